Source: an optimization exercise on an open RTL-to-GDS flow (aim: small area). Production flows keep margins and buffers that such runs may drop. RTL that was checked went through simulation tests only; none was proved equivalent to the original. The runs stand in the order in which they began. Some may have run side by side, so a run need not build on the results above it, and the first need not be the original design. Some runs may be left out. An edit can pass the tests and still lose a function that they never use. Only the layout flow was run in run 3; the RTL was not checked for function there. Power and IR drop assume default switching activity.

==> flow/run.sh <==
#!/bin/bash
# synth_recipe.tcl (not shown) runs the flow's synth.tcl, then flattens the netlist and writes it again
# the make line also repeats each setting of config.mk as NAME=value (left out here)
make -C /OpenROAD-flow-scripts/flow DESIGN_CONFIG=/design/flow/config.mk WORK_HOME=/design/flow/orfs CLKGATE_MAP_FILE= SYNTH_SCRIPT=/design/flow/synth_recipe.tcl finish
==> flow/config.mk <==
export PLATFORM = sky130hd
export DESIGN_NAME = MIPS
export DESIGN_NICKNAME = MIPS
export VERILOG_FILES = /design/flow/design.v
export SDC_FILE = /design/flow/constraint.sdc
export NUM_CORES = 4
export LEC_CHECK = 0
export CAP_MARGIN = 20
export CORE_MARGIN = 2
export CORE_UTILIZATION = 40
export PLACE_DENSITY = 0.6
export SLEW_MARGIN = 20
==> flow/constraint.sdc <==
create_clock -name core_clock -period 12.0 [get_ports {clk}]
set_input_delay 2.4000 -clock core_clock [delete_from_list [all_inputs] [get_ports {clk}]]
set_output_delay 2.4000 -clock core_clock [all_outputs]
set_load 0.01 [all_outputs]
==> flow/design.v <==
`timescale 1ns / 1ps
module JC_block(
    input [15:0] jmp_address_pm,
    input [15:0] current_address,
    input [5:0] op,
    input [1:0] flag_ex,
    input interrupt,
    input clk,
    input reset,
    output [15:0] jmp_loc,
    output pc_mux_sel
    );
    wire JV;
    wire JNV;
    wire JZ;
    wire JNZ;
    wire JMP;
    wire RET;
    wire [1:0] flag_mux_1;
    wire [1:0] flag_mux_2;
    reg [1:0] flag_reg;
    wire [15:0] nxt_address;
    wire [15:0] current_address_mux;
    reg [15:0] current_address_reg;
    wire [15:0] jmp_address_mux;
    reg F1;
    reg F2;
    assign JV =  ~op[5] & op[4] & op[3] & op[2] & ~op[1] & ~op[0] ;  
    assign JNV = ~op[5] & op[4] & op[3] & op[2] & ~op[1] & op[0] ;  
    assign JZ =  ~op[5] & op[4] & op[3] & op[2] & op[1] & ~op[0] ;  
    assign JNZ = ~op[5] & op[4] & op[3] & op[2] & op[1] & op[0] ;  
    assign JMP = ~op[5] & op[4] & op[3] & ~op[2] & ~op[1] & ~op[0] ;
    assign RET = ~op[5] & op[4] & ~op[3] & ~op[2] & ~op[1] & ~op[0] ;
    assign flag_mux_1 = (F2) ? flag_ex : flag_reg ;
    assign flag_mux_2 = (RET) ? flag_reg : flag_ex ;
    assign nxt_address = current_address + 1;
    assign current_address_mux = (interrupt)? nxt_address : current_address_reg ;
    assign jmp_address_mux = (F1) ? 'hf0000 : jmp_address_pm;
    assign jmp_loc = (RET) ? current_address_reg : jmp_address_mux ;
    assign pc_mux_sel = ( JV & flag_mux_2[0] ) | ( ~flag_mux_2[0] & JNV ) | ( JZ & flag_mux_2[1] ) | ( ~flag_mux_2[1] & JNZ ) | JMP | RET | F1 ;
    always @(posedge clk ) begin
        if (reset) begin
            flag_reg <= flag_mux_1 ;
            current_address_reg <= current_address_mux ;
            F1 <= interrupt;
            F2 <= interrupt;  
        end
        else begin
            flag_reg <= 0 ;
            current_address_reg <= 0 ;
            F1 <= 0 ;
            F2 <= 0 ;
        end
    end
endmodule  
`timescale 1ns / 1ps
module stall_control_block(
    input [5:0] op,
    input clk,
    input reset,
    output stall,
    output reg stall_pm
    );
    wire HLT;
    wire ld;
    wire JUMP;
    reg ldD0;
    reg jumpD0;
    reg jumpD1;
    assign HLT = op[0] & (~op[1]) & (~op[2]) & (~op[3]) & op[4] & (~op[5]);
    assign ld  = (~op[0]) & (~op[1]) & op[2] & (~op[3]) & op[4] & (~op[5]) & (~ldD0);
    assign JUMP = op[2] & op[3] & op[4] & (~op[5]) &( ~jumpD1);
    assign stall = HLT | ld | JUMP;
    always @(posedge clk)
    begin
			if(reset)begin
					ldD0 <= ld;
					jumpD0 <= JUMP;
					jumpD1 <= jumpD0;
					stall_pm <= stall;
            end
			else begin
					ldD0 <= 0;
					jumpD0 <= 0;
					jumpD1 <= 0;
					stall_pm <= 0;
			end
     end
endmodule
`timescale 1ns / 1ps
module program_memory_block(
    output [31:0] ins,
    output [15:0] current_address,
    input [15:0] jmp_loc,
    input pc_mux_sel,
    input [31:0] pm_rdata,
    input stall,
    input stall_pm,
    input reset,
    input clk
    );
    wire [31:0] PM_out;
    wire [15:0] hold_address_tmp;
    wire [15:0] next_address_tmp;
    wire [31:0] ins_prv_tmp;
	wire [31:0] ins_pm;
    assign PM_out = pm_rdata;
    reg [15:0] hold_address;
    reg [15:0] next_address;
    wire [15:0] CAJ;
    wire [15:0] CAR; 
    reg [31:0] ins_prv;
    assign CAJ = (stall == 1'b0) ? next_address : hold_address;
    assign CAR = (pc_mux_sel == 1'b0) ? CAJ : jmp_loc;
    assign current_address  = (reset == 1'b0) ? 16'b0 : CAR;
    assign ins_pm = (stall_pm == 1'b0) ? PM_out : ins_prv;
    assign ins = (reset == 1'b0) ? 32'b0 : ins_pm;
    assign hold_address_tmp = (reset == 1'b0) ? 16'b0 : current_address;
    assign next_address_tmp = (reset == 1'b0) ? 16'b0 : current_address + 16'b0000000000000001;
    assign ins_prv_tmp = (reset == 1'b0) ? 32'b0 : ins;
    always @ (posedge clk) begin
    if(reset)
       begin
            hold_address <= hold_address_tmp;
            next_address <= next_address_tmp;
            ins_prv <= ins_prv_tmp;
       end
       else begin
            hold_address <= 0;
            next_address <= 0;
            ins_prv <= 0;
       end
    end
endmodule
`timescale 1ns / 1ps
module Register_Bank_Block(
     input [15:0] ans_ex,
    input [15:0] ans_dm,
    input [15:0] ans_wb,
    input [15:0] imm,
    input [4:0] RA,
    input [4:0] RB,
    input [4:0] RW_dm,
    input [1:0] mux_sel_A,
    input [1:0] mux_sel_B,
    input imm_sel,
    input clk,
    output [15:0] A,
    output [15:0] B
    );
reg [15:0] RegBank [31:0];
reg [15:0] AR;
reg [15:0] BR;
wire [15:0] BI;
always @(posedge clk)
begin  
        AR <= RegBank[RA];
        BR <= RegBank[RB];
        RegBank[RW_dm] <= ans_dm;
end
assign A = (mux_sel_A == 2'b00) ? AR :
    (mux_sel_A == 2'b01) ? ans_ex :
    (mux_sel_A == 2'b10) ? ans_dm :
    (mux_sel_A == 2'b11) ? ans_wb : 0 ;
assign BI = (mux_sel_B == 2'b00) ? BR :
    (mux_sel_B == 2'b01) ? ans_ex :
    (mux_sel_B == 2'b10) ? ans_dm :
    (mux_sel_B == 2'b11) ? ans_wb : 0 ;
assign B = (imm_sel == 1'b0) ? BI : imm ;
endmodule
`timescale 1ns / 1ps
module execution_block(input [15:0] A,
                       input [15:0] B,
                       input [15:0] data_in,
                       input [5:0] op_dec,
                       input clk,
                       input reset,
                       output reg [15:0] ans_ex,
                       output reg [15:0] DM_data,
                       output reg [15:0] data_out,
                       output [1:0] flag_ex);
    wire [15:0] ans_tmp;
    wire [15:0] data_out_buff;
    reg [1:0] flag_prv;
    assign {flag_ex[0], ans_tmp} = (op_dec == 6'b000000) ? A + B :   
                                   (op_dec == 6'b000001) ? A + (~B) + 1 :   
                                   (op_dec == 6'b000010) ? {1'b0, B} :   
                                   (op_dec == 6'b000100) ? {1'b0, A & B} :   
                                   (op_dec == 6'b000101) ? {1'b0, A | B} :   
                                   (op_dec == 6'b000110) ? {1'b0, A ^ B} :   
                                   (op_dec == 6'b000111) ? {1'b0, ~B} :   
                                   (op_dec == 6'b001000) ? A + B :   
                                   (op_dec == 6'b001001) ? A + (~B) + 1 :   
                                   (op_dec == 6'b001010) ? {1'b0, B} :   
                                   (op_dec == 6'b001100) ? {1'b0, A & B} :   
                                   (op_dec == 6'b001101) ? {1'b0, A | B} :   
                                   (op_dec == 6'b001110) ? {1'b0, A ^ B} :   
                                   (op_dec == 6'b001111) ? {1'b0, ~B} :   
                                   (op_dec == 6'b010000) ? {1'b0, ans_ex} :   
                                   (op_dec == 6'b010001) ? {1'b0, ans_ex} :   
                                   (op_dec == 6'b010100) ? {1'b0, A} :   
                                   (op_dec == 6'b010101) ? {1'b0, A} :   
                                   (op_dec == 6'b010110) ? {1'b0, data_in} :   
                                   (op_dec == 6'b010111) ? {1'b0, ans_ex} :   
                                   (op_dec == 6'b011000) ? {1'b0, ans_ex} :   
                                   (op_dec == 6'b011001) ? {1'b0, A << B} :   
                                   (op_dec == 6'b011010) ? {1'b0, A >> B} :   
                                   (op_dec == 6'b011011) ? {1'b0, $signed(A) >>> B} :   
                                   (op_dec == 6'b011100) ? {flag_prv[0], ans_ex} :   
                                   (op_dec == 6'b011101) ? {flag_prv[0], ans_ex} :   
                                   (op_dec == 6'b011110) ? {flag_prv[0], ans_ex} :   
                                   (op_dec == 6'b011111) ? {flag_prv[0], ans_ex} :   
                                   {1'b0, 16'b0};   
    assign data_out_buff = (op_dec == 6'b010111) ? A : 0;   
    assign flag_ex[1] = (op_dec >= 6'b011100) ? flag_prv[1]:
                        (op_dec >= 6'b010000 & op_dec != 6'b010111) ? 0:
                         (ans_ex == 0) ? 1'b1 : 0;
    always @(posedge clk) begin
        if (reset) begin
            ans_ex <= ans_tmp;
            data_out <= data_out_buff;
            DM_data <= B;
            flag_prv <= flag_ex;
        end
        else begin
            ans_ex <= 0;
            data_out <= 0;
            DM_data <= 0;
            flag_prv <= 0;
        end
    end
endmodule  
`timescale 1ns / 1ps
module Data_Memory_Block(
    input [15:0] ans_ex,
    input [15:0] DM_data,
    input mem_rw_ex,
    input mem_en_ex,
    input mem_mux_sel_dm,
    input reset,
    input clk,
    output dm_en,
    output dm_we,
    output [15:0] dm_addr,
    output [15:0] dm_wdata,
    input [15:0] dm_rdata,
    output [15:0] ans_dm
    );
reg [15:0] Ex_out;
wire [15:0] DM_out;
assign dm_en = mem_en_ex;
assign dm_we = mem_rw_ex;
assign dm_addr = ans_ex;
assign dm_wdata = DM_data;
assign DM_out = dm_rdata;
always @(posedge clk)
begin
    if(reset)
       begin
            Ex_out <= ans_ex;
       end
       else begin
            Ex_out <= 0;
       end
end
assign ans_dm = (mem_mux_sel_dm == 1'b0)? Ex_out : DM_out;
endmodule
`timescale 1ns / 1ps
module dc_block(
input [31:0]ins,
input clk,
input reset,
output reg [15:0] imm,
output reg[5:0]op_dec,
output [4:0] RW_dm,
output [1:0] mux_sel_A,
output [1:0] mux_sel_B,
output reg imm_sel,
output reg mem_en_ex,
output reg mem_rw_ex,
output reg mem_mux_sel_dm
    );
wire JMP,Cond_J,LD_fb,Imm,ld,ST;
reg ld_dff,st_dff,lower_dff;
assign JMP = (~ins[31] && ins[30] && ins[29] && ~ins[28] && ~ins[27] && ~ins[26]);
assign Cond_J = (~ins[31] && ins[30] && ins[29] && ins[28]);
assign LD_fb = (~ins[31] && ins[30] && ~ins[29] && ins[28] && ~ins[27] && ~ins[26] && ~ld_dff);
assign Imm = (~ins[31] && ~ins[30] && ins[29]);
assign ld = (~ins[31] && ins[30] && ~ins[29] && ins[28] && ~ins[27] && ~ins[26]);
assign ST = (~ins[31] && ins[30] && ~ins[29] && ins[28] && ~ins[27] && ins[26]);
wire [5:0]op_dec_tmp;
wire [14:0]extendand;
wire [14:0]extend;
assign op_dec_tmp = (reset==0?5'b0:ins[31:26]);
wire JCnor,ld_fb_dff_tmp;
reg ld_fb_dff;
assign JCnor = ~(JMP || Cond_J || ld_dff);
assign ld_fb_dff_tmp  = (reset==0?0:ld_fb_dff);
assign extend = (JCnor==0?15'b0:15'b111111111111111);
assign extendand[0] = (extend[0] && ins[11]);    
assign extendand[1] = (extend[1] && ins[12]); 
assign extendand[2] = (extend[2] && ins[13]); 
assign extendand[3] = (extend[3] && ins[14]); 
assign extendand[4] = (extend[4] && ins[15]); 
assign extendand[5] = (extend[5] && ins[16]); 
assign extendand[6] = (extend[6] && ins[17]); 
assign extendand[7] = (extend[7] && ins[18]); 
assign extendand[8] = (extend[8] && ins[19]); 
assign extendand[9] = (extend[9] && ins[20]); 
assign extendand[10] = (extend[10] && ins[21]); 
assign extendand[11] = (extend[11] && ins[22]); 
assign extendand[12] = (extend[12] && ins[23]); 
assign extendand[13] = (extend[13] && ins[24]); 
assign extendand[14] = (extend[14] && ins[25]); 
wire ldand,ld_dff_tmp,st_dff_tmp,lower_dff_tmp;
assign ldand = (ld && ~ld_dff);
assign ld_dff_tmp = (reset==0?0:ldand);
assign st_dff_tmp = (reset==0?0:ST);
assign lower_dff_tmp = (reset==0?0:ins[26]);
wire loweror,lowerand,ldff1_tmp,ldff2_tmp,ldff3_tmp,ldff4_tmp;
reg ldff_2;
assign loweror = (ld_dff || st_dff);
assign lowerand = (loweror && ~lower_dff);
assign ldff1_tmp = (reset==0?0:lower_dff);
assign ldff2_tmp = (reset==0?0:lowerand);
assign ldff3_tmp = (reset==0?0:loweror);
assign ldff4_tmp = (reset==0?0:ldff_2);
wire immdff_tmp;
assign immdff_tmp = (reset==0?0:Imm);
wire [15:0]immreg_tmp;
assign immreg_tmp = (reset==0?0:ins[15:0]);
reg [4:0]r1,r2,r3,r4,r5,r6;
wire [4:0]r1_tmp,r2_tmp,r3_tmp,r4_tmp,r5_tmp,r6_tmp;
assign r1_tmp = (reset==0?0:extendand[9:5]);
assign r2_tmp = (reset==0?0:extendand[14:10]);
assign r3_tmp = (reset==0?0:r2);
assign r4_tmp = (reset==0?0:r3);
assign r5_tmp = (reset==0?0:r4);
assign r6_tmp = (reset==0?0:extendand[4:0]);
assign RW_dm = r4;
wire comp1,comp2,comp3,comp4,comp5,comp6;
wire a1,a2,a3,a4;
assign comp1 = (r1==r3?1:0);
assign comp2 = (r1==r4?1:0);
assign comp3 = (r5==r1?1:0);
assign comp4 = (r3==r6?1:0);
assign comp5 = (r6==r4?1:0);
assign comp6 = (r5==r6?1:0);
assign a1 = (~comp1 && comp2);
assign a2 = (~comp1 && ~comp2 && comp3);
assign a3 = (~comp4 && comp5);
assign a4 = (~comp4 && ~comp5 && comp6);
wire [1:0]enc1,enc2;
assign enc1 = ((1 && (comp1==0) && (a1==0) && (a2==0))==1?2'b00:
                ((1 && (comp1==1) && (a1==0) && (a2==0))==1?2'b01:
					 ( (1 && (comp1==0 || comp1==1) && (a1==1) && (a2==0))==1?2'b10:2'b11)));
assign enc2 = ((1 && (comp4==0) && (a3==0) && (a4==0))==1?2'b00:
                ((1 && (comp4==1) && (a3==0) && (a4==0))==1?2'b01:
					 ( (1 && (comp4==0 || comp4==1) && (a3==1) && (a4==0))==1?2'b10:2'b11)));
assign mux_sel_A = enc1;
assign mux_sel_B = enc2;
always @(posedge clk)
begin
op_dec <= op_dec_tmp;
ld_fb_dff <= ld_fb_dff_tmp;
ld_dff <= ld_dff_tmp;
st_dff <= st_dff_tmp;
lower_dff <= lower_dff_tmp;
mem_rw_ex <= ldff1_tmp;
ldff_2 <= ldff2_tmp;
mem_mux_sel_dm <= ldff4_tmp;
mem_en_ex <= ldff3_tmp;
imm_sel <= immdff_tmp;
imm <= immreg_tmp;
r1 <= r1_tmp;
r2 <= r2_tmp;
r3 <= r3_tmp;
r4 <= r4_tmp;
r5 <= r5_tmp;
r6 <= r6_tmp;
end
endmodule
`timescale 1ns / 1ps
module write_back_block(
    input [15:0] ans_dm,
    input clk,
    input reset,
    output reg [15:0] ans_wb
    );
    always @(posedge clk)
    begin
       if(reset)
       begin
            ans_wb  <= ans_dm;
       end
       else begin
            ans_wb <= 0;
       end
    end
endmodule
`timescale 1ns / 1ps
module MIPS(
    input [15:0] data_in,
    input clk,
    input interrupt,
    input reset,
    output [15:0] data_out,
    output [15:0] pm_addr,
    input [31:0] pm_rdata,
    output dm_en,
    output dm_we,
    output [15:0] dm_addr,
    output [15:0] dm_wdata,
    input [15:0] dm_rdata
    );
wire [31:0] ins;
wire [15:0] A;
wire [15:0] B;
wire [15:0] Current_Address;
wire [15:0] ans_ex;
wire [15:0] ans_dm;
wire [15:0] ans_wb;
wire [1:0] mux_sel_A;
wire [1:0] mux_sel_B;
wire imm_sel;
assign pm_addr = Current_Address;
wire stall,stall_pm,pc_mux_sel;
wire [15:0] jmp_loc;
wire [1:0] flag_ex;
wire [15:0] DM_data;
wire [15:0] imm;
wire [5:0] op_dec;
wire [4:0] RW_dm;
wire mem_en_ex,mem_rw_ex,mem_mux_sel_dm;
JC_block jc(
    .jmp_address_pm(ins[14:0]),
    .current_address(Current_Address),
    .op(ins[31:26]),
    .flag_ex(flag_ex),
    .interrupt(interrupt),
    .clk(clk),
    .reset(reset),
    .jmp_loc(jmp_loc),
    .pc_mux_sel(pc_mux_sel)
    );
stall_control_block sc(
    .op(ins[31:26]),
    .clk(clk),
    .reset(reset),
    .stall(stall),
    .stall_pm(stall_pm)
    );
program_memory_block pm(
    .ins(ins),
    .current_address(Current_Address),
    .jmp_loc(jmp_loc),
    .pc_mux_sel(pc_mux_sel),
    .pm_rdata(pm_rdata),
    .stall(stall),
    .stall_pm(stall_pm),
    .reset(reset),
    .clk(clk)
    );
Register_Bank_Block reg_bank(
    .ans_ex(ans_ex),
    .ans_dm(ans_dm),
    .ans_wb(ans_wb),
    .imm(imm),
    .RA(ins[20:16]),
    .RB(ins[15:11]),
    .RW_dm(RW_dm),
    .mux_sel_A(mux_sel_A),
    .mux_sel_B(mux_sel_B),
    .imm_sel(imm_sel),
    .clk(clk),
    .A(A),
    .B(B)
    );
execution_block ex(
		.A(A),
		.B(B),
      .data_in(data_in),
      .op_dec(op_dec),
      .clk(clk),
      .reset(reset),
      .ans_ex(ans_ex),
      .DM_data(DM_data),
      .data_out(data_out),
      .flag_ex(flag_ex)
		);
Data_Memory_Block dm(
	 .ans_ex(ans_ex),
    .DM_data(DM_data),
    .mem_rw_ex(mem_rw_ex),
    .mem_en_ex(mem_en_ex),
    .mem_mux_sel_dm(mem_mux_sel_dm),
    .reset(reset),
    .clk(clk),
    .dm_en(dm_en),
    .dm_we(dm_we),
    .dm_addr(dm_addr),
    .dm_wdata(dm_wdata),
    .dm_rdata(dm_rdata),
    .ans_dm(ans_dm)
    );
dc_block dc(
	 .ins(ins),
    .clk(clk),
	 .reset(reset),
    .imm(imm),
    .op_dec(op_dec),
    .RW_dm(RW_dm),
    .mux_sel_A(mux_sel_A),
    .mux_sel_B(mux_sel_B),
    .imm_sel(imm_sel),
    .mem_en_ex(mem_en_ex),
    .mem_rw_ex(mem_rw_ex),
    .mem_mux_sel_dm(mem_mux_sel_dm)
    );
write_back_block wb(
    .ans_dm(ans_dm),
    .clk(clk),
    .reset(reset),
    .ans_wb(ans_wb)
    );
endmodule
==> notes.md, run 1 <==
# setup viols final=0; CTS Root Buffer Type=clkbuf_16; Post-synth EDFFs=roughly 510; top flop regs=reg_bank.RegBank (512), pm.ins_prv (32); worst-path fanout max=35; max incr delay on CP=640 ps; setup bufs post-CTS=0; DRT iter0 DRCs=between 4k and 5k; HPWL after DPL=roughly 110 mm; WP buf/inv=4; Worst slew margin=0.141; die span in y=approximately 320 µm; worst endpoint required time=9600 ps; crit path DAT=between 8000 and 9000 ps; DR WL/cell=roughly 31 µm; Tcrit/Tclk final=0.947; clock transition at the registers of the reported paths=~60 ps; Synth Flop Type=edfxtp_1; share of layout cells above drive strength 1=0.127; setup TNS=0 ps; CTS tree=built; fraction of registers with async set/reset=0; Crit. End Element=primary output; synth-to-layout area growth=14.0%; Design Area, Final=approximately 46,000 µm²; I/O Buffers=between 100 and 150; Post-DP Area=between 40,000 and 50,000 µm²; crit path from=dm_rdata[0]; post-CTS sizing=0; crit-path cells=clkdlybuf4s50_1, mux2_2, or3_1, a21oi_1, o31a_1, clkinv_2, ha_1, inv_1, fa_1, o21bai_1, a21oi_2, o21ai_1, a21oi_2, a31oi_1, or3_1, a221o_1, a41oi_2, o21a_4, nor2b_1, a211oi_1, clkdlybuf4s50_1; clk_skew=24.4 ps; crit start category=primary input; Congestion Overflow GR=0; commonest non-fill, non-tap cell in the layout=nand2_1; Die ar.=a little over 100,000 µm²; Worst Setup EP=pm_addr[1]; Clk Latency, worst-skew pair=680 ps; Worst Hold Class=flop to flop; unrepaired setup endpoints after global routing=no; CTS Buf Count=82; mapped cell area=between 40,000 and 50,000 µm²; Worst VDD drop=0.104 mV; maximum clock rate=0.0880 GHz; family with the most delay on the worst path=compound AO/OA/AOI/OAI gates; placer's final routability congestion estimate=1.02; slowest library cell on the worst path=clkdlybuf4s50_1; Crit. path cell count=21; Clock Sinks=749; Yosys reg bits=roughly 750; syn_nets=approximately 4.1k; DIE WIDTH=roughly 320 µm; max-slew violation count=0; most frequent cells in the layout=nand2_1 (812), edfxtp_1 (512), nand3_1 (259); htree depth=3; Syn. warnings=9; I/O pin cnt=~130; GR Util met1=0.395; vias per cell=roughly 6.4; final count of hold timing violations=0; critical path type=primary input to primary output; leakage=about 17 nW; clk buf depth=3; synthesized area per cell=between 10 and 15 µm²; Distinct cells, synth=98; core area=~100,000 µm²; Final min period=11,360 ps; nets=~4.2k; met2 Track Usage GR=0.507; largest net degree at the start of global routing=~150; grt peak-use layer=met2; initial antenna violation count=6; Core Rows=between 100 and 150; P per Cell Area=168 nW/µm²; Hold Buf Count CTS=0; fillers=9,423; sequential-to-total area share from yosys stat=0.497; antenna-violating nets left=0; Reg-to-Reg End=jc.current_address_reg[14]$_SDFFE_PN0P_; vias in the first global route=~33k; total number of vias=between 30k and 40k; cells after synthesis=4,017; drt first pass iters=8; Largest Register=reg_bank.RegBank; max-cap violations=0; max reg flops=roughly 510; Reg2Reg Setup Slack=a little over 3000 ps; wirelength, routed=about 170 mm; Residual DRC=0; initial core utilization=0.404; Reg2Reg Depth=27; RR Startpoint=dc.r4[4]$_SDFF_PN0_; global-route wire length before repair=between 200 and 250 mm; GR Layer Usage met3=0.0617; worst slew pin tran=about 1300 ps; status=finished clean; Global Route Usage Sum=0.317
## worst min path at each step
stage / endpoint / start / depth (start not counted) / slack (ps)
6_report: sc.ldD0$_SDFF_PN0_ / sc.ldD0$_SDFF_PN0_ / 1 / 420
5_1_grt: sc.ldD0$_SDFF_PN0_ / sc.ldD0$_SDFF_PN0_ / 1 / 440
4_1_cts: sc.ldD0$_SDFF_PN0_ / sc.ldD0$_SDFF_PN0_ / 1 / 420
3_5_place_dp: sc.ldD0$_SDFF_PN0_ / sc.ldD0$_SDFF_PN0_ / 1 / 410
3_3_place_gp: sc.ldD0$_SDFF_PN0_ / sc.ldD0$_SDFF_PN0_ / 1 / 410
2_1_floorplan: sc.ldD0$_SDFF_PN0_ / sc.ldD0$_SDFF_PN0_ / 1 / 390
## power breakdown
| part | switching (mW) | internal [mW] | total (mW) | leakage [nW] |
|---|---|---|---|---|
| clock | 1.10 | 1.43 | 2.53 | 1.31 |
| sequential | 0.0930 | 2.90 | 2.99 | 6.73 |
| combinational | 1.52 | 0.728 | 2.25 | 8.64 |
| total | 2.71 | 5.06 | 7.77 | 16.7 |
## per-layer routing
metal	share of wire	routed length [µm]
met4	0.071	11900
met3	0.086	14300
met2	0.46	76800
met1	0.38	64000
met5	0.00020	34
## cell usage after synthesis (all sizes together), types with 10 or more instances
master,number,share of area
dfxtp,237,0.12
a211oi,44,0.0089
o21ai,152,0.019
or2,13,0.0020
inv,87,0.0081
xnor2,50,0.011
a31oi,37,0.0057
o21bai,10,0.0019
edfxtp,512,0.38
o2111ai,11,0.0024
a221oi,31,0.0070
and3,78,0.012
mux2i,92,0.023
a221o,12,0.0030
mux2,44,0.012
a311oi,132,0.029
ha,49,0.015
a21oi,149,0.019
mux4,128,0.071
nor2,266,0.025
xor2,20,0.0043
nor3,66,0.0083
clkbuf,205,0.019
nand3,260,0.032
o221ai,27,0.0058
nand2,819,0.076
nor2b,20,0.0032
nand2b,25,0.0039
and2,60,0.0093
nor4,21,0.0036
nand4,14,0.0022
buf,100,0.012
o211ai,27,0.0050
o31ai,35,0.0066
a22o,11,0.0024
o22ai,19,0.0029
a21o,11,0.0020
a2111oi,10,0.0022
or3,33,0.0051
## stage by stage
| stage | total power, mW | worst slack (ps) | util | hold slack [ps] | cells |
|---|---|---|---|---|---|
| 6_report | 7.77 | 637 | 0.461 | 417 | 5429 |
| 5_1_grt | 8.01 | 441 | 0.461 | 444 | 5429 |
| 4_1_cts | 7.72 | 783 | 0.460 | 419 | 5426 |
| 3_5_place_dp | 5.21 | 818 | 0.433 | 406 | 5276 |
| 3_3_place_gp | 5.24 | 907 | 0.433 | 406 | 5276 |
| 2_1_floorplan | 4.34 | 2300 | - | 393 | 4017 |
## area by class of cell
| class | instances | area [µm²] | share of cell area |
|---|---|---|---|
| inverters | 90 | 364 | 0.00789 |
| multi-input cells | 2873 | 18900 | 0.411 |
| flip-flops and latches | 749 | 20100 | 0.436 |
| diodes | 1 | 2.50 | 0.0000542 |
| clock buffers | 118 | 2340 | 0.0507 |
| well taps | 1298 | 1620 | 0.0352 |
| repair buffers | 268 | 2420 | 0.0524 |
| clock inverters | 32 | 325 | 0.00705 |
## logic make-up after synthesis
family | share of synthesized area
adders and majority gates | 0.0161
muxes | 0.107
xor gates and xnor gates | 0.0152
and+or+nand+nor | 0.187
DFF | 0.497
buffers and inverters | 0.0390
AOI/OAI and AO/OA | 0.139
==> run 2: changes to the inputs <==
--- a/flow/config.mk
+++ b/flow/config.mk
@@ -8,5 +8,7 @@
 export CAP_MARGIN = 20
 export CORE_MARGIN = 2
-export CORE_UTILIZATION = 40
-export PLACE_DENSITY = 0.6
+export CORE_UTILIZATION = 55
+export CTS_BUF_LIST = sky130_fd_sc_hd__clkbuf_4 sky130_fd_sc_hd__clkbuf_8
+export CTS_CLUSTER_SIZE = 25
+export PLACE_DENSITY = 0.7
 export SLEW_MARGIN = 20
==> run 2 against run 1 <==
Net effect: sequential power barely moved; area after synthesis unchanged; critical path depth decreased by 1; clock power fell by 4%; worst setup slack worse by 290 ps; fmax is 2.5% lower; routed wire length shrank 4.8%; flip-flop and latch count stayed put; critical endpoint is now pm_addr[3].
==> notes.md, run 2 <==
fraction of registers with async set/reset=0 (unchanged); commonest non-fill, non-tap cell in the layout=nand2_1; Yosys reg bits=749 (unchanged); Clk pwr share=0.317 (-0.008); post-CTS sizing=0 (unchanged); Clock Sinks=749 (unchanged); crit path DAT=9260 ps (+300 ps); # setup viols final=0 (unchanged); Tcrit/Tclk final=0.971 (+0.0245); max-slew violation count=0 (unchanged); worst-path fanout max=37 (+5.7%); crit start category=primary input; unrepaired setup endpoints after global routing=no; clk buf depth=3 (unchanged); placer's final routability congestion estimate=1.10 (+7.7%); leakage=16.8 nW (+0.57%); most common cell in the synthesized netlist=nand2_1; Area contributors post-synth=edfxtp_1 (38%), dfxtp_1 (12%), nand2_1 (7.6%), mux4_2 (7.1%), nand3_1 (3.2%); Compound-Gate Fraction of Synth Area=0.139 (unchanged); DIE WIDTH=275 µm (-15%); Final WS setup=343 ps (-294 ps); Distinct cells, synth=98 (unchanged); Design Area, Final=45,700 µm² (-1.0%); Post-synth EDFFs=512 (unchanged); Worst VDD drop=0.106 mV (+1.3%); syn_nets=4,135 (unchanged); Commonest cells post-synth=nand2_1 (818), edfxtp_1 (512), nor2_1 (263), nand3_1 (259), dfxtp_1 (237); DRT iter0 DRCs=5,035 (+11%); maximum clock rate=0.0858 GHz (-2.5%); Post-Synth Adder-Cell Area=0.0161 (unchanged); antenna-violating nets left=0 (unchanged); Final min period=11,660 ps (+294 ps); Power Internal=4.99 mW (-1.4%); nets=4,218 (+0.86%); CTS Root Buffer Type=clkbuf_8; synth-to-layout area growth=12.9%; Syn. warnings=9 (unchanged); P per Cell Area=168 nW/µm² (-0.52%); share of layout cells above drive strength 1=0.142 (+0.0148); Core Rows=99 (-15%); wirelength, routed=159 mm (-4.8%); Reg2Reg Depth=29 (+7.4%); max-cap violations=0 (unchanged); initial core utilization=0.555 (+0.151); status=finished clean; largest family of logic cells by synthesized area=simple AND/OR/NAND/NOR gates; Synth Area in Simple Gates=0.187 (unchanged); worst endpoint required time=9600 ps (about the same); Seq pwr share=0.393 (+0.008); clock transition at the registers of the reported paths=50 ps (about the same); I/O Buffers=132 (unchanged); Worst Hold Class=flop to flop; cells after synthesis=4,017 (unchanged); critical path type=primary input to primary output; Hold Path Cell Cnt=1 (unchanged); final count of hold timing violations=0 (unchanged); Synth Flop Type=edfxtp_1; Post-Synth XOR/XNOR Area=0.0152 (unchanged); post-route total power=7.65 mW (-1.5%); Hold Buf Count CTS=0 (unchanged); largest net degree at the start of global routing=139 (-6.7%); Post-DP Area=42,900 µm² (-1.1%); clk_skew=40.9 ps (+16.5 ps); synthesized area per cell=10.1 µm² (unchanged); post-synthesis mux area share=0.107 (unchanged); vias in the first global route=33.5k (+0.69%); top flop regs=reg_bank.RegBank (512), pm.ins_prv (32); setup TNS=0 ps (unchanged); Residual DRC=0 (unchanged); HPWL after DPL=104 mm (-6.9%); worst slew pin tran=1260 ps (-13.2 ps); Worst slew margin=0.154 (+0.0130); CTS tree=built; mapped cell area=40,500 µm² (unchanged); core area=72,800 µm² (-27%); Crit. End Element=primary output; total number of vias=35.6k (+2.9%); I/O pin cnt=133 (unchanged); vias per cell=6.88 (+8.1%); switching fraction of total power=0.348 (-0.000577); most frequent cells in the layout=nand2_1 (813), edfxtp_1 (512), nand3_1 (259); switching pwr=2.66 mW (-1.7%); global-route wire length before repair=229 mm (-3.9%); Global Route Usage Sum=0.418 (+0.101); setup bufs post-CTS=0 (unchanged); Largest Register=reg_bank.RegBank; htree depth=3 (unchanged); max reg flops=512 (unchanged); DR WL/cell=30.7 µm (about the same); sequential-to-total area share from yosys stat=0.497 (unchanged); top-area cell type share of the netlist area=0.380 (unchanged); die span in y=275 µm (-15%); pre-CTS setup slack=612 ps (-206 ps); initial antenna violation count=16 (+10); Congestion Overflow GR=0 (unchanged); drt first pass iters=12 (+4); Clk Latency, worst-skew pair=760 ps (+80 ps); CTS Buf Count=119 (+45%); leading area contributor after synthesis=edfxtp_1; logic gate share of total power=0.290 (about the same); Die ar.=75,700 µm² (-27%)
## run 2: path summary, 6_finish.rpt
kind | start | end | slack [ps]
worst min-delay path | sc.ldD0$_SDFF_PN0_ | sc.ldD0$_SDFF_PN0_ | 420
worst max register to register | dc.mem_mux_sel_dm$_SDFF_PN0_ | jc.current_address_reg[12]$_SDFFE_PN0P_ | 3220
worst min register to register | sc.ldD0$_SDFF_PN0_ | sc.ldD0$_SDFF_PN0_ | 420
worst max-delay path | dm_rdata[13] | pm_addr[3] | 340
## run 2: metrics by stage
| stage | hold WS [ps] | cells | util |
|---|---|---|---|
| 6_report | 423 | 5171 | 0.627 |
| 5_1_grt | 447 | 5160 | 0.627 |
| 4_1_cts | 423 | 5157 | 0.626 |
| 3_5_place_dp | 409 | 4938 | 0.589 |
| 3_3_place_gp | 413 | 4937 | 0.589 |
| 2_1_floorplan | 393 | 4017 | - |
## run 2: power groups by stage
stage	clock network (mW)	logic, mW	registers, mW
6_report	2.43	2.22	3.01
5_1_grt	2.55	2.32	3.01
4_1_cts	2.44	2.10	3.00
3_5_place_dp	0	2.09	3.05
3_3_place_gp	0	2.11	3.05
2_1_floorplan	0	1.34	3.00
## run 2: layout make-up
| cell class | instances | area [µm²] |
|---|---|---|
| diodes | 14 | 35.0 |
| clock buffers | 189 | 2310 |
| clock inverters | 30 | 365 |
| fillers | 5989 | 27200 |
| inverters | 90 | 363 |
| multi-input cells | 2873 | 18900 |
| flip-flops and latches | 749 | 20100 |
| well taps | 959 | 1200 |
| repair buffers | 267 | 2380 |
## run 2: logic make-up after synthesis
group / Yosys count
compound gates: 794
simple gates: 1694
buf+inv: 395
flops: 749
mux: 264
xor+xnor: 70
fa+ha+maj: 51
## run 2: critical path, cell delays in order
cell and delay, ps:
clkdlybuf4s50_1 400, mux2i_1 240, clkinv_1 860, a22o_1 470, a221oi_2 620, inv_1 180, ha_1 450, a21oi_1 250
nor2b_1 190, nand2_1 70, o211ai_1 100, a31oi_1 60, buf_4 170, or3_1 340, a221o_1 510, a41oi_2 280
o21a_4 460, buf_4 270, mux2i_2 300, clkdlybuf4s50_1 580
## run 2: routing by layer
metal / wire length (µm) / GRT usage / vias to the layer above
li1: - / - / 15100
met5: 27 / 0 / -
met3: 19100 / 0.121 / 749
met1: 56900 / 0.521 / 17000
met2: 70000 / 0.634 / 2744
met4: 12900 / 0.277 / 4
==> run 3: changes to the inputs <==
==> flow/design.v (replaced) <==
module MIPS(
    input [15:0] data_in,
    input clk,
    input interrupt,
    input reset,
    output reg [15:0] data_out,
    output [15:0] pm_addr,
    input [31:0] pm_rdata,
    output reg dm_en,
    output reg dm_we,
    output reg [15:0] dm_addr,
    output reg [15:0] dm_wdata,
    input [15:0] dm_rdata
    );
reg [31:0] ins_prv;      
reg stall_pm;
reg [15:0] hold_address;
reg rq;                  
reg ldD0, jumpD0, jumpD1;
reg F1;
reg [15:0] creg;         
wire [31:0] ins = reset ? (stall_pm ? ins_prv : pm_rdata) : 32'b0;
wire [5:0] op = ins[31:26];
wire op_ld   = (op == 6'b010100);
wire op_hlt  = (op == 6'b010001);
wire op_ret  = (op == 6'b010000);
wire op_jmp  = (op == 6'b011000);
wire op_cj   = (op[5:2] == 4'b0111);
wire ld   = op_ld & ~ldD0;
wire jump = op_cj & ~jumpD1;
wire stall = op_hlt | ld | jump;
wire [1:0] flag_ex;
wire take_cj = op_cj & (op[1] ? (flag_ex[1] ^ op[0]) : (flag_ex[0] ^ op[0]));
wire pc_mux_sel = take_cj | op_jmp | op_ret | F1;
wire [15:0] inc = hold_address + 16'd1;
wire [15:0] creg_eff = F1 ? inc : creg;
wire [15:0] jmp_loc = op_ret ? creg_eff : (F1 ? 16'b0 : {1'b0, ins[14:0]});
wire [15:0] CAJ = (stall | ~rq) ? hold_address : inc;
wire [15:0] current_address = reset ? (pc_mux_sel ? jmp_loc : CAJ) : 16'b0;
assign pm_addr = current_address;
wire jcnor = ~(op_jmp | op_cj | ldD0);
reg jc_q;
always @(posedge clk) begin
    ins_prv <= ins;
    stall_pm <= stall;
    hold_address <= current_address;
    rq <= reset;
    ldD0 <= ld;
    jumpD0 <= jump;
    jumpD1 <= reset & jumpD0;
    F1 <= reset & interrupt;
    creg <= reset ? creg_eff : 16'b0;
    jc_q <= jcnor;
end
wire [5:0] op_dec = ins_prv[31:26];
wire [15:0] imm = ins_prv[15:0];
wire imm_sel = (op_dec[5:3] == 3'b001);
wire st_dff = (op_dec == 6'b010101);
wire lower_dff = op_dec[0];
wire loweror = ldD0 | st_dff;
wire [4:0] r1 = jc_q ? ins_prv[20:16] : 5'b0;
wire [4:0] r2 = jc_q ? ins_prv[25:21] : 5'b0;
wire [4:0] r6 = jc_q ? ins_prv[15:11] : 5'b0;
reg [4:0] r3, r4, r5;
reg ldff_2, mem_mux_sel_dm;
always @(posedge clk) begin
    r3 <= reset ? r2 : 5'b0;
    r4 <= reset ? r3 : 5'b0;
    r5 <= reset ? r4 : 5'b0;
    dm_we <= reset & lower_dff;
    ldff_2 <= reset & loweror & ~lower_dff;
    mem_mux_sel_dm <= reset & ldff_2;
    dm_en <= reset & loweror;
end
reg [15:0] RegBank [0:31];
reg [15:0] AR, BR;
reg [15:0] ans_ex, Ex_out, ans_wb;
wire [15:0] ans_dm = mem_mux_sel_dm ? dm_rdata : Ex_out;
genvar g, k;
generate for (g = 0; g < 32; g = g + 1) begin : wr
    always @(posedge clk) if (r4 == g) RegBank[g] <= ans_dm;
end endgenerate
wire [31:0] sa = 32'b1 << ins[20:16];
wire [31:0] sb = 32'b1 << ins[15:11];
wire [15:0] rda, rdb;
generate for (k = 0; k < 16; k = k + 1) begin : rd
    wire [31:0] col;
    for (g = 0; g < 32; g = g + 1) begin : c
        assign col[g] = RegBank[g][k];
    end
    rd32 ua(.d(col), .s(sa), .y(rda[k]));
    rd32 ub(.d(col), .s(sb), .y(rdb[k]));
end endgenerate
always @(posedge clk) begin
    AR <= rda;
    BR <= rdb;
end
wire [15:0] A = (r1 == r3) ? ans_ex : (r1 == r4) ? ans_dm : (r1 == r5) ? ans_wb : AR;
wire [15:0] B = imm_sel ? imm :
                (r6 == r3) ? ans_ex : (r6 == r4) ? ans_dm : (r6 == r5) ? ans_wb : BR;
reg [1:0] flag_prv;
wire sub = op_dec[0];
wire [15:0] Bx = sub ? ~B : B;
wire [16:0] sum = {1'b0, A} + {1'b0, Bx} + {16'b0, sub};
wire addc = sub ? ~sum[16] : sum[16];
wire [15:0] Arev;
genvar gi;
generate for (gi = 0; gi < 16; gi = gi + 1) begin : rv
    assign Arev[gi] = A[15-gi];
end endgenerate
wire sh_left = (op_dec[1:0] == 2'b01);
wire fill = (op_dec[1:0] == 2'b11) & A[15];
wire [15:0] sh_in = sh_left ? Arev : A;
wire [31:0] sh_full = {{16{fill}}, sh_in} >> B[3:0];
wire [15:0] sh_r = (|B[15:4]) ? {16{fill}} : sh_full[15:0];
wire [15:0] sh_rrev;
generate for (gi = 0; gi < 16; gi = gi + 1) begin : rv2
    assign sh_rrev[gi] = sh_r[15-gi];
end endgenerate
wire [15:0] sh_res = sh_left ? sh_rrev : sh_r;
reg [15:0] ans_tmp;
reg c_tmp;
always @* begin
    ans_tmp = 16'b0;
    c_tmp = 1'b0;
    if (op_dec[5:4] == 2'b00) begin
        case (op_dec[2:0])
            3'b000, 3'b001: begin ans_tmp = sum[15:0]; c_tmp = addc; end
            3'b010: ans_tmp = B;
            3'b100: ans_tmp = A & B;
            3'b101: ans_tmp = A | B;
            3'b110: ans_tmp = A ^ B;
            3'b111: ans_tmp = ~B;
            default: ans_tmp = 16'b0;
        endcase
    end else if (op_dec[5:4] == 2'b01) begin
        case (op_dec[3:0])
            4'b0000, 4'b0001, 4'b0111, 4'b1000: ans_tmp = ans_ex;
            4'b0100, 4'b0101: ans_tmp = A;
            4'b0110: ans_tmp = data_in;
            4'b1001, 4'b1010, 4'b1011: ans_tmp = sh_res;
            4'b1100, 4'b1101, 4'b1110, 4'b1111: begin ans_tmp = ans_ex; c_tmp = flag_prv[0]; end
            default: ans_tmp = 16'b0;
        endcase
    end
end
assign flag_ex[0] = c_tmp;
assign flag_ex[1] = (op_dec[5] | (op_dec[4:2] == 3'b111)) ? flag_prv[1] :
                    (op_dec[4] & (op_dec[3:0] != 4'b0111)) ? 1'b0 :
                    (ans_ex == 16'b0);
always @(posedge clk) begin
    ans_ex <= reset ? ans_tmp : 16'b0;
    data_out <= (reset && op_dec == 6'b010111) ? A : 16'b0;
    dm_wdata <= B;
    flag_prv <= reset ? flag_ex : 2'b0;
    Ex_out <= ans_ex;
    ans_wb <= ans_dm;
end
always @* dm_addr = ans_ex;
endmodule
module cell_aoi222(input a1, a2, b1, b2, c1, c2, output y);
    assign y = ~((a1 & a2) | (b1 & b2) | (c1 & c2));
endmodule
module cell_aoi22(input a1, a2, b1, b2, output y);
    assign y = ~((a1 & a2) | (b1 & b2));
endmodule
module rd32(input [31:0] d, input [31:0] s, output y);
    wire [10:0] n;
    genvar g;
    generate for (g = 0; g < 10; g = g + 1) begin : a
        cell_aoi222 u(.a1(d[3*g]), .a2(s[3*g]), .b1(d[3*g+1]), .b2(s[3*g+1]), .c1(d[3*g+2]), .c2(s[3*g+2]), .y(n[g]));
    end endgenerate
    cell_aoi22 u10(.a1(d[30]), .a2(s[30]), .b1(d[31]), .b2(s[31]), .y(n[10]));
    assign y = ~&n;
endmodule
==> flow/config.mk (replaced) <==
export PLATFORM = sky130hd
export DESIGN_NAME = MIPS
export DESIGN_NICKNAME = MIPS
export VERILOG_FILES = /design/flow/design.v
export SDC_FILE = /design/flow/constraint.sdc
export NUM_CORES = 4
export LEC_CHECK = 0
export CAP_MARGIN = 20
export CORE_MARGIN = 2
export CORE_UTILIZATION = 40
export PLACE_DENSITY = 0.6
export SLEW_MARGIN = 20
export SYNTH_HIERARCHICAL = 1
export SYNTH_MINIMUM_KEEP_SIZE = 0
==> run 3 against run 2 <==
Net effect: still clean; total power shrank 4.8%; area after synthesis shrank 17%; global-route usage shrank 10 points; clock power grew 4%; largest power group unchanged.
==> notes.md, run 3 <==
status=finished clean; leakage=13.5 nW (-19%); Post-Synth Adder-Cell Area=0.0185 (+0.00236); Worst Hold Class=flop to flop; clock transition at the registers of the reported paths=50 ps (about the same); sequential-to-total area share from yosys stat=0.580 (+0.0829); Seq pwr share=0.411 (+0.018); most frequent cells in the layout=edfxtp_1 (512), a222oi_1 (323), nor2_1 (225); Global Route Usage Sum=0.313 (-0.104); P per Cell Area=185 nW/µm² (+10%); Design Area, Final=39,400 µm² (-14%); Largest Register=RegBank; Commonest cells post-synth=edfxtp_1 (512), a222oi_1 (323), nor2_1 (291), dfxtp_1 (204), nand2_1 (168); max-slew violation count=0 (unchanged); core area=83,300 µm² (+14%); share of layout cells above drive strength 1=0.136 (-0.00594); mapped cell area=33,500 µm² (-17%); fraction of registers with async set/reset=0 (unchanged); commonest non-fill, non-tap cell in the layout=edfxtp_1; HPWL after DPL=92.0 mm (-11%); logic gate share of total power=0.242 (-0.048); total number of vias=28.1k (-21%); initial core utilization=0.403 (-0.153); Crit. End Element=primary output; Compound-Gate Fraction of Synth Area=0.202 (+0.0629); fillers=7,452 (+24%); CTS tree=built; Worst slew margin=0.128 (-0.0262); Hold Path Cell Cnt=1 (unchanged); Final min period=10,870 ps (-784 ps); vias per cell=6.86 (-0.34%); maximum clock rate=0.0920 GHz (+7.2%); final count of hold timing violations=0 (unchanged); post-synthesis mux area share=0.0462 (-0.0604); setup TNS=0 ps (unchanged); Congestion Overflow GR=0 (unchanged); Distinct cells, synth=93 (-5.1%); DRT iter0 DRCs=5,402 (+7.3%); worst endpoint required time=9600 ps (about the same); top flop regs=RegBank (512), ins_prv (32); Reg2Reg Depth=21 (-28%); Tcrit/Tclk final=0.906 (-0.0653); syn_nets=2,871 (-31%); wirelength, routed=139 mm (-13%); Yosys reg bits=716 (-4.4%); Power Internal=4.91 mW (-1.6%); nets=3,066 (-27%); post-CTS sizing=0 (unchanged); multi-input logic area=13,600 µm² (-28%); switching pwr=2.37 mW (-11%); max-cap violations=0 (unchanged); worst-path fanout max=37 (unchanged); synth-to-layout area growth=17.5%; initial antenna violation count=12 (-4); Area contributors post-synth=edfxtp_1 (46%), dfxtp_1 (12%), a222oi_1 (9.6%), nor2_1 (3.3%), mux2i_1 (2.8%); Hold Buf Count CTS=0 (unchanged); Syn. warnings=8 (-1); synthesized area per cell=12.2 µm² (+21%); CTS Buf Count=79 (-34%); crit start category=primary input; drt first pass iters=14 (+2); cells after synthesis=2,755 (-31%); vias in the first global route=27.0k (-19%); worst slew pin tran=1310 ps (+42.6 ps); DIE WIDTH=294 µm (+6.7%); # setup viols final=0 (unchanged); most common cell in the synthesized netlist=edfxtp_1; crit path DAT=8470 ps (-790 ps); Post-DP Area=36,600 µm² (-15%); Die ar.=86,200 µm² (+14%); largest net degree at the start of global routing=64 (-54%); htree depth=3 (unchanged); critical path type=primary input to primary output; Synth Flop Type=edfxtp_1; Clk pwr share=0.347 (+0.030); I/O pin cnt=133 (unchanged); antenna-violating nets left=0 (unchanged); Storage cell area=19,500 µm² (-3.3%); Residual DRC=0 (unchanged); I/O Buffers=132 (unchanged); die span in y=294 µm (+6.7%); leading area contributor after synthesis=edfxtp_1; DR WL/cell=33.9 µm (+10%); switching fraction of total power=0.326 (-0.0225); clk buf depth=3 (unchanged); final core utilization=0.473 (-0.154); Core Rows=106 (+7.1%); Post-Synth XOR/XNOR Area=0.0191 (+0.00391); Post-synth EDFFs=512 (unchanged); clk_skew=48.2 ps (+7.29 ps); CTS Root Buffer Type=clkbuf_16; Synth Area in Simple Gates=0.112 (-0.0750); post-route total power=7.28 mW (-4.8%); max reg flops=512 (unchanged); unrepaired setup endpoints after global routing=no; placer's final routability congestion estimate=0.993 (-9.7%); Worst VDD drop=0.123 mV (+17%); global-route wire length before repair=195 mm (-15%); top-area cell type share of the netlist area=0.458 (+0.0784); setup bufs post-CTS=0 (unchanged); largest family of logic cells by synthesized area=compound AO/OA/AOI/OAI gates; Clk Latency, worst-skew pair=670 ps (-90 ps); Clock Sinks=716 (-4.4%)
run 3: final timing paths:
check	slack, ps	endpoint	startpoint
setup / recovery	1130	pm_addr[1]	dm_rdata[3]
hold / removal	450	jumpD1$_DFF_P_	jumpD0$_DFF_P_
setup reg to reg	4900	hold_address[1]$_DFF_P_	r4[3]$_SDFF_PN0_
hold reg to reg	450	jumpD1$_DFF_P_	jumpD0$_DFF_P_
run 3: cell families (layout without fill, tap and decap cells):
group	after synthesis	count (layout)
AO/OA/AOI/OAI	804	804
XOR/XNOR	73	73
flip-flops	716	716
buffers and inverters	184	445
AND/OR/NAND/NOR	790	790
multiplexers	139	139
adder cells (fa/ha/maj)	49	49
other	0	2
run 3: Yosys stat by module, one instance, submodules excluded:
module	copies in the design	area (µm²)	flip-flops and latches	cells inside
MIPS	1	29200	716	2275
cell_aoi22	32	12.5	0	1
cell_aoi222	320	10.0	0	1
rd32	32	23.8	0	4
run 3: cell type report:
type | count | share of cell area
repair buffers | 226 | 0.0519
multi-input cells | 1855 | 0.344
clock inverters | 52 | 0.0156
flip-flops and latches | 716 | 0.494
inverters | 72 | 0.00692
well taps | 1080 | 0.0343
clock buffers | 95 | 0.0536
diodes | 2 | 0.000127
run 3: routing by layer:
metal	up-vias	global-route usage	part of all wire	routed length [µm]
li1	11800	-	-	-
met1	13800	0.383	0.36	49800
met2	2066	0.505	0.46	64000
met3	465	0.0676	0.11	15100
met4	2	0.198	0.072	10000
met5	-	0	0.000079	11
run 3: through the flow:
step | std cells | setup slack [ps] | hold WS [ps]
floorplan | 2755 | 2740 | 392
global placement | 3945 | 1320 | 418
detailed placement | 3946 | 1220 | 419
CTS | 4093 | 1210 | 449
global route | 4096 | 933 | 458
finish | 4098 | 1130 | 448
run 3: worst max-delay path, stage by stage:
cell	delay (ps)
clkdlybuf4s50_1	450
mux2_2	690
nor2_1	120
o31ai_2	210
buf_4	280
inv_1	280
xnor2_1	210
ha_1	370
a21oi_1	170
o211ai_1	330
nand3_1	200
and3_1	210
o21a_1	200
or3_1	360
o211ai_1	100
xor2_1	130
a311oi_4	320
buf_4	340
a311oi_1	90
a211oi_1	370
clkdlybuf4s50_1	610
run 3: power groups by stage:
stage | registers, mW | logic, mW | clock network (mW)
3_3_place_gp | 3.04 | 1.69 | 0
2_1_floorplan | 3.00 | 0.986 | 0
5_1_grt | 3.00 | 1.85 | 2.65
3_5_place_dp | 3.04 | 1.71 | 0
4_1_cts | 2.99 | 1.71 | 2.55
6_report | 2.99 | 1.76 | 2.52
==> run 4: changes to the inputs <==
==> flow/design.v (replaced) <==
module MIPS(
    input [15:0] data_in,
    input clk,
    input interrupt,
    input reset,
    output reg [15:0] data_out,
    output [15:0] pm_addr,
    input [31:0] pm_rdata,
    output reg dm_en,
    output reg dm_we,
    output [15:0] dm_addr,
    output reg [15:0] dm_wdata,
    input [15:0] dm_rdata
    );
genvar g, k;
reg [31:0] ins_prv;      
reg stall_pm;
reg [15:0] hold_address;
reg rq;                  
reg ldD0, jumpD0, jumpD1;
reg F1;
reg [15:0] creg;         
wire [31:0] ins = reset ? (stall_pm ? ins_prv : pm_rdata) : 32'b0;
wire [5:0] op = ins[31:26];
wire op_ld   = (op == 6'b010100);
wire op_hlt  = (op == 6'b010001);
wire op_ret  = (op == 6'b010000);
wire op_jmp  = (op == 6'b011000);
wire op_cj   = (op[5:2] == 4'b0111);
wire ld   = op_ld & ~ldD0;
wire jump = op_cj & ~jumpD1;
wire stall = op_hlt | ld | jump;
wire [1:0] flag_ex;
wire take_cj = op_cj & (op[1] ? (flag_ex[1] ^ op[0]) : (flag_ex[0] ^ op[0]));
wire pc_mux_sel = take_cj | op_jmp | op_ret | F1;
wire [15:0] inc = hold_address + 16'd1;
wire [15:0] creg_eff = F1 ? inc : creg;
wire seq = ~(stall | ~rq);
wire p_creg = reset & pc_mux_sel & op_ret & ~F1;
wire p_inc  = reset & (pc_mux_sel ? (op_ret & F1) : seq);
wire p_hold = reset & ~pc_mux_sel & ~seq;
wire p_ins  = reset & pc_mux_sel & ~op_ret & ~F1;
wire [15:0] jfield = {1'b0, ins[14:0]};
wire [15:0] current_address;
generate for (k = 0; k < 16; k = k + 1) begin : pcm
    wire n0;
    cell_aoi222 u0(.a1(creg[k]), .a2(p_creg), .b1(inc[k]), .b2(p_inc), .c1(hold_address[k]), .c2(p_hold), .y(n0));
    assign current_address[k] = ~(n0 & ~(jfield[k] & p_ins));
end endgenerate
assign pm_addr = current_address;
wire jcnor = ~(op_jmp | op_cj | ldD0);
reg jc_q;
always @(posedge clk) begin
    ins_prv <= ins;
    stall_pm <= stall;
    hold_address <= current_address;
    rq <= reset;
    ldD0 <= ld;
    jumpD0 <= jump;
    jumpD1 <= reset & jumpD0;
    F1 <= reset & interrupt;
    creg <= reset ? creg_eff : 16'b0;
    jc_q <= jcnor;
end
wire [5:0] op_dec = ins_prv[31:26];
wire [15:0] imm = ins_prv[15:0];
wire imm_sel = (op_dec[5:3] == 3'b001);
wire st_dff = (op_dec == 6'b010101);
wire lower_dff = op_dec[0];
wire loweror = ldD0 | st_dff;
wire [4:0] r1 = jc_q ? ins_prv[20:16] : 5'b0;
wire [4:0] r2 = jc_q ? ins_prv[25:21] : 5'b0;
wire [4:0] r6 = jc_q ? ins_prv[15:11] : 5'b0;
reg [4:0] r3, r4, r5;
reg ldff_2, mem_mux_sel_dm;
always @(posedge clk) begin
    r3 <= reset ? r2 : 5'b0;
    r4 <= reset ? r3 : 5'b0;
    r5 <= reset ? r4 : 5'b0;
    dm_we <= reset & lower_dff;
    ldff_2 <= reset & loweror & ~lower_dff;
    mem_mux_sel_dm <= reset & ldff_2;
    dm_en <= reset & loweror;
end
reg [15:0] RegBank [0:31];
reg [15:0] AR, BR;
reg [15:0] ans_ex, Ex_out, ans_wb;
wire [15:0] ans_dm = mem_mux_sel_dm ? dm_rdata : Ex_out;
generate for (g = 0; g < 32; g = g + 1) begin : wr
    wire we = (r4 == g);
    wire [15:0] dn;
    for (k = 0; k < 16; k = k + 1) begin : b
        cell_a22o u(.a1(ans_dm[k]), .a2(we), .b1(RegBank[g][k]), .b2(~we), .y(dn[k]));
    end
    always @(posedge clk) RegBank[g] <= dn;
end endgenerate
wire [31:0] sa = 32'b1 << ins[20:16];
wire [31:0] sb = 32'b1 << ins[15:11];
wire [15:0] rda, rdb;
generate for (k = 0; k < 16; k = k + 1) begin : rd
    wire [31:0] col;
    for (g = 0; g < 32; g = g + 1) begin : c
        assign col[g] = RegBank[g][k];
    end
    rd32 ua(.d(col), .s(sa), .y(rda[k]));
    rd32 ub(.d(col), .s(sb), .y(rdb[k]));
end endgenerate
always @(posedge clk) begin
    AR <= rda;
    BR <= rdb;
end
wire c1 = (r1 == r3), c2 = (r1 == r4), c3 = (r1 == r5);
wire c4 = (r6 == r3), c5 = (r6 == r4), c6 = (r6 == r5);
wire mm = mem_mux_sel_dm;
wire sA_ex = c1;
wire sA_dr = ~c1 & c2 & mm;
wire sA_eo = ~c1 & c2 & ~mm;
wire sA_wb = ~c1 & ~c2 & c3;
wire sA_ar = ~c1 & ~c2 & ~c3;
wire sB_im = imm_sel;
wire sB_ex = ~imm_sel & c4;
wire sB_dr = ~imm_sel & ~c4 & c5 & mm;
wire sB_eo = ~imm_sel & ~c4 & c5 & ~mm;
wire sB_wb = ~imm_sel & ~c4 & ~c5 & c6;
wire sB_br = ~imm_sel & ~c4 & ~c5 & ~c6;
wire [15:0] A, B;
generate for (k = 0; k < 16; k = k + 1) begin : fw
    wire na0, nb0, nb1;
    cell_aoi222 ua0(.a1(ans_ex[k]), .a2(sA_ex), .b1(dm_rdata[k]), .b2(sA_dr), .c1(Ex_out[k]), .c2(sA_eo), .y(na0));
    assign A[k] = ~(na0 & ~(ans_wb[k] & sA_wb) & ~(AR[k] & sA_ar));
    cell_aoi222 ub0(.a1(ans_ex[k]), .a2(sB_ex), .b1(dm_rdata[k]), .b2(sB_dr), .c1(Ex_out[k]), .c2(sB_eo), .y(nb0));
    cell_aoi222 ub1(.a1(ans_wb[k]), .a2(sB_wb), .b1(BR[k]), .b2(sB_br), .c1(imm[k]), .c2(sB_im), .y(nb1));
    assign B[k] = ~(nb0 & nb1);
end endgenerate
reg [1:0] flag_prv;
wire alu_grp = (op_dec[5:4] == 2'b00);
wire sub = (op_dec[2:0] == 3'b001);
wire [15:0] Bx = B ^ {16{sub}};
wire [16:0] cy;
wire [15:0] sum;
assign cy[0] = sub;
generate for (k = 0; k < 16; k = k + 1) begin : add
    cell_fa u(.a(A[k]), .b(Bx[k]), .ci(cy[k]), .s(sum[k]), .co(cy[k+1]));
end endgenerate
wire addc = cy[16] ^ sub;
wire sh_left = ~op_dec[1] & op_dec[0];
wire fill = op_dec[1] & op_dec[0] & A[15];
wire [15:0] sx0 = A;
wire [15:0] sx1, sx2, sx3, sx4;       
shstage #(.S(1), .INV(0)) st0(.x(sx0), .amt(B[0]), .left(sh_left), .fill(fill), .y(sx1));
shstage #(.S(2), .INV(1)) st1(.x(sx1), .amt(B[1]), .left(sh_left), .fill(fill), .y(sx2));
shstage #(.S(4), .INV(0)) st2(.x(sx2), .amt(B[2]), .left(sh_left), .fill(fill), .y(sx3));
shstage #(.S(8), .INV(1)) st3(.x(sx3), .amt(B[3]), .left(sh_left), .fill(fill), .y(sx4));
wire big = |B[15:4];
reg [3:0] kt;
always @* begin
    case (op_dec[2:0])
        3'b010: kt = 4'b1010;
        3'b100: kt = 4'b1000;
        3'b101: kt = 4'b1110;
        3'b110: kt = 4'b0110;
        3'b111: kt = 4'b0101;
        default: kt = 4'b0000;
    endcase
end
wire r_add  = alu_grp & ~op_dec[2] & ~op_dec[1];
wire r_lu   = alu_grp & (op_dec[2] | (op_dec[1] & ~op_dec[0]));
wire grp01  = (op_dec[5:4] == 2'b01);
wire r_hold = grp01 & ((op_dec[3:0] == 4'b0000) | (op_dec[3:0] == 4'b0001) | (op_dec[3:0] == 4'b0111) |
                       (op_dec[3:0] == 4'b1000) | (op_dec[3:2] == 2'b11));
wire r_a    = grp01 & (op_dec[3:1] == 3'b010);
wire r_in   = grp01 & (op_dec[3:0] == 4'b0110);
wire r_sh   = grp01 & (op_dec[3:2] == 2'b10) & (op_dec[1:0] != 2'b00);
wire r_shv  = r_sh & ~big;
wire r_fill = r_sh & big & fill;
wire [15:0] ans_tmp;
generate for (k = 0; k < 16; k = k + 1) begin : res
    wire lu = B[k] ? (A[k] ? kt[3] : kt[1]) : (A[k] ? kt[2] : kt[0]);
    wire n0, n1, n2;
    cell_aoi222 u0(.a1(sum[k]), .a2(r_add), .b1(lu), .b2(r_lu), .c1(ans_ex[k]), .c2(r_hold), .y(n0));
    cell_aoi222 u1(.a1(A[k]), .a2(r_a), .b1(data_in[k]), .b2(r_in), .c1(sx4[k]), .c2(r_shv), .y(n1));
    assign ans_tmp[k] = ~(n0 & n1 & ~r_fill);
end endgenerate
wire c_tmp = (r_add & addc) | (grp01 & (op_dec[3:2] == 2'b11) & flag_prv[0]);
assign flag_ex[0] = c_tmp;
assign flag_ex[1] = (op_dec[5] | (op_dec[4:2] == 3'b111)) ? flag_prv[1] :
                    (op_dec[4] & (op_dec[3:0] != 4'b0111)) ? 1'b0 :
                    (ans_ex == 16'b0);
always @(posedge clk) begin
    ans_ex <= reset ? ans_tmp : 16'b0;
    data_out <= (reset && op_dec == 6'b010111) ? A : 16'b0;
    dm_wdata <= B;
    flag_prv <= reset ? flag_ex : 2'b0;
    Ex_out <= ans_ex;
    ans_wb <= ans_dm;
end
assign dm_addr = ans_ex;
endmodule
module shstage #(parameter S = 1, parameter INV = 0) (
    input [15:0] x, input amt, input left, input fill, output [15:0] y);
    wire sk = ~amt;
    wire sl = amt & left;
    wire sr = amt & ~left;
    wire fd = INV ? ~fill : fill;               
    genvar i;
    generate for (i = 0; i < 16; i = i + 1) begin : b
        if (i - S >= 0 && i + S <= 15) begin : full
            cell_aoi222 u(.a1(x[i]), .a2(sk), .b1(x[i-S]), .b2(sl), .c1(x[i+S]), .c2(sr), .y(y[i]));
        end else if (i - S < 0) begin : le
            if (INV) begin : iv
                cell_aoi222 u(.a1(x[i]), .a2(sk), .b1(x[i+S]), .b2(sr), .c1(amt), .c2(left), .y(y[i]));
            end else begin : tr
                cell_aoi22 u(.a1(x[i]), .a2(sk), .b1(x[i+S]), .b2(sr), .y(y[i]));
            end
        end else begin : re
            cell_aoi222 u(.a1(x[i]), .a2(sk), .b1(x[i-S]), .b2(sl), .c1(fd), .c2(sr), .y(y[i]));
        end
    end endgenerate
endmodule
module cell_aoi222(input a1, a2, b1, b2, c1, c2, output y);
    assign y = ~((a1 & a2) | (b1 & b2) | (c1 & c2));
endmodule
module cell_aoi221(input a1, a2, b1, b2, c1, output y);
    assign y = ~((a1 & a2) | (b1 & b2) | c1);
endmodule
module cell_aoi22(input a1, a2, b1, b2, output y);
    assign y = ~((a1 & a2) | (b1 & b2));
endmodule
module cell_fa(input a, b, ci, output s, co);
    assign s = a ^ b ^ ci;
    assign co = (a & b) | (ci & (a ^ b));
endmodule
module rd32(input [31:0] d, input [31:0] s, output y);
    wire [9:0] n;
    genvar g;
    generate for (g = 0; g < 10; g = g + 1) begin : a
        cell_aoi222 u(.a1(d[3*g]), .a2(s[3*g]), .b1(d[3*g+1]), .b2(s[3*g+1]), .c1(d[3*g+2]), .c2(s[3*g+2]), .y(n[g]));
    end endgenerate
    wire m30, m31, p0, p1, p2;
    cell_nand2 u30(.a(d[30]), .b(s[30]), .y(m30));
    cell_nand2 u31(.a(d[31]), .b(s[31]), .y(m31));
    cell_nand4 q0(.a(n[0]), .b(n[1]), .c(n[2]), .d(n[3]), .y(p0));
    cell_nand4 q1(.a(n[4]), .b(n[5]), .c(n[6]), .d(n[7]), .y(p1));
    cell_nand4 q2(.a(n[8]), .b(n[9]), .c(m30), .d(m31), .y(p2));
    cell_or3 q3(.a(p0), .b(p1), .c(p2), .y(y));
endmodule
module cell_nand2(input a, b, output y);
    assign y = ~(a & b);
endmodule
module cell_nand4(input a, b, c, d, output y);
    assign y = ~(a & b & c & d);
endmodule
module cell_or3(input a, b, c, output y);
    assign y = a | b | c;
endmodule
module cell_a22o(input a1, a2, b1, b2, output y);
    assign y = (a1 & a2) | (b1 & b2);
endmodule
==> run 4 against run 3 <==
Net effect: the layout now fails its checks (setup timing); largest power group is now clock; final cell count is 5.0% higher; critical path type unchanged; register-to-register slack got worse by 3000 ps; critical endpoint is now pm_addr[9]; global-route usage rose by 1.8 points; critical path depth is 8 higher; combinational power shrank 65%; fmax down 18%; largest cell class is now multi-input combinational cells; highest routed layer is now met4.
==> notes.md, run 4 <==
CTS Buf Count=79 (unchanged); status=finished with violations; Worst VDD drop=0.107 mV (-13%); top flop regs=RegBank (512), ins_prv (32); clk buf depth=3 (unchanged); max reg flops=512 (unchanged); mapped cell area=30,600 µm² (-8.9%); max-cap violations=0 (unchanged); Congestion Overflow GR=0 (unchanged); Area contributors post-synth=dfxtp_1 (47%), a222oi_1 (16%), a22o_1 (15%), nand2_1 (3.2%), nor2_1 (2.1%); Post-DP Area=34,700 µm² (-5.4%); DRT iter0 DRCs=6,742 (+25%); Commonest cells post-synth=dfxtp_1 (716), a22o_1 (515), a222oi_1 (476), nand2_1 (262), nor2_1 (173); Hold Buf Count CTS=0 (unchanged); final count of hold timing violations=0 (unchanged); share of layout cells above drive strength 1=0.144 (+0.00727); initial antenna violation count=5 (-7); Power Internal=4.16 mW (-15%); placer's final routability congestion estimate=1.01 (+1.8%); worst-path fanout max=6 (-84%); Design Area, Final=37,400 µm² (-5.0%); commonest non-fill, non-tap cell in the layout=dfxtp_1; sequential-to-total area share from yosys stat=0.469 (-0.111); syn_nets=2,970 (+3.4%); CTS Root Buffer Type=clkbuf_16; DR WL/cell=31.7 µm (-6.6%); family with the most delay on the worst path=adder cells; switching fraction of total power=0.269 (-0.0571); die span in y=280 µm (-4.5%); max incr delay on CP=440 ps (-250 ps); Clock Sinks=716 (unchanged); critical path type=primary input to primary output; I/O pin cnt=133 (unchanged); pre-CTS setup slack=-2260 ps (-3480 ps); Final WS setup=-1230 ps (-2360 ps); P per Cell Area=152 nW/µm² (-18%); Worst slew margin=0.248 (+0.120); leading area contributor after synthesis=dfxtp_1; top-area cell type share of the netlist area=0.469 (+0.0105); Yosys reg bits=716 (unchanged); I/O Buffers=132 (unchanged); maximum clock rate=0.0756 GHz (-18%); Seq pwr share=0.443 (+0.032); most frequent CP cell=fa_2; synth-to-layout area growth=22.5%; Worst Hold Class=flop to flop; # setup viols final=16 (+16); leakage=14.2 nW (+4.5%); Die ar.=78,600 µm² (-8.7%); worst slew pin tran=1130 ps (-178 ps); core area=75,800 µm² (-9.0%); switching pwr=1.53 mW (-36%); Clk pwr share=0.447 (+0.100); HPWL after DPL=90.6 mm (-1.5%); DIE WIDTH=280 µm (-4.5%); fraction of registers with async set/reset=0 (unchanged); hold slack=443 ps (-5.47 ps); synthesized area per cell=10.6 µm² (-13%); Core Rows=101 (-4.7%); most common cell in the synthesized netlist=dfxtp_1; htree depth=3 (unchanged); crit path DAT=10,830 ps (+2360 ps); CTS tree=built; total number of vias=31.2k (+11%); Synth Flop Type=dfxtp_1; Tcrit/Tclk final=1.10 (+0.197); antenna-violating nets left=0 (unchanged); cells after synthesis=2,886 (+4.8%); Syn. warnings=9 (+1); largest net degree at the start of global routing=50 (-22%); Global Route Usage Sum=0.331 (+0.0181); Largest Register=RegBank; Final min period=13,230 ps (+2360 ps); Post-synth EDFFs=0 (-100%); Residual DRC=0 (unchanged); unrepaired setup endpoints after global routing=yes; global-route wire length before repair=197 mm (+1.2%); clock transition at the registers of the reported paths=60 ps (about the same); Distinct cells, synth=72 (-23%); wirelength, routed=136 mm (-1.9%); clk_skew=45.0 ps (-3.23 ps); vias in the first global route=28.8k (+6.6%); WP buf/inv=3 (-2); slowest library cell on the worst path=fa_2; max-slew violation count=0 (unchanged); crit start category=primary input; Clk Latency, worst-skew pair=670 ps (about the same); nets=3,345 (+9.1%); Reg2Reg Setup Slack=1910 ps (-2990 ps); worst endpoint required time=9600 ps (about the same); drt first pass iters=17 (+3); initial core utilization=0.403 (+0.000493); SO Viols=setup timing; most frequent cells in the layout=dfxtp_1 (715), a22o_1 (515), a222oi_1 (476); logic gate share of total power=0.109 (-0.133); Crit. End Element=primary output; vias per cell=7.26 (+5.8%)
[run 4: metal layers]
layer,share of wire,GRT usage,up-vias
met1,0.39,0.441,15400
li1,-,-,13100
met2,0.45,0.520,2391
met5,0,0,-
met4,0.047,0.136,0
met3,0.12,0.0721,316
[run 4: final timing paths]
kind / end / from / cells past startpoint
worst min register to register: jumpD0$_DFF_P_ / jumpD1$_DFF_P_ / 1
worst min-delay path: jumpD0$_DFF_P_ / jumpD1$_DFF_P_ / 1
worst max register to register: hold_address[6]$_DFF_P_ / ins_prv[11]$_DFF_P_ / 37
worst max-delay path: pm_addr[9] / dm_rdata[0] / 29
[run 4: final cells by class]
class | count | area [µm²]
well taps | 978 | 1220
inverters | 65 | 244
clock buffers | 110 | 2250
flip-flops and latches | 716 | 14300
clock inverters | 33 | 459
repair buffers | 363 | 3010
diodes | 3 | 7.51
fillers | 6900 | 38400
multi-input cells | 2036 | 15900
[run 4: logic make-up after synthesis]
family          share of synthesized area
compound gates                      0.345
xor+xnor                           0.0126
fa+ha+maj                          0.0109
buf+inv                            0.0175
flops                               0.469
mux                                0.0257
simple gates                        0.120
[run 4: what timing repair did]
action / in CTS / in global routing
cloned: 1 / 0
pin swaps: 15 / 8
setup endpoints to repair: 16 / 16
gates resized for setup: 72 / 3
buffers inserted: 10 / 2
[run 4: power by group through the flow]
stage | clock network, mW | registers [mW] | logic, mW
final | 2.55 | 2.52 | 0.623
after global routing | 2.66 | 2.53 | 0.647
after CTS | 2.56 | 2.52 | 0.600
after detailed placement | 0 | 2.57 | 0.596
after global placement | 0 | 2.57 | 0.589
after floorplan | 0 | 2.55 | 0.332
[run 4: Yosys stat by module, one instance, submodules excluded, a selection]
module,flops+latches,cells,area (µm²)
MIPS,716,1672,19800
cell_or3,0,1,6.26
cell_fa,0,1,20.0
cell_aoi222,0,1,10.0
cell_aoi22,0,1,12.5
cell_a22o,0,1,8.76
cell_nand2,0,1,3.75
cell_nand4,0,1,6.26
[run 4: per-stage QoR]
stage / total power [mW] / std cells / setup TNS, ps / utilization
floorplan: 2.88 / 2886 / -7090 / -
global placement: 3.16 / 4144 / -33770 / 0.457
detailed placement: 3.17 / 4144 / -35360 / 0.457
CTS: 5.68 / 4298 / -18220 / 0.493
global route: 5.83 / 4301 / -22250 / 0.494
finish: 5.69 / 4304 / -18540 / 0.494
==> run 5: changes to the inputs <==
--- a/flow/design.v
+++ b/flow/design.v
@@ -21,5 +21,10 @@
 reg F1;
 reg [15:0] creg;         
-wire [31:0] ins = reset ? (stall_pm ? ins_prv : pm_rdata) : 32'b0;
+wire s_pm = reset & ~stall_pm;
+wire s_prv = reset & stall_pm;
+wire [31:0] ins;
+generate for (k = 0; k < 32; k = k + 1) begin : im
+    cell_a22o u(.a1(pm_rdata[k]), .a2(s_pm), .b1(ins_prv[k]), .b2(s_prv), .y(ins[k]));
+end endgenerate
 wire [5:0] op = ins[31:26];
 wire op_ld   = (op == 6'b010100);
@@ -49,4 +54,10 @@
 end endgenerate
 assign pm_addr = current_address;
+wire s_ci = reset & F1;
+wire s_cc = reset & ~F1;
+wire [15:0] creg_d;
+generate for (k = 0; k < 16; k = k + 1) begin : cm
+    cell_a22o u(.a1(inc[k]), .a2(s_ci), .b1(creg[k]), .b2(s_cc), .y(creg_d[k]));
+end endgenerate
 wire jcnor = ~(op_jmp | op_cj | ldD0);
 reg jc_q;
@@ -60,5 +71,5 @@
     jumpD1 <= reset & jumpD0;
     F1 <= reset & interrupt;
-    creg <= reset ? creg_eff : 16'b0;
+    creg <= creg_d;
     jc_q <= jcnor;
 end
@@ -86,5 +97,9 @@
 reg [15:0] AR, BR;
 reg [15:0] ans_ex, Ex_out, ans_wb;
-wire [15:0] ans_dm = mem_mux_sel_dm ? dm_rdata : Ex_out;
+wire [15:0] ans_dm;
+wire mm_n = ~mem_mux_sel_dm;
+generate for (k = 0; k < 16; k = k + 1) begin : dmx
+    cell_a22o u(.a1(dm_rdata[k]), .a2(mem_mux_sel_dm), .b1(Ex_out[k]), .b2(mm_n), .y(ans_dm[k]));
+end endgenerate
 generate for (g = 0; g < 32; g = g + 1) begin : wr
     wire we = (r4 == g);
@@ -110,6 +125,12 @@
     BR <= rdb;
 end
-wire c1 = (r1 == r3), c2 = (r1 == r4), c3 = (r1 == r5);
-wire c4 = (r6 == r3), c5 = (r6 == r4), c6 = (r6 == r5);
+wire n1, n2, n3, n4, n5, n6;     
+cmp5 q1(.a(r1), .b(r3), .ne(n1));
+cmp5 q2(.a(r1), .b(r4), .ne(n2));
+cmp5 q3(.a(r1), .b(r5), .ne(n3));
+cmp5 q4(.a(r6), .b(r3), .ne(n4));
+cmp5 q5(.a(r6), .b(r4), .ne(n5));
+cmp5 q6(.a(r6), .b(r5), .ne(n6));
+wire c1 = ~n1, c2 = ~n2, c3 = ~n3, c4 = ~n4, c5 = ~n5, c6 = ~n6;
 wire mm = mem_mux_sel_dm;
 wire sA_ex = c1;
@@ -143,5 +164,7 @@
     cell_fa u(.a(A[k]), .b(Bx[k]), .ci(cy[k]), .s(sum[k]), .co(cy[k+1]));
 end endgenerate
-wire addc = cy[16] ^ sub;
+wire cout;
+cout16 ucl(.a(A), .b(Bx), .ci(sub), .co(cout));
+wire addc = cout ^ sub;
 wire sh_left = ~op_dec[1] & op_dec[0];
 wire fill = op_dec[1] & op_dec[0] & A[15];
@@ -164,7 +187,7 @@
     endcase
 end
-wire r_add  = alu_grp & ~op_dec[2] & ~op_dec[1];
-wire r_lu   = alu_grp & (op_dec[2] | (op_dec[1] & ~op_dec[0]));
-wire grp01  = (op_dec[5:4] == 2'b01);
+wire r_add  = reset & alu_grp & ~op_dec[2] & ~op_dec[1];
+wire r_lu   = reset & alu_grp & (op_dec[2] | (op_dec[1] & ~op_dec[0]));
+wire grp01  = reset & (op_dec[5:4] == 2'b01);
 wire r_hold = grp01 & ((op_dec[3:0] == 4'b0000) | (op_dec[3:0] == 4'b0001) | (op_dec[3:0] == 4'b0111) |
                        (op_dec[3:0] == 4'b1000) | (op_dec[3:2] == 2'b11));
@@ -176,5 +199,6 @@
 wire [15:0] ans_tmp;
 generate for (k = 0; k < 16; k = k + 1) begin : res
-    wire lu = B[k] ? (A[k] ? kt[3] : kt[1]) : (A[k] ? kt[2] : kt[0]);
+    wire lu;
+    cell_mux4 ul(.d0(kt[0]), .d1(kt[2]), .d2(kt[1]), .d3(kt[3]), .s0(A[k]), .s1(B[k]), .y(lu));
     wire n0, n1, n2;
     cell_aoi222 u0(.a1(sum[k]), .a2(r_add), .b1(lu), .b2(r_lu), .c1(ans_ex[k]), .c2(r_hold), .y(n0));
@@ -188,5 +212,5 @@
                     (ans_ex == 16'b0);
 always @(posedge clk) begin
-    ans_ex <= reset ? ans_tmp : 16'b0;
+    ans_ex <= ans_tmp;
     data_out <= (reset && op_dec == 6'b010111) ? A : 16'b0;
     dm_wdata <= B;
@@ -257,2 +281,42 @@
     assign y = (a1 & a2) | (b1 & b2);
 endmodule
+module cell_xor2(input a, b, output y);
+    assign y = a ^ b;
+endmodule
+module cell_nand3(input a, b, c, output y);
+    assign y = ~(a & b & c);
+endmodule
+module cell_xnor2(input a, b, output y);
+    assign y = ~(a ^ b);
+endmodule
+module cell_nor2(input a, b, output y);
+    assign y = ~(a | b);
+endmodule
+module cell_mux4(input d0, d1, d2, d3, s0, s1, output y);
+    assign y = s1 ? (s0 ? d3 : d2) : (s0 ? d1 : d0);
+endmodule
+module cmp5(input [4:0] a, input [4:0] b, output ne);
+    wire [4:0] x;
+    wire e0, e1;
+    genvar i;
+    generate for (i = 0; i < 4; i = i + 1) begin : b_
+        cell_xor2 u(.a(a[i]), .b(b[i]), .y(x[i]));
+    end endgenerate
+    wire e2;
+    cell_nor2 u5(.a(x[0]), .b(x[1]), .y(e0));
+    cell_nor2 u6(.a(x[2]), .b(x[3]), .y(e1));
+    cell_xnor2 u7(.a(a[4]), .b(b[4]), .y(e2));
+    cell_nand3 u8(.a(e0), .b(e1), .c(e2), .y(ne));
+endmodule
+module cout16(input [15:0] a, input [15:0] b, input ci, output co);
+    wire [15:0] g = a & b;
+    wire [15:0] t = a | b;
+    wire [3:0] G, T;
+    genvar j;
+    generate for (j = 0; j < 4; j = j + 1) begin : grp
+        assign G[j] = g[4*j+3] | (t[4*j+3] & g[4*j+2]) | (t[4*j+3] & t[4*j+2] & g[4*j+1]) |
+                      (t[4*j+3] & t[4*j+2] & t[4*j+1] & g[4*j]);
+        assign T[j] = &t[4*j+3:4*j];
+    end endgenerate
+    assign co = G[3] | (T[3] & G[2]) | (T[3] & T[2] & G[1]) | (T[3] & T[2] & T[1] & (G[0] | (T[0] & ci)));
+endmodule
--- a/flow/config.mk
+++ b/flow/config.mk
@@ -6,9 +6,11 @@
 export NUM_CORES = 4
 export LEC_CHECK = 0
-export CAP_MARGIN = 20
+export CAP_MARGIN = 10
 export CORE_MARGIN = 2
 export CORE_UTILIZATION = 40
+export CTS_CLUSTER_DIAMETER = 80
+export CTS_CLUSTER_SIZE = 20
 export PLACE_DENSITY = 0.6
-export SLEW_MARGIN = 20
+export SLEW_MARGIN = 10
 export SYNTH_HIERARCHICAL = 1
 export SYNTH_MINIMUM_KEEP_SIZE = 0
==> run 5 against run 4 <==
Net effect: the run now finishes clean; worst hold slack got worse by 4.0 ps; sequential share of layout area is 4.3 points higher; register-to-register slack improved by 280 ps; global-route usage is 1.2 points lower; via count decreased by 9.2%; total power is 17% lower; flip-flop and latch count unchanged; non-clock buffer count fell by 131; clock power down 38%; synthesized cell count shrank 11%; design area decreased by 10%; critical endpoint is now pm_addr[14]; highest routed layer is now met5.
==> notes.md, run 5 <==
status=finished clean; die span in y=274 µm (-2.3%); Worst VDD drop=0.129 mV (+21%); crit path DAT=7860 ps (-2970 ps); Worst Hold Class=flop to flop; critical path type=primary input to primary output; slowest library cell on the worst path=nor3b_2; fraction of registers with async set/reset=0 (unchanged); max-cap violations=0 (unchanged); post-CTS sizing=0 (-100%); Reg2Reg Setup Slack=2190 ps (+280 ps); I/O Buffers=132 (unchanged); Largest Register=RegBank; HPWL after DPL=83.5 mm (-7.8%); commonest non-fill, non-tap cell in the layout=dfxtp_1; leakage=12.6 nW (-11%); Syn. warnings=9 (unchanged); Distinct cells, synth=59 (-18%); DRT iter0 DRCs=6,400 (-5.1%); cells after synthesis=2,581 (-11%); crit-path cells=clkdlybuf4s50_1, a222oi_1, nand2_1, xor2_1, o22ai_1, nor2_1, a21oi_1, o2111ai_1, a211o_1, xnor2_1, o32ai_4, o21ai_2, nor3b_2, or2_4, nor3b_2, a222oi_1, o21ai_0, clkdlybuf4s50_1; Reg2Reg Depth=27 (-27%); syn_nets=2,665 (-10%); Hold Path Cell Cnt=1 (unchanged); clk buf depth=3 (unchanged); top flop regs=RegBank (512), ins_prv (32); Crit. path cell count=18 (-38%); setup TNS=0 ps (+18,540 ps); I/O pin cnt=133 (unchanged); top-area cell type share of the netlist area=0.492 (+0.0229); max reg flops=512 (unchanged); mapped cell area=29,100 µm² (-4.7%); drt first pass iters=17 (unchanged); Clk Latency, worst-skew pair=630 ps (-40 ps); Worst slew margin=0.0717 (-0.176); max incr delay on CP=900 ps (+460 ps); WP buf/inv=2 (-1); setup bufs post-CTS=0 (-10); share of layout cells above drive strength 1=0.0809 (-0.0627); Residual DRC=0 (unchanged); DR WL/cell=32.9 µm (+3.8%); Congestion Overflow GR=0 (unchanged); Area contributors post-synth=dfxtp_1 (49%), a22o_1 (17%), a222oi_1 (16%), nand4_1 (2.1%), nand2_1 (2.0%); largest net degree at the start of global routing=34 (-32%); Final WS setup=1740 ps (+2980 ps); final core utilization=0.469 (-0.0251); # setup viols final=0 (-16); Core Rows=98 (-3.0%); leading area contributor after synthesis=dfxtp_1; Global Route Usage Sum=0.320 (-0.0119); Yosys reg bits=716 (unchanged); Highest Signal Layer=met5; most common cell in the synthesized netlist=dfxtp_1; total number of vias=28.4k (-9.2%); initial core utilization=0.406 (+0.00245); htree depth=2 (-1); met1 wire length=49.8 mm (-6.8%); family with the most delay on the worst path=simple AND/OR/NAND/NOR gates; Clock Sinks=716 (unchanged); CTS tree=built; unrepaired setup endpoints after global routing=no; sequential-to-total area share from yosys stat=0.492 (+0.0229); maximum clock rate=0.0975 GHz (+29%); worst endpoint required time=9600 ps (about the same); crit start category=primary input; core area=71,900 µm² (-5.2%); final count of hold timing violations=0 (unchanged); clock transition at the registers of the reported paths=80 ps (+20 ps); initial antenna violation count=2 (-3); Post-synth EDFFs=0 (unchanged); CTS Root Buffer Type=clkbuf_16; Die ar.=75,000 µm² (-4.6%); Crit. End Element=primary output; clk_skew=30.5 ps (-14.5 ps); vias per cell=7.45 (+2.6%); synthesized area per cell=11.3 µm² (+6.6%); Synth Flop Type=dfxtp_1; most frequent cells in the layout=dfxtp_1 (716), a22o_1 (562), a222oi_1 (475); Tcrit/Tclk final=0.855 (-0.248); P per Cell Area=140 nW/µm² (-7.9%); met3 WL=14.6 mm (-7.4%); worst-path fanout max=16 (+10); DIE WIDTH=274 µm (-2.3%); worst slew pin tran=1390 ps (+259 ps); global-route wire length before repair=181 mm (-8.1%); nets=2,924 (-13%); DR WL met2=54.9 mm (-9.5%); pre-CTS setup slack=1430 ps (+3690 ps); synth-to-layout area growth=15.5%; antenna-violating nets left=0 (unchanged); Hold Buf Count CTS=0 (unchanged); placer's final routability congestion estimate=0.986 (-2.5%); max-slew violation count=0 (unchanged); vias in the first global route=26.2k (-8.9%); wirelength, routed=125 mm (-8.1%); CTS Buf Count=44 (-44%); Final min period=10,260 ps (-2980 ps); Commonest cells post-synth=dfxtp_1 (716), a22o_1 (576), a222oi_1 (475), nand2_1 (153), nor2_1 (114)
run 5: cell count changes after synthesis, sizes merged, moves of 19 or more:
cell and change:
nand2 -109, a22o +61, nor2 -59, mux2i -45, clkbuf -32, o31a -32
mux2 -28, and2 +27, o21ai -23, nor2b -20, nand4b -19
run 5: Yosys stat by module (local to each module, per instance), excerpt:
module      area [µm²]  flops+latches  cells  times used
cell_xnor2        8.76              0      1           6
cell_nand2        3.75              0      1          64
cell_xor2         8.76              0      1          24
cell_nand3        5.00              0      1           6
cell_aoi22        12.5              0      1           5
cell_or3          6.26              0      1          32
cout16             231              0     38           1
run 5: power breakdown:
part           switching [mW]  internal, mW  total (mW)
Sequential             0.0797          2.46        2.54
Combinational           0.384         0.199       0.582
Clock                   0.860         0.731        1.59
Total                    1.32          3.39        4.71
run 5: cells by family (layout without fill, tap and decap cells):
logic type | after synthesis | in the layout | synth area share
xor gates and xnor gates | 62 | 62 | 0.0186
DFF | 716 | 716 | 0.492
buffers and inverters | 83 | 358 | 0.0110
muxes | 18 | 18 | 0.0131
AOI/OAI and AO/OA | 1120 | 1120 | 0.355
other | 0 | 3 | 0
and+or+nand+nor | 562 | 562 | 0.0977
adders and majority gates | 20 | 20 | 0.0125
run 5: final timing paths:
| check | from | end |
|---|---|---|
| worst max-delay path | dm_rdata[3] | pm_addr[14] |
| worst min-delay path | jumpD1$_DFF_P_ | jumpD0$_DFF_P_ |
| worst max register to register | jc_q$_DFF_P_ | ans_ex[15]$_DFF_P_ |
| worst min register to register | jumpD1$_DFF_P_ | jumpD0$_DFF_P_ |
run 5: routing by layer:
layer,up-vias,global-route usage
met1,14000,0.440
li1,11800,-
met2,2203,0.489
met4,2,0.131
met5,-,0
met3,300,0.0641
run 5: cell type report:
| class | instances | area (µm²) |
|---|---|---|
| fillers | 6544 | 38200 |
| multi-input cells | 1782 | 14500 |
| flip-flops and latches | 716 | 14300 |
| repair buffers | 232 | 2070 |
| well taps | 950 | 1190 |
| clock buffers | 50 | 1130 |
| inverters | 64 | 240 |
| clock inverters | 12 | 174 |
| diodes | 3 | 7.51 |
run 5: stage by stage:
| stage | instance area, µm² | instances | hold WS (ps) | power [mW] |
|---|---|---|---|---|
| floorplan | 29100 | 2581 | 384 | 2.88 |
| global placement | 32300 | 3742 | 414 | 3.14 |
| detailed placement | 32300 | 3742 | 412 | 3.15 |
| CTS | 33600 | 3804 | 446 | 4.71 |
| global route | 33700 | 3806 | 457 | 4.85 |
| finish | 33700 | 3809 | 439 | 4.71 |
==> run 6: changes to the inputs <==
==> flow/flow/run.sh (new file) <==
#!/bin/bash
# Standard layout, with the smallest buffer (buf_1) on every input and output port.
set -euo pipefail
export BUFFER_PORTS_ARGS="-buffer_cell sky130_fd_sc_hd__buf_1"
bash standard.sh > standard.log 2>&1
==> flow/standard.sh (new file) <==
#!/bin/bash
# synth_recipe.tcl (not shown) runs the flow's synth.tcl, then flattens the netlist and writes it again
# the make line also repeats each setting of config.mk as NAME=value (left out here)
make -C /OpenROAD-flow-scripts/flow DESIGN_CONFIG=/design/flow/config.mk WORK_HOME=/design/flow/orfs CLKGATE_MAP_FILE= SYNTH_SCRIPT=/design/flow/synth_recipe.tcl "${@:-finish}"
removed: flow/run.sh
==> run 6 against run 5 <==
Net effect: highest routed layer unchanged; design area is 2.4% lower; first-iteration DRC count up 7.0%; worst setup slack improved by 460 ps; non-clock buffer count shrank 5; critical endpoint is now ans_ex[15]$_DFF_P_; critical path depth increased by 9; combinational power shrank 5.0%; routed wire length grew 0.12%; still clean on timing, DRC and antenna; via count grew 0.76%; critical path type is now flop to flop; clock power about the same; final cell count is 0.18% lower.
==> notes.md, run 6 <==
nets=2,919 (-0.17%); hold slack=422 ps (-16.5 ps); Storage cell area=14,300 µm² (unchanged); # setup viols final=0 (unchanged); leakage=12.2 nW (-2.7%); post-CTS sizing=0 (unchanged); max incr delay on CP=580 ps (-320 ps); initial core utilization=0.406 (unchanged); met1 wire length=49.2 mm (-1.1%); total number of vias=28.6k (+0.76%); drt first pass iters=17 (unchanged); worst-path fanout max=18 (+2); final count of hold timing violations=0 (unchanged); htree depth=2 (unchanged); clk_skew=25.9 ps (-4.61 ps); Tcrit/Tclk final=0.816 (-0.0384); WP buf/inv=2 (unchanged); Highest Signal Layer=met5; Final min period=9800 ps (-461 ps); Design Area, Final=32,900 µm² (-2.4%); global-route wire length before repair=180 mm (-0.50%); commonest non-fill, non-tap cell in the layout=dfxtp_1; fillers=6,737 (+2.9%); Area contributors post-synth=dfxtp_1 (49%), a22o_1 (17%), a222oi_1 (16%), nand4_1 (2.1%), nand2_1 (2.0%); Commonest cells post-synth=dfxtp_1 (716), a22o_1 (576), a222oi_1 (475), nand2_1 (153), nor2_1 (114); cells after synthesis=2,581 (unchanged); most common cell in the synthesized netlist=dfxtp_1; wirelength, routed=125 mm (+0.12%); Residual DRC=0 (unchanged); worst slew pin tran=1390 ps (+4.65 ps); I/O pin cnt=133 (unchanged); vias per cell=7.52 (+0.95%); Clk Latency, worst-skew pair=630 ps (about the same); family with the most delay on the worst path=adder cells; syn_nets=2,665 (unchanged); core area=71,900 µm² (unchanged); Core Rows=98 (unchanged); placed cells=3,737 (-0.13%); fraction of registers with async set/reset=0 (unchanged); met3 WL=15.5 mm (+6.5%); share of layout cells above drive strength 1=0.0821 (+0.00122); crit path DAT=10,270 ps (+2410 ps); I/O Buffers=132 (unchanged); fin cells=3,802 (-0.18%); status=finished clean; Reg2Reg Setup Slack=2200 ps (about the same); Clock Sinks=716 (unchanged); final core utilization=0.457 (-0.0114); largest net degree at the start of global routing=34 (unchanged); Reg-to-Reg End=ans_ex[15]$_DFF_P_; Worst VDD drop=0.131 mV (+1.3%); Post-synth EDFFs=0 (unchanged); DR WL/cell=33.0 µm (+0.30%); CTS tree=built; Global Route Usage Sum=0.318 (-0.00203); Crit. End Element=flop; CTS Buf Count=44 (unchanged); top-area cell type share of the netlist area=0.492 (unchanged); setup bufs post-CTS=0 (unchanged); crit path from=jc_q$_DFF_P_; slowest library cell on the worst path=dfxtp_1; Hold Buf Count CTS=0 (unchanged); Largest Register=RegBank; placer's final routability congestion estimate=0.985 (about the same); Yosys reg bits=716 (unchanged); crit start category=flop; clk buf depth=3 (unchanged); Syn. warnings=9 (unchanged); max-slew violation count=0 (unchanged); RR Startpoint=jc_q$_DFF_P_; worst endpoint required time=12,480 ps (+2880 ps); clock transition at the registers of the reported paths=80 ps (about the same); Worst slew margin=0.0686 (-0.00311); Post-DP Area=31,500 µm² (-2.7%); Distinct cells, synth=59 (unchanged); synth-to-layout area growth=12.7%; maximum clock rate=0.102 GHz (+4.7%); Worst Hold Class=flop to flop; sequential-to-total area share from yosys stat=0.492 (unchanged); most frequent cells in the layout=dfxtp_1 (716), a22o_1 (560), a222oi_1 (475); Crit. path cell count=27 (+9); initial antenna violation count=5 (+3); die span in y=274 µm (unchanged); multi-input logic area=14,500 µm² (+0.10%); Reg2Reg Depth=27 (unchanged); HPWL after DPL=83.1 mm (-0.47%); DRT iter0 DRCs=6,846 (+7.0%); max-cap violations=0 (unchanged); unrepaired setup endpoints after global routing=no; Congestion Overflow GR=0 (unchanged); max reg flops=512 (unchanged); critical path type=flop to flop; DIE WIDTH=274 µm (unchanged); leading area contributor after synthesis=dfxtp_1; P per Cell Area=143 nW/µm² (+2.5%); Die ar.=75,000 µm² (unchanged); setup TNS=0 ps (unchanged); mapped cell area=29,100 µm² (unchanged); Synth Flop Type=dfxtp_1; synthesized area per cell=11.3 µm² (unchanged); Worst Setup EP=ans_ex[15]$_DFF_P_; CTS Root Buffer Type=clkbuf_16; antenna-violating nets left=0 (unchanged); most frequent CP cell=fa_1; DR WL met2=54.7 mm (-0.41%); vias in the first global route=26.4k (+0.46%); top flop regs=RegBank (512), ins_prv (32)
[run 6: cell counts after synthesis]
Identical to the previous run, type by type.
[run 6: worst register-to-register path, stage by stage, from the launching register on]
cell      delay (ps)
dfxtp_1          580
and2_1           300
xor2_1            90
nor2_1           130
nand3_1          160
inv_1            490
nor3_1            90
buf_4            230
a222oi_1         290
nand2_1          310
fa_1             530
fa_1             390
fa_1             390
fa_1             390
fa_1             380
fa_1             390
fa_1             390
fa_1             390
fa_1             410
fa_1             400
fa_1             400
fa_1             390
fa_1             390
fa_1             390
fa_1             390
fa_1             440
a222oi_1         390
nand3_1          120
[run 6: how the worst min path moves through the flow]
stage | slack, ps | startpoint | to | cells past startpoint
2_1_floorplan | 380 | jumpD1$_DFF_P_ | jumpD0$_DFF_P_ | 1
4_1_cts | 420 | jumpD1$_DFF_P_ | jumpD0$_DFF_P_ | 1
3_3_place_gp | 400 | jumpD1$_DFF_P_ | jumpD0$_DFF_P_ | 1
5_1_grt | 430 | jumpD1$_DFF_P_ | jumpD0$_DFF_P_ | 1
6_report | 420 | jumpD1$_DFF_P_ | jumpD0$_DFF_P_ | 1
3_5_place_dp | 410 | jumpD1$_DFF_P_ | jumpD0$_DFF_P_ | 1
[run 6: logic make-up (layout without fill, tap and decap cells)]
group           Yosys count  in the layout  synth area share
xor+xnor                 62             62            0.0186
flops                   716            716             0.492
compound gates         1120           1120             0.355
mux                      18             18            0.0131
other cells               0              2                 0
simple gates            562            562            0.0977
buf+inv                  83            352            0.0110
fa+ha+maj                20             20            0.0125
[run 6: power breakdown]
group | switching (mW) | internal [mW] | total (mW)
sequential | 0.0799 | 2.46 | 2.54
combinational | 0.382 | 0.171 | 0.553
clock | 0.856 | 0.764 | 1.62
total | 1.32 | 3.39 | 4.71
[run 6: per-module statistics from Yosys, one instance, submodules excluded, a selection]
| module | flops+latches | cells | cell area, µm² |
|---|---|---|---|
| cout16 | 0 | 38 | 231 |
| cell_mux4 | 0 | 1 | 22.5 |
| cell_nand4 | 0 | 1 | 6.26 |
| MIPS | 716 | 1201 | 16900 |
| cell_xnor2 | 0 | 1 | 8.76 |
| cell_a22o | 0 | 1 | 8.76 |
| cell_aoi222 | 0 | 1 | 10.0 |
| cell_xor2 | 0 | 1 | 8.76 |
| cell_or3 | 0 | 1 | 6.26 |
| cell_aoi22 | 0 | 1 | 12.5 |
| cell_fa | 0 | 1 | 20.0 |
[run 6: area by class of cell]
class / instances / area share
inverter: 64 / 0.00731
timing repair buffer: 227 / 0.0369
tap: 950 / 0.0362
multi-input combinational: 1782 / 0.443
clock buffer: 50 / 0.0355
sequential: 716 / 0.436
antenna: 2 / 0.000152
clock inverter: 11 / 0.00510
[run 6: layer usage]
metal,up-vias,GRT usage
met2,2394,0.485
met4,2,0.124
li1,11800,-
met1,14100,0.440
met3,292,0.0626
met5,-,0
[run 6: metrics by stage]
stage               power, mW  worst slack [ps]
finish                   4.71              2200
global route             4.85              1820
CTS                      4.70              2400
detailed placement       3.12              1820
global placement         3.11              1870
floorplan                2.88              2300
==> run 7: changes to the inputs <==
--- a/flow/design.v
+++ b/flow/design.v
@@ -95,5 +95,5 @@
 end
 reg [15:0] RegBank [0:31];
-reg [15:0] AR, BR;
+reg [15:0] AR;
 reg [15:0] ans_ex, Ex_out, ans_wb;
 wire [15:0] ans_dm;
@@ -111,5 +111,5 @@
 end endgenerate
 wire [31:0] sa = 32'b1 << ins[20:16];
-wire [31:0] sb = 32'b1 << ins[15:11];
+wire [31:0] sb = 32'b1 << ins_prv[15:11];
 wire [15:0] rda, rdb;
 generate for (k = 0; k < 16; k = k + 1) begin : rd
@@ -123,7 +123,6 @@
 always @(posedge clk) begin
     AR <= rda;
-    BR <= rdb;
 end
-wire n1, n2, n3, n4, n5, n6;     
+wire n1, n2, n3, n4, n5;     
 cmp5 q1(.a(r1), .b(r3), .ne(n1));
 cmp5 q2(.a(r1), .b(r4), .ne(n2));
@@ -131,6 +130,5 @@
 cmp5 q4(.a(r6), .b(r3), .ne(n4));
 cmp5 q5(.a(r6), .b(r4), .ne(n5));
-cmp5 q6(.a(r6), .b(r5), .ne(n6));
-wire c1 = ~n1, c2 = ~n2, c3 = ~n3, c4 = ~n4, c5 = ~n5, c6 = ~n6;
+wire c1 = ~n1, c2 = ~n2, c3 = ~n3, c4 = ~n4, c5 = ~n5;
 wire mm = mem_mux_sel_dm;
 wire sA_ex = c1;
@@ -143,14 +141,12 @@
 wire sB_dr = ~imm_sel & ~c4 & c5 & mm;
 wire sB_eo = ~imm_sel & ~c4 & c5 & ~mm;
-wire sB_wb = ~imm_sel & ~c4 & ~c5 & c6;
-wire sB_br = ~imm_sel & ~c4 & ~c5 & ~c6;
+wire sB_br = ~imm_sel & ~c4 & ~c5;
 wire [15:0] A, B;
 generate for (k = 0; k < 16; k = k + 1) begin : fw
-    wire na0, nb0, nb1;
+    wire na0, nb0;
     cell_aoi222 ua0(.a1(ans_ex[k]), .a2(sA_ex), .b1(dm_rdata[k]), .b2(sA_dr), .c1(Ex_out[k]), .c2(sA_eo), .y(na0));
     assign A[k] = ~(na0 & ~(ans_wb[k] & sA_wb) & ~(AR[k] & sA_ar));
     cell_aoi222 ub0(.a1(ans_ex[k]), .a2(sB_ex), .b1(dm_rdata[k]), .b2(sB_dr), .c1(Ex_out[k]), .c2(sB_eo), .y(nb0));
-    cell_aoi222 ub1(.a1(ans_wb[k]), .a2(sB_wb), .b1(BR[k]), .b2(sB_br), .c1(imm[k]), .c2(sB_im), .y(nb1));
-    assign B[k] = ~(nb0 & nb1);
+    assign B[k] = ~(nb0 & ~(rdb[k] & sB_br) & ~(imm[k] & sB_im));
 end endgenerate
 reg [1:0] flag_prv;
==> run 7 against run 6 <==
Net effect: still clean; critical path depth is 3 lower; worst setup slack worse by 710 ps; routed wire length is 3.0% lower; synthesized cell count is 0.35% higher; final cell count is 0.29% lower; area after synthesis is 1.1% lower; flip-flop and latch count is 16 lower; worst hold slack better by 30 ps; sequential share of layout area is 0.34 points lower; total power is 3.1% lower; global-route usage is 0.64 points lower; via count is 2.2% lower.
==> notes.md, run 7 <==
Distinct cells, synth=58 (-1.7%); crit start category=flop; Final min period=10,500 ps (+707 ps); Clk pwr share=0.346 (+0.002); leading area contributor after synthesis=dfxtp_1; I/O pin cnt=133 (unchanged); placer's final routability congestion estimate=0.988 (+0.31%); Clk Latency, worst-skew pair=620 ps (about the same); Residual DRC=0 (unchanged); drt first pass iters=20 (+3); P per Cell Area=141 nW/µm² (-1.7%); DIE WIDTH=272 µm (-0.54%); initial core utilization=0.404 (-0.00168); Commonest cells post-synth=dfxtp_1 (700), a22o_1 (576), a222oi_1 (459), nand2_1 (184), nor2_1 (111); nets=2,907 (-0.41%); top flop regs=RegBank (512), ins_prv (32); CTS tree=built; HPWL after DPL=82.7 mm (-0.55%); CTS Buf Count=44 (unchanged); core area=71,400 µm² (-0.68%); I/O Buffers=132 (unchanged); Final WS setup=1500 ps (-707 ps); vias per cell=7.37 (-1.9%); Crit. End Element=primary output; Syn. warnings=9 (unchanged); clk buf depth=3 (unchanged); syn_nets=2,674 (+0.34%); Congestion Overflow GR=0 (unchanged); status=finished clean; Power Internal=3.30 mW (-2.8%); switching fraction of total power=0.278 (-0.00197); worst endpoint required time=9600 ps (-2880 ps); antenna-violating nets left=0 (unchanged); share of layout cells above drive strength 1=0.0719 (-0.0102); # setup viols final=0 (unchanged); Worst slew margin=0.105 (+0.0365); pre-CTS setup slack=1750 ps (-68.2 ps); clock transition at the registers of the reported paths=80 ps (about the same); DR WL/cell=32.1 µm (-2.8%); Post-synth EDFFs=0 (unchanged); Post-DP Area=31,000 µm² (-1.4%); Largest Register=RegBank; switching pwr=1.27 mW (-3.8%); Global Route Usage Sum=0.311 (-0.00637); synthesized area per cell=11.1 µm² (-1.4%); Clock Sinks=700 (-2.2%); mapped cell area=28,800 µm² (-1.1%); fillers=6,669 (-1.0%); sequential-to-total area share from yosys stat=0.486 (-0.00567); clk_skew=26.5 ps (+0.571 ps); global-route wire length before repair=175 mm (-2.8%); max-cap violations=0 (unchanged); max-slew violation count=0 (unchanged); initial antenna violation count=3 (-2); worst-path fanout max=17 (-1); top-area cell type share of the netlist area=0.486 (-0.00567); logic gate share of total power=0.113 (-0.004); final count of hold timing violations=0 (unchanged); Design Area, Final=32,400 µm² (-1.5%); Tcrit/Tclk final=0.875 (+0.0589); DRT iter0 DRCs=6,099 (-11%); total number of vias=28.0k (-2.2%); worst slew pin tran=1340 ps (-54.6 ps); crit path DAT=8100 ps (-2170 ps); largest net degree at the start of global routing=34 (unchanged); most frequent cells in the layout=dfxtp_1 (700), a22o_1 (569), a222oi_1 (459); Area contributors post-synth=dfxtp_1 (49%), a22o_1 (18%), a222oi_1 (16%), nand2_1 (2.4%), nand4_1 (2.1%); leakage=12.0 nW (-1.8%); Yosys reg bits=700 (-2.2%); Seq pwr share=0.540 (about the same); hold slack=453 ps (+30.1 ps); Worst VDD drop=0.111 mV (-15%); Hold Buf Count CTS=0 (unchanged); cells after synthesis=2,590 (+0.35%); setup TNS=0 ps (unchanged); critical path type=flop to primary output; setup bufs post-CTS=0 (unchanged); synth-to-layout area growth=12.3%; die span in y=272 µm (-0.54%); commonest non-fill, non-tap cell in the layout=dfxtp_1; Synth Flop Type=dfxtp_1; unrepaired setup endpoints after global routing=no; vias in the first global route=25.4k (-3.5%); wirelength, routed=122 mm (-3.0%); Core Rows=98 (unchanged); Worst Hold Class=flop to flop; htree depth=2 (unchanged); max reg flops=512 (unchanged); most common cell in the synthesized netlist=dfxtp_1; CTS Root Buffer Type=clkbuf_16; Die ar.=74,200 µm² (-1.1%); fraction of registers with async set/reset=0 (unchanged); maximum clock rate=0.0952 GHz (-6.7%); post-CTS sizing=0 (unchanged)
==> run 7: cell types whose count changed in the layout (fill, tap and decap cells not counted), moves of 7 or more <==
cell      change
nand2_1      +31
inv_1        -17
a222oi_1     -16
dfxtp_1      -16
a21boi_0     +12
o21ai_2      -12
a22o_1        +9
a22o_2        -9
o21ai_0       +9
buf_4         -7
==> run 7: path summary, 6_finish.rpt <==
kind         slack, ps                  to  cells after the start                start
max               1500          pm_addr[9]                     24  ins_prv[14]$_DFF_P_
min                450      jumpD1$_DFF_P_                      1       jumpD0$_DFF_P_
max reg2reg       1690  ans_ex[15]$_DFF_P_                     27  ins_prv[14]$_DFF_P_
min reg2reg        450      jumpD1$_DFF_P_                      1       jumpD0$_DFF_P_
==> run 7: critical path: stages, from the launching register on <==
cell and delay (ps):
dfxtp_1 760, nor2_1 110, nand2_1 230, nor2_1 70, buf_4 220, a222oi_1 590
nand4_1 340, or3_1 480, nand2_1 160, nand3_1 520, xor2_1 480, o22ai_1 140
nor2_1 200, a21oi_1 100, o2111ai_1 250, a211o_1 320, xor2_1 220, nand3_1 110
nand2_1 110, o21ai_0 130, o31ai_4 600, and3b_1 710, a222oi_1 180, o21ai_0 220
buf_1 210
==> run 7: layout make-up <==
cell class                      count  area [µm²]  share of cell area
Tap cell                          950        1190              0.0367
Clock buffer                       47        1150              0.0356
Antenna cell                        2        5.00            0.000155
Inverter                           48         180             0.00557
Sequential cell                   700       14000               0.433
Multi-Input combinational cell   1810       14500               0.448
Timing Repair Buffer              219        1150              0.0355
Clock inverter                     15         168             0.00518
==> run 7: power by group through the flow <==
stage          Combinational [mW]  Sequential, mW  Clock, mW
5_1_grt                     0.537            2.47       1.69
3_3_place_gp                0.492            2.52          0
4_1_cts                     0.500            2.46       1.60
6_report                    0.517            2.47       1.58
3_5_place_dp                0.498            2.52          0
2_1_floorplan               0.299            2.49          0
==> run 7: metal layers <==
layer	GRT usage	share of wire
met1	0.434	0.40
met2	0.466	0.43
met4	0.139	0.051
met5	0	0
met3	0.0594	0.11
==> run 7: cells by family after synthesis <==
logic type	synth area share
adders and majority gates	0.0126
DFF	0.486
xor gates and xnor gates	0.0170
AOI/OAI and AO/OA	0.356
buffers and inverters	0.0110
muxes	0.0135
and+or+nand+nor	0.104
==> run 7: per-module statistics from Yosys (local to each module, per instance), excerpt <==
module / flip-flops and latches / cell area [µm²] / copies in the design / cells
cell_nor2: 0 / 3.75 / 10 / 1
cell_mux4: 0 / 22.5 / 16 / 1
cell_nand3: 0 / 5.00 / 5 / 1
cell_a22o: 0 / 8.76 / 576 / 1
cell_aoi222: 0 / 10.0 / 459 / 1
cell_xnor2: 0 / 8.76 / 5 / 1
MIPS: 700 / 16800 / 1 / 1234
cell_fa: 0 / 20.0 / 16 / 1
cell_xor2: 0 / 8.76 / 20 / 1
cell_nand2: 0 / 3.75 / 64 / 1
cell_or3: 0 / 6.26 / 32 / 1
cell_aoi22: 0 / 12.5 / 5 / 1
cout16: 0 / 231 / 1 / 38
cell_nand4: 0 / 6.26 / 96 / 1
==> run 7: per-stage QoR <==
| step | power [mW] | util | std cells |
|---|---|---|---|
| floorplan | 2.79 | - | 2590 |
| global placement | 3.01 | 0.435 | 3726 |
| global route | 4.70 | 0.454 | 3789 |
| detailed placement | 3.01 | 0.435 | 3726 |
| finish | 4.57 | 0.454 | 3791 |
| CTS | 4.57 | 0.453 | 3788 |
==> run 8: changes to the inputs <==
--- a/flow/config.mk
+++ b/flow/config.mk
@@ -6,11 +6,12 @@
 export NUM_CORES = 4
 export LEC_CHECK = 0
-export CAP_MARGIN = 10
+export CAP_MARGIN = 20
 export CORE_MARGIN = 2
 export CORE_UTILIZATION = 40
 export CTS_CLUSTER_DIAMETER = 80
 export CTS_CLUSTER_SIZE = 20
+export GPL_TIMING_DRIVEN = 0
 export PLACE_DENSITY = 0.6
-export SLEW_MARGIN = 10
+export SLEW_MARGIN = 20
 export SYNTH_HIERARCHICAL = 1
 export SYNTH_MINIMUM_KEEP_SIZE = 0
==> run 8 against run 7 <==
Net effect: still clean; final cell count fell by 0.90%; clock power barely moved; routed wire length rose by 0.44%; clock skew rose by 0.59 ps; critical path depth increased by 3; flip-flop and latch count did not move; via count is 0.78% higher; register-to-register slack worse by 1100 ps; critical endpoint is now ans_ex[15]$_DFF_P_.
==> notes.md, run 8 <==
grt peak-use layer=met2; worst endpoint required time=12,480 ps (+2880 ps); status=finished clean; WP buf/inv=1 (-1); Tcrit/Tclk final=0.952 (+0.0766); Design Area, Final=32,500 µm² (+0.39%); DR WL/cell=32.5 µm (+1.4%); critical path type=flop to flop; I/O Buffers=132 (unchanged); wirelength, routed=122 mm (+0.44%); Syn. warnings=9 (unchanged); post-CTS sizing=0 (unchanged); family with the most delay on the worst path=adder cells; Global Route Usage Sum=0.314 (+0.00268); most frequent cells in the layout=dfxtp_1 (700), a22o_1 (560), a222oi_1 (459); Commonest cells post-synth=dfxtp_1 (700), a22o_1 (576), a222oi_1 (459), nand2_1 (184), nor2_1 (111); htree depth=2 (unchanged); placer's final routability congestion estimate=1.01 (+2.4%); total number of vias=28.2k (+0.78%); max incr delay on CP=770 ps (about the same); top-area cell type share of the netlist area=0.486 (unchanged); max-cap violations=0 (unchanged); die span in y=272 µm (unchanged); vias per cell=7.50 (+1.7%); CTS Buf Count=44 (unchanged); I/O pin cnt=133 (unchanged); worst-path fanout max=16 (-1); CTS Root Buffer Type=clkbuf_16; Residual DRC=0 (unchanged); leakage=11.8 nW (-1.5%); cells after synthesis=2,590 (unchanged); final count of hold timing violations=0 (unchanged); initial core utilization=0.404 (unchanged); antenna-violating nets left=0 (unchanged); setup TNS=0 ps (unchanged); Clk Latency, worst-skew pair=620 ps (about the same); Worst VDD drop=0.103 mV (-6.7%); Largest Register=RegBank; fraction of registers with async set/reset=0 (unchanged); clk buf depth=3 (unchanged); top flop regs=RegBank (512), ins_prv (32); # setup viols final=0 (unchanged); max-slew violation count=0 (unchanged); Final WS setup=578 ps (-920 ps); HPWL after DPL=82.3 mm (-0.45%); Post-DP Area=31,200 µm² (+0.44%); Distinct cells, synth=58 (unchanged); most frequent CP cell=fa_1; worst slew pin tran=1240 ps (-99.2 ps); CTS tree=built; max reg flops=512 (unchanged); crit start category=flop; pre-CTS setup slack=977 ps (-772 ps); Area contributors post-synth=dfxtp_1 (49%), a22o_1 (18%), a222oi_1 (16%), nand2_1 (2.4%), nand4_1 (2.1%); Core Rows=98 (unchanged); Worst Hold Class=flop to flop; syn_nets=2,674 (unchanged); nets=2,879 (-0.96%); drt first pass iters=17 (-15%); slowest library cell on the worst path=clkbuf_1; maximum clock rate=0.0875 GHz (-8.1%); DRT iter0 DRCs=6,898 (+13%); mapped cell area=28,800 µm² (unchanged); global-route wire length before repair=177 mm (+1.2%); largest net degree at the start of global routing=33 (-2.9%); hold slack=462 ps (+9.46 ps); Final min period=11,420 ps (+920 ps); initial antenna violation count=2 (-1); DIE WIDTH=272 µm (unchanged); clock transition at the registers of the reported paths=80 ps (about the same); Yosys reg bits=700 (unchanged); vias in the first global route=26.1k (+2.7%); met2 Track Usage GR=0.462 (-0.00355); Clock Sinks=700 (unchanged); Hold Path Cell Cnt=1 (unchanged); core area=71,400 µm² (unchanged); crit path DAT=11,900 ps (+3800 ps); GR Layer Usage met3=0.0775 (+0.0181); Synth Flop Type=dfxtp_1; unrepaired setup endpoints after global routing=no; Crit. path cell count=27 (+13%); leading area contributor after synthesis=dfxtp_1; Hold Buf Count CTS=0 (unchanged); Worst slew margin=0.172 (+0.0664); Post-synth EDFFs=0 (unchanged); synthesized area per cell=11.1 µm² (unchanged); synth-to-layout area growth=12.8%; Die ar.=74,200 µm² (unchanged); Crit. End Element=flop; GR Util met1=0.426 (-0.00819); Congestion Overflow GR=0 (unchanged); P per Cell Area=140 nW/µm² (-0.43%); clk_skew=27.1 ps (+0.588 ps); share of layout cells above drive strength 1=0.0791 (+0.00726); commonest non-fill, non-tap cell in the layout=dfxtp_1; sequential-to-total area share from yosys stat=0.486 (unchanged); Reg2Reg Depth=27 (unchanged); final core utilization=0.455 (+0.00179); most common cell in the synthesized netlist=dfxtp_1; setup bufs post-CTS=0 (unchanged)
-- run 8: final cells by class --
| type | count | area [µm²] |
|---|---|---|
| multi-input cells | 1810 | 14700 |
| clock buffers | 46 | 1130 |
| plain buffers | 32 | 136 |
| repair buffers | 159 | 977 |
| clock inverters | 11 | 151 |
| well taps | 950 | 1190 |
| inverters | 48 | 180 |
| diodes | 1 | 2.50 |
| flip-flops and latches | 700 | 14000 |
| fillers | 6598 | 38900 |
-- run 8: metal layers --
metal / wire length, µm / share of wire / vias to the layer above
met5: 26 / 0.00021 / -
met4: 6940 / 0.057 / 4
met3: 15400 / 0.13 / 326
met2: 52100 / 0.43 / 2247
met1: 47600 / 0.39 / 13900
li1: - / - / 11700
-- run 8: through the flow --
step | std cells | total power [mW]
after global routing | 3756 | 4.70
after detailed placement | 3698 | 3.03
after floorplan | 2590 | 2.79
final | 3757 | 4.56
after global placement | 3672 | 2.99
after CTS | 3755 | 4.56
-- run 8: final timing paths --
kind | from | endpoint | slack (ps)
hold reg to reg | ldD0$_DFF_P_ | jc_q$_DFF_P_ | 460
setup reg to reg | ins_prv[11]$_DFF_P_ | ans_ex[15]$_DFF_P_ | 580
hold / removal | ldD0$_DFF_P_ | jc_q$_DFF_P_ | 460
setup / recovery | ins_prv[11]$_DFF_P_ | ans_ex[15]$_DFF_P_ | 580
-- run 8: cells by family (layout without fill, tap and decap cells) --
| group | Yosys count | in the layout | share of synthesized area |
|---|---|---|---|
| and+or+nand+nor | 596 | 596 | 0.104 |
| AOI/OAI and AO/OA | 1119 | 1119 | 0.356 |
| muxes | 19 | 19 | 0.0135 |
| buffers and inverters | 80 | 296 | 0.0110 |
| other | 0 | 1 | 0 |
| DFF | 700 | 700 | 0.486 |
| xor gates and xnor gates | 56 | 56 | 0.0170 |
| adders and majority gates | 20 | 20 | 0.0126 |
-- run 8: report_power, final --
part           total (mW)  internal, mW  switching (mW)
Combinational       0.541         0.172           0.368
Sequential           2.46          2.39          0.0642
Clock                1.56         0.729           0.835
Total                4.56          3.30            1.27
-- run 8: Yosys stat by module (local to each module, per instance), a selection --
module / area [µm²] / copies in the design
cout16: 231 / 1
cell_xnor2: 8.76 / 5
cell_nor2: 3.75 / 10
cell_aoi222: 10.0 / 459
cell_mux4: 22.5 / 16
cell_or3: 6.26 / 32
==> run 9: changes to the inputs <==
--- a/flow/config.mk
+++ b/flow/config.mk
@@ -8,9 +8,9 @@
 export CAP_MARGIN = 20
 export CORE_MARGIN = 2
-export CORE_UTILIZATION = 40
+export CORE_UTILIZATION = 55
 export CTS_CLUSTER_DIAMETER = 80
 export CTS_CLUSTER_SIZE = 20
 export GPL_TIMING_DRIVEN = 0
-export PLACE_DENSITY = 0.6
+export PLACE_DENSITY = 0.7
 export SLEW_MARGIN = 20
 export SYNTH_HIERARCHICAL = 1
==> run 9 against run 8 <==
Net effect: area after synthesis stayed put; sequential power hardly changed; clock-buffer cell count unchanged; total power is 1.8% lower; largest power group unchanged; clock skew shrank 8.4 ps; critical path depth is the same; highest routed layer unchanged.
==> notes.md, run 9 <==
status=finished clean; DIE WIDTH=233 µm (-15%); share of layout cells above drive strength 1=0.0769 (-0.00219); setup bufs post-CTS=0 (unchanged); worst-path fanout max=16 (unchanged); setup TNS=0 ps (unchanged); syn_nets=2,674 (unchanged); I/O pin cnt=133 (unchanged); Residual DRC=0 (unchanged); top-area cell type share of the netlist area=0.486 (unchanged); placed cells=3,424 (-7.4%); Worst slew margin=0.146 (-0.0257); # setup viols final=0 (unchanged); Die ar.=54,300 µm² (-27%); leading area contributor after synthesis=dfxtp_1; leakage=11.8 nW (-0.54%); DR WL/cell=33.6 µm (+3.3%); unrepaired setup endpoints after global routing=no; fraction of registers with async set/reset=0 (unchanged); Reg2Reg Setup Slack=540 ps (-40 ps); global-route wire length before repair=167 mm (-5.6%); critical path type=flop to flop; Synth Flop Type=dfxtp_1; max-slew violation count=0 (unchanged); commonest non-fill, non-tap cell in the layout=dfxtp_1; worst slew pin tran=1280 ps (+38.4 ps); most frequent cells in the layout=dfxtp_1 (700), a22o_1 (560), a222oi_1 (459); Global Route Usage Sum=0.410 (+0.0966); CTS tree=built; Crit. End Element=flop; nets=2,871 (-0.28%); sequential-to-total area share from yosys stat=0.486 (unchanged); Worst Hold Endpoint=jumpD1$_DFF_P_; synthesized area per cell=11.1 µm² (unchanged); Syn. warnings=9 (unchanged); RR Startpoint=ins_prv[12]$_DFF_P_; Reg2Reg Depth=27 (unchanged); crit start category=flop; DRT iter0 DRCs=7,273 (+5.4%); worst endpoint required time=12,470 ps (about the same); antenna-violating nets left=0 (unchanged); post-CTS sizing=0 (unchanged); crit path DAT=11,940 ps (+40 ps); Hold Buf Count CTS=0 (unchanged); synth-to-layout area growth=11.2%; Largest Register=RegBank; max-cap violations=0 (unchanged); fin cells=3,477 (-7.5%); Distinct cells, synth=58 (unchanged); Worst VDD drop=0.111 mV (+7.2%); cells after synthesis=2,590 (unchanged); Commonest cells post-synth=dfxtp_1 (700), a22o_1 (576), a222oi_1 (459), nand2_1 (184), nor2_1 (111); maximum clock rate=0.0872 GHz (-0.37%); total number of vias=28.4k (+0.84%); clk_skew=18.7 ps (-8.38 ps); Area contributors post-synth=dfxtp_1 (49%), a22o_1 (18%), a222oi_1 (16%), nand2_1 (2.4%), nand4_1 (2.1%); htree depth=2 (unchanged); die span in y=233 µm (-15%); Clock Sinks=700 (unchanged); final count of hold timing violations=0 (unchanged); max reg flops=512 (unchanged); drt first pass iters=17 (unchanged); Post-synth EDFFs=0 (unchanged); post-route total power=4.48 mW (-1.8%); clk buf depth=3 (unchanged); vias per cell=8.17 (+9.0%); clock transition at the registers of the reported paths=80 ps (about the same); HPWL after DPL=79.1 mm (-4.0%); mapped cell area=28,800 µm² (unchanged); Yosys reg bits=700 (unchanged); Core Rows=83 (-15%); most common cell in the synthesized netlist=dfxtp_1; Reg-to-Reg End=ans_ex[15]$_DFF_P_; Final min period=11,460 ps (+42.0 ps); top flop regs=RegBank (512), ins_prv (32); hold slack=448 ps (-14.2 ps); I/O Buffers=132 (unchanged); wirelength, routed=117 mm (-4.4%); Clk Latency, worst-skew pair=600 ps (-20 ps); vias in the first global route=25.3k (-3.3%); largest net degree at the start of global routing=33 (unchanged); Hold Path Origin=jumpD0$_DFF_P_; Worst Hold Class=flop to flop; Congestion Overflow GR=0 (unchanged); initial antenna violation count=4 (+2); CTS Root Buffer Type=clkbuf_16; Hold Path Cell Cnt=1 (unchanged); core area=51,600 µm² (-28%); initial core utilization=0.558 (+0.155); Tcrit/Tclk final=0.955 (+0.00350); CTS Buf Count=41 (-6.8%); placer's final routability congestion estimate=1.01 (-0.60%); P per Cell Area=140 nW/µm² (-0.48%)
## run 9: cell counts after synthesis
Identical to the previous run, type by type.
## run 9: layout make-up
cell class / count / area, µm²
Inverter: 48 / 180
Multi-Input combinational cell: 1810 / 14700
Sequential cell: 700 / 14000
Timing Repair Buffer: 154 / 966
Antenna cell: 2 / 5.00
Clock inverter: 5 / 81.3
Fill cell: 4308 / 19600
Clock buffer: 46 / 1100
Buffer: 32 / 138
Tap cell: 680 / 851
## run 9: worst max path at each step
stage	from	endpoint	slack, ps	cells after the start
2_1_floorplan	dm_rdata[0]	ans_ex[15]$_DFF_P_	2250	21
3_3_place_gp	ins_prv[14]$_DFF_P_	ans_ex[15]$_DFF_P_	1040	27
3_5_place_dp	ins_prv[12]$_DFF_P_	ans_ex[15]$_DFF_P_	940	27
4_1_cts	ins_prv[12]$_DFF_P_	ans_ex[15]$_DFF_P_	940	27
5_1_grt	ins_prv[12]$_DFF_P_	ans_ex[15]$_DFF_P_	480	27
6_report	ins_prv[12]$_DFF_P_	ans_ex[15]$_DFF_P_	540	27
## run 9: critical path: stages (launching register included)
cell and delay [ps]:
dfxtp_1 560, nand2b_1 160, clkbuf_1 820, nor2_2 400
a222oi_1 680, nand4_1 360, or3_1 560, nand2_1 130
nand3_1 360, xor2_1 300, fa_1 480, fa_1 400
fa_1 420, fa_1 400, fa_1 410, fa_1 390
fa_1 390, fa_1 390, fa_1 410, fa_1 420
fa_1 400, fa_1 400, fa_1 400, fa_1 410
fa_1 400, fa_1 440, a222oi_1 360, nand3_1 110
## run 9: cells by family (layout without fill, tap and decap cells)
| group | Yosys count | after routing | synth area share |
|---|---|---|---|
| AO/OA/AOI/OAI | 1119 | 1119 | 0.356 |
| XOR/XNOR | 56 | 56 | 0.0170 |
| adder cells (fa/ha/maj) | 20 | 20 | 0.0126 |
| buffers and inverters | 80 | 285 | 0.0110 |
| flip-flops | 700 | 700 | 0.486 |
| multiplexers | 19 | 19 | 0.0135 |
| other | 0 | 2 | 0 |
| AND/OR/NAND/NOR | 596 | 596 | 0.104 |
## run 9: power by group
group,leakage (nW),switching [mW],total (mW),internal (mW)
logic,5.53,0.363,0.537,0.174
registers,5.66,0.0651,2.46,2.39
clock network,0.576,0.790,1.48,0.694
## run 9: routing by layer
metal	up-vias	share of wire	global-route usage
met5	-	0.00024	0
met2	2520	0.41	0.566
li1	11700	-	-
met4	6	0.048	0.174
met1	13900	0.38	0.587
met3	310	0.16	0.128
## run 9: per-stage QoR
| stage | util | area, µm² | setup WS [ps] |
|---|---|---|---|
| after floorplan | - | 28800 | 2250 |
| after global placement | 0.585 | 30200 | 1040 |
| after detailed placement | 0.597 | 30800 | 944 |
| after CTS | 0.619 | 32000 | 936 |
| after global routing | 0.621 | 32100 | 484 |
| final | 0.621 | 32100 | 536 |
## run 9: modules after synthesis (local to each module, per instance), a selection
| module | cell area [µm²] | cells | flip-flops and latches | copies in the design |
|---|---|---|---|---|
| cout16 | 231 | 38 | 0 | 1 |
| cell_a22o | 8.76 | 1 | 0 | 576 |
| cell_nand4 | 6.26 | 1 | 0 | 96 |
| cell_aoi22 | 12.5 | 1 | 0 | 5 |
| cell_aoi222 | 10.0 | 1 | 0 | 459 |
| cell_nand3 | 5.00 | 1 | 0 | 5 |
==> run 10: changes to the inputs <==
==> flow/config.mk (replaced) <==
export PLATFORM = sky130hd
export DESIGN_NAME = MIPS
export DESIGN_NICKNAME = MIPS
export VERILOG_FILES = /design/flow/design.v
export SDC_FILE = /design/flow/constraint.sdc
export NUM_CORES = 4
export LEC_CHECK = 0
export CAP_MARGIN = 10
export CORE_MARGIN = 2
export CORE_UTILIZATION = 40
export CTS_CLUSTER_DIAMETER = 80
export CTS_CLUSTER_SIZE = 25
export PLACE_DENSITY = 0.6
export SLEW_MARGIN = 10
export SYNTH_HIERARCHICAL = 1
export SYNTH_MINIMUM_KEEP_SIZE = 0
==> run 10 against run 9 <==
Net effect: final cell count grew 9.1%; still clean on timing, DRC and antenna; sequential power is essentially flat; clock skew grew 18 ps; clock-buffer cell count shrank 3; non-clock buffer count grew 34; critical path depth shrank 3; worst setup slack gained 860 ps; worst hold slack gained 5.6 ps; sequential share of layout area shrank 0.37 points; clock power grew 5%; via count shrank 1.6%; critical endpoint is now pm_addr[9]; flip-flop and latch count is the same; highest routed layer is now met4.
==> notes.md, run 10 <==
final count of hold timing violations=0 (unchanged); grt peak-use layer=met2; synth-to-layout area growth=12.2%; Synth Flop Type=dfxtp_1; syn_nets=2,674 (unchanged); Largest Register=RegBank; initial antenna violation count=3 (-1); Reg2Reg Setup Slack=1700 ps (+1160 ps); GR Layer Usage met3=0.0554 (-0.0729); mapped cell area=28,800 µm² (unchanged); max-cap violations=0 (unchanged); RR Startpoint=ins_prv[14]$_DFF_P_; DR WL/cell=32.1 µm (-4.4%); Syn. warnings=9 (unchanged); most common cell in the synthesized netlist=dfxtp_1; setup TNS=0 ps (unchanged); placer's final routability congestion estimate=0.988 (-1.8%); Congestion Overflow GR=0 (unchanged); worst slew pin tran=1370 ps (+93.0 ps); WP buf/inv=2 (+1); crit path DAT=8200 ps (-3740 ps); hold slack=453 ps (+5.55 ps); core area=71,400 µm² (+38%); Distinct cells, synth=58 (unchanged); GR Util met1=0.436 (-0.151); DRT iter0 DRCs=6,393 (-12%); Hold Path Origin=jumpD0$_DFF_P_; I/O Buffers=132 (unchanged); commonest non-fill, non-tap cell in the layout=dfxtp_1; crit start category=flop; leading area contributor after synthesis=dfxtp_1; initial core utilization=0.404 (-0.155); Tcrit/Tclk final=0.884 (-0.0717); nets=2,903 (+1.1%); Final WS setup=1400 ps (+861 ps); fillers=6,656 (+55%); max reg flops=512 (unchanged); Reg2Reg Depth=27 (unchanged); Worst slew margin=0.0836 (-0.0622); unrepaired setup endpoints after global routing=no; top flop regs=RegBank (512), ins_prv (32); Worst VDD drop=0.0918 mV (-17%); drt first pass iters=17 (unchanged); crit path from=ins_prv[14]$_DFF_P_; most frequent cells in the layout=dfxtp_1 (700), a22o_1 (569), a222oi_1 (459); Hold Path Cell Cnt=1 (unchanged); Global Route Usage Sum=0.311 (-0.0995); DIE WIDTH=272 µm (+17%); post-CTS sizing=0 (unchanged); htree depth=2 (unchanged); I/O pin cnt=133 (unchanged); # setup viols final=0 (unchanged); worst-path fanout max=17 (+1); Commonest cells post-synth=dfxtp_1 (700), a22o_1 (576), a222oi_1 (459), nand2_1 (184), nor2_1 (111); vias in the first global route=25.3k (+0.32%); sequential-to-total area share from yosys stat=0.486 (unchanged); top-area cell type share of the netlist area=0.486 (unchanged); Residual DRC=0 (unchanged); fraction of registers with async set/reset=0 (unchanged); wirelength, routed=122 mm (+4.3%); critical path type=flop to primary output; Post-synth EDFFs=0 (unchanged); Worst Hold Endpoint=jumpD1$_DFF_P_; Crit. End Element=primary output; family with the most delay on the worst path=simple AND/OR/NAND/NOR gates; worst endpoint required time=9600 ps (-2870 ps); CTS tree=built; Clock Sinks=700 (unchanged); Hold Buf Count CTS=0 (unchanged); total number of vias=28.0k (-1.6%); clk_skew=36.7 ps (+18.0 ps); met2 Track Usage GR=0.466 (-0.0996); CTS Buf Count=39 (-4.9%); maximum clock rate=0.0943 GHz (+8.1%); cells after synthesis=2,590 (unchanged); synthesized area per cell=11.1 µm² (unchanged); die span in y=272 µm (+17%); pre-CTS setup slack=1750 ps (+805 ps); P per Cell Area=140 nW/µm² (+0.31%); global-route wire length before repair=175 mm (+4.7%); share of layout cells above drive strength 1=0.0718 (-0.00512); clk buf depth=3 (unchanged); Worst Hold Class=flop to flop; Area contributors post-synth=dfxtp_1 (49%), a22o_1 (18%), a222oi_1 (16%), nand2_1 (2.4%), nand4_1 (2.1%); vias per cell=7.37 (-9.8%); Die ar.=74,200 µm² (+37%); leakage=12.0 nW (+1.9%); slowest library cell on the worst path=dfxtp_1; antenna-violating nets left=0 (unchanged); Final min period=10,600 ps (-861 ps); max-slew violation count=0 (unchanged); clock transition at the registers of the reported paths=100 ps (+20 ps); CTS Root Buffer Type=clkbuf_16; Clk Latency, worst-skew pair=630 ps (+30 ps); Core Rows=98 (+18%); max incr delay on CP=770 ps (-50 ps); setup bufs post-CTS=0 (unchanged); crit-path cells=nor2_1, nand2_1, nor2_1, buf_4, a222oi_1, nand4_1, or3_1, nand2_1, nand3_1, xor2_1, o22ai_1, nor2_1, a21oi_1, o2111ai_1, a211o_1, xor2_1, nand3_1, nand2_1, o21ai_0, o31ai_4, and3b_1, a222oi_1, o21ai_0, buf_1; status=finished clean; Reg-to-Reg End=ans_ex[15]$_DFF_P_; Yosys reg bits=700 (unchanged); HPWL after DPL=82.7 mm (+4.6%); largest net degree at the start of global routing=34 (+3.0%)
[run 10: routing by layer]
layer | wire (µm) | vias to the layer above | part of all wire
met4 | 6070 | 0 | 0.050
met3 | 13600 | 257 | 0.11
li1 | - | 11800 | -
met2 | 52700 | 2114 | 0.43
met1 | 49300 | 13800 | 0.40
met5 | 0 | - | 0
[run 10: Yosys stat by module, one instance, submodules excluded, a selection]
module	copies in the design	flops+latches	cell area, µm²	cells inside
cell_aoi22	5	0	12.5	1
cell_nand4	96	0	6.26	1
cell_or3	32	0	6.26	1
cell_mux4	16	0	22.5	1
cell_nand3	5	0	5.00	1
cell_xnor2	5	0	8.76	1
cell_nand2	64	0	3.75	1
cout16	1	0	231	38
cell_xor2	20	0	8.76	1
cell_fa	16	0	20.0	1
cell_a22o	576	0	8.76	1
MIPS	1	700	16800	1234
cell_aoi222	459	0	10.0	1
cell_nor2	10	0	3.75	1
[run 10: worst register-to-register path, stage by stage (launching register included)]
cell and delay (ps):
dfxtp_1 770, or3b_2 340, nor2_1 60, buf_4 220, a222oi_1 480, nand4_1 260, or3_1 500, nand2_1 160
nand3_1 270, xor2_1 270, fa_1 440, fa_1 410, fa_1 410, fa_1 390, fa_1 390, fa_1 380
fa_1 390, fa_1 380, fa_1 390, fa_1 390, fa_1 390, fa_1 400, fa_1 390, fa_1 390
fa_1 400, fa_1 430, a222oi_1 350, nand3_1 110
[run 10: how the worst max path moves through the flow]
stage	slack, ps	to	cells after the start
3_5_place_dp	1750	ans_ex[15]$_DFF_P_	22
6_report	1400	pm_addr[9]	24
5_1_grt	1250	pm_addr[11]	24
3_3_place_gp	1800	ans_ex[15]$_DFF_P_	22
2_1_floorplan	2250	ans_ex[15]$_DFF_P_	21
4_1_cts	1720	pm_addr[12]	24
[run 10: power breakdown]
| part | switching [mW] | internal (mW) | total (mW) | leakage (nW) |
|---|---|---|---|---|
| Sequential | 0.0726 | 2.39 | 2.47 | 5.66 |
| Clock | 0.860 | 0.687 | 1.55 | 0.612 |
| Combinational | 0.358 | 0.160 | 0.518 | 5.72 |
| Total | 1.29 | 3.24 | 4.53 | 12.0 |
[run 10: cell type report]
cell class	count	area [µm²]	area share
Antenna cell	1	2.50	0.0000774
Clock inverter	20	260	0.00805
Multi-Input combinational cell	1810	14500	0.449
Clock buffer	43	1020	0.0316
Inverter	48	180	0.00557
Sequential cell	700	14000	0.433
Timing Repair Buffer	220	1160	0.0358
Tap cell	950	1190	0.0368
[run 10: logic make-up after synthesis]
logic type / count (synthesis) / share of synthesized area
simple gates: 596 / 0.104
xor+xnor: 56 / 0.0170
flops: 700 / 0.486
fa+ha+maj: 20 / 0.0126
buf+inv: 80 / 0.0110
mux: 19 / 0.0135
compound gates: 1119 / 0.356
[run 10: metrics by stage]
step	cell area [µm²]	total power, mW	std cells	util
6_report	32300	4.53	3792	0.453
5_1_grt	32300	4.66	3791	0.453
4_1_cts	32300	4.53	3789	0.453
3_5_place_dp	31000	3.01	3726	0.435
3_3_place_gp	31000	3.01	3726	0.435
2_1_floorplan	28800	2.79	2590	-
==> run 11: changes to the inputs <==
--- a/flow/config.mk
+++ b/flow/config.mk
@@ -8,8 +8,8 @@
 export CAP_MARGIN = 10
 export CORE_MARGIN = 2
-export CORE_UTILIZATION = 40
+export CORE_UTILIZATION = 55
 export CTS_CLUSTER_DIAMETER = 80
-export CTS_CLUSTER_SIZE = 25
-export PLACE_DENSITY = 0.6
+export CTS_CLUSTER_SIZE = 20
+export PLACE_DENSITY = 0.7
 export SLEW_MARGIN = 10
 export SYNTH_HIERARCHICAL = 1
==> run 11 against run 10 <==
Net effect: register-to-register slack worse by 180 ps; via count up 2.4%; critical path depth decreased by 2; still clean on timing, DRC and antenna; flip-flop and latch count unchanged; first-iteration DRC count rose by 26%; total power is 2.3% lower; worst setup slack gained 46 ps; clock power is 7% lower; critical path type unchanged; clock skew down 5.7 ps; final cell count fell by 7.5%; core utilization grew 16 points; area after synthesis stayed put.
==> notes.md, run 11 <==
status=finished clean; HPWL after DPL=78.4 mm (-5.2%); Final min period=10,560 ps (-45.6 ps); critical path type=flop to primary output; family with the most delay on the worst path=simple AND/OR/NAND/NOR gates; Commonest cells post-synth=dfxtp_1 (700), a22o_1 (576), a222oi_1 (459), nand2_1 (184), nor2_1 (111); final core utilization=0.617 (+0.164); most frequent cells in the layout=dfxtp_1 (700), a22o_1 (575), a222oi_1 (459); max-slew violation count=0 (unchanged); antenna-violating nets left=0 (unchanged); top flop regs=RegBank (512), ins_prv (32); Yosys reg bits=700 (unchanged); die span in y=233 µm (-15%); Distinct cells, synth=58 (unchanged); # setup viols final=0 (unchanged); top-area cell type share of the netlist area=0.486 (unchanged); DIE WIDTH=233 µm (-15%); initial antenna violation count=7 (+4); Residual DRC=0 (unchanged); DRT iter0 DRCs=8,041 (+26%); placer's final routability congestion estimate=1.05 (+6.3%); crit-path cells=or3b_2, nor2_1, a222oi_1, nand4_1, or3_1, nand2_1, nand3_1, xor2_1, o22ai_1, nor2_1, a21oi_1, o2111ai_1, a211o_1, xor2_1, nand3_1, nand2_1, o21ai_0, o31ai_4, and3b_1, a222oi_1, o21ai_0, buf_1; Worst VDD drop=0.132 mV (+43%); most common cell in the synthesized netlist=dfxtp_1; Congestion Overflow GR=0 (unchanged); Post-synth EDFFs=0 (unchanged); worst endpoint required time=9600 ps (about the same); DR WL/cell=33.8 µm (+5.4%); RR Startpoint=ins_prv[15]$_DFF_P_; nets=2,903 (unchanged); vias per cell=8.17 (+11%); vias in the first global route=25.7k (+1.6%); global-route wire length before repair=171 mm (-2.1%); setup TNS=0 ps (unchanged); Storage cell area=14,000 µm² (unchanged); Die ar.=54,300 µm² (-27%); max-cap violations=0 (unchanged); Worst Hold Class=flop to flop; Hold Buf Count CTS=0 (unchanged); maximum clock rate=0.0947 GHz (+0.43%); cells after synthesis=2,590 (unchanged); leakage=11.9 nW (-0.50%); crit path from=ins_prv[15]$_DFF_P_; Largest Register=RegBank; fillers=4,271 (-36%); htree depth=2 (unchanged); Tcrit/Tclk final=0.880 (-0.00380); share of layout cells above drive strength 1=0.0655 (-0.00634); max reg flops=512 (unchanged); clock transition at the registers of the reported paths=80 ps (-20 ps); largest net degree at the start of global routing=34 (unchanged); synthesized area per cell=11.1 µm² (unchanged); Clk Latency, worst-skew pair=610 ps (-20 ps); post-CTS sizing=0 (unchanged); I/O pin cnt=133 (unchanged); wirelength, routed=119 mm (-2.5%); final count of hold timing violations=0 (unchanged); total number of vias=28.6k (+2.4%); synth-to-layout area growth=10.5%; Synth Flop Type=dfxtp_1; worst-path fanout max=17 (unchanged); initial core utilization=0.558 (+0.155); P per Cell Area=139 nW/µm² (-0.83%); Core Rows=83 (-15%); syn_nets=2,674 (unchanged); leading area contributor after synthesis=dfxtp_1; sequential-to-total area share from yosys stat=0.486 (unchanged); clk_skew=31.0 ps (-5.68 ps); CTS Buf Count=41 (+5.1%); Syn. warnings=9 (unchanged); crit start category=flop; unrepaired setup endpoints after global routing=no; Global Route Usage Sum=0.420 (+0.109); setup bufs post-CTS=0 (unchanged); multi-input logic area=14,500 µm² (about the same); Clock Sinks=700 (unchanged); post-route total power=4.43 mW (-2.3%); core area=51,600 µm² (-28%); max incr delay on CP=980 ps (+210 ps); mapped cell area=28,800 µm² (unchanged); fraction of registers with async set/reset=0 (unchanged); commonest non-fill, non-tap cell in the layout=dfxtp_1; crit path DAT=8160 ps (-40 ps); Area contributors post-synth=dfxtp_1 (49%), a22o_1 (18%), a222oi_1 (16%), nand2_1 (2.4%), nand4_1 (2.1%); worst slew pin tran=1400 ps (+30.1 ps); CTS tree=built; I/O Buffers=132 (unchanged); Hold Path Origin=jumpD0$_DFF_P_; clk buf depth=3 (unchanged); WP buf/inv=1 (-1); slowest library cell on the worst path=nor2_1; CTS Root Buffer Type=clkbuf_16; drt first pass iters=23 (+6); Worst slew margin=0.0635 (-0.0202); Crit. End Element=primary output
==> run 11: cell counts after synthesis <==
No cell type changed its count.
==> run 11: kinds of logic (layout without fill, tap and decap cells) <==
logic type / after synthesis / after routing / share of synthesized area
AO/OA/AOI/OAI: 1119 / 1119 / 0.356
flip-flops: 700 / 700 / 0.486
AND/OR/NAND/NOR: 596 / 596 / 0.104
buffers and inverters: 80 / 316 / 0.0110
XOR/XNOR: 56 / 56 / 0.0170
adder cells (fa/ha/maj): 20 / 20 / 0.0126
multiplexers: 19 / 19 / 0.0135
other: 0 / 2 / 0
==> run 11: path summary, 6_finish.rpt <==
check,depth (start not counted),to,slack (ps)
setup / recovery,22,pm_addr[14],1440
hold / removal,1,jumpD1$_DFF_P_,440
setup reg to reg,26,ans_ex[15]$_DFF_P_,1520
hold reg to reg,1,jumpD1$_DFF_P_,440
==> run 11: area by class of cell <==
type | instances | share of cell area
diodes | 2 | 0.000157
clock buffers | 45 | 0.0337
clock inverters | 5 | 0.00204
inverters | 48 | 0.00566
multi-input cells | 1810 | 0.456
flip-flops and latches | 700 | 0.440
well taps | 680 | 0.0267
repair buffers | 218 | 0.0358
==> run 11: power by group <==
part	leakage [nW]	switching (mW)	internal [mW]
sequential	5.66	0.0709	2.39
clock	0.560	0.783	0.660
combinational	5.71	0.358	0.161
total	11.9	1.21	3.22
==> run 11: metal layers <==
metal	track usage	share of wire	routed length, µm
met4	0.191	0.052	6230
met2	0.583	0.40	47700
met1	0.587	0.38	45000
met3	0.138	0.17	19800
met5	0.00735	0.00067	80
==> run 11: through the flow <==
stage,hold slack [ps],instances,cell area [µm²],setup WS (ps)
after floorplan,405,2590,28800,2250
after global placement,422,3455,30700,1850
after detailed placement,428,3455,30700,1680
after CTS,447,3505,31800,1780
after global routing,474,3506,31800,1240
final,442,3508,31800,1440
==> run 11: Yosys stat by module (local to each module, per instance), excerpt <==
module / cells inside / times used / flops+latches
cell_or3: 1 / 32 / 0
cell_nand4: 1 / 96 / 0
cell_xnor2: 1 / 5 / 0
cell_aoi222: 1 / 459 / 0
cell_a22o: 1 / 576 / 0
cell_nor2: 1 / 10 / 0
MIPS: 1234 / 1 / 700
cell_nand2: 1 / 64 / 0
cout16: 38 / 1 / 0
cell_mux4: 1 / 16 / 0
cell_fa: 1 / 16 / 0
cell_xor2: 1 / 20 / 0
cell_aoi22: 1 / 5 / 0
cell_nand3: 1 / 5 / 0
==> run 12: changes to the inputs <==
--- a/flow/config.mk
+++ b/flow/config.mk
@@ -10,5 +10,5 @@
 export CORE_UTILIZATION = 55
 export CTS_CLUSTER_DIAMETER = 80
-export CTS_CLUSTER_SIZE = 20
+export CTS_CLUSTER_SIZE = 25
 export PLACE_DENSITY = 0.7
 export SLEW_MARGIN = 10
==> run 12 against run 11 <==
Net effect: design area decreased by 0.14%; synthesized cell count unchanged; non-clock buffer count increased by 1; global-route usage increased by 0.076 points; largest power group unchanged.
==> notes.md, run 12 <==
max-slew violation count=0 (unchanged); placer's final routability congestion estimate=1.05 (unchanged); switching pwr=1.23 mW (+1.3%); CTS Root Buffer Type=clkbuf_16; setup bufs post-CTS=0 (unchanged); P per Cell Area=138 nW/µm² (-0.71%); Commonest cells post-synth=dfxtp_1 (700), a22o_1 (576), a222oi_1 (459), nand2_1 (184), nor2_1 (111); CTS Buf Count=36 (-12%); Worst VDD drop=0.156 mV (+19%); vias per cell=8.17 (about the same); vias in the first global route=25.6k (-0.37%); most frequent cells in the layout=dfxtp_1 (700), a22o_1 (575), a222oi_1 (459); mapped cell area=28,800 µm² (unchanged); Worst Hold Class=flop to flop; worst slew pin tran=1430 ps (+33.2 ps); Yosys reg bits=700 (unchanged); Post-DP Area=30,700 µm² (unchanged); maximum clock rate=0.0946 GHz (-0.12%); Synth Flop Type=dfxtp_1; Largest Register=RegBank; Reg2Reg Depth=26 (unchanged); core area=51,600 µm² (unchanged); Syn. warnings=9 (unchanged); syn_nets=2,674 (unchanged); sequential-to-total area share from yosys stat=0.486 (unchanged); Power Internal=3.16 mW (-1.7%); clk buf depth=3 (unchanged); DIE WIDTH=233 µm (unchanged); nets=2,899 (-0.14%); htree depth=2 (unchanged); Design Area, Final=31,800 µm² (-0.14%); synth-to-layout area growth=10.3%; CTS tree=built; most common cell in the synthesized netlist=dfxtp_1; worst endpoint required time=9600 ps (about the same); max-cap violations=0 (unchanged); final count of hold timing violations=0 (unchanged); synthesized area per cell=11.1 µm² (unchanged); leading area contributor after synthesis=dfxtp_1; Worst Setup EP=pm_addr[14]; switching fraction of total power=0.280 (+0.00591); crit start category=flop; die span in y=233 µm (unchanged); crit path from=ins_prv[11]$_DFF_P_; logic gate share of total power=0.118 (about the same); share of layout cells above drive strength 1=0.0668 (+0.00130); worst-path fanout max=17 (unchanged); HPWL after DPL=78.4 mm (unchanged); fin cells=3,513 (+0.14%); Tcrit/Tclk final=0.881 (+0.00107); total number of vias=28.7k (+0.21%); Seq pwr share=0.562 (+0.005); final core utilization=0.616 (-0.000849); placed cells=3,455 (unchanged); max reg flops=512 (unchanged); Clock Sinks=700 (unchanged); DR WL/cell=33.8 µm (about the same); global-route wire length before repair=171 mm (about the same); Crit. End Element=primary output; unrepaired setup endpoints after global routing=no; status=finished clean; Area contributors post-synth=dfxtp_1 (49%), a22o_1 (18%), a222oi_1 (16%), nand2_1 (2.4%), nand4_1 (2.1%); DRT iter0 DRCs=8,267 (+2.8%); Final min period=10,570 ps (+12.8 ps); Global Route Usage Sum=0.421 (+0.000759); clk_skew=27.3 ps (-3.72 ps); hold slack=443 ps (+1.84 ps); setup TNS=0 ps (unchanged); Residual DRC=0 (unchanged); # setup viols final=0 (unchanged); critical path type=flop to primary output; RR Startpoint=ins_prv[15]$_DFF_P_; post-CTS sizing=0 (unchanged); Worst slew margin=0.0413 (-0.0222); initial antenna violation count=6 (-1); Clk pwr share=0.320 (-0.006); clock transition at the registers of the reported paths=90 ps (about the same); I/O Buffers=132 (unchanged); I/O pin cnt=133 (unchanged); commonest non-fill, non-tap cell in the layout=dfxtp_1; Clk Latency, worst-skew pair=620 ps (about the same); fraction of registers with async set/reset=0 (unchanged); antenna-violating nets left=0 (unchanged); crit path DAT=8170 ps (about the same); Distinct cells, synth=58 (unchanged); Reg2Reg Setup Slack=1540 ps (+20 ps); Congestion Overflow GR=0 (unchanged); Hold Buf Count CTS=0 (unchanged); top-area cell type share of the netlist area=0.486 (unchanged); wirelength, routed=119 mm (about the same); largest net degree at the start of global routing=34 (unchanged); Reg-to-Reg End=ans_ex[15]$_DFF_P_; Die ar.=54,300 µm² (unchanged); top flop regs=RegBank (512), ins_prv (32); leakage=11.9 nW (-0.22%); Post-synth EDFFs=0 (unchanged); initial core utilization=0.558 (unchanged); cells after synthesis=2,590 (unchanged); drt first pass iters=17 (-26%); Core Rows=83 (unchanged)
-- run 12: routing by layer --
metal  share of wire  GRT usage  up-vias  wire length (µm)
met2            0.41      0.587     2730             48200
met1            0.38      0.584    13900             44600
met5         0.00094    0.00919        -               112
met4           0.052      0.189       12              6140
li1                -          -    11700                 -
met3            0.17      0.143      354             19800
-- run 12: through the flow --
step / power (mW) / setup WS (ps)
floorplan: 2.79 / 2250
global placement: 3.00 / 1850
detailed placement: 3.00 / 1680
CTS: 4.36 / 1800
global route: 4.50 / 1220
finish: 4.39 / 1430
-- run 12: cells by family (layout without fill, tap and decap cells) --
group	count (synthesis)	count (layout)	synth area share
compound gates	1119	1119	0.356
xor+xnor	56	56	0.0170
fa+ha+maj	20	20	0.0126
buf+inv	80	321	0.0110
flops	700	700	0.486
mux	19	19	0.0135
other cells	0	2	0
simple gates	596	596	0.104
-- run 12: worst min-delay path by stage --
stage / from / to / slack, ps / cells after the start
2_1_floorplan: ldD0$_DFF_P_ / jc_q$_DFF_P_ / 400 / 1
3_3_place_gp: jumpD0$_DFF_P_ / jumpD1$_DFF_P_ / 420 / 1
3_5_place_dp: ldD0$_DFF_P_ / jc_q$_DFF_P_ / 430 / 1
4_1_cts: jumpD0$_DFF_P_ / jumpD1$_DFF_P_ / 450 / 1
5_1_grt: jumpD0$_DFF_P_ / jumpD1$_DFF_P_ / 480 / 1
6_report: jumpD0$_DFF_P_ / jumpD1$_DFF_P_ / 440 / 1
-- run 12: power groups by stage --
| stage | clock [mW] | combinational, mW | sequential, mW |
|---|---|---|---|
| detailed placement | 0 | 0.489 | 2.51 |
| CTS | 1.41 | 0.492 | 2.46 |
| global route | 1.50 | 0.534 | 2.47 |
| global placement | 0 | 0.485 | 2.51 |
| floorplan | 0 | 0.299 | 2.49 |
| finish | 1.41 | 0.518 | 2.47 |
-- run 12: final cells by class --
type                            count  area (µm²)
Antenna cell                        2        5.00
Inverter                           48         180
Multi-Input combinational cell   1810       14500
Clock inverter                     13         135
Clock buffer                       41         951
Timing Repair Buffer              219        1150
Sequential cell                   700       14000
Tap cell                          680         851
Fill cell                        4312       19800
-- run 12: critical path: stages (launching register included) --
cell	delay, ps
dfxtp_1	460
nand2b_1	450
nor2_1	420
a222oi_1	790
nand4_1	430
or3_1	530
nand2_1	130
nand3_1	510
xor2_1	490
o22ai_1	140
nor2_1	200
a21oi_1	90
o2111ai_1	220
a211o_1	260
xor2_1	220
nand3_1	100
nand2_1	110
o21ai_0	130
o31ai_4	590
and3b_1	690
a222oi_1	190
o21ai_0	210
buf_1	190
-- run 12: Yosys stat by module, one instance, submodules excluded, excerpt --
module | cells inside | flip-flops and latches | copies in the design
cell_fa | 1 | 0 | 16
cell_aoi22 | 1 | 0 | 5
cell_aoi222 | 1 | 0 | 459
MIPS | 1234 | 700 | 1
cell_nor2 | 1 | 0 | 10
cell_nand2 | 1 | 0 | 64
cell_a22o | 1 | 0 | 576
cell_nand4 | 1 | 0 | 96
cell_xnor2 | 1 | 0 | 5
cell_mux4 | 1 | 0 | 16
cell_nand3 | 1 | 0 | 5
cell_or3 | 1 | 0 | 32
cell_xor2 | 1 | 0 | 20
==> run 13: changes to the inputs <==
--- a/flow/config.mk
+++ b/flow/config.mk
@@ -8,8 +8,8 @@
 export CAP_MARGIN = 10
 export CORE_MARGIN = 2
-export CORE_UTILIZATION = 55
+export CORE_UTILIZATION = 62
 export CTS_CLUSTER_DIAMETER = 80
 export CTS_CLUSTER_SIZE = 25
-export PLACE_DENSITY = 0.7
+export PLACE_DENSITY = 0.75
 export SLEW_MARGIN = 10
 export SYNTH_HIERARCHICAL = 1
==> run 13 against run 12 <==
Net effect: total power rose by 0.33%; non-clock buffer count fell by 22; critical path depth rose by 5; largest power group unchanged; register-to-register slack got worse by 350 ps; final cell count fell by 2.7%; global-route usage rose by 2.9 points; routed wire length fell by 4.5%; largest cell class unchanged; clock-buffer cell count rose by 1.
==> notes.md, run 13 <==
top flop regs=RegBank (512), ins_prv (32); Syn. warnings=9 (unchanged); Final WS setup=1190 ps (-235 ps); Clock Sinks=700 (unchanged); CTS tree=built; Final min period=10,810 ps (+235 ps); fillers=3,536 (-18%); most frequent cells in the layout=dfxtp_1 (700), a22o_1 (575), a222oi_1 (459); most common cell in the synthesized netlist=dfxtp_1; HPWL after DPL=75.3 mm (-3.9%); antenna-violating nets left=0 (unchanged); drt first pass iters=20 (+3); Core Rows=79 (-4.8%); I/O Buffers=132 (unchanged); initial core utilization=0.623 (+0.0646); Post-Synth Adder-Cell Area=0.0126 (unchanged); Post-Synth XOR/XNOR Area=0.0170 (unchanged); commonest non-fill, non-tap cell in the layout=dfxtp_1; nets=2,877 (-0.76%); worst-path fanout max=16 (-1); final count of hold timing violations=0 (unchanged); P per Cell Area=139 nW/µm² (+1.0%); CTS Buf Count=36 (unchanged); vias in the first global route=25.3k (-1.3%); Commonest cells post-synth=dfxtp_1 (700), a22o_1 (576), a222oi_1 (459), nand2_1 (184), nor2_1 (111); Crit. End Element=flop; pre-CTS setup slack=1760 ps (+74.6 ps); critical path type=flop to flop; DIE WIDTH=220 µm (-5.7%); Hold Buf Count CTS=0 (unchanged); initial antenna violation count=4 (-2); largest net degree at the start of global routing=34 (unchanged); crit path DAT=11,260 ps (+3090 ps); largest family of logic cells by synthesized area=compound AO/OA/AOI/OAI gates; clk_skew=36.4 ps (+9.08 ps); crit start category=flop; global-route wire length before repair=164 mm (-4.4%); worst slew pin tran=1370 ps (-66.5 ps); clk buf depth=3 (unchanged); Tcrit/Tclk final=0.901 (+0.0196); Congestion Overflow GR=0 (unchanged); core area=46,300 µm² (-10%); Reg-to-Reg End=ans_ex[15]$_DFF_P_; post-route total power=4.40 mW (+0.33%); setup bufs post-CTS=0 (unchanged); I/O pin cnt=133 (unchanged); die span in y=220 µm (-5.7%); RR Startpoint=ins_prv[11]$_DFF_P_; Synth Area in Simple Gates=0.104 (unchanged); max reg flops=512 (unchanged); cells after synthesis=2,590 (unchanged); fin cells=3,418 (-2.7%); Residual DRC=0 (unchanged); max-slew violation count=0 (unchanged); synthesized area per cell=11.1 µm² (unchanged); placed cells=3,361 (-2.7%); setup TNS=0 ps (unchanged); leading area contributor after synthesis=dfxtp_1; Worst Hold Class=flop to flop; total number of vias=28.8k (+0.21%); Worst slew margin=0.0858 (+0.0445); unrepaired setup endpoints after global routing=no; share of layout cells above drive strength 1=0.0595 (-0.00731); Yosys reg bits=700 (unchanged); clock transition at the registers of the reported paths=100 ps (about the same); post-synthesis mux area share=0.0135 (unchanged); DR WL/cell=33.2 µm (-1.9%); Compound-Gate Fraction of Synth Area=0.356 (unchanged); top-area cell type share of the netlist area=0.486 (unchanged); Area contributors post-synth=dfxtp_1 (49%), a22o_1 (18%), a222oi_1 (16%), nand2_1 (2.4%), nand4_1 (2.1%); Post-synth EDFFs=0 (unchanged); wirelength, routed=113 mm (-4.5%); Hold Path Cell Cnt=1 (unchanged); status=finished clean; Reg2Reg Setup Slack=1190 ps (-350 ps); DRT iter0 DRCs=7,551 (-8.7%); Clk Latency, worst-skew pair=610 ps (about the same); post-CTS sizing=0 (unchanged); Global Route Usage Sum=0.449 (+0.0287); syn_nets=2,674 (unchanged); placer's final routability congestion estimate=1.11 (+5.9%); Largest Register=RegBank; maximum clock rate=0.0925 GHz (-2.2%); sequential-to-total area share from yosys stat=0.486 (unchanged); vias per cell=8.42 (+3.0%); synth-to-layout area growth=9.57%; fraction of registers with async set/reset=0 (unchanged); Reg2Reg Depth=27 (+3.8%); Worst Hold Endpoint=mem_mux_sel_dm$_DFF_P_; Die ar.=48,200 µm² (-11%); leakage=11.8 nW (-0.78%); Worst VDD drop=0.145 mV (-6.8%); CTS Root Buffer Type=clkbuf_16; max-cap violations=0 (unchanged); # setup viols final=0 (unchanged); mapped cell area=28,800 µm² (unchanged); htree depth=2 (unchanged); Distinct cells, synth=58 (unchanged); worst endpoint required time=12,450 ps (+2850 ps); Synth Flop Type=dfxtp_1; Hold Path Origin=ldff_2$_DFF_P_
[run 13: per-stage QoR]
stage | hold slack [ps] | cell area, µm² | utilization
finish | 451 | 31600 | 0.683
global route | 468 | 31600 | 0.683
CTS | 444 | 31600 | 0.682
detailed placement | 420 | 30400 | 0.658
global placement | 422 | 30400 | 0.658
floorplan | 405 | 28800 | -
[run 13: area by class of cell]
type / count / area, µm² / area share
well taps: 607 / 759 / 0.0240
clock buffers: 42 / 965 / 0.0305
clock inverters: 12 / 158 / 0.00499
flip-flops and latches: 700 / 14000 / 0.444
diodes: 2 / 5.00 / 0.000158
multi-input cells: 1810 / 14500 / 0.460
repair buffers: 197 / 983 / 0.0311
inverters: 48 / 180 / 0.00571
[run 13: power breakdown]
part | switching, mW | internal, mW | total, mW
Sequential | 0.0726 | 2.39 | 2.47
Combinational | 0.347 | 0.158 | 0.506
Clock | 0.797 | 0.634 | 1.43
[run 13: worst max-delay path by stage]
stage                        start                  to  slack, ps  cells after the start
4_1_cts        ins_prv[11]$_DFF_P_  ans_ex[15]$_DFF_P_       1760                     27
5_1_grt        ins_prv[11]$_DFF_P_  ans_ex[15]$_DFF_P_       1120                     27
2_1_floorplan          dm_rdata[0]  ans_ex[15]$_DFF_P_       2250                     21
3_3_place_gp           dm_rdata[0]  ans_ex[15]$_DFF_P_       1900                     22
3_5_place_dp           dm_rdata[0]  ans_ex[15]$_DFF_P_       1760                     22
6_report       ins_prv[11]$_DFF_P_  ans_ex[15]$_DFF_P_       1190                     27
[run 13: per-module statistics from Yosys, one instance, submodules excluded, excerpt]
module | area [µm²] | flops+latches
cell_mux4 | 22.5 | 0
cell_nand2 | 3.75 | 0
cout16 | 231 | 0
cell_xor2 | 8.76 | 0
cell_nor2 | 3.75 | 0
MIPS | 16800 | 700
cell_or3 | 6.26 | 0
cell_a22o | 8.76 | 0
cell_aoi22 | 12.5 | 0
cell_nand4 | 6.26 | 0
cell_fa | 20.0 | 0
cell_xnor2 | 8.76 | 0
cell_nand3 | 5.00 | 0
cell_aoi222 | 10.0 | 0
[run 13: metal layers]
metal / GRT usage / share of wire
met3: 0.160 / 0.17
met4: 0.189 / 0.053
met5: 0.0125 / 0.00098
met1: 0.616 / 0.37
met2: 0.640 / 0.41
[run 13: cell families after synthesis]
| kind of cell | after synthesis |
|---|---|
| muxes | 19 |
| AOI/OAI and AO/OA | 1119 |
| buffers and inverters | 80 |
| DFF | 700 |
| xor gates and xnor gates | 56 |
| adders and majority gates | 20 |
| and+or+nand+nor | 596 |
[run 13: critical path, stage by stage (launching register included)]
cell	delay, ps
dfxtp_1	470
nand2b_1	700
nor2_1	120
buf_4	240
a222oi_1	620
nand4_1	350
or3_1	550
nand2_1	180
nand3_1	230
xor2_1	240
fa_1	480
fa_1	410
fa_1	390
fa_1	390
fa_1	400
fa_1	400
fa_1	390
fa_1	390
fa_1	380
fa_1	410
fa_1	420
fa_1	390
fa_1	390
fa_1	390
fa_1	390
fa_1	450
a222oi_1	360
nand3_1	120

## afterwards: timing with drivers on the ports
In the flow no input, the clock included, has a driving cell. The finished layouts below were timed again as built, in two steps.
Step 1 (the two cells are an assumption about what drives the block):
set clk [get_ports {clk}]
set_driving_cell -lib_cell sky130_fd_sc_hd__clkbuf_16 $clk
set_driving_cell -lib_cell sky130_fd_sc_hd__buf_2 [delete_from_list [all_inputs] $clk]
Step 2 adds t to the input delays and takes it off the output delays; t is the mean of the earliest and latest rising clock arrival at the registers after step 1. Input paths then give back, and output paths get back, about the clock's delay inside the block.
Slacks: no drivers / after step 1 / after step 2; pairs: no drivers / after step 1.
run	t (ns)	setup WS [ns]	worst setup path at the end
run 1	0.730	0.637 / 0.616 / 0.616	input to output
run 2	0.810	0.343 / 0.316 / 0.316	input to output
run 3	0.716	1.127 / 1.103 / 1.103	input to output
run 4	0.714	-1.232 / -1.272 / -1.272	input to output
run 5	0.683	1.743 / 1.711 / 1.336	input to register
run 6	0.690	2.205 / 2.205 / 1.717	input to register
run 7	0.667	1.497 / 1.433 / 1.643	input to register
run 8	0.671	0.578 / 0.578 / 0.578	register to register
run 9	0.661	0.536 / 0.536 / 0.536	register to register
run 10	0.679	1.396 / 1.331 / 1.668	input to register
run 11	0.655	1.442 / 1.380 / 1.516	register to register
run 12	0.668	1.429 / 1.364 / 1.513	input to register
run 13	0.655	1.194 / 1.194 / 1.194	register to register
For run 6, which loses most, drivers alone change the setup slack by 0.000 ns; drivers and shift together by -0.488 ns.
